Context: an optimization exercise on an open-source flow, tuned for small area, a short achievable clock period and few clock cycles per item. The choices shown serve that exercise and are no tape-out recipe.
Where RTL was checked, it was by simulation tests only, not by an equivalence proof against the original.
Runs are listed by start time; runs that overlapped did not see each other's results, and the first one shown may already differ from the original design.
The series may have gaps, and a smaller design here may also do less where the tests do not look.
For runs 2 to 5, 17 and 18, only the layout was checked, not whether the RTL still works.
No driver is modelled on the clock port, so clocking that relies on it looks cheaper here than on a real chip.
Power figures rest on the tool's default switching activity, not on a simulated workload.

$ cat design.v
module sync_fifo (
    input  wire        clk,
    input  wire        reset,
    input  wire        FIFO_WR_EN,
    input  wire        FIFO_RD_EN,
    input  wire [31:0] write_data,
    output reg  [31:0] read_data,
    output wire        FIFO_FULL,
    output wire        FIFO_EMPTY
);
    localparam DEPTH      = 16;
    localparam ADDR_WIDTH = 4;            
    localparam PTR_WIDTH  = ADDR_WIDTH + 1;  
    reg [31:0] mem [0:DEPTH-1];
    reg [PTR_WIDTH-1:0] wr_ptr;    
    reg [PTR_WIDTH-1:0] rd_ptr;
    wire [ADDR_WIDTH-1:0] wr_addr = wr_ptr[ADDR_WIDTH-1:0];
    wire [ADDR_WIDTH-1:0] rd_addr = rd_ptr[ADDR_WIDTH-1:0];
    assign FIFO_EMPTY = (wr_ptr == rd_ptr);
    assign FIFO_FULL =
        (wr_addr == rd_addr) && (wr_ptr[PTR_WIDTH-1] != rd_ptr[PTR_WIDTH-1]);
    always @(posedge clk or posedge reset) begin
        if (reset) begin
            wr_ptr <= 0;
        end else begin
            if (FIFO_WR_EN && !FIFO_FULL) begin
                mem[wr_addr] <= write_data;
                wr_ptr <= wr_ptr + 1;        
            end
        end
    end
    always @(posedge clk or posedge reset) begin
        if (reset) begin
            rd_ptr <= 0;
            read_data <= 0;
        end else begin
            if (FIFO_RD_EN && !FIFO_EMPTY) begin
                read_data <= mem[rd_addr];
                rd_ptr <= rd_ptr + 1;        
            end
        end
    end
endmodule
`timescale 1ns / 1ps
module dma_controller(
    input wire clk,
    input wire reset,
    input wire trigger,
    input wire [4:0] length,
    input wire [31:0] source_address,
    input wire [31:0] destination_add,
    input wire ARREADY,
    input wire [31:0] RDATA,
    input wire RVALID,
    input wire AWREADY,
    input wire WREADY,
    input wire BVALID,
    output reg done,
    output reg [31:0] ARADDR,
    output reg ARVALID,
    output reg RREADY,
    output reg [31:0] AWADDR,
    output reg AWVALID,
    output reg [31:0] WDATA,
    output reg WVALID,
    output reg BREADY
);
    localparam READ_IDLE = 2'b00;
    localparam READ_INIT = 2'b01;
    localparam READ_WAIT = 2'b10;
    localparam READ_DATA = 2'b11;
    localparam WRITE_IDLE = 3'b000;
    localparam WRITE_WAIT = 3'b001;
    localparam WRITE_DATA = 3'b010;
    localparam WRITE_AW_HANDSHAKE = 3'b011;
    localparam WRITE_W_HANDSHAKE = 3'b100;
    localparam WRITE_RESP = 3'b101;
    localparam WRITE_STALL = 3'b110;
    reg [1:0] read_state;
    reg [2:0] write_state;
    reg [4:0] read_count, write_count;
    reg [31:0] current_read_addr, current_write_addr;
    reg [2:0] xfer_words;    
    reg fifo_write_en, fifo_read_en;
    wire fifo_full, fifo_empty;
    wire [31:0] fifo_read_data;
    reg [31:0] fifo_write_data;
    wire read_done, write_done;
    sync_fifo fifo (
        .clk(clk),
        .reset(reset),
        .FIFO_RD_EN(fifo_read_en),
        .FIFO_WR_EN(fifo_write_en),
        .write_data(fifo_write_data),
        .read_data(fifo_read_data),
        .FIFO_FULL(fifo_full),
        .FIFO_EMPTY(fifo_empty)
    );
    assign read_done = (read_count == xfer_words) && !(xfer_words == 0);
    assign write_done = (write_count == xfer_words) && !(xfer_words == 0);
    always @(posedge clk or posedge reset) begin
        if (reset) begin
            done <= 0;
        end
        else if (read_state == READ_IDLE && trigger) begin
            done <= 0;
        end
        else begin
            done <= read_done && write_done;
        end
    end    
    always @(posedge clk or posedge reset) begin
        if (reset) begin
            read_state <= READ_IDLE;
            read_count <= 0;
            xfer_words <= 0;
            ARADDR <= 0;
            ARVALID <= 0;
            RREADY <= 1;
            fifo_write_en <= 0;
        end else begin
            case (read_state)
                READ_IDLE: begin
                    ARADDR <= 0;
                    ARVALID <= 0;
                    if (trigger) begin
                        read_count <= 0;
                        xfer_words <= length[4:2];
                        current_read_addr <= source_address;
                        read_state <= READ_INIT;
                    end    
                end
                READ_INIT: begin
                    fifo_write_en <= 0;
                    if (read_count == xfer_words) begin    
                        read_state <= READ_IDLE;
                    end
                    else if (!fifo_full) begin
                        ARADDR <= current_read_addr;
                        ARVALID <= 1;
                        read_state <= READ_WAIT;
                    end
                end
                READ_WAIT: begin
                    if (ARREADY && ARVALID) begin
                        ARVALID <= 0;
                        read_state <= READ_DATA;
                    end
                end
                READ_DATA: begin
                    if (RVALID && RREADY) begin
                        fifo_write_en <= 1;
                        fifo_write_data <= RDATA;
                        read_count <= read_count + 1;
                        current_read_addr <= current_read_addr + 4;                 
                        read_state <= READ_INIT;
                    end    
                end                      
                default: read_state <= READ_IDLE;
            endcase
        end
    end
    always @(posedge clk or posedge reset) begin
        if (reset) begin
            write_state <= WRITE_IDLE;
            write_count <= 0;
            AWADDR <= 32'b0;            
            WDATA <= 32'b0;            
            AWVALID <= 0;
            WVALID <= 0;
            BREADY <= 1;
            fifo_read_en <= 0;
        end 
        else begin
            case (write_state)
                WRITE_IDLE: begin
                    AWADDR <= 32'b0;
                    WDATA <= 32'b0;
                    AWVALID <= 0;
                    WVALID <= 0;
                    if(!fifo_empty) begin
                        write_count <= 0;
                        current_write_addr <= destination_add;
                        fifo_read_en <= 1;
                        write_state <= WRITE_WAIT;
                    end
                    else if (trigger && read_state == READ_IDLE) begin
                        write_count <= 0;
                    end
                end
                WRITE_WAIT: begin
                    fifo_read_en <= 0;
                    if (write_count == xfer_words) begin   
                        write_state <= WRITE_IDLE;
                    end    
                    else begin
                        write_state <= WRITE_DATA;
                    end
                end
                WRITE_DATA: begin
                        AWADDR <= current_write_addr;
                        AWVALID <= 1;
                        WDATA <= fifo_read_data;
                        WVALID <= 1;
                        write_state <= WRITE_AW_HANDSHAKE;
                end
                WRITE_AW_HANDSHAKE: begin
                    if(AWVALID && AWREADY) begin
                        AWVALID <= 0;
                        write_state <= WRITE_W_HANDSHAKE;
                    end
                end
                WRITE_W_HANDSHAKE: begin
                    if(WVALID && WREADY) begin
                        WVALID <= 0;
                        write_state <= WRITE_RESP;
                    end
                end
                WRITE_RESP: begin
                    if(BVALID && BREADY) begin
                        write_count <= write_count + 1;
                        current_write_addr <= current_write_addr + 4;
                        if (!fifo_empty) begin
                            fifo_read_en <= 1;
                            write_state <= WRITE_WAIT;
                        end
                        else begin
                            write_state <= WRITE_STALL;
                        end
                    end
                end
                WRITE_STALL: begin
                    if (write_count == xfer_words) begin
                        write_state <= WRITE_IDLE;
                    end
                    else if (!fifo_empty) begin
                        fifo_read_en <= 1;
                        write_state <= WRITE_WAIT;
                    end
                end
                default: write_state <= WRITE_WAIT;
            endcase 
        end
    end
endmodule  
$ cat run.sh
#!/bin/bash
# synth_recipe.tcl (not shown) runs the flow's synth.tcl, then flattens the netlist and writes it again
# the make line also repeats each setting of config.mk as NAME=value (left out here)
make -C /OpenROAD-flow-scripts/flow DESIGN_CONFIG=/design/flow/config.mk WORK_HOME=/design/flow/orfs CLKGATE_MAP_FILE= SYNTH_SCRIPT=/design/flow/synth_recipe.tcl finish
$ cat config.mk
export PLATFORM = sky130hd
export DESIGN_NAME = dma_controller
export DESIGN_NICKNAME = dma_controller
export VERILOG_FILES = /design/flow/design.v
export SDC_FILE = /design/flow/constraint.sdc
export NUM_CORES = 4
export LEC_CHECK = 0
export CAP_MARGIN = 20
export CORE_MARGIN = 2
export CORE_UTILIZATION = 40
export SLEW_MARGIN = 20
$ cat constraint.sdc
create_clock -name core_clock -period 4.0 [get_ports {clk}]
set_input_delay 0.8000 -clock core_clock [delete_from_list [all_inputs] [get_ports {clk}]]
set_output_delay 0.8000 -clock core_clock [all_outputs]
set_load 0.01 [all_outputs]
==> results.py, run 1 <==
metrics = {
    "route": {
        "wl_mm": 85.0,
        "vias_per_cell": 5.65,
        "dr_total_vias": 20400,
        "drc": 0,
        "drt_iter0_markers": 1921,
        "firstDrtPassIters": 7,
        "ant_nets": 0,
        "post_drt_wl_per_cell_um": 23.6,
    },
    "sta": {
        "fmaxAchievable_ghz": 0.332,
        "period_minus_slack_ns": 3.01,
        "skew_ns": 0.0404,
        "timing_hold_violations_final": 0,
        "hold_ws_ns": 0.459,
        "worst_pin_slew_ns": 0.889,
        "relSlewSlack_pct": 40.6,
        "post-route-period-util_pct": 75.3,
        "rsz0062_at_grt": "false",
        "final_max_slew_viol_count": 0,
        "setup_viol": 0,
    },
    "setup_path": {
        "arrival_ns": 3.52,
        "cp-start-kind": "flip-flop",
        "worst-path-max-fanout": 49,
        "crit_required_ns": 4.50,
        "crit_chain": "inv_1 > ha_4 > nor3_2 > buf_4 > a211oi_1 > a311oi_1 > a2111oi_0 > o31ai_1",
        "path_class": "reg2reg",
        "cpPeakStageDelay_ns": 0.78,
        "critPathSlowestCell": "a2111oi_0",
        "endpoint_kind": "flip-flop",
    },
    "synthesis": {
        "synthSimpleGateAreaFrac_pct": 10.8,
        "synth_cell_type_count": 80,
        "synth_compound_area_share_pct": 10.8,
        "synth-xor-area-share_pct": 2.17,
        "synthCells": 2311,
        "synth_edf_count": 608,
        "synth_ff_type": "edfxtp_1",
        "synth_top_area_share_pct": 58.0,
        "synth_top_family_by_area": "compound AO/OA/AOI/OAI gates",
        "synth_area_mm2": 0.0315,
        "ys_seq_elements": 770,
        "ys_top_cells_by_count": "edfxtp_1 (608), nand2_1 (349), dfrtp_1 (162), nor2_1 (122), o21ai_0 (121)",
        "synthTopCellsByArea": "edfxtp_1 (58%), dfrtp_1 (13%), nand2_1 (4.2%)",
        "synth_mux_area_share_pct": 1.68,
        "syn_avg_cell_area_um2": 13.6,
        "seq_area_frac_synth_pct": 70.9,
        "async_flop_share_pct": 21.0,
        "synth.largest_area_cell": "edfxtp_1",
        "synth_most_common_cell": "edfxtp_1",
        "synth_warnings": 3,
        "synthAdderAreaFrac_pct": 0.716,
    },
    "clocking": {
        "clock_sinks": 770,
        "cts-resized-gates": 0,
        "cts_hold_buf": 0,
        "post_cts_buffers": 0,
        "cts_tree": "done",
        "clk_path_buf_depth": 3,
        "worstSkewPairLatency_ns": 0.65,
        "path_clk_slew_ns": 0.06,
        "clock-root-buffer": "clkbuf_16",
        "numCtsBuffers": 80,
        "cts_max_level": 3,
    },
    "place": {
        "place_congestion": 0.809,
        "dp_hpwl_mm": 48.9,
        "dp.cells": 3457,
        "numPortBuffers": 206,
    },
    "floorplan": {
        "ios": 211,
        "core_mm2": 0.0777,
        "dieHeight_um": 284,
        "rows": 102,
        "start_util_pct": 40.5,
        "die_w_um": 284,
        "die_area_mm2": 0.0809,
    },
    "grt": {
        "grt_first_pass_wirelength_mm": 128,
        "grtUsageMet2_pct": 33.5,
        "grt-ovfl-total": 0,
        "busiest_layer": "met2",
        "antenna_found_initial": 0,
        "grt_usage_pct": 20.7,
        "gr-usage-met3_pct": 3.00,
        "grt_max_degree": 140,
        "grt_pass1_vias": 20100,
        "grt.met1_usage_pct": 29.2,
    },
    "final_layout": {
        "fin_cells": 3608,
        "area_delta_synth_final_pct": 19.5,
        "num_antenna_cells": 0,
        "drive_gt1_share_pct": 10.4,
        "nNetsFinal": 2627,
    },
    "power_and_ir_drop": {
        "p_per_area_mw_per_mm2": 509,
        "ir_worst_vdd_uv": 349,
        "p_leak_nw": 12.8,
    },
    "status": {
        "status": "no timing/DRC/antenna violations",
    },
    "hold_path": {
        "min_path_type": "reg2reg",
    },
    "job": {
        "maxCapViolCount": 0,
    },
}
[per-layer routing]
layer | vias to the layer above | part of all wire, %
met4 | 0 | 2.2
li1 | 9112 | -
met5 | - | 0
met1 | 10300 | 43
met3 | 127 | 7.1
met2 | 808 | 48
[flip-flops by register name (all words and copies together) (netlist names), 3 cells and up]
| signal | count |
|---|---|
| current_write_addr | 32 |
| AWADDR | 32 |
| WDATA | 32 |
| write_count | 5 |
| read_count | 5 |
| current_read_addr | 32 |
| fifo.mem | 512 |
| fifo_write_data | 32 |
| xfer_words | 3 |
| fifo.wr_ptr | 5 |
| fifo.read_data | 32 |
| ARADDR | 32 |
| write_state | 3 |
| fifo.rd_ptr | 5 |
[layout by cell type (no fill, tap or decap), types with 33 or more instances in the layout]
master and instances:
a21oi_1 78, a221oi_1 33, a22o_1 34, a22oi_1 58, buf_4 41, clkbuf_16 82, clkdlybuf4s50_1 206, dfrtp_1 159
edfxtp_1 608, nand2_1 348, nand3_1 116, nor2_1 104, o21ai_0 121, xnor2_1 56
[critical path, delay by kind of cell, from the launching register on]
family	cells	cell delay (ns)
compound gates	4	1.24
flops	1	0.49
simple gates	1	0.10
buf+inv	2	0.38
fa+ha+maj	1	0.62
[power by group]
group          switching [W]  total, W  internal (W)
clock                0.00319   0.00762       0.00442
combinational        0.00117   0.00199      0.000814
sequential          0.000381   0.00952       0.00914
total                0.00475    0.0191        0.0144
[cell type report]
class                      count  area [µm²]
clock buffer                 106        2190
clock inverter                44         513
fill                        6645       40100
inverter                      23        90.1
multi-input combinational   1360        8450
sequential                   770       22300
tap                         1040        1300
timing repair buffer         265        2730
[cells by family (layout without fill, tap and decap cells)]
kind of cell | after synthesis | after routing
compound gates | 494 | 494
other cells | 1 | 2
fa+ha+maj | 18 | 18
flops | 770 | 770
simple gates | 725 | 725
xor+xnor | 78 | 78
buf+inv | 182 | 438
mux | 43 | 43
[path summary, 6_finish.rpt]
path                                      start           endpoint  slack (ns)  cells past startpoint
hold / removal             current_read_addr[0]          ARADDR[0]        0.46                      2
setup reg to reg                 fifo.rd_ptr[1]  fifo.read_data[3]        0.99                      8
hold reg to reg            current_read_addr[0]          ARADDR[0]        0.46                      2
max in group asynchronous                 reset     fifo.rd_ptr[3]        2.20                      3
setup / recovery                 fifo.rd_ptr[1]  fifo.read_data[3]        0.99                      8
min in group asynchronous                 reset      read_state[0]        1.01                      3
[metrics by stage]
step | worst slack (ns) | power, W | setup TNS [ns] | utilization [%] | instance area (µm²)
floorplan | -0.856 | 0.0108 | -131.57 | - | 31500
global placement | 0.809 | 0.0116 | 0 | 44.9 | 34900
detailed placement | 0.822 | 0.0117 | 0 | 44.9 | 34900
CTS | 1.04 | 0.0193 | 0 | 48.3 | 37600
global route | 0.778 | 0.0198 | 0 | 48.4 | 37600
finish | 0.988 | 0.0191 | 0 | 48.4 | 37600
Testbench counts, summed over its fixed seeds: cycles 17,536, words 1,889.
==> run 2, diff against run 1 <==
==> design.v (replaced) <==
`timescale 1ns / 1ps
module dma_controller(
    input wire clk,
    input wire reset,
    input wire trigger,
    input wire [4:0] length,
    input wire [31:0] source_address,
    input wire [31:0] destination_add,
    input wire ARREADY,
    input wire [31:0] RDATA,
    input wire RVALID,
    input wire AWREADY,
    input wire WREADY,
    input wire BVALID,
    output reg done,
    output wire [31:0] ARADDR,
    output wire ARVALID,
    output wire RREADY,
    output wire [31:0] AWADDR,
    output wire AWVALID,
    output wire [31:0] WDATA,
    output wire WVALID,
    output wire BREADY
);
    wire [2:0] words = length[4:2];
    addr_stream ar (.clk(clk), .reset(reset), .trigger(trigger), .words(words),
                    .base(source_address), .ready(ARREADY),
                    .valid(ARVALID), .addr(ARADDR));
    addr_stream aw (.clk(clk), .reset(reset), .trigger(trigger), .words(words),
                    .base(destination_add), .ready(AWREADY),
                    .valid(AWVALID), .addr(AWADDR));
    reg [2:0] b_left;
    wire busy = |b_left;
    assign WDATA = RDATA;
    assign WVALID = RVALID & busy;
    assign RREADY = WREADY & busy;
    assign BREADY = BVALID;
    always @(posedge clk or posedge reset) begin
        if (reset) begin
            b_left <= 3'd0;
            done <= 1'b0;
        end else if (trigger) begin
            b_left <= words;
            done <= 1'b0;
        end else if (busy && BVALID) begin
            b_left <= b_left - 3'd1;
            done <= b_left == 3'd1;
        end
    end
endmodule
module addr_stream(
    input wire clk,
    input wire reset,
    input wire trigger,
    input wire [2:0] words,
    input wire [31:0] base,
    input wire ready,
    output wire valid,
    output wire [31:0] addr
);
    localparam G = 4;                       
    localparam NG = (27 + G - 1) / G;       
    reg busy;
    reg [2:0] idx;
    reg [2:0] flip_lo;
    reg [NG-1:0] carry;
    assign valid = trigger | busy;
    wire hs = valid & ready;
    wire [2:0] idx_inc = idx + 3'd1;
    wire last = idx_inc == words;
    wire step = hs & !last;                 
    always @(posedge clk or posedge reset) begin
        if (reset) begin
            idx <= 3'd0;
            busy <= 1'b0;
        end else begin
            if (hs)
                idx <= last ? 3'd0 : idx_inc;
            if (hs)
                busy <= !last;
            else if (trigger)
                busy <= 1'b1;
        end
    end
    wire [2:0] flip_inc = flip_lo ^ {addr[3] & addr[2], addr[2], 1'b1};
    wire carry_inc = carry[0] | (&addr[4:2]);
    wire [26:0] up = base[31:5];
    always @(posedge clk) begin
        if (step)
            flip_lo <= flip_inc;
        else if (!busy)
            flip_lo <= 3'd0;
    end
    reg carry0;
    always @(posedge clk) begin
        if (step)
            carry0 <= carry_inc;
        else if (!busy)
            carry0 <= 1'b0;
    end
    genvar g, k;
    generate
        for (g = 0; g < NG; g = g + 1) begin : grp
            if (g == 0) begin : first
                always @(*) carry[g] = carry0;
            end else begin : rest
                reg below;
                always @(posedge clk)
                    below <= &up[g*G-1:0];
                always @(*) carry[g] = carry0 & below;
            end
        end
    endgenerate
    assign addr[1:0] = base[1:0];           
    assign addr[4:2] = base[4:2] ^ flip_lo;
    generate
        for (k = 0; k < 27; k = k + 1) begin : bit_up
            localparam integer GB = (k / G) * G;    
            wire inner;
            if (k == GB) begin : first
                assign inner = 1'b1;
            end else begin : rest
                assign inner = &up[k-1:GB];
            end
            assign addr[5 + k] = up[k] ^ (carry[k / G] & inner);
        end
    endgenerate
endmodule
==> flow/run.sh (new file) <==
#!/bin/bash
# Standard layout, but with the smallest buffer on the ports (the flow upsizes
# them where timing needs it).
set -euo pipefail
export BUFFER_PORTS_ARGS="-buffer_cell sky130_fd_sc_hd__buf_1"
bash standard.sh > standard.log 2>&1
==> standard.sh (new file) <==
#!/bin/bash
# synth_recipe.tcl (not shown) runs the flow's synth.tcl, then flattens the netlist and writes it again
# the make line also repeats each setting of config.mk as NAME=value (left out here)
make -C /OpenROAD-flow-scripts/flow DESIGN_CONFIG=/design/flow/config.mk WORK_HOME=/design/flow/orfs CLKGATE_MAP_FILE= SYNTH_SCRIPT=/design/flow/synth_recipe.tcl "${@:-finish}"
--- a/config.mk
+++ b/config.mk
@@ -8,4 +8,6 @@
 export CAP_MARGIN = 20
 export CORE_MARGIN = 2
 export CORE_UTILIZATION = 40
+export CTS_BUF_LIST = sky130_fd_sc_hd__clkbuf_4
+export SETUP_SLACK_MARGIN = 1.5
 export SLEW_MARGIN = 20
removed: run.sh
==> results.py, run 2 <==
metrics = {
    "route": {
        "ant_nets": 0,
        "firstDrtPassIters": 6,
        "vias_per_cell": 4.85,
        "post_drt_wl_per_cell_um": 12.6,
        "wl_mm": 6.06,
        "drc": 0,
        "drt_iter0_markers": 45,
        "dr_total_vias": 2331,
    },
    "synthesis": {
        "synth_top_area_share_pct": 11.3,
        "async_flop_share_pct": 37.5,
        "synth_most_common_cell": "buf_4",
        "synthCells": 295,
        "synth_area_mm2": 0.00266,
        "ys_seq_elements": 32,
        "synthTopCellsByArea": "dfrtp_1 (11%), buf_4 (10%), dfxtp_1 (9.0%)",
        "synth_ff_type": "dfxtp_1",
        "syn_avg_cell_area_um2": 9.00,
        "ys_top_cells_by_count": "buf_4 (37), xor2_1 (26), xnor2_1 (25), inv_1 (23), ha_1 (19)",
        "synth_warnings": 2,
        "synth.largest_area_cell": "dfrtp_1",
        "seq_area_frac_synth_pct": 29.4,
        "synth_edf_count": 8,
        "synth_cell_type_count": 33,
    },
    "clocking": {
        "path_clk_slew_ns": 0.10,
        "cts-resized-gates": 0,
        "clock_sinks": 32,
        "numCtsBuffers": 5,
        "clk_path_buf_depth": 2,
        "worstSkewPairLatency_ns": 0.32,
        "clock-root-buffer": "clkbuf_4",
        "cts_hold_buf": 0,
        "cts_tree": "done",
        "cts_max_level": 2,
    },
    "final_layout": {
        "stdcell_area_mm2": 0.00307,
        "area_delta_synth_final_pct": 15.5,
        "drive_gt1_share_pct": 5.20,
        "nNetsFinal": 531,
        "reg_top3": "ar.grp.rest.below: 6 flops, aw.grp.rest.below: 6 flops",
        "final_util_pct": 48.0,
        "final_cell_mix": "buf_1 (136), xor2_1 (26), xnor2_1 (25)",
        "layout_commonest_cell": "buf_1",
        "num_antenna_cells": 0,
    },
    "sta": {
        "period_minus_slack_ns": 2.39,
        "final_max_slew_viol_count": 0,
        "fin_setup_tns_ns": 0,
        "fmaxAchievable_ghz": 0.418,
        "rsz0062_at_grt": "false",
        "post-route-period-util_pct": 59.8,
        "timing_hold_violations_final": 0,
        "worst_pin_slew_ns": 0.657,
        "skew_ns": 0.00391,
        "setup_viol": 0,
        "relSlewSlack_pct": 55.7,
        "setup_ws_ns": 1.61,
    },
    "floorplan": {
        "ios": 211,
        "start_util_pct": 41.6,
        "core_mm2": 0.00639,
        "die_area_mm2": 0.00731,
        "rows": 29,
        "dieHeight_um": 85.5,
        "die_w_um": 85.5,
    },
    "power_and_ir_drop": {
        "switching_share_pct": 41.0,
        "ir_worst_vdd_uv": 296,
        "pwr-share-comb_pct": 49.3,
        "seq_power_share_pct": 37.2,
        "switchingPower_w": 0.000566,
        "p_per_area_mw_per_mm2": 450,
        "internal_power_w": 0.000815,
        "p_leak_nw": 1.29,
        "p_clk_share_pct": 13.5,
    },
    "setup_path": {
        "worst-path-max-fanout": 3,
        "cp-start-kind": "primary input",
        "r2r_slack_ns": 1.79,
        "r2r_cells": 4,
        "crit_top_cell": "buf_1",
        "arrival_ns": 1.59,
        "crit_required_ns": 3.20,
        "crit_chain": "buf_1 > nand4_1 > nor2_1 > xor2_1 > buf_1",
        "r2r-end": "aw.flip_lo[0]",
        "worstReg2RegStart": "aw.idx[0]",
        "critPathSlowestCell": "buf_1",
        "path_class": "in2out",
        "endpoint_kind": "output pin",
        "cpPeakStageDelay_ns": 0.17,
    },
    "place": {
        "place_congestion": 0.753,
        "place_ws_ns": 1.58,
        "numPortBuffers": 136,
        "post_dp_cell_area_mm2": 0.00297,
        "dp_hpwl_mm": 5.23,
    },
    "grt": {
        "grt_first_pass_wirelength_mm": 9.67,
        "antenna_found_initial": 0,
        "grt_max_degree": 14,
        "grt-ovfl-total": 0,
        "grt_usage_pct": 16.4,
        "grt_pass1_vias": 2214,
    },
    "status": {
        "status": "no timing/DRC/antenna violations",
    },
    "job": {
        "maxCapViolCount": 0,
    },
    "hold_path": {
        "min_path_type": "in2async",
    },
}
run 2: cell families after synthesis:
group	Yosys count	share of synthesized area, %
AND/OR/NAND/NOR	98	20.1
buffers and inverters	63	14.1
XOR/XNOR	53	18.7
flip-flops	32	29.4
AO/OA/AOI/OAI	27	7.54
adder cells (fa/ha/maj)	19	8.95
multiplexers	3	1.23
run 2: per-stage QoR:
step,hold WS (ns),instances,power [W]
final,0.447,481,0.00138
after global routing,0.481,481,0.00151
after CTS,0.457,479,0.00139
after detailed placement,0.474,468,0.00118
after global placement,0.469,468,0.00116
after floorplan,0.453,295,0.00102
run 2: repair_timing:
action / 4_1_cts / 5_1_grt
pin swaps: 0 / 0
endpoints found under the setup margin: 2 / 9
buffers inserted: 3 / 2
run 2: critical path: cells and delay by family:
kind	cells	cell delay, ns
xor gates and xnor gates	1	0.16
and+or+nand+nor	2	0.31
buffers and inverters	2	0.32
run 2: cell type report:
type	instances	area (µm²)
fillers	671	3320
inverters	23	86.3
repair buffers	141	548
clock buffers	7	52.6
multi-input cells	200	1500
well taps	77	96.3
clock inverters	1	3.75
flip-flops and latches	32	781
run 2: worst max-delay path by stage:
stage                             startpoint            end  slack [ns]  depth (start not counted)
final                     source_address[10]     ARADDR[12]        1.61                          5
after global routing               ar.carry0     ARADDR[10]        1.51                          5
after CTS                          aw.carry0     AWADDR[22]        1.53                          4
after detailed placement           length[3]  aw.flip_lo[2]        1.58                          4
after global placement             length[3]      aw.carry0        1.59                          4
after floorplan            source_address[9]     ARADDR[12]        1.91                          3
run 2: per-layer routing:
layer | share of wire, % | vias up | routed length, µm | GRT usage, %
li1 | - | 1185 | - | -
met1 | 39 | 1063 | 2390 | 18.7
met2 | 54 | 70 | 3270 | 30.1
met3 | 5.2 | 13 | 318 | 3.70
met4 | 1.3 | 0 | 81 | 5.34
met5 | 0 | - | 0 | 0
run 2: power groups by stage:
stage | logic (W) | registers (W) | clock network [W]
final | 0.000680 | 0.000514 | 0.000186
after global routing | 0.000767 | 0.000529 | 0.000210
after CTS | 0.000661 | 0.000530 | 0.000197
after detailed placement | 0.000627 | 0.000549 | 0
after global placement | 0.000616 | 0.000549 | 0
after floorplan | 0.000515 | 0.000506 | 0
==> run 3, diff against run 2 <==
--- a/design.v
+++ b/design.v
@@ -58,7 +58,7 @@
     output wire valid,
     output wire [31:0] addr
 );
-    localparam G = 4;                       
+    localparam G = 3;                       
     localparam NG = (27 + G - 1) / G;       
     reg busy;
     reg [2:0] idx;
==> results.py, run 3 <==
metrics = {
    "setup_path": {
        "arrival_ns": 1.58,
        "cpPeakStageDelay_ns": 0.52,
        "worst-path-max-fanout": 9,
        "endpoint_kind": "output pin",
        "crit_chain": "and2_1 > ha_1 > xor2_1 > buf_1",
        "cp-start-kind": "flip-flop",
        "crit_required_ns": 3.20,
        "critPathSlowestCell": "edfxtp_1",
        "path_class": "reg2out",
    },
    "synthesis": {
        "synth_ff_type": "dfxtp_1",
        "synth_top_area_share_pct": 11.6,
        "synth_edf_count": 8,
        "synth_warnings": 2,
        "synthCells": 299,
        "synth_mux_area_share_pct": 0.409,
        "synth_most_common_cell": "buf_4",
        "ys_top_cells_by_count": "buf_4 (37), nand3_1 (30), xnor2_1 (25), ha_1 (23), xor2_1 (22)",
        "synthAdderAreaFrac_pct": 10.4,
        "synth-xor-area-share_pct": 16.7,
        "synth_cell_type_count": 38,
        "synth_top_family_by_area": "simple AND/OR/NAND/NOR gates",
        "synthTopCellsByArea": "dfxtp_1 (12%), dfrtp_1 (11%), ha_1 (10%)",
        "synth_area_mm2": 0.00276,
        "synthSimpleGateAreaFrac_pct": 21.1,
        "ys_seq_elements": 36,
        "synth.largest_area_cell": "dfxtp_1",
        "seq_area_frac_synth_pct": 31.2,
        "syn_avg_cell_area_um2": 9.22,
        "async_flop_share_pct": 33.3,
        "synth_compound_area_share_pct": 7.08,
    },
    "sta": {
        "timing_hold_violations_final": 0,
        "worst_pin_slew_ns": 0.513,
        "setup_viol": 0,
        "post-route-period-util_pct": 59.6,
        "skew_ns": 0.0177,
        "fmaxAchievable_ghz": 0.419,
        "rsz0062_at_grt": "false",
        "fin_setup_tns_ns": 0,
        "final_max_slew_viol_count": 0,
        "period_minus_slack_ns": 2.38,
        "relSlewSlack_pct": 65.8,
    },
    "floorplan": {
        "core_mm2": 0.00672,
        "start_util_pct": 41.0,
        "die_w_um": 87.0,
        "rows": 30,
        "ios": 211,
        "dieHeight_um": 87.0,
        "die_area_mm2": 0.00757,
    },
    "job": {
        "maxCapViolCount": 0,
    },
    "clocking": {
        "cts_tree": "done",
        "numCtsBuffers": 5,
        "clock_sinks": 36,
        "path_clk_slew_ns": 0.12,
        "worstSkewPairLatency_ns": 0.34,
        "clk_path_buf_depth": 2,
        "cts_max_level": 2,
        "clock-root-buffer": "clkbuf_4",
    },
    "final_layout": {
        "drive_gt1_share_pct": 5.90,
        "nNetsFinal": 538,
        "reg_top3": "ar.grp.rest.below: 8 flops, aw.grp.rest.below: 8 flops",
        "stdcell_area_mm2": 0.00315,
        "final_cell_mix": "buf_1 (136), nand3_1 (30), xnor2_1 (25)",
        "area_delta_synth_final_pct": 14.4,
        "layout_commonest_cell": "buf_1",
        "num_antenna_cells": 0,
    },
    "route": {
        "wl_mm": 5.69,
        "firstDrtPassIters": 5,
        "dr_total_vias": 2341,
        "drt_iter0_markers": 42,
        "vias_per_cell": 4.81,
        "post_drt_wl_per_cell_um": 11.7,
        "drc": 0,
        "ant_nets": 0,
    },
    "grt": {
        "grt-ovfl-total": 0,
        "grt_usage_pct": 14.0,
        "antenna_found_initial": 0,
        "grt_pass1_vias": 2017,
        "grt_first_pass_wirelength_mm": 8.54,
        "grt_max_degree": 14,
    },
    "power_and_ir_drop": {
        "p_per_area_mw_per_mm2": 431,
        "p_leak_nw": 1.29,
        "ir_worst_vdd_uv": 209,
    },
    "place": {
        "place_congestion": 0.828,
        "numPortBuffers": 136,
        "dp_hpwl_mm": 4.87,
        "post_dp_cell_area_mm2": 0.00309,
    },
    "hold_path": {
        "min_path_type": "in2async",
    },
    "status": {
        "status": "no timing/DRC/antenna violations",
    },
}
## run 3: cell types whose count changed in the layout (fill, tap and decap cells not counted), sizes merged, moves of 3 or more
cell and change:
and2 +4, and3 -6, buf -3, dfxtp +4, ha +4, nand3 +22, nand4 -16, nor2 -7
nor2b -4, or2 +4, xor2 -4
## run 3: cell families after synthesis
family,count (synthesis)
adders and majority gates,23
muxes,1
buffers and inverters,59
xor gates and xnor gates,49
AOI/OAI and AO/OA,29
DFF,36
and+or+nand+nor,102
## run 3: worst max-delay path, delay by kind of cell (launching register included)
family | cells | cell delay, ns
flip-flops | 1 | 0.52
AND/OR/NAND/NOR | 1 | 0.21
adder cells (fa/ha/maj) | 1 | 0.19
buffers and inverters | 1 | 0.18
XOR/XNOR | 1 | 0.14
## run 3: through the flow
stage / cells / hold slack (ns) / power [W] / util, % / setup WS [ns]
after floorplan: 299 / 0.453 / 0.00103 / - / 1.93
after global placement: 477 / 0.466 / 0.00117 / 45.9 / 1.68
after detailed placement: 477 / 0.474 / 0.00118 / 45.9 / 1.68
after CTS: 485 / 0.439 / 0.00137 / 46.7 / 1.55
after global routing: 487 / 0.462 / 0.00148 / 46.9 / 1.51
final: 487 / 0.439 / 0.00136 / 46.9 / 1.62
## run 3: routing by layer
| layer | up-vias | global-route usage (%) | share of wire, % |
|---|---|---|---|
| li1 | 1194 | - | - |
| met1 | 1066 | 16.1 | 42 |
| met2 | 71 | 25.1 | 51 |
| met3 | 10 | 3.32 | 5.6 |
| met4 | 0 | 5.11 | 1.4 |
| met5 | - | 0 | 0 |
## run 3: cell type report
type,count,area [µm²]
Fill cell,696,3570
Clock buffer,6,45.0
Multi-Input combinational cell,204,1540
Sequential cell,36,861
Timing Repair Buffer,138,526
Tap cell,80,100
Inverter,21,78.8
Clock inverter,2,7.51
## run 3: final timing paths
path                       startpoint       endpoint  slack (ns)  cells after the start
setup / recovery            ar.carry0     ARADDR[12]        1.62                      4
hold / removal                  reset      b_left[1]        0.44                      2
setup reg to reg            aw.idx[0]  aw.flip_lo[0]        2.07                      4
hold reg to reg             aw.idx[1]      aw.idx[1]        0.49                      2
max in group asynchronous       reset      aw.idx[1]        3.20                      2
min in group core_clock     aw.idx[1]      aw.idx[1]        0.49                      2
## run 3: power by group
| part | internal (W) | leakage [nW] | total (W) | switching, W |
|---|---|---|---|---|
| clock | 0.0000719 | 0.0307 | 0.000188 | 0.000116 |
| combinational | 0.000263 | 0.909 | 0.000606 | 0.000343 |
| sequential | 0.000485 | 0.349 | 0.000566 | 0.0000812 |
## run 3: what timing repair did
item / in CTS / in global routing
buffers inserted: 0 / 2
endpoints found under the hold margin: 0 / 0
hold buffers: 0 / 0
gates resized for setup: 0 / 0
endpoints found under the setup margin: 0 / 11
==> run 4, diff against run 3 <==
--- a/design.v
+++ b/design.v
@@ -58,7 +58,7 @@
     output wire valid,
     output wire [31:0] addr
 );
-    localparam G = 3;                       
+    localparam G = 4;                       
     localparam NG = (27 + G - 1) / G;       
     reg busy;
     reg [2:0] idx;
==> flow/run.sh (replaced) <==
#!/bin/bash
# Standard layout in steps: the smallest buffer on the ports, no timing repair
# before clock tree synthesis, then repair by resizing gates only.
set -euo pipefail
export BUFFER_PORTS_ARGS="-buffer_cell sky130_fd_sc_hd__buf_1"
export SETUP_SLACK_MARGIN=0
bash standard.sh synth floorplan place > standard_place.log 2>&1
export SETUP_SLACK_MARGIN=1.8
export SETUP_MOVE_SEQUENCE=sizeup,swap
bash standard.sh cts > standard_cts.log 2>&1
bash standard.sh > standard_finish.log 2>&1
--- a/config.mk
+++ b/config.mk
@@ -9,5 +9,4 @@
 export CORE_MARGIN = 2
 export CORE_UTILIZATION = 40
 export CTS_BUF_LIST = sky130_fd_sc_hd__clkbuf_4
-export SETUP_SLACK_MARGIN = 1.5
 export SLEW_MARGIN = 20
==> results.py, run 4 <==
metrics = {
    "status": {
        "status": "no timing/DRC/antenna violations",
    },
    "setup_path": {
        "path_class": "reg2out",
        "timing.critical_path.to": "AWADDR[23]",
        "worstReg2RegStart": "aw.idx[0]",
        "crit_path_start": "aw.carry0",
        "endpoint_kind": "output pin",
        "cp-start-kind": "flip-flop",
        "r2r_slack_ns": 1.97,
        "r2r-end": "aw.flip_lo[0]",
        "arrival_ns": 1.66,
        "crit_required_ns": 3.20,
        "r2r_cells": 4,
        "worst-path-max-fanout": 13,
    },
    "synthesis": {
        "ys_top_cells_by_count": "buf_4 (37), xor2_1 (26), xnor2_1 (25), inv_1 (23), ha_1 (19)",
        "ys_seq_elements": 32,
        "synth_ff_type": "dfxtp_1",
        "synth.largest_area_cell": "dfrtp_1",
        "synth_top_area_share_pct": 11.3,
        "synth_edf_count": 8,
        "synth_warnings": 2,
        "synth_cell_type_count": 33,
        "synthAdderAreaFrac_pct": 8.95,
        "synth_compound_area_share_pct": 7.54,
        "synth_mux_area_share_pct": 1.23,
        "synth-xor-area-share_pct": 18.7,
        "async_flop_share_pct": 37.5,
        "synth_area_mm2": 0.00266,
        "synth_most_common_cell": "buf_4",
        "syn_avg_cell_area_um2": 9.00,
        "synthSimpleGateAreaFrac_pct": 20.1,
        "seq_area_frac_synth_pct": 29.4,
        "synthTopCellsByArea": "dfrtp_1 (11%), buf_4 (10%), dfxtp_1 (9.0%)",
        "synth_top_family_by_area": "simple AND/OR/NAND/NOR gates",
        "synthCells": 295,
    },
    "floorplan": {
        "core_mm2": 0.00639,
        "rows": 29,
        "ios": 211,
        "dieHeight_um": 85.5,
        "die_w_um": 85.5,
        "start_util_pct": 41.6,
        "die_area_mm2": 0.00731,
    },
    "route": {
        "dr_total_vias": 2344,
        "drc": 0,
        "wl_mm": 6.45,
        "vias_per_cell": 4.92,
        "drt_iter0_markers": 26,
        "ant_nets": 0,
        "firstDrtPassIters": 4,
        "post_drt_wl_per_cell_um": 13.5,
    },
    "grt": {
        "grt.met1_usage_pct": 19.2,
        "busiest_layer": "met2",
        "grt_usage_pct": 17.4,
        "grt_first_pass_wirelength_mm": 10.2,
        "grt_pass1_vias": 2361,
        "gr-usage-met3_pct": 3.70,
        "antenna_found_initial": 0,
        "grt_max_degree": 14,
        "grt-ovfl-total": 0,
        "grtUsageMet2_pct": 32.8,
    },
    "final_layout": {
        "drive_gt1_share_pct": 23.8,
        "final_cell_mix": "buf_1 (88), buf_2 (37), xor2_1 (24)",
        "num_antenna_cells": 0,
        "stdcell_area_mm2": 0.00338,
        "layout_commonest_cell": "buf_1",
        "area_delta_synth_final_pct": 27.3,
        "reg_top3": "ar.grp.rest.below: 6 flops, aw.grp.rest.below: 6 flops",
        "nNetsFinal": 526,
    },
    "clocking": {
        "post_cts_buffers": 0,
        "cts_max_level": 2,
        "path_clk_slew_ns": 0.09,
        "cts_hold_buf": 0,
        "worstSkewPairLatency_ns": 0.32,
        "clk_path_buf_depth": 2,
        "cts_tree": "done",
        "clock_sinks": 32,
        "clock-root-buffer": "clkbuf_4",
        "numCtsBuffers": 5,
    },
    "sta": {
        "worst_pin_slew_ns": 0.461,
        "relSlewSlack_pct": 69.0,
        "final_max_slew_viol_count": 0,
        "period_minus_slack_ns": 2.46,
        "fmaxAchievable_ghz": 0.406,
        "skew_ns": 0.00347,
        "fin_setup_tns_ns": 0,
        "rsz0062_at_grt": "true",
        "post-route-period-util_pct": 61.6,
        "setup_viol": 0,
        "timing_hold_violations_final": 0,
    },
    "place": {
        "post_dp_cell_area_mm2": 0.00297,
        "dp_hpwl_mm": 5.23,
        "numPortBuffers": 136,
        "place_congestion": 0.753,
    },
    "power_and_ir_drop": {
        "p_per_area_mw_per_mm2": 414,
        "ir_worst_vdd_uv": 305,
        "p_leak_nw": 1.43,
    },
    "hold_path": {
        "min_path_type": "in2async",
    },
    "job": {
        "maxCapViolCount": 0,
    },
}
[run 4: what timing repair did]
item,CTS,global route
gates resized for setup,87,19
cloned,0,0
pin swaps,18,21
setup endpoints to repair,62,61
[run 4: through the flow]
| stage | utilization (%) | setup WS (ns) | power (W) | cells | hold slack, ns |
|---|---|---|---|---|---|
| floorplan | - | 1.91 | 0.00102 | 295 | 0.453 |
| global placement | 46.6 | 1.59 | 0.00116 | 468 | 0.469 |
| detailed placement | 46.6 | 1.58 | 0.00118 | 468 | 0.474 |
| CTS | 51.4 | 1.52 | 0.00140 | 476 | 0.457 |
| global route | 52.9 | 1.40 | 0.00152 | 476 | 0.481 |
| finish | 52.9 | 1.54 | 0.00140 | 476 | 0.447 |
[run 4: routing by layer]
layer  part of all wire [%]  wire, µm  vias up
met5                      0         0        -
met4                    1.3        81        0
met3                    4.8       307       13
met2                     56      3600       74
met1                     38      2450     1087
li1                       -         -     1170
[run 4: cell families (layout without fill, tap and decap cells)]
logic type / count (synthesis) / count (layout)
xor+xnor: 53 / 53
fa+ha+maj: 19 / 19
simple gates: 98 / 98
compound gates: 27 / 27
flops: 32 / 32
mux: 3 / 3
buf+inv: 63 / 167
[run 4: how the worst min path moves through the flow]
stage          startpoint   endpoint  cells past startpoint  slack (ns)
3_3_place_gp    ar.idx[1]  ar.idx[1]                      2        0.47
5_1_grt             reset  ar.idx[2]                      2        0.48
2_1_floorplan   ar.idx[1]  ar.idx[1]                      2        0.45
6_report            reset    aw.busy                      2        0.45
4_1_cts             reset  ar.idx[2]                      2        0.46
3_5_place_dp    aw.idx[1]  aw.idx[1]                      2        0.47
[run 4: final cells by class]
type	count	area, µm²
clock inverter	1	3.75
clock buffer	7	52.6
tap	77	96.3
sequential	32	781
fill	624	3010
timing repair buffer	136	636
inverter	23	86.3
multi-input combinational	200	1720
[run 4: power breakdown]
| part | internal [W] | leakage (nW) | switching [W] |
|---|---|---|---|
| clock | 0.0000811 | 0.0338 | 0.000104 |
| sequential | 0.000446 | 0.318 | 0.000102 |
| combinational | 0.000295 | 1.08 | 0.000371 |
[run 4: critical path: stages (launching register included)]
cell and delay (ns):
edfxtp_1 0.63, and2_4 0.27, nand3_2 0.10, xnor2_2 0.19, buf_2 0.15
==> run 5, diff against run 4 <==
--- a/flow/run.sh
+++ b/flow/run.sh
@@ -5,7 +5,7 @@
 export BUFFER_PORTS_ARGS="-buffer_cell sky130_fd_sc_hd__buf_1"
 export SETUP_SLACK_MARGIN=0
 bash standard.sh synth floorplan place > standard_place.log 2>&1
-export SETUP_SLACK_MARGIN=1.8
+export SETUP_SLACK_MARGIN=2.0
 export SETUP_MOVE_SEQUENCE=sizeup,swap
 bash standard.sh cts > standard_cts.log 2>&1
 bash standard.sh > standard_finish.log 2>&1
==> results.py, run 5 <==
metrics = {
    "route": {
        "met3WireLength_um": 316,
        "drt_iter0_markers": 38,
        "ant_nets": 0,
        "dr_total_vias": 2360,
        "wl_met2_mm": 3.84,
        "drc": 0,
        "wl_met1_mm": 2.46,
        "post_drt_wl_per_cell_um": 14.1,
        "top_layer_used": "met4",
        "wl_mm": 6.69,
        "firstDrtPassIters": 4,
        "vias_per_cell": 4.96,
    },
    "job": {
        "maxCapViolCount": 0,
    },
    "final_layout": {
        "num_antenna_cells": 0,
        "drive_gt1_share_pct": 29.3,
        "layout_commonest_cell": "buf_1",
        "area_delta_synth_final_pct": 34.3,
        "stdcell_area_mm2": 0.00356,
        "final_cell_mix": "buf_1 (77), buf_2 (39), xor2_1 (24)",
        "reg_top3": "ar.grp.rest.below: 6 flops, aw.grp.rest.below: 6 flops",
        "nNetsFinal": 526,
    },
    "power_and_ir_drop": {
        "p_leak_nw": 1.51,
        "p_per_area_mw_per_mm2": 432,
        "ir_worst_vdd_uv": 313,
    },
    "synthesis": {
        "synthCells": 295,
        "synthAdderAreaFrac_pct": 8.95,
        "synth_area_mm2": 0.00266,
        "synth_edf_count": 8,
        "synth_mux_area_share_pct": 1.23,
        "synth_top_family_by_area": "simple AND/OR/NAND/NOR gates",
        "async_flop_share_pct": 37.5,
        "synthSimpleGateAreaFrac_pct": 20.1,
        "synth-xor-area-share_pct": 18.7,
        "synth.largest_area_cell": "dfrtp_1",
        "ys_seq_elements": 32,
        "synth_compound_area_share_pct": 7.54,
        "syn_avg_cell_area_um2": 9.00,
        "synth_cell_type_count": 33,
        "synth_most_common_cell": "buf_4",
        "synth_warnings": 2,
        "synth_ff_type": "dfxtp_1",
        "synth_top_area_share_pct": 11.3,
        "ys_top_cells_by_count": "buf_4 (37), xor2_1 (26), xnor2_1 (25), inv_1 (23), ha_1 (19)",
        "seq_area_frac_synth_pct": 29.4,
        "synthTopCellsByArea": "dfrtp_1 (11%), buf_4 (10%), dfxtp_1 (9.0%)",
    },
    "clocking": {
        "clock_sinks": 32,
        "clk_path_buf_depth": 2,
        "cts_hold_buf": 0,
        "path_clk_slew_ns": 0.10,
        "cts_tree": "done",
        "worstSkewPairLatency_ns": 0.32,
        "post_cts_buffers": 0,
        "clock-root-buffer": "clkbuf_4",
        "numCtsBuffers": 5,
        "cts_max_level": 2,
    },
    "floorplan": {
        "core_mm2": 0.00639,
        "start_util_pct": 41.6,
        "die_w_um": 85.5,
        "die_area_mm2": 0.00731,
        "dieHeight_um": 85.5,
        "rows": 29,
        "ios": 211,
    },
    "setup_path": {
        "cpPeakStageDelay_ns": 0.63,
        "worst-path-max-fanout": 13,
        "endpoint_kind": "output pin",
        "crit_required_ns": 3.20,
        "timing.critical_path.buf_inv": 1,
        "arrival_ns": 1.67,
        "path_delay_family": "flip-flops",
        "cp-start-kind": "flip-flop",
        "critPathSlowestCell": "edfxtp_1",
        "path_class": "reg2out",
        "crit_chain": "and2_4 > nand3_2 > xnor2_2 > buf_2",
    },
    "sta": {
        "rsz0062_at_grt": "true",
        "post-route-period-util_pct": 61.7,
        "fmaxAchievable_ghz": 0.405,
        "final_max_slew_viol_count": 0,
        "relSlewSlack_pct": 66.9,
        "setup_viol": 0,
        "skew_ns": 0.00234,
        "hold_ws_ns": 0.445,
        "fin_setup_tns_ns": 0,
        "timing_hold_violations_final": 0,
        "worst_pin_slew_ns": 0.493,
        "period_minus_slack_ns": 2.47,
        "setup_ws_ns": 1.53,
    },
    "grt": {
        "grt_first_pass_wirelength_mm": 10.4,
        "grt_pass1_vias": 2406,
        "grt_usage_pct": 17.7,
        "grt_max_degree": 14,
        "grt-ovfl-total": 0,
        "antenna_found_initial": 0,
    },
    "place": {
        "dp_hpwl_mm": 5.23,
        "numPortBuffers": 136,
        "post_dp_cell_area_mm2": 0.00297,
        "place_ws_ns": 1.58,
        "place_congestion": 0.753,
    },
    "hold_path": {
        "min_path_type": "in2async",
    },
    "status": {
        "status": "no timing/DRC/antenna violations",
    },
}
## run 5: cell count changes in the layout (fill, tap and decap cells not counted), moves of 2 or more
cell,before,now
buf_1,88,77
buf_2,37,39
buf_6,10,15
buf_8,0,4
inv_1,23,19
inv_2,0,4
nor3_1,6,4
nor3_2,0,2
o21ai_1,4,2
o21ai_2,0,2
xnor2_1,22,19
xnor2_4,0,4
## run 5: path summary, 6_finish.rpt
path                            cells past startpoint  slack (ns)       from       endpoint
worst max-delay path                                4        1.53  aw.carry0     AWADDR[23]
worst min-delay path                                2        0.44      reset      aw.idx[0]
worst max register to register                      4        2.10  aw.idx[0]  aw.flip_lo[0]
worst min register to register                      2        0.49  aw.idx[1]      aw.idx[1]
max in group asynchronous                           2        3.24      reset      ar.idx[2]
min in group core_clock                             2        0.49  aw.idx[1]      aw.idx[1]
## run 5: final cells by class
| cell class | instances | area, µm² |
|---|---|---|
| Clock buffer | 7 | 52.6 |
| Clock inverter | 1 | 3.75 |
| Fill cell | 600 | 2820 |
| Inverter | 23 | 86.3 |
| Multi-Input combinational cell | 200 | 1810 |
| Sequential cell | 32 | 781 |
| Tap cell | 77 | 96.3 |
| Timing Repair Buffer | 136 | 733 |
## run 5: what timing repair did
item	4_1_cts	5_1_grt
resized for setup	104	51
pin swaps	20	25
setup endpoints to repair	72	72
## run 5: worst reg2reg max path, stage by stage (launching register included)
cell	delay, ns
dfrtp_1	0.44
ha_1	0.35
xor2_1	0.42
nor3_2	0.13
o21ai_2	0.26
## run 5: logic make-up after synthesis
logic type | count (synthesis)
flops | 32
mux | 3
fa+ha+maj | 19
xor+xnor | 53
compound gates | 27
buf+inv | 63
simple gates | 98
## run 5: layer usage
layer  global-route usage (%)  vias to the layer above
met5                        0                        -
met4                     5.48                        0
met3                     3.70                       13
met2                     33.7                       76
met1                     19.4                     1098
li1                         -                     1173
## run 5: through the flow
step / power [W] / cells / utilization (%)
final: 0.00154 / 476 / 55.8
after global routing: 0.00167 / 476 / 55.8
after CTS: 0.00144 / 476 / 52.5
after detailed placement: 0.00118 / 468 / 46.6
after global placement: 0.00116 / 468 / 46.6
after floorplan: 0.00102 / 295 / -
## run 5: where the power goes
group,internal (W),switching [W]
clock,0.0000812,0.000106
combinational,0.000380,0.000403
sequential,0.000446,0.000122
==> run 6, diff against run 5 <==
--- a/design.v
+++ b/design.v
@@ -92,22 +92,27 @@
             flip_lo <= 3'd0;
     end
     reg carry0;
-    always @(posedge clk) begin
+    reg carry0_next;
+    always @(*) begin
         if (step)
-            carry0 <= carry_inc;
+            carry0_next = carry_inc;
         else if (!busy)
-            carry0 <= 1'b0;
+            carry0_next = 1'b0;
+        else
+            carry0_next = carry0;
     end
+    always @(posedge clk)
+        carry0 <= carry0_next;
     genvar g, k;
     generate
         for (g = 0; g < NG; g = g + 1) begin : grp
             if (g == 0) begin : first
                 always @(*) carry[g] = carry0;
             end else begin : rest
-                reg below;
+                reg into;
                 always @(posedge clk)
-                    below <= &up[g*G-1:0];
-                always @(*) carry[g] = carry0 & below;
+                    into <= carry0_next & (&up[g*G-1:0]);
+                always @(*) carry[g] = into;
             end
         end
     endgenerate
==> flow/run.sh (replaced) <==
#!/bin/bash
# Standard layout, but with the smallest buffer on the ports (the flow upsizes
# them where timing needs it).
set -euo pipefail
export BUFFER_PORTS_ARGS="-buffer_cell sky130_fd_sc_hd__buf_1"
bash standard.sh > standard.log 2>&1
--- a/config.mk
+++ b/config.mk
@@ -9,4 +9,5 @@
 export CORE_MARGIN = 2
 export CORE_UTILIZATION = 40
 export CTS_BUF_LIST = sky130_fd_sc_hd__clkbuf_4
+export SETUP_SLACK_MARGIN = 1.5
 export SLEW_MARGIN = 20
==> results.py, run 6 <==
metrics = {
    "power_and_ir_drop": {
        "switching_share_pct": 41.9,
        "p_clk_share_pct": 14.3,
        "pwr-share-comb_pct": 46.9,
        "power_w": 0.00136,
        "ir_worst_vdd_uv": 313,
        "p_per_area_mw_per_mm2": 469,
        "switchingPower_w": 0.000569,
        "seq_power_share_pct": 38.7,
        "p_leak_nw": 1.10,
        "internal_power_w": 0.000787,
    },
    "grt": {
        "grt_max_degree": 13,
        "grt_usage_pct": 16.8,
        "antenna_found_initial": 0,
        "grt_pass1_vias": 2160,
        "grt_first_pass_wirelength_mm": 9.74,
        "grt-ovfl-total": 0,
    },
    "synthesis": {
        "synth.largest_area_cell": "dfrtp_1",
        "synth_area_mm2": 0.00251,
        "synthCells": 271,
        "synth_cell_type_count": 38,
        "ys_top_cells_by_count": "buf_4 (37), xnor2_1 (31), xor2_1 (23), ha_1 (19), nand4_1 (19)",
        "ys_seq_elements": 32,
        "synth_top_area_share_pct": 11.9,
        "async_flop_share_pct": 37.5,
        "synth_edf_count": 6,
        "seq_area_frac_synth_pct": 30.2,
        "synth_warnings": 2,
        "synthTopCellsByArea": "dfrtp_1 (12%), dfxtp_1 (11%), buf_4 (11%)",
        "syn_avg_cell_area_um2": 9.28,
        "synth_most_common_cell": "buf_4",
        "synth_ff_type": "dfxtp_1",
    },
    "hold_path": {
        "min_path_type": "in2async",
    },
    "route": {
        "firstDrtPassIters": 4,
        "post_drt_wl_per_cell_um": 13.1,
        "drt_iter0_markers": 41,
        "top_layer_used": "met4",
        "wl_met1_mm": 2.28,
        "ant_nets": 0,
        "dr_total_vias": 2249,
        "wl_met2_mm": 3.14,
        "drc": 0,
        "vias_per_cell": 4.99,
        "wl_mm": 5.93,
        "met3WireLength_um": 415,
    },
    "setup_path": {
        "timing.critical_path.to": "AWVALID",
        "cpPeakStageDelay_ns": 0.34,
        "crit_path_start": "trigger",
        "r2r-end": "ar.grp[5].rest.into",
        "arrival_ns": 1.53,
        "crit_top_cell": "buf_1",
        "cp-start-kind": "primary input",
        "r2r_cells": 5,
        "r2r_slack_ns": 1.97,
        "worst-path-max-fanout": 11,
        "crit_chain": "buf_1 > nor2_1 > inv_1 > buf_1",
        "crit_required_ns": 3.20,
        "endpoint_kind": "output pin",
        "path_class": "in2out",
        "critPathSlowestCell": "buf_1",
        "worstReg2RegStart": "ar.idx[0]",
    },
    "sta": {
        "setup_viol": 0,
        "final_max_slew_viol_count": 0,
        "worst_pin_slew_ns": 0.659,
        "rsz0062_at_grt": "false",
        "post-route-period-util_pct": 58.3,
        "fmaxAchievable_ghz": 0.429,
        "fin_setup_tns_ns": 0,
        "period_minus_slack_ns": 2.33,
        "relSlewSlack_pct": 55.6,
        "hold_ws_ns": 0.439,
        "timing_hold_violations_final": 0,
        "skew_ns": 0.00870,
    },
    "floorplan": {
        "rows": 28,
        "start_util_pct": 42.0,
        "dieHeight_um": 83.3,
        "die_w_um": 83.3,
        "ios": 211,
        "die_area_mm2": 0.00694,
        "core_mm2": 0.00599,
    },
    "clocking": {
        "clk_path_buf_depth": 2,
        "cts-resized-gates": 0,
        "cts_hold_buf": 0,
        "path_clk_slew_ns": 0.11,
        "cts_max_level": 2,
        "clock_sinks": 32,
        "cts_tree": "done",
        "post_cts_buffers": 0,
        "numCtsBuffers": 5,
        "clock-root-buffer": "clkbuf_4",
        "worstSkewPairLatency_ns": 0.33,
    },
    "place": {
        "dp_hpwl_mm": 5.05,
        "numPortBuffers": 136,
        "post_dp_cell_area_mm2": 0.00284,
        "place_congestion": 0.820,
    },
    "final_layout": {
        "final_cell_mix": "buf_1 (136), xnor2_1 (31), xor2_1 (23)",
        "stdcell_area_mm2": 0.00289,
        "num_antenna_cells": 0,
        "nNetsFinal": 503,
        "n_fill_cell": 608,
        "layout_commonest_cell": "buf_1",
        "drive_gt1_share_pct": 3.46,
        "reg_top3": "ar.grp.rest.into: 6 flops, aw.grp.rest.into: 6 flops",
        "area_delta_synth_final_pct": 15.0,
    },
    "job": {
        "maxCapViolCount": 0,
    },
    "status": {
        "status": "no timing/DRC/antenna violations",
    },
}
[run 6: cell types whose count changed after synthesis, moves of 4 or more]
cell,before,now
and3_1,6,2
xnor2_1,25,31
nor2b_1,8,4
and2_1,14,4
inv_1,23,8
a41oi_1,0,4
nand3_1,12,16
o311ai_0,4,0
[run 6: cell type report]
| class | count | area, µm² | share of cell area [%] |
|---|---|---|---|
| timing repair buffer | 137 | 518 | 17.9 |
| sequential | 32 | 761 | 26.3 |
| tap | 75 | 93.8 | 3.24 |
| multi-input combinational | 191 | 1430 | 49.6 |
| clock inverter | 1 | 3.75 | 0.130 |
| inverter | 8 | 30.0 | 1.04 |
| clock buffer | 7 | 52.6 | 1.82 |
[run 6: per-layer routing]
metal,vias up,GRT usage [%]
li1,1133,-
met1,1017,17.9
met4,0,4.32
met2,82,31.4
met3,17,5.67
met5,-,0
[run 6: critical path, delay by kind of cell]
family / cells / cell delay, ns
buffers and inverters: 3 / 0.61
and+or+nand+nor: 1 / 0.12
[run 6: power by group through the flow]
| stage | Clock, W | Combinational [W] | Sequential, W |
|---|---|---|---|
| 2_1_floorplan | 0 | 0.000505 | 0.000507 |
| 3_3_place_gp | 0 | 0.000626 | 0.000528 |
| 3_5_place_dp | 0 | 0.000642 | 0.000530 |
| 4_1_cts | 0.000204 | 0.000644 | 0.000524 |
| 5_1_grt | 0.000220 | 0.000716 | 0.000536 |
| 6_report | 0.000194 | 0.000636 | 0.000525 |
[run 6: how the worst min path moves through the flow]
stage	slack (ns)	start	end
after floorplan	0.46	ar.idx[2]	ar.idx[2]
after CTS	0.44	reset	aw.idx[1]
after global routing	0.46	reset	aw.idx[2]
final	0.44	reset	aw.idx[0]
after detailed placement	0.49	ar.idx[2]	ar.idx[2]
after global placement	0.49	ar.idx[2]	ar.idx[2]
[run 6: cell families after synthesis]
family / after synthesis / share of synthesized area (%)
compound gates: 29 / 8.56
fa+ha+maj: 19 / 9.45
simple gates: 87 / 18.4
flops: 32 / 30.2
xor+xnor: 56 / 20.6
buf+inv: 48 / 12.7
[run 6: stage by stage]
step / setup slack [ns] / cells / utilization [%]
floorplan: 1.92 / 271 / -
global placement: 1.56 / 443 / 47.3
detailed placement: 1.54 / 443 / 47.3
CTS: 1.67 / 451 / 48.3
global route: 1.57 / 451 / 48.3
finish: 1.67 / 451 / 48.3
Testbench counts for the RTL of run 6, summed over its fixed seeds: cycles 5,957, words 1,889.
==> run 7, diff against run 6 <==
--- a/config.mk
+++ b/config.mk
@@ -9,5 +9,5 @@
 export CORE_MARGIN = 2
 export CORE_UTILIZATION = 40
 export CTS_BUF_LIST = sky130_fd_sc_hd__clkbuf_4
-export SETUP_SLACK_MARGIN = 1.5
+export SETUP_SLACK_MARGIN = 1.9
 export SLEW_MARGIN = 20
==> results.py, run 7 <==
metrics = {
    "status": {
        "status": "no timing/DRC/antenna violations",
    },
    "grt": {
        "grt-ovfl-total": 0,
        "grt_first_pass_wirelength_mm": 10.9,
        "grt_max_degree": 13,
        "antenna_found_initial": 0,
        "gr-usage-met3_pct": 6.06,
        "grtUsageMet2_pct": 37.0,
        "grt_usage_pct": 18.8,
        "grt_pass1_vias": 2348,
        "grt.met1_usage_pct": 18.9,
        "busiest_layer": "met2",
    },
    "place": {
        "numPortBuffers": 136,
        "place_congestion": 0.820,
        "dp_hpwl_mm": 5.05,
    },
    "sta": {
        "fin_setup_tns_ns": 0,
        "timing_hold_violations_final": 0,
        "final_max_slew_viol_count": 0,
        "setup_viol": 0,
        "post-route-period-util_pct": 55.3,
        "rsz0062_at_grt": "true",
        "worst_pin_slew_ns": 0.666,
        "fmaxAchievable_ghz": 0.452,
        "skew_ns": 0.00769,
        "period_minus_slack_ns": 2.21,
        "relSlewSlack_pct": 55.1,
    },
    "floorplan": {
        "ios": 211,
        "rows": 28,
        "die_area_mm2": 0.00694,
        "die_w_um": 83.3,
        "dieHeight_um": 83.3,
        "core_mm2": 0.00599,
        "start_util_pct": 42.0,
    },
    "synthesis": {
        "ys_seq_elements": 32,
        "ys_top_cells_by_count": "buf_4 (37), xnor2_1 (31), xor2_1 (23), ha_1 (19), nand4_1 (19)",
        "synth_area_mm2": 0.00251,
        "async_flop_share_pct": 37.5,
        "synth_top_area_share_pct": 11.9,
        "synthTopCellsByArea": "dfrtp_1 (12%), dfxtp_1 (11%), buf_4 (11%)",
        "seq_area_frac_synth_pct": 30.2,
        "synth_edf_count": 6,
        "synthCells": 271,
        "synth_warnings": 2,
        "synth.largest_area_cell": "dfrtp_1",
        "syn_avg_cell_area_um2": 9.28,
        "synth_ff_type": "dfxtp_1",
        "synth_most_common_cell": "buf_4",
        "synth_cell_type_count": 38,
    },
    "final_layout": {
        "reg_top3": "ar.grp.rest.into: 6 flops, aw.grp.rest.into: 6 flops",
        "final_cell_mix": "buf_2 (43), buf_1 (36), xnor2_1 (25)",
        "final_util_pct": 63.9,
        "layout_commonest_cell": "buf_2",
        "drive_gt1_share_pct": 44.3,
        "area_delta_synth_final_pct": 52.2,
        "num_antenna_cells": 0,
        "nNetsFinal": 513,
    },
    "power_and_ir_drop": {
        "p_per_area_mw_per_mm2": 413,
        "ir_worst_vdd_uv": 363,
        "p_leak_nw": 1.59,
    },
    "clocking": {
        "clock-root-buffer": "clkbuf_4",
        "clk_path_buf_depth": 2,
        "path_clk_slew_ns": 0.11,
        "cts_tree": "done",
        "clock_sinks": 32,
        "worstSkewPairLatency_ns": 0.32,
        "cts_hold_buf": 0,
        "numCtsBuffers": 5,
        "cts_max_level": 2,
    },
    "route": {
        "vias_per_cell": 5.08,
        "wl_mm": 7.15,
        "drc": 0,
        "ant_nets": 0,
        "drt_iter0_markers": 37,
        "dr_total_vias": 2344,
        "post_drt_wl_per_cell_um": 15.5,
        "firstDrtPassIters": 4,
    },
    "setup_path": {
        "endpoint_kind": "output pin",
        "path_class": "in2out",
        "arrival_ns": 1.41,
        "worst-path-max-fanout": 3,
        "r2r_cells": 5,
        "crit_required_ns": 3.20,
        "cp-start-kind": "primary input",
    },
    "hold_path": {
        "min_path_type": "in2async",
    },
    "job": {
        "maxCapViolCount": 0,
    },
}
run 7: cell counts after synthesis:
Identical to the previous run, type by type.
run 7: layer usage:
| metal | part of all wire, % | vias to the layer above | wire (µm) |
|---|---|---|---|
| met1 | 34 | 1092 | 2460 |
| met4 | 1.4 | 0 | 102 |
| met2 | 58 | 88 | 4170 |
| li1 | - | 1148 | - |
| met3 | 5.8 | 16 | 416 |
| met5 | 0 | - | 0 |
run 7: worst max-delay path, cell delays in order:
cell	delay, ns
buf_8	0.08
and2_4	0.16
nand2_4	0.05
xnor2_2	0.16
buf_2	0.16
run 7: worst paths after layout:
path | from | endpoint | slack, ns
setup / recovery | source_address[21] | ARADDR[23] | 1.79
hold / removal | reset | aw.idx[2] | 0.45
setup reg to reg | ar.idx[0] | ar.grp[5].rest.into | 1.96
hold reg to reg | ar.idx[2] | ar.idx[2] | 0.50
max in group asynchronous | reset | aw.busy | 3.22
min in group core_clock | ar.idx[2] | ar.idx[2] | 0.50
run 7: cell families (layout without fill, tap and decap cells):
family,count (synthesis),in the layout,share of synthesized area (%)
AOI/OAI and AO/OA,29,29,8.56
xor gates and xnor gates,56,56,20.6
adders and majority gates,19,19,9.45
buffers and inverters,48,163,12.7
DFF,32,32,30.2
and+or+nand+nor,87,87,18.4
run 7: layout make-up:
class / count / area [µm²]
Clock inverter: 1 / 3.75
Tap cell: 75 / 93.8
Multi-Input combinational cell: 191 / 1820
Inverter: 8 / 30.0
Clock buffer: 7 / 52.6
Fill cell: 500 / 2160
Sequential cell: 32 / 763
Timing Repair Buffer: 147 / 1060
run 7: per-stage QoR:
| stage | worst slack (ns) | instances | hold slack, ns | cell area (µm²) | power, W |
|---|---|---|---|---|---|
| 6_report | 1.79 | 461 | 0.448 | 3830 | 0.00158 |
| 4_1_cts | 1.77 | 454 | 0.441 | 3550 | 0.00146 |
| 2_1_floorplan | 1.92 | 271 | 0.461 | 2510 | 0.00101 |
| 3_3_place_gp | 1.56 | 443 | 0.488 | 2840 | 0.00115 |
| 5_1_grt | 1.76 | 461 | 0.470 | 3830 | 0.00170 |
| 3_5_place_dp | 1.54 | 443 | 0.494 | 2840 | 0.00117 |
run 7: power breakdown:
part / internal (W) / switching, W / leakage (nW) / total [W]
clock: 0.0000812 / 0.000111 / 0.0338 / 0.000192
combinational: 0.000420 / 0.000417 / 1.24 / 0.000837
sequential: 0.000443 / 0.000108 / 0.318 / 0.000551
run 7: timing repair:
item | CTS | global route
setup buffers | 3 | 7
setup endpoints to repair | 61 | 63
endpoints found under the hold margin | 0 | 0
pin swaps | 34 | 34
resized for setup | 194 | 69
==> run 8, diff against run 7 <==
--- a/config.mk
+++ b/config.mk
@@ -9,5 +9,5 @@
 export CORE_MARGIN = 2
 export CORE_UTILIZATION = 40
 export CTS_BUF_LIST = sky130_fd_sc_hd__clkbuf_4
-export SETUP_SLACK_MARGIN = 1.9
+export SETUP_SLACK_MARGIN = 1.7
 export SLEW_MARGIN = 20
==> results.py, run 8 <==
metrics = {
    "power_and_ir_drop": {
        "seq_power_share_pct": 38.5,
        "internal_power_w": 0.000795,
        "ir_worst_vdd_uv": 315,
        "power_w": 0.00136,
        "p_per_area_mw_per_mm2": 463,
        "switchingPower_w": 0.000570,
        "pwr-share-comb_pct": 47.2,
        "p_leak_nw": 1.21,
        "p_clk_share_pct": 14.3,
        "switching_share_pct": 41.8,
    },
    "synthesis": {
        "synthSimpleGateAreaFrac_pct": 18.4,
        "ys_seq_elements": 32,
        "synth-xor-area-share_pct": 20.6,
        "synth_cell_type_count": 38,
        "synth_compound_area_share_pct": 8.56,
        "synth_ff_type": "dfxtp_1",
        "synth_most_common_cell": "buf_4",
        "synth_warnings": 2,
        "ys_top_cells_by_count": "buf_4 (37), xnor2_1 (31), xor2_1 (23), ha_1 (19), nand4_1 (19)",
        "synth_mux_area_share_pct": 0,
        "synthTopCellsByArea": "dfrtp_1 (12%), dfxtp_1 (11%), buf_4 (11%)",
        "synthAdderAreaFrac_pct": 9.45,
        "synth_area_mm2": 0.00251,
        "synth_top_area_share_pct": 11.9,
        "synth_top_family_by_area": "XOR/XNOR gates",
        "synth_edf_count": 6,
        "async_flop_share_pct": 37.5,
        "synth.largest_area_cell": "dfrtp_1",
        "seq_area_frac_synth_pct": 30.2,
        "synthCells": 271,
        "syn_avg_cell_area_um2": 9.28,
    },
    "route": {
        "vias_per_cell": 4.98,
        "post_drt_wl_per_cell_um": 13.2,
        "dr_total_vias": 2251,
        "wl_mm": 5.95,
        "firstDrtPassIters": 4,
        "drt_iter0_markers": 40,
        "drc": 0,
        "ant_nets": 0,
    },
    "grt": {
        "grt.met1_usage_pct": 17.9,
        "grt_usage_pct": 16.8,
        "grtUsageMet2_pct": 31.5,
        "gr-usage-met3_pct": 5.67,
        "grt_first_pass_wirelength_mm": 9.74,
        "antenna_found_initial": 0,
        "grt-ovfl-total": 0,
        "grt_pass1_vias": 2162,
        "grt_max_degree": 13,
        "busiest_layer": "met2",
    },
    "floorplan": {
        "core_mm2": 0.00599,
        "start_util_pct": 42.0,
        "rows": 28,
        "ios": 211,
        "die_area_mm2": 0.00694,
        "die_w_um": 83.3,
        "dieHeight_um": 83.3,
    },
    "clocking": {
        "cts_hold_buf": 0,
        "path_clk_slew_ns": 0.11,
        "clock-root-buffer": "clkbuf_4",
        "clock_sinks": 32,
        "numCtsBuffers": 5,
        "cts_tree": "done",
        "clk_path_buf_depth": 2,
        "worstSkewPairLatency_ns": 0.33,
        "cts_max_level": 2,
    },
    "place": {
        "post_dp_cell_area_mm2": 0.00284,
        "place_ws_ns": 1.54,
        "dp_hpwl_mm": 5.05,
        "place_congestion": 0.820,
        "numPortBuffers": 136,
    },
    "sta": {
        "final_max_slew_viol_count": 0,
        "fin_setup_tns_ns": 0,
        "rsz0062_at_grt": "true",
        "timing_hold_violations_final": 0,
        "relSlewSlack_pct": 55.9,
        "skew_ns": 0.00951,
        "setup_viol": 0,
        "post-route-period-util_pct": 56.5,
        "fmaxAchievable_ghz": 0.442,
        "worst_pin_slew_ns": 0.654,
        "setup_ws_ns": 1.74,
        "period_minus_slack_ns": 2.26,
    },
    "setup_path": {
        "worst-path-max-fanout": 3,
        "arrival_ns": 1.46,
        "crit_chain": "buf_1 > and3_1 > nand2_1 > xnor2_1 > clkbuf_2",
        "cp-start-kind": "primary input",
        "critPathSlowestCell": "and3_1",
        "endpoint_kind": "output pin",
        "crit_required_ns": 3.20,
        "path_class": "in2out",
        "cpPeakStageDelay_ns": 0.18,
    },
    "final_layout": {
        "layout_commonest_cell": "buf_1",
        "reg_top3": "ar.grp.rest.into: 6 flops, aw.grp.rest.into: 6 flops",
        "final_cell_mix": "buf_1 (100), xnor2_1 (31), clkbuf_2 (30)",
        "drive_gt1_share_pct": 13.8,
        "stdcell_area_mm2": 0.00295,
        "area_delta_synth_final_pct": 17.3,
        "num_antenna_cells": 0,
        "multi_input_area_mm2": 0.00144,
        "n_fill_cell": 600,
        "seqCellArea_um2": 761,
        "nNetsFinal": 504,
    },
    "job": {
        "maxCapViolCount": 0,
    },
    "hold_path": {
        "min_path_type": "in2async",
    },
    "status": {
        "status": "no timing/DRC/antenna violations",
    },
}
run 8: cell counts after synthesis:
No cell type changed its count.
run 8: power by group through the flow:
stage	Combinational (W)	Sequential (W)	Clock [W]
after global placement	0.000626	0.000528	0
final	0.000644	0.000525	0.000195
after floorplan	0.000505	0.000507	0
after CTS	0.000645	0.000524	0.000204
after detailed placement	0.000642	0.000530	0
after global routing	0.000724	0.000536	0.000220
run 8: repair_timing:
item,in CTS,in global routing
setup endpoints to repair,2,25
setup buffers,0,1
pin swaps,0,4
gates resized for setup,3,39
cloned,0,0
hold endpoints to repair,0,0
run 8: routing by layer:
metal  part of all wire (%)  vias up
met1                     38     1014
met5                      0        -
met2                     54       88
met4                    1.2        0
met3                    6.9       16
li1                       -     1133
run 8: metrics by stage:
stage	instances	hold WS, ns	utilization, %
global route	452	0.458	49.2
detailed placement	443	0.494	47.3
floorplan	271	0.461	-
finish	452	0.439	49.2
CTS	451	0.441	48.4
global placement	443	0.488	47.3
run 8: kinds of logic after synthesis:
kind of cell / count (synthesis)
buffers and inverters: 48
and+or+nand+nor: 87
xor gates and xnor gates: 56
adders and majority gates: 19
AOI/OAI and AO/OA: 29
DFF: 32
run 8: final timing paths:
path                                         start  slack [ns]                  end  cells after the start
min in group core_clock                  ar.idx[2]        0.51            ar.idx[2]                      1
worst min register to register           ar.idx[2]        0.51            ar.idx[2]                      1
worst min-delay path                         reset        0.44            aw.idx[0]                      2
worst max-delay path            source_address[10]        1.74           ARADDR[12]                      5
worst max register to register           ar.idx[0]        1.97  ar.grp[5].rest.into                      5
max in group asynchronous                    reset        3.22              aw.busy                      2
run 8: cell type report:
cell class	instances	share of cell area, %
Timing Repair Buffer	138	19.3
Inverter	8	1.02
Sequential cell	32	25.8
Multi-Input combinational cell	191	48.8
Tap cell	75	3.18
Clock inverter	1	0.127
Clock buffer	7	1.78
run 8: worst max-delay path: cells and delay by family:
kind	cells	cell delay, ns
AND/OR/NAND/NOR	2	0.25
XOR/XNOR	1	0.13
buffers and inverters	2	0.28
==> run 9, diff against run 8 <==
--- a/design.v
+++ b/design.v
@@ -61,28 +61,25 @@
     localparam G = 4;                       
     localparam NG = (27 + G - 1) / G;       
     reg busy;
-    reg [2:0] idx;
     reg [2:0] flip_lo;
     reg [NG-1:0] carry;
     assign valid = trigger | busy;
     wire hs = valid & ready;
-    wire [2:0] idx_inc = idx + 3'd1;
-    wire last = idx_inc == words;
+    wire [2:0] flip_inc = flip_lo ^ {addr[3] & addr[2], addr[2], 1'b1};
+    wire [2:0] lo = base[4:2];
+    wire c1 = lo[0] & words[0];
+    wire c2 = (lo[1] & words[1]) | ((lo[1] | words[1]) & c1);
+    wire [2:0] flip_end = words ^ {c2, c1, 1'b0};
+    wire last = flip_inc == flip_end;
     wire step = hs & !last;                 
     always @(posedge clk or posedge reset) begin
-        if (reset) begin
-            idx <= 3'd0;
+        if (reset)
             busy <= 1'b0;
-        end else begin
-            if (hs)
-                idx <= last ? 3'd0 : idx_inc;
-            if (hs)
-                busy <= !last;
-            else if (trigger)
-                busy <= 1'b1;
-        end
+        else if (hs)
+            busy <= !last;
+        else if (trigger)
+            busy <= 1'b1;
     end
-    wire [2:0] flip_inc = flip_lo ^ {addr[3] & addr[2], addr[2], 1'b1};
     wire carry_inc = carry[0] | (&addr[4:2]);
     wire [26:0] up = base[31:5];
     always @(posedge clk) begin
--- a/config.mk
+++ b/config.mk
@@ -8,6 +8,6 @@
 export CAP_MARGIN = 20
 export CORE_MARGIN = 2
 export CORE_UTILIZATION = 40
-export CTS_BUF_LIST = sky130_fd_sc_hd__clkbuf_4
+export CTS_BUF_LIST = sky130_fd_sc_hd__clkbuf_4 sky130_fd_sc_hd__clkbuf_8
 export SETUP_SLACK_MARGIN = 1.7
 export SLEW_MARGIN = 20
==> results.py, run 9 <==
metrics = {
    "final_layout": {
        "n_fill_cell": 589,
        "fin_cells": 459,
        "final_cell_mix": "buf_1 (102), xnor2_1 (31), clkbuf_2 (24)",
        "layout_commonest_cell": "buf_1",
        "num_antenna_cells": 0,
        "nNetsFinal": 511,
        "area_delta_synth_final_pct": 21.1,
        "drive_gt1_share_pct": 15.1,
        "reg_top3": "ar.grp.rest.into: 6 flops, aw.grp.rest.into: 6 flops",
    },
    "clocking": {
        "clock-root-buffer": "clkbuf_8",
        "path_clk_slew_ns": 0.10,
        "cts_tree": "done",
        "worstSkewPairLatency_ns": 0.27,
        "cts_max_level": 1,
        "clock_sinks": 26,
        "cts_hold_buf": 0,
        "numCtsBuffers": 3,
        "clk_path_buf_depth": 2,
    },
    "place": {
        "place_ws_ns": 1.33,
        "place_congestion": 0.840,
        "numPortBuffers": 136,
        "dp.cells": 453,
        "dp_hpwl_mm": 4.81,
    },
    "status": {
        "status": "no timing/DRC/antenna violations",
    },
    "route": {
        "post_drt_wl_per_cell_um": 12.5,
        "drc": 0,
        "vias_per_cell": 5.06,
        "firstDrtPassIters": 6,
        "wl_mm": 5.72,
        "dr_total_vias": 2323,
        "drt_iter0_markers": 45,
        "ant_nets": 0,
    },
    "setup_path": {
        "r2r_slack_ns": 1.94,
        "endpoint_kind": "output pin",
        "worst-path-max-fanout": 3,
        "crit_required_ns": 3.20,
        "critPathSlowestCell": "and3_4",
        "cp-start-kind": "primary input",
        "r2r_cells": 5,
        "worstReg2RegStart": "ar.flip_lo[0]",
        "arrival_ns": 1.44,
        "path_class": "in2out",
        "cpPeakStageDelay_ns": 0.18,
        "r2r-end": "ar.grp[2].rest.into",
        "crit_chain": "clkbuf_2 > and3_4 > nand2_1 > xnor2_1 > buf_2",
        "crit_path_start": "source_address[22]",
    },
    "power_and_ir_drop": {
        "ir_worst_vdd_uv": 292,
        "p_leak_nw": 1.19,
        "p_per_area_mw_per_mm2": 431,
    },
    "grt": {
        "grt_max_degree": 16,
        "grt_pass1_vias": 1975,
        "grt-ovfl-total": 0,
        "grt_first_pass_wirelength_mm": 8.20,
        "antenna_found_initial": 0,
        "grt_usage_pct": 15.3,
    },
    "synthesis": {
        "synth_mux_area_share_pct": 0.409,
        "synth_top_family_by_area": "simple AND/OR/NAND/NOR gates",
        "synth_cell_type_count": 46,
        "synth_compound_area_share_pct": 11.0,
        "synthAdderAreaFrac_pct": 8.69,
        "synth_top_area_share_pct": 11.4,
        "synth_ff_type": "dfxtp_1",
        "synth-xor-area-share_pct": 20.8,
        "async_flop_share_pct": 23.1,
        "synth_warnings": 2,
        "synthTopCellsByArea": "dfxtp_1 (11%), xnor2_1 (11%), buf_4 (11%)",
        "synth_edf_count": 6,
        "synth_most_common_cell": "buf_4",
        "ys_top_cells_by_count": "buf_4 (37), xnor2_1 (32), xor2_1 (21), nand3_1 (19)",
        "seq_area_frac_synth_pct": 24.9,
        "synthSimpleGateAreaFrac_pct": 20.8,
        "ys_seq_elements": 26,
        "synth.largest_area_cell": "dfxtp_1",
        "syn_avg_cell_area_um2": 8.68,
        "synthCells": 282,
        "synth_area_mm2": 0.00245,
    },
    "floorplan": {
        "dieHeight_um": 82.2,
        "ios": 211,
        "rows": 28,
        "die_w_um": 82.2,
        "start_util_pct": 41.4,
        "core_mm2": 0.00592,
        "die_area_mm2": 0.00676,
    },
    "job": {
        "maxCapViolCount": 0,
    },
    "sta": {
        "period_minus_slack_ns": 2.24,
        "rsz0062_at_grt": "false",
        "post-route-period-util_pct": 55.9,
        "final_max_slew_viol_count": 0,
        "skew_ns": 0.00435,
        "fin_setup_tns_ns": 0,
        "relSlewSlack_pct": 59.4,
        "setup_ws_ns": 1.76,
        "worst_pin_slew_ns": 0.606,
        "fmaxAchievable_ghz": 0.447,
        "setup_viol": 0,
        "timing_hold_violations_final": 0,
    },
    "hold_path": {
        "min_path_type": "in2async",
    },
}
run 9: per-stage QoR:
stage	hold WS (ns)	util, %	total power [W]	cell area [µm²]
5_1_grt	0.412	50.1	0.00137	2970
2_1_floorplan	0.525	-	0.000878	2460
3_5_place_dp	0.532	46.9	0.00102	2780
6_report	0.412	50.1	0.00128	2970
4_1_cts	0.412	48.5	0.00126	2870
3_3_place_gp	0.504	46.9	0.00102	2780
run 9: logic make-up (layout without fill, tap and decap cells):
logic type,after synthesis,count (layout)
AND/OR/NAND/NOR,93,93
XOR/XNOR,55,55
buffers and inverters,50,152
AO/OA/AOI/OAI,40,40
flip-flops,26,26
adder cells (fa/ha/maj),17,17
multiplexers,1,1
run 9: area by class of cell:
| cell class | instances | area (µm²) | area share, % |
|---|---|---|---|
| flip-flops and latches | 26 | 611 | 20.6 |
| repair buffers | 138 | 574 | 19.4 |
| well taps | 75 | 93.8 | 3.16 |
| clock inverters | 1 | 30.0 | 1.01 |
| inverters | 10 | 37.5 | 1.27 |
| clock buffers | 3 | 41.3 | 1.39 |
| multi-input cells | 206 | 1580 | 53.2 |
run 9: repair_timing:
item | CTS | global route
endpoints found under the hold margin | 0 | 0
pin swaps | 0 | 6
setup buffers | 0 | 2
gates resized for setup | 7 | 45
endpoints found under the setup margin | 18 | 26
run 9: worst max-delay path by stage:
stage / to / depth (start not counted) / slack (ns)
floorplan: aw.flip_lo[0] / 6 / 1.72
global placement: ar.flip_lo[0] / 5 / 1.37
detailed placement: ar.flip_lo[0] / 5 / 1.33
CTS: AWADDR[24] / 5 / 1.70
global route: ARADDR[24] / 5 / 1.70
finish: ARADDR[24] / 5 / 1.76
run 9: power by group:
| group | internal, W | total [W] | switching [W] |
|---|---|---|---|
| combinational | 0.000273 | 0.000632 | 0.000358 |
| clock | 0.000134 | 0.000223 | 0.0000892 |
| sequential | 0.000342 | 0.000423 | 0.0000804 |
run 9: worst max-delay path, delay by kind of cell:
kind          cells  cell delay (ns)
buf+inv           2             0.26
simple gates      2             0.24
xor+xnor          1             0.14
run 9: layer usage:
metal | track usage (%) | up-vias | wire (µm)
met5 | 0 | - | 0
met4 | 4.50 | 0 | 85
met3 | 2.17 | 8 | 451
met2 | 29.6 | 93 | 2950
met1 | 17.0 | 1050 | 2240
li1 | - | 1172 | -
Testbench counts for the RTL of run 9, summed over its fixed seeds: cycles 5,957, words 1,889.
==> run 10, diff against run 9 <==
--- a/config.mk
+++ b/config.mk
@@ -8,6 +8,5 @@
 export CAP_MARGIN = 20
 export CORE_MARGIN = 2
 export CORE_UTILIZATION = 40
-export CTS_BUF_LIST = sky130_fd_sc_hd__clkbuf_4 sky130_fd_sc_hd__clkbuf_8
-export SETUP_SLACK_MARGIN = 1.7
+export SETUP_SLACK_MARGIN = 1.8
 export SLEW_MARGIN = 20
==> results.py, run 10 <==
metrics = {
    "route": {
        "post_drt_wl_per_cell_um": 13.2,
        "drc": 0,
        "drt_iter0_markers": 41,
        "vias_per_cell": 5.12,
        "firstDrtPassIters": 4,
        "dr_total_vias": 2375,
        "wl_mm": 6.10,
        "ant_nets": 0,
    },
    "synthesis": {
        "synth_area_mm2": 0.00245,
        "synth_cell_type_count": 46,
        "synth_warnings": 2,
        "syn_avg_cell_area_um2": 8.68,
        "synthTopCellsByArea": "dfxtp_1 (11%), xnor2_1 (11%), buf_4 (11%)",
        "async_flop_share_pct": 23.1,
        "ys_seq_elements": 26,
        "synth_ff_type": "dfxtp_1",
        "ys_top_cells_by_count": "buf_4 (37), xnor2_1 (32), xor2_1 (21), nand3_1 (19)",
        "synth_most_common_cell": "buf_4",
        "synth.largest_area_cell": "dfxtp_1",
        "synth_edf_count": 6,
        "synth_top_area_share_pct": 11.4,
        "synthCells": 282,
        "seq_area_frac_synth_pct": 24.9,
    },
    "place": {
        "place_ws_ns": 1.48,
        "dp_hpwl_mm": 4.74,
        "numPortBuffers": 136,
        "place_congestion": 0.796,
    },
    "grt": {
        "antenna_found_initial": 0,
        "grt_first_pass_wirelength_mm": 8.77,
        "grt_usage_pct": 16.0,
        "grt_pass1_vias": 2183,
        "grt-ovfl-total": 0,
        "grt_max_degree": 15,
    },
    "clocking": {
        "clock_sinks": 26,
        "cts_tree": "done",
        "clk_path_buf_depth": 2,
        "cts_max_level": 1,
        "path_clk_slew_ns": 0.10,
        "worstSkewPairLatency_ns": 0.27,
        "clock-root-buffer": "clkbuf_8",
        "cts_hold_buf": 0,
        "numCtsBuffers": 3,
    },
    "floorplan": {
        "dieHeight_um": 82.2,
        "rows": 28,
        "ios": 211,
        "start_util_pct": 41.4,
        "die_w_um": 82.2,
        "die_area_mm2": 0.00676,
        "core_mm2": 0.00592,
    },
    "sta": {
        "worst_pin_slew_ns": 0.398,
        "relSlewSlack_pct": 73.2,
        "final_max_slew_viol_count": 0,
        "fmaxAchievable_ghz": 0.450,
        "rsz0062_at_grt": "true",
        "period_minus_slack_ns": 2.22,
        "post-route-period-util_pct": 55.6,
        "fin_setup_tns_ns": 0,
        "setup_viol": 0,
        "timing_hold_violations_final": 0,
        "setup_ws_ns": 1.78,
        "skew_ns": 0.00773,
    },
    "power_and_ir_drop": {
        "ir_worst_vdd_uv": 298,
        "power_w": 0.00134,
        "p_per_area_mw_per_mm2": 388,
        "p_leak_nw": 1.41,
    },
    "setup_path": {
        "crit_chain": "buf_6 > and3_4 > nand2_2 > xnor2_1 > buf_2",
        "worst-path-max-fanout": 3,
        "endpoint_kind": "output pin",
        "crit_required_ns": 3.20,
        "path_class": "in2out",
        "r2r_cells": 5,
        "critPathSlowestCell": "and3_4",
        "cp-start-kind": "primary input",
        "cpPeakStageDelay_ns": 0.19,
        "arrival_ns": 1.42,
    },
    "hold_path": {
        "min_path_type": "in2async",
    },
    "final_layout": {
        "area_delta_synth_final_pct": 41.2,
        "num_antenna_cells": 0,
        "layout_commonest_cell": "buf_1",
        "nNetsFinal": 516,
        "drive_gt1_share_pct": 36.5,
        "final_cell_mix": "buf_1 (59), buf_2 (36), xnor2_1 (27)",
        "reg_top3": "ar.grp.rest.into: 6 flops, aw.grp.rest.into: 6 flops",
    },
    "status": {
        "status": "no timing/DRC/antenna violations",
    },
    "job": {
        "maxCapViolCount": 0,
    },
}
## run 10: per-layer routing
| metal | track usage (%) | vias to the layer above | part of all wire [%] |
|---|---|---|---|
| met3 | 3.26 | 10 | 7.9 |
| met4 | 3.50 | 0 | 1.1 |
| met1 | 18.0 | 1094 | 40 |
| met2 | 30.6 | 92 | 51 |
| met5 | 0 | - | 0 |
| li1 | - | 1179 | - |
## run 10: report_power, final
group	leakage [nW]	internal [W]	switching [W]
clock	0.0228	0.0000712	0.0000831
sequential	0.244	0.000343	0.0000900
combinational	1.14	0.000364	0.000391
total	1.41	0.000778	0.000564
## run 10: repair_timing
item                       CTS  global route
gates cloned                 0             0
pin swaps                    7            41
gates resized for setup     55           147
buffers inserted             3             4
setup endpoints to repair   38            66
## run 10: kinds of logic after synthesis
kind of cell / synth area share [%]
and+or+nand+nor: 20.8
xor gates and xnor gates: 20.8
buffers and inverters: 13.4
AOI/OAI and AO/OA: 11.0
DFF: 24.9
adders and majority gates: 8.69
muxes: 0.409
## run 10: critical path, delay by kind of cell
family	cells	cell delay, ns
xor gates and xnor gates	1	0.15
buffers and inverters	2	0.23
and+or+nand+nor	2	0.24
## run 10: path summary, 6_finish.rpt
path	start	to	slack [ns]
worst max-delay path	destination_add[26]	AWADDR[28]	1.78
worst min-delay path	reset	b_left[2]	0.41
worst max register to register	ar.flip_lo[1]	ar.flip_lo[2]	1.98
min in group core_clock	done	done	0.53
max in group asynchronous	reset	aw.busy	3.39
worst min register to register	done	done	0.53
## run 10: stage by stage
stage,hold WS [ns],util [%],instance area (µm²),std cells
5_1_grt,0.439,58.4,3460,464
3_5_place_dp,0.514,47.3,2800,453
6_report,0.408,58.4,3460,464
3_3_place_gp,0.504,47.3,2800,453
4_1_cts,0.414,50.9,3010,460
2_1_floorplan,0.525,-,2490,282
## run 10: area by class of cell
class	instances	area (µm²)
Multi-Input combinational cell	206	1860
Inverter	10	37.5
Sequential cell	26	611
Tap cell	75	93.8
Fill cell	533	2460
Timing Repair Buffer	143	807
Clock buffer	4	45.0
==> run 11, diff against run 10 <==
--- a/config.mk
+++ b/config.mk
@@ -8,5 +8,5 @@
 export CAP_MARGIN = 20
 export CORE_MARGIN = 2
 export CORE_UTILIZATION = 40
-export SETUP_SLACK_MARGIN = 1.8
+export SETUP_SLACK_MARGIN = 1.6
 export SLEW_MARGIN = 20
==> results.py, run 11 <==
metrics = {
    "setup_path": {
        "endpoint_kind": "output pin",
        "cpPeakStageDelay_ns": 0.22,
        "crit_chain": "buf_1 > and3_4 > nand2_1 > xnor2_1 > clkbuf_2",
        "path_class": "in2out",
        "r2r_slack_ns": 1.95,
        "cp-start-kind": "primary input",
        "timing.critical_path.to": "AWADDR[28]",
        "crit_path_start": "destination_add[26]",
        "r2r_cells": 5,
        "worst-path-max-fanout": 3,
        "arrival_ns": 1.54,
        "r2r-end": "ar.flip_lo[2]",
        "crit_required_ns": 3.20,
        "worstReg2RegStart": "ar.flip_lo[0]",
        "critPathSlowestCell": "and3_4",
    },
    "synthesis": {
        "synthTopCellsByArea": "dfxtp_1 (11%), xnor2_1 (11%), buf_4 (11%)",
        "ys_top_cells_by_count": "buf_4 (37), xnor2_1 (32), xor2_1 (21), nand3_1 (19)",
        "syn_avg_cell_area_um2": 8.68,
        "synthSimpleGateAreaFrac_pct": 20.8,
        "synth.largest_area_cell": "dfxtp_1",
        "synth-xor-area-share_pct": 20.8,
        "synth_top_family_by_area": "simple AND/OR/NAND/NOR gates",
        "synth_compound_area_share_pct": 11.0,
        "synth_cell_type_count": 46,
        "synthAdderAreaFrac_pct": 8.69,
        "synth_ff_type": "dfxtp_1",
        "synth_top_area_share_pct": 11.4,
        "synth_mux_area_share_pct": 0.409,
        "synth_warnings": 2,
        "seq_area_frac_synth_pct": 24.9,
        "ys_seq_elements": 26,
        "async_flop_share_pct": 23.1,
        "synthCells": 282,
        "synth_area_mm2": 0.00245,
        "synth_edf_count": 6,
        "synth_most_common_cell": "buf_4",
    },
    "hold_path": {
        "min_path_type": "in2async",
    },
    "sta": {
        "setup_viol": 0,
        "worst_pin_slew_ns": 0.624,
        "rsz0062_at_grt": "false",
        "relSlewSlack_pct": 58.2,
        "skew_ns": 0.00253,
        "final_max_slew_viol_count": 0,
        "fin_setup_tns_ns": 0,
        "fmaxAchievable_ghz": 0.428,
        "post-route-period-util_pct": 58.4,
        "period_minus_slack_ns": 2.34,
        "timing_hold_violations_final": 0,
    },
    "clocking": {
        "post_cts_buffers": 0,
        "cts_max_level": 1,
        "clock_sinks": 26,
        "clk_path_buf_depth": 2,
        "cts_tree": "done",
        "worstSkewPairLatency_ns": 0.27,
        "cts_hold_buf": 0,
        "path_clk_slew_ns": 0.09,
        "numCtsBuffers": 3,
        "clock-root-buffer": "clkbuf_8",
    },
    "route": {
        "vias_per_cell": 5.15,
        "drc": 0,
        "ant_nets": 0,
        "drt_iter0_markers": 45,
        "wl_mm": 5.77,
        "post_drt_wl_per_cell_um": 12.6,
        "firstDrtPassIters": 4,
        "dr_total_vias": 2353,
    },
    "floorplan": {
        "start_util_pct": 41.4,
        "ios": 211,
        "rows": 28,
        "dieHeight_um": 82.2,
        "die_area_mm2": 0.00676,
        "core_mm2": 0.00592,
        "die_w_um": 82.2,
    },
    "job": {
        "maxCapViolCount": 0,
    },
    "grt": {
        "antenna_found_initial": 0,
        "grt-ovfl-total": 0,
        "grt_first_pass_wirelength_mm": 8.47,
        "grt_max_degree": 15,
        "grt_usage_pct": 15.7,
        "grt_pass1_vias": 2018,
    },
    "power_and_ir_drop": {
        "internal_power_w": 0.000688,
        "p_leak_nw": 1.07,
        "p_clk_share_pct": 14.3,
        "seq_power_share_pct": 34.7,
        "ir_worst_vdd_uv": 304,
        "pwr-share-comb_pct": 51.0,
        "p_per_area_mw_per_mm2": 422,
        "switchingPower_w": 0.000517,
        "switching_share_pct": 42.9,
    },
    "place": {
        "post_dp_cell_area_mm2": 0.00277,
        "numPortBuffers": 136,
        "place_congestion": 0.806,
        "dp_hpwl_mm": 4.89,
    },
    "status": {
        "status": "no timing/DRC/antenna violations",
    },
    "final_layout": {
        "area_delta_synth_final_pct": 16.5,
        "layout_commonest_cell": "buf_1",
        "stdcell_area_mm2": 0.00285,
        "reg_top3": "ar.grp.rest.into: 6 flops, aw.grp.rest.into: 6 flops",
        "drive_gt1_share_pct": 4.97,
        "nNetsFinal": 509,
        "final_cell_mix": "buf_1 (132), xnor2_1 (32), xor2_1 (21)",
        "num_antenna_cells": 0,
    },
}
[run 11: worst min-delay path by stage]
stage | to | slack [ns]
global route | b_left[2] | 0.41
global placement | done | 0.51
floorplan | b_left[1] | 0.52
finish | b_left[2] | 0.40
CTS | b_left[2] | 0.41
detailed placement | done | 0.51
[run 11: layout make-up]
type,count,area (µm²)
inverters,10,37.5
well taps,75,93.8
multi-input cells,206,1540
repair buffers,136,515
flip-flops and latches,26,611
clock buffers,4,55.1
fillers,636,3070
[run 11: critical path: cells and delay by family]
kind	cells	cell delay [ns]
xor+xnor	1	0.16
buf+inv	2	0.30
simple gates	2	0.28
[run 11: power by group through the flow]
stage	Combinational [W]	Clock, W	Sequential (W)
floorplan	0.000467	0	0.000403
global placement	0.000587	0	0.000421
detailed placement	0.000591	0	0.000422
CTS	0.000598	0.000178	0.000417
global route	0.000679	0.000189	0.000427
finish	0.000615	0.000172	0.000419
[run 11: routing by layer]
| metal | routed length, µm | up-vias | global-route usage (%) |
|---|---|---|---|
| li1 | - | 1168 | - |
| met4 | 114 | 0 | 5.17 |
| met5 | 0 | - | 0 |
| met1 | 2230 | 1072 | 16.9 |
| met3 | 482 | 10 | 3.48 |
| met2 | 2940 | 103 | 30.0 |
[run 11: kinds of logic (layout without fill, tap and decap cells)]
family,Yosys count,count (layout)
AOI/OAI and AO/OA,40,40
xor gates and xnor gates,55,55
adders and majority gates,17,17
buffers and inverters,50,150
DFF,26,26
muxes,1,1
and+or+nand+nor,93,93
[run 11: through the flow]
step                      power (W)  std cells  hold WS [ns]  setup WS [ns]  utilization (%)
after global routing        0.00129        457         0.410           1.60             48.2
after CTS                   0.00119        457         0.408           1.60             47.7
after global placement      0.00101        453         0.508           1.20             46.7
after floorplan            0.000870        282         0.525           1.65                -
after detailed placement    0.00101        453         0.511           1.16             46.7
final                       0.00121        457         0.404           1.66             48.2
[run 11: repair_timing]
action / 4_1_cts / 5_1_grt
setup endpoints to repair: 7 / 22
pin swaps: 0 / 0
resized for setup: 1 / 9
==> run 12, diff against run 11 <==
--- a/config.mk
+++ b/config.mk
@@ -5,8 +5,8 @@
 export SDC_FILE = /design/flow/constraint.sdc
 export NUM_CORES = 4
 export LEC_CHECK = 0
-export CAP_MARGIN = 20
+export CAP_MARGIN = 0
 export CORE_MARGIN = 2
 export CORE_UTILIZATION = 40
-export SETUP_SLACK_MARGIN = 1.6
-export SLEW_MARGIN = 20
+export SETUP_SLACK_MARGIN = 1.7
+export SLEW_MARGIN = 0
==> results.py, run 12 <==
metrics = {
    "sta": {
        "skew_ns": 0.00407,
        "rsz0062_at_grt": "false",
        "relSlewSlack_pct": 59.4,
        "fin_setup_tns_ns": 0,
        "fmaxAchievable_ghz": 0.447,
        "post-route-period-util_pct": 55.9,
        "period_minus_slack_ns": 2.24,
        "setup_ws_ns": 1.76,
        "final_max_slew_viol_count": 0,
        "worst_pin_slew_ns": 0.606,
        "setup_viol": 0,
        "hold_ws_ns": 0.407,
        "timing_hold_violations_final": 0,
    },
    "synthesis": {
        "synthTopCellsByArea": "dfxtp_1 (11%), xnor2_1 (11%), buf_4 (11%)",
        "synth_ff_type": "dfxtp_1",
        "ys_seq_elements": 26,
        "synth_top_area_share_pct": 11.4,
        "synth_warnings": 2,
        "ys_top_cells_by_count": "buf_4 (37), xnor2_1 (32), xor2_1 (21), nand3_1 (19)",
        "synth.largest_area_cell": "dfxtp_1",
        "synthCells": 282,
        "syn_avg_cell_area_um2": 8.68,
        "synth_edf_count": 6,
        "synth_area_mm2": 0.00245,
        "seq_area_frac_synth_pct": 24.9,
        "async_flop_share_pct": 23.1,
        "synth_most_common_cell": "buf_4",
        "synth_cell_type_count": 46,
    },
    "clocking": {
        "cts_hold_buf": 0,
        "cts_tree": "done",
        "path_clk_slew_ns": 0.10,
        "clock-root-buffer": "clkbuf_8",
        "worstSkewPairLatency_ns": 0.27,
        "numCtsBuffers": 3,
        "clock_sinks": 26,
        "cts_max_level": 1,
        "clk_path_buf_depth": 2,
    },
    "floorplan": {
        "die_area_mm2": 0.00676,
        "rows": 28,
        "dieHeight_um": 82.2,
        "start_util_pct": 41.4,
        "ios": 211,
        "die_w_um": 82.2,
        "core_mm2": 0.00592,
    },
    "route": {
        "drt_iter0_markers": 41,
        "ant_nets": 0,
        "post_drt_wl_per_cell_um": 12.5,
        "dr_total_vias": 2340,
        "wl_mm": 5.74,
        "firstDrtPassIters": 4,
        "vias_per_cell": 5.10,
        "drc": 0,
    },
    "final_layout": {
        "num_antenna_cells": 0,
        "drive_gt1_share_pct": 15.1,
        "area_delta_synth_final_pct": 20.9,
        "final_util_pct": 50.0,
        "n_fill_cell": 593,
        "nNetsFinal": 511,
        "reg_top3": "ar.grp.rest.into: 6 flops, aw.grp.rest.into: 6 flops",
        "final_cell_mix": "buf_1 (102), xnor2_1 (31), clkbuf_2 (24)",
        "fin_cells": 459,
        "layout_commonest_cell": "buf_1",
    },
    "power_and_ir_drop": {
        "p_per_area_mw_per_mm2": 424,
        "internal_power_w": 0.000725,
        "pwr-share-comb_pct": 50.3,
        "seq_power_share_pct": 33.7,
        "p_clk_share_pct": 16.0,
        "switching_share_pct": 42.3,
        "ir_worst_vdd_uv": 293,
        "p_leak_nw": 1.18,
        "switchingPower_w": 0.000530,
    },
    "place": {
        "place_congestion": 0.840,
        "dp.cells": 453,
        "dp_hpwl_mm": 4.81,
        "numPortBuffers": 136,
        "place_ws_ns": 1.33,
    },
    "grt": {
        "grt_pass1_vias": 1974,
        "grt_usage_pct": 15.4,
        "grt_max_degree": 16,
        "grt_first_pass_wirelength_mm": 8.21,
        "antenna_found_initial": 0,
        "grt-ovfl-total": 0,
    },
    "setup_path": {
        "endpoint_kind": "output pin",
        "path_class": "in2out",
        "crit_required_ns": 3.20,
        "worst-path-max-fanout": 3,
        "cp-start-kind": "primary input",
        "arrival_ns": 1.44,
    },
    "status": {
        "status": "no timing/DRC/antenna violations",
    },
    "job": {
        "maxCapViolCount": 0,
    },
    "hold_path": {
        "min_path_type": "in2async",
    },
}
## run 12: final cells by class
type | instances | area (µm²) | share of cell area (%)
multi-input cells | 206 | 1580 | 53.3
inverters | 10 | 37.5 | 1.27
repair buffers | 138 | 574 | 19.4
clock buffers | 4 | 66.3 | 2.24
flip-flops and latches | 26 | 611 | 20.6
well taps | 75 | 93.8 | 3.17
## run 12: timing repair
action,CTS,global route
pin swaps,0,6
setup buffers,0,2
setup endpoints to repair,18,26
resized for setup,7,45
hold endpoints to repair,0,0
## run 12: power groups by stage
stage	clock network [W]	registers, W	logic, W
after floorplan	0	0.000406	0.000472
after global placement	0	0.000425	0.000590
after detailed placement	0	0.000427	0.000591
after CTS	0.000206	0.000421	0.000606
after global routing	0.000217	0.000433	0.000698
final	0.000201	0.000423	0.000631
## run 12: final timing paths
path                                    startpoint  slack [ns]  cells past startpoint             endpoint
worst max-delay path            source_address[22]        1.76                      5           ARADDR[24]
worst min-delay path                         reset        0.41                      2            b_left[1]
worst max register to register       ar.flip_lo[0]        1.94                      5  ar.grp[2].rest.into
worst min register to register                done        0.55                      2                 done
max in group asynchronous                    reset        3.38                      2            b_left[0]
min in group core_clock                       done        0.55                      2                 done
## run 12: critical path, cell delays in order
cell	delay, ns
clkbuf_2	0.11
and3_4	0.18
nand2_1	0.06
xnor2_1	0.14
buf_2	0.15
## run 12: per-stage QoR
step,instance area (µm²),total power [W]
2_1_floorplan,2460,0.000878
3_3_place_gp,2780,0.00102
3_5_place_dp,2780,0.00102
4_1_cts,2870,0.00123
5_1_grt,2960,0.00135
6_report,2960,0.00126
## run 12: cells by family (layout without fill, tap and decap cells)
kind of cell,Yosys count,after routing,synth area share (%)
adder cells (fa/ha/maj),17,17,8.69
AND/OR/NAND/NOR,93,93,20.8
AO/OA/AOI/OAI,40,40,11.0
multiplexers,1,1,0.409
XOR/XNOR,55,55,20.8
flip-flops,26,26,24.9
buffers and inverters,50,152,13.4
## run 12: routing by layer
| metal | wire [µm] | GRT usage [%] | vias to the layer above |
|---|---|---|---|
| met2 | 2970 | 29.4 | 103 |
| met5 | 0 | 0 | - |
| li1 | - | - | 1171 |
| met4 | 85 | 5.50 | 0 |
| met1 | 2210 | 17.2 | 1058 |
| met3 | 478 | 2.17 | 8 |
==> run 13, diff against run 12 <==
--- a/config.mk
+++ b/config.mk
@@ -5,8 +5,9 @@
 export SDC_FILE = /design/flow/constraint.sdc
 export NUM_CORES = 4
 export LEC_CHECK = 0
-export CAP_MARGIN = 0
+export CAP_MARGIN = 20
 export CORE_MARGIN = 2
-export CORE_UTILIZATION = 40
+export CORE_UTILIZATION = 60
+export PLACE_DENSITY = 0.8
 export SETUP_SLACK_MARGIN = 1.7
-export SLEW_MARGIN = 0
+export SLEW_MARGIN = 20
==> results.py, run 13 <==
metrics = {
    "status": {
        "status": "no timing/DRC/antenna violations",
    },
    "synthesis": {
        "synth_edf_count": 6,
        "async_flop_share_pct": 23.1,
        "synthCells": 282,
        "synth_area_mm2": 0.00245,
        "syn_avg_cell_area_um2": 8.68,
        "synth_top_area_share_pct": 11.4,
        "synth_most_common_cell": "buf_4",
        "synth_warnings": 2,
        "seq_area_frac_synth_pct": 24.9,
        "synthTopCellsByArea": "dfxtp_1 (11%), xnor2_1 (11%), buf_4 (11%)",
        "synth_cell_type_count": 46,
        "synth_ff_type": "dfxtp_1",
        "synth.largest_area_cell": "dfxtp_1",
        "ys_top_cells_by_count": "buf_4 (37), xnor2_1 (32), xor2_1 (21), nand3_1 (19)",
        "ys_seq_elements": 26,
    },
    "sta": {
        "relSlewSlack_pct": 55.7,
        "timing_hold_violations_final": 0,
        "rsz0062_at_grt": "false",
        "final_max_slew_viol_count": 0,
        "fmaxAchievable_ghz": 0.441,
        "post-route-period-util_pct": 56.7,
        "period_minus_slack_ns": 2.27,
        "setup_viol": 0,
        "skew_ns": 0.00150,
        "hold_ws_ns": 0.402,
        "worst_pin_slew_ns": 0.661,
        "fin_setup_tns_ns": 0,
    },
    "power_and_ir_drop": {
        "p_leak_nw": 1.20,
        "ir_worst_vdd_uv": 326,
        "p_per_area_mw_per_mm2": 435,
        "power_w": 0.00128,
    },
    "clocking": {
        "numCtsBuffers": 3,
        "cts_hold_buf": 0,
        "clock_sinks": 26,
        "worstSkewPairLatency_ns": 0.27,
        "path_clk_slew_ns": 0.10,
        "clock-root-buffer": "clkbuf_8",
        "cts_max_level": 1,
        "cts_tree": "done",
        "clk_path_buf_depth": 2,
    },
    "route": {
        "wl_mm": 6.73,
        "vias_per_cell": 5.65,
        "drt_iter0_markers": 113,
        "post_drt_wl_per_cell_um": 15.5,
        "dr_total_vias": 2445,
        "drc": 0,
        "ant_nets": 0,
        "firstDrtPassIters": 5,
    },
    "floorplan": {
        "ios": 211,
        "start_util_pct": 61.7,
        "die_w_um": 67.9,
        "die_area_mm2": 0.00461,
        "dieHeight_um": 67.9,
        "rows": 23,
        "core_mm2": 0.00397,
    },
    "place": {
        "post_dp_cell_area_mm2": 0.00275,
        "dp.cells": 428,
        "place_congestion": 0.844,
        "numPortBuffers": 136,
        "dp_hpwl_mm": 5.70,
    },
    "grt": {
        "antenna_found_initial": 0,
        "grt_first_pass_wirelength_mm": 9.98,
        "grt_pass1_vias": 2226,
        "grt_max_degree": 16,
        "grt_usage_pct": 28.6,
        "grt-ovfl-total": 0,
    },
    "final_layout": {
        "fin_cells": 433,
        "final_cell_mix": "buf_1 (99), xnor2_1 (30), clkbuf_2 (27)",
        "area_delta_synth_final_pct": 20.1,
        "layout_commonest_cell": "buf_1",
        "num_antenna_cells": 0,
        "nNetsFinal": 510,
        "reg_top3": "ar.grp.rest.into: 6 flops, aw.grp.rest.into: 6 flops",
        "stdcell_area_mm2": 0.00294,
        "drive_gt1_share_pct": 16.2,
    },
    "setup_path": {
        "r2r_cells": 5,
        "arrival_ns": 1.47,
        "cpPeakStageDelay_ns": 0.18,
        "crit_chain": "buf_1 > and3_1 > nand2_1 > xnor2_1 > buf_2",
        "r2r-end": "ar.flip_lo[2]",
        "worstReg2RegStart": "ar.flip_lo[0]",
        "endpoint_kind": "output pin",
        "path_delay_family": "buffers and inverters",
        "cp-start-kind": "primary input",
        "worst-path-max-fanout": 3,
        "timing.critical_path.buf_inv": 2,
        "critPathSlowestCell": "and3_1",
        "path_class": "in2out",
        "r2r_slack_ns": 1.96,
        "crit_required_ns": 3.20,
    },
    "job": {
        "maxCapViolCount": 0,
    },
    "hold_path": {
        "min_path_type": "in2async",
    },
}
[run 13: cell counts after synthesis]
No cell type changed its count.
[run 13: final cells by class]
cell class	count	area (µm²)
clock buffer	4	66.3
sequential	26	611
inverter	10	37.5
tap	50	62.6
multi-input combinational	206	1590
fill	327	1030
timing repair buffer	137	579
[run 13: timing repair]
item	in CTS	in global routing
pin swaps	0	6
setup endpoints to repair	18	44
resized for setup	10	47
setup buffers	0	1
endpoints found under the hold margin	0	0
[run 13: metrics by stage]
stage	utilization (%)	setup slack, ns
6_report	74.1	1.73
5_1_grt	74.1	1.69
4_1_cts	71.6	1.70
3_5_place_dp	69.2	1.36
3_3_place_gp	69.2	1.41
2_1_floorplan	-	1.72
[run 13: where the power goes]
group	switching [W]	total (W)	internal, W
Sequential	0.0000789	0.000421	0.000342
Combinational	0.000375	0.000659	0.000284
Clock	0.0000908	0.000200	0.000109
[run 13: worst reg2reg max path: stages (launching register included)]
cell and delay (ns):
edfxtp_1 0.48, xnor2_2 0.21, or3_4 0.39, a211o_1 0.32
and2_2 0.21, a221oi_1 0.25
[run 13: worst max path at each step]
stage / from / to / slack [ns] / cells after the start
finish: destination_add[22] / AWADDR[24] / 1.73 / 5
global placement: length[3] / ar.flip_lo[1] / 1.41 / 5
CTS: destination_add[26] / AWADDR[28] / 1.70 / 5
detailed placement: length[3] / ar.flip_lo[0] / 1.36 / 5
floorplan: length[3] / aw.flip_lo[0] / 1.72 / 6
global route: source_address[13] / ARADDR[14] / 1.69 / 4
[run 13: kinds of logic (layout without fill, tap and decap cells)]
kind of cell | count (synthesis) | count (layout) | synth area share (%)
mux | 1 | 1 | 0.409
buf+inv | 50 | 151 | 13.4
flops | 26 | 26 | 24.9
xor+xnor | 55 | 55 | 20.8
fa+ha+maj | 17 | 17 | 8.69
compound gates | 40 | 40 | 11.0
simple gates | 93 | 93 | 20.8
[run 13: layer usage]
metal	global-route usage [%]	part of all wire (%)
met3	5.76	8.3
met2	51.6	53
met1	33.8	37
met4	9.50	2.0
met5	0	0
==> run 14, diff against run 13 <==
--- a/config.mk
+++ b/config.mk
@@ -7,7 +7,6 @@
 export LEC_CHECK = 0
 export CAP_MARGIN = 20
 export CORE_MARGIN = 2
-export CORE_UTILIZATION = 60
-export PLACE_DENSITY = 0.8
+export CORE_UTILIZATION = 40
 export SETUP_SLACK_MARGIN = 1.7
 export SLEW_MARGIN = 20
==> results.py, run 14 <==
metrics = {
    "setup_path": {
        "worst-path-max-fanout": 3,
        "cp-start-kind": "primary input",
        "crit_required_ns": 3.20,
        "path_class": "in2out",
        "arrival_ns": 1.44,
        "endpoint_kind": "output pin",
    },
    "sta": {
        "period_minus_slack_ns": 2.24,
        "setup_viol": 0,
        "setup_ws_ns": 1.76,
        "fin_setup_tns_ns": 0,
        "fmaxAchievable_ghz": 0.447,
        "worst_pin_slew_ns": 0.606,
        "post-route-period-util_pct": 55.9,
        "timing_hold_violations_final": 0,
        "final_max_slew_viol_count": 0,
        "relSlewSlack_pct": 59.4,
        "skew_ns": 0.00407,
        "rsz0062_at_grt": "false",
    },
    "clocking": {
        "cts_tree": "done",
        "numCtsBuffers": 3,
        "cts_hold_buf": 0,
        "clock-root-buffer": "clkbuf_8",
        "cts_max_level": 1,
        "clock_sinks": 26,
        "clk_path_buf_depth": 2,
        "path_clk_slew_ns": 0.10,
        "worstSkewPairLatency_ns": 0.27,
    },
    "grt": {
        "grt_usage_pct": 15.4,
        "grt_max_degree": 16,
        "antenna_found_initial": 0,
        "grt_pass1_vias": 1974,
        "grt-ovfl-total": 0,
        "grt_first_pass_wirelength_mm": 8.21,
    },
    "place": {
        "dp_hpwl_mm": 4.81,
        "numPortBuffers": 136,
        "place_ws_ns": 1.33,
        "place_congestion": 0.840,
        "dp.cells": 453,
    },
    "final_layout": {
        "drive_gt1_share_pct": 15.1,
        "layout_commonest_cell": "buf_1",
        "num_antenna_cells": 0,
        "n_fill_cell": 593,
        "reg_top3": "ar.grp.rest.into: 6 flops, aw.grp.rest.into: 6 flops",
        "fin_cells": 459,
        "final_util_pct": 50.0,
        "nNetsFinal": 511,
        "final_cell_mix": "buf_1 (102), xnor2_1 (31), clkbuf_2 (24)",
        "area_delta_synth_final_pct": 20.9,
    },
    "route": {
        "dr_total_vias": 2340,
        "wl_met1_mm": 2.21,
        "post_drt_wl_per_cell_um": 12.5,
        "drt_iter0_markers": 41,
        "vias_per_cell": 5.10,
        "top_layer_used": "met4",
        "wl_met2_mm": 2.97,
        "met3WireLength_um": 478,
        "ant_nets": 0,
        "firstDrtPassIters": 4,
        "drc": 0,
        "wl_mm": 5.74,
    },
    "power_and_ir_drop": {
        "p_clk_share_pct": 16.0,
        "pwr-share-comb_pct": 50.3,
        "ir_worst_vdd_uv": 293,
        "switching_share_pct": 42.3,
        "seq_power_share_pct": 33.7,
        "p_leak_nw": 1.18,
        "p_per_area_mw_per_mm2": 424,
        "switchingPower_w": 0.000530,
        "internal_power_w": 0.000725,
    },
    "job": {
        "maxCapViolCount": 0,
    },
    "synthesis": {
        "synth.largest_area_cell": "dfxtp_1",
        "synthTopCellsByArea": "dfxtp_1 (11%), xnor2_1 (11%), buf_4 (11%)",
        "syn_avg_cell_area_um2": 8.68,
        "synth_ff_type": "dfxtp_1",
        "synth_cell_type_count": 46,
        "async_flop_share_pct": 23.1,
        "ys_seq_elements": 26,
        "synth_area_mm2": 0.00245,
        "synth_edf_count": 6,
        "synth_top_area_share_pct": 11.4,
        "seq_area_frac_synth_pct": 24.9,
        "ys_top_cells_by_count": "buf_4 (37), xnor2_1 (32), xor2_1 (21), nand3_1 (19)",
        "synth_most_common_cell": "buf_4",
        "synth_warnings": 2,
        "synthCells": 282,
    },
    "hold_path": {
        "min_path_type": "in2async",
    },
    "floorplan": {
        "die_w_um": 82.2,
        "start_util_pct": 41.4,
        "rows": 28,
        "core_mm2": 0.00592,
        "ios": 211,
        "dieHeight_um": 82.2,
        "die_area_mm2": 0.00676,
    },
    "status": {
        "status": "no timing/DRC/antenna violations",
    },
}
## run 14: area by class of cell
type	count	area [µm²]	area share, %
Multi-Input combinational cell	206	1580	53.3
Sequential cell	26	611	20.6
Timing Repair Buffer	138	574	19.4
Tap cell	75	93.8	3.17
Clock buffer	4	66.3	2.24
Inverter	10	37.5	1.27
## run 14: power by group through the flow
stage / logic [W] / registers [W] / clock network [W]
final: 0.000631 / 0.000423 / 0.000201
after global routing: 0.000698 / 0.000433 / 0.000217
after CTS: 0.000606 / 0.000421 / 0.000206
after detailed placement: 0.000591 / 0.000427 / 0
after global placement: 0.000590 / 0.000425 / 0
after floorplan: 0.000472 / 0.000406 / 0
## run 14: metrics by stage
step           area, µm²  hold WS (ns)  total power (W)
6_report            2960         0.407          0.00126
4_1_cts             2870         0.406          0.00123
2_1_floorplan       2460         0.525         0.000878
3_5_place_dp        2780         0.532          0.00102
5_1_grt             2960         0.408          0.00135
3_3_place_gp        2780         0.504          0.00102
## run 14: kinds of logic after synthesis
family,count (synthesis),share of synthesized area (%)
buffers and inverters,50,13.4
DFF,26,24.9
xor gates and xnor gates,55,20.8
muxes,1,0.409
AOI/OAI and AO/OA,40,11.0
adders and majority gates,17,8.69
and+or+nand+nor,93,20.8
## run 14: routing by layer
metal / GRT usage (%) / up-vias
li1: - / 1171
met1: 17.2 / 1058
met2: 29.4 / 103
met3: 2.17 / 8
met4: 5.50 / 0
met5: 0 / -
## run 14: what timing repair did
item	in CTS	in global routing
pin swaps	0	6
endpoints found under the setup margin	18	26
setup buffers	0	2
gates resized for setup	7	45
## run 14: worst max-delay path, stage by stage
cell and delay (ns):
clkbuf_2 0.11, and3_4 0.18, nand2_1 0.06, xnor2_1 0.14, buf_2 0.15
## run 14: path summary, 6_finish.rpt
check,slack (ns),cells after the start,to,start
worst max-delay path,1.76,5,ARADDR[24],source_address[22]
worst min-delay path,0.41,2,b_left[1],reset
worst max register to register,1.94,5,ar.grp[2].rest.into,ar.flip_lo[0]
worst min register to register,0.55,2,done,done
max in group asynchronous,3.38,2,b_left[0],reset
min in group core_clock,0.55,2,done,done
==> run 15, diff against run 14 <==
--- a/config.mk
+++ b/config.mk
@@ -5,6 +5,7 @@
 export SDC_FILE = /design/flow/constraint.sdc
 export NUM_CORES = 4
 export LEC_CHECK = 0
+export ABC_AREA = 1
 export CAP_MARGIN = 20
 export CORE_MARGIN = 2
 export CORE_UTILIZATION = 40
==> results.py, run 15 <==
metrics = {
    "floorplan": {
        "core_mm2": 0.00603,
        "start_util_pct": 42.0,
        "dieHeight_um": 83.6,
        "ios": 211,
        "rows": 28,
        "die_w_um": 83.6,
        "die_area_mm2": 0.00699,
    },
    "synthesis": {
        "ys_seq_elements": 26,
        "synth_area_mm2": 0.00253,
        "ys_top_cells_by_count": "nand2_1 (93), inv_1 (40), buf_4 (38), xor2_1 (36), nand3_1 (33)",
        "synth_most_common_cell": "nand2_1",
        "synthCells": 361,
        "synth_mux_area_share_pct": 0,
        "syn_avg_cell_area_um2": 7.02,
        "synthSimpleGateAreaFrac_pct": 29.9,
        "synthAdderAreaFrac_pct": 8.40,
        "seq_area_frac_synth_pct": 24.1,
        "synthTopCellsByArea": "nand2_1 (14%), xor2_1 (12%), buf_4 (11%)",
        "synth_top_family_by_area": "simple AND/OR/NAND/NOR gates",
        "synth_edf_count": 6,
        "synth.largest_area_cell": "nand2_1",
        "synth_warnings": 2,
        "synth_ff_type": "dfxtp_1",
        "synth_top_area_share_pct": 13.8,
        "synth_compound_area_share_pct": 5.23,
        "synth-xor-area-share_pct": 15.2,
        "async_flop_share_pct": 23.1,
        "synth_cell_type_count": 22,
    },
    "power_and_ir_drop": {
        "p_leak_nw": 1.50,
        "p_per_area_mw_per_mm2": 372,
        "ir_worst_vdd_uv": 208,
    },
    "setup_path": {
        "path_class": "in2out",
        "worst-path-max-fanout": 3,
        "cpPeakStageDelay_ns": 0.16,
        "critPathSlowestCell": "xnor2_2",
        "crit_required_ns": 3.20,
        "crit_chain": "buf_2 > nand2_2 > nor2_4 > nand2_2 > xnor2_2 > buf_2",
        "cp-start-kind": "primary input",
        "path_delay_family": "buffers and inverters",
        "endpoint_kind": "output pin",
        "worstReg2RegStart": "aw.flip_lo[0]",
        "arrival_ns": 1.47,
        "timing.critical_path.buf_inv": 2,
        "crit_path_start": "source_address[6]",
    },
    "grt": {
        "grt-ovfl-total": 0,
        "antenna_found_initial": 0,
        "grt_usage_pct": 16.0,
        "grt_max_degree": 16,
        "grt_pass1_vias": 2311,
        "grt_first_pass_wirelength_mm": 9.72,
    },
    "final_layout": {
        "drive_gt1_share_pct": 15.3,
        "reg_top3": "ar.grp.rest.into: 6 flops, aw.grp.rest.into: 6 flops",
        "area_delta_synth_final_pct": 20.8,
        "final_cell_mix": "buf_1 (102), nand2_1 (89), inv_1 (38)",
        "num_antenna_cells": 0,
        "nNetsFinal": 590,
        "layout_commonest_cell": "buf_1",
    },
    "route": {
        "firstDrtPassIters": 4,
        "vias_per_cell": 4.70,
        "ant_nets": 0,
        "drc": 0,
        "wl_mm": 5.89,
        "dr_total_vias": 2527,
        "drt_iter0_markers": 42,
        "post_drt_wl_per_cell_um": 11.0,
    },
    "hold_path": {
        "min_path_type": "in2async",
    },
    "sta": {
        "skew_ns": 0.00340,
        "fin_setup_tns_ns": 0,
        "final_max_slew_viol_count": 0,
        "post-route-period-util_pct": 56.9,
        "setup_ws_ns": 1.73,
        "period_minus_slack_ns": 2.27,
        "rsz0062_at_grt": "true",
        "relSlewSlack_pct": 66.6,
        "worst_pin_slew_ns": 0.498,
        "fmaxAchievable_ghz": 0.440,
        "setup_viol": 0,
        "timing_hold_violations_final": 0,
    },
    "job": {
        "maxCapViolCount": 0,
    },
    "place": {
        "numPortBuffers": 136,
        "dp_hpwl_mm": 4.94,
        "place_congestion": 0.816,
        "place_ws_ns": 1.62,
    },
    "clocking": {
        "cts_tree": "done",
        "numCtsBuffers": 3,
        "worstSkewPairLatency_ns": 0.27,
        "cts_max_level": 1,
        "clk_path_buf_depth": 2,
        "cts_hold_buf": 0,
        "path_clk_slew_ns": 0.10,
        "clock_sinks": 26,
        "clock-root-buffer": "clkbuf_8",
    },
    "status": {
        "status": "no timing/DRC/antenna violations",
    },
}
-- run 15: layout make-up --
type	count	area, µm²
clock buffer	4	66.3
fill	630	2960
inverter	40	150
multi-input combinational	257	1580
sequential	26	611
tap	75	93.8
timing repair buffer	136	558
-- run 15: logic make-up (layout without fill, tap and decap cells) --
logic type,after synthesis,after routing
buffers and inverters,78,180
DFF,26,26
xor gates and xnor gates,44,44
AOI/OAI and AO/OA,25,25
adders and majority gates,17,17
and+or+nand+nor,171,171
-- run 15: final timing paths --
check / slack (ns) / cells after the start / end
min in group core_clock: 0.56 / 3 / done
worst max register to register: 2.24 / 11 / aw.flip_lo[0]
max in group asynchronous: 3.42 / 2 / b_left[1]
worst max-delay path: 1.73 / 6 / ARADDR[8]
worst min-delay path: 0.39 / 2 / done
worst min register to register: 0.56 / 3 / done
-- run 15: metrics by stage --
stage,hold slack [ns],std cells,area [µm²],util [%],power [W]
6_report,0.392,538,3060,50.8,0.00114
5_1_grt,0.397,538,3060,50.8,0.00125
4_1_cts,0.388,538,2960,49.0,0.00114
3_5_place_dp,0.556,534,2850,47.3,0.000933
3_3_place_gp,0.518,534,2850,47.3,0.000921
2_1_floorplan,0.503,361,2530,-,0.000798
-- run 15: power by group --
group	internal [W]	total, W	switching (W)
Combinational	0.000188	0.000557	0.000369
Sequential	0.000337	0.000385	0.0000476
Clock	0.000109	0.000197	0.0000882
Total	0.000634	0.00114	0.000505
-- run 15: timing repair --
item | 4_1_cts | 5_1_grt
pin swaps | 1 | 11
endpoints found under the setup margin | 9 | 22
resized for setup | 19 | 47
buffers inserted | 0 | 0
endpoints found under the hold margin | 0 | 0
-- run 15: worst reg2reg max path, stage by stage (launching register included) --
cell and delay, ns:
edfxtp_1 0.48, inv_1 0.11, nand2_1 0.08, nand2_2 0.12, nand2_1 0.06, nand2_1 0.08
nand2_1 0.07, nand2_1 0.06, nand2_1 0.06, nand2_2 0.10, nand2_1 0.12, nand2_1 0.16
-- run 15: layer usage --
metal | GRT usage, % | routed length (µm)
met1 | 19.3 | 2490
met2 | 28.7 | 2830
met3 | 4.25 | 530
met4 | 3.37 | 38
met5 | 0 | 0
==> run 16, diff against run 15 <==
--- a/config.mk
+++ b/config.mk
@@ -5,9 +5,9 @@
 export SDC_FILE = /design/flow/constraint.sdc
 export NUM_CORES = 4
 export LEC_CHECK = 0
-export ABC_AREA = 1
 export CAP_MARGIN = 20
 export CORE_MARGIN = 2
 export CORE_UTILIZATION = 40
+export CTS_BUF_LIST = sky130_fd_sc_hd__clkbuf_8
 export SETUP_SLACK_MARGIN = 1.7
 export SLEW_MARGIN = 20
==> results.py, run 16 <==
metrics = {
    "floorplan": {
        "die_w_um": 82.2,
        "die_area_mm2": 0.00676,
        "start_util_pct": 41.4,
        "ios": 211,
        "rows": 28,
        "dieHeight_um": 82.2,
        "core_mm2": 0.00592,
    },
    "hold_path": {
        "min_path_type": "in2async",
    },
    "power_and_ir_drop": {
        "ir_worst_vdd_uv": 292,
        "p_leak_nw": 1.19,
        "p_per_area_mw_per_mm2": 431,
    },
    "sta": {
        "worst_pin_slew_ns": 0.606,
        "post-route-period-util_pct": 55.9,
        "timing_hold_violations_final": 0,
        "period_minus_slack_ns": 2.24,
        "skew_ns": 0.00435,
        "rsz0062_at_grt": "false",
        "relSlewSlack_pct": 59.4,
        "fmaxAchievable_ghz": 0.447,
        "fin_setup_tns_ns": 0,
        "hold_ws_ns": 0.412,
        "final_max_slew_viol_count": 0,
        "setup_viol": 0,
    },
    "setup_path": {
        "cp-start-kind": "primary input",
        "path_class": "in2out",
        "r2r-end": "ar.grp[2].rest.into",
        "timing.critical_path.buf_inv": 2,
        "worst-path-max-fanout": 3,
        "r2r_cells": 5,
        "arrival_ns": 1.44,
        "crit_required_ns": 3.20,
        "endpoint_kind": "output pin",
        "critPathSlowestCell": "and3_4",
        "worstReg2RegStart": "ar.flip_lo[0]",
        "cpPeakStageDelay_ns": 0.18,
        "r2r_slack_ns": 1.94,
        "path_delay_family": "buffers and inverters",
        "crit_chain": "clkbuf_2 > and3_4 > nand2_1 > xnor2_1 > buf_2",
    },
    "grt": {
        "grt_usage_pct": 15.3,
        "grt_pass1_vias": 1975,
        "grt-ovfl-total": 0,
        "grt_max_degree": 16,
        "antenna_found_initial": 0,
        "grt_first_pass_wirelength_mm": 8.20,
    },
    "synthesis": {
        "ys_top_cells_by_count": "buf_4 (37), xnor2_1 (32), xor2_1 (21), nand3_1 (19)",
        "synth_cell_type_count": 46,
        "synth_warnings": 2,
        "synth.largest_area_cell": "dfxtp_1",
        "synthTopCellsByArea": "dfxtp_1 (11%), xnor2_1 (11%), buf_4 (11%)",
        "seq_area_frac_synth_pct": 24.9,
        "synth_area_mm2": 0.00245,
        "syn_avg_cell_area_um2": 8.68,
        "synthCells": 282,
        "ys_seq_elements": 26,
        "synth_ff_type": "dfxtp_1",
        "async_flop_share_pct": 23.1,
        "synth_top_area_share_pct": 11.4,
        "synth_most_common_cell": "buf_4",
        "synth_edf_count": 6,
    },
    "route": {
        "wl_mm": 5.72,
        "drt_iter0_markers": 45,
        "post_drt_wl_per_cell_um": 12.5,
        "firstDrtPassIters": 6,
        "drc": 0,
        "ant_nets": 0,
        "vias_per_cell": 5.06,
        "dr_total_vias": 2323,
    },
    "clocking": {
        "clk_path_buf_depth": 2,
        "path_clk_slew_ns": 0.10,
        "cts_tree": "done",
        "clock-root-buffer": "clkbuf_8",
        "cts_max_level": 1,
        "cts_hold_buf": 0,
        "numCtsBuffers": 3,
        "clock_sinks": 26,
        "worstSkewPairLatency_ns": 0.27,
    },
    "place": {
        "numPortBuffers": 136,
        "place_congestion": 0.840,
        "dp.cells": 453,
        "dp_hpwl_mm": 4.81,
    },
    "final_layout": {
        "area_delta_synth_final_pct": 21.1,
        "nNetsFinal": 511,
        "n_fill_cell": 589,
        "num_antenna_cells": 0,
        "final_cell_mix": "buf_1 (102), xnor2_1 (31), clkbuf_2 (24)",
        "layout_commonest_cell": "buf_1",
        "drive_gt1_share_pct": 15.1,
        "reg_top3": "ar.grp.rest.into: 6 flops, aw.grp.rest.into: 6 flops",
        "fin_cells": 459,
    },
    "job": {
        "maxCapViolCount": 0,
    },
    "status": {
        "status": "no timing/DRC/antenna violations",
    },
}
## run 16: through the flow
| stage | utilization, % | setup WS (ns) | instance area [µm²] | power (W) |
|---|---|---|---|---|
| detailed placement | 46.9 | 1.33 | 2780 | 0.00102 |
| global route | 50.1 | 1.70 | 2970 | 0.00137 |
| floorplan | - | 1.72 | 2460 | 0.000878 |
| global placement | 46.9 | 1.37 | 2780 | 0.00102 |
| CTS | 48.5 | 1.70 | 2870 | 0.00126 |
| finish | 50.1 | 1.76 | 2970 | 0.00128 |
## run 16: area by class of cell
type,instances,area (µm²),share of cell area [%]
Multi-Input combinational cell,206,1580,53.2
Clock buffer,3,41.3,1.39
Clock inverter,1,30.0,1.01
Tap cell,75,93.8,3.16
Inverter,10,37.5,1.27
Timing Repair Buffer,138,574,19.4
Sequential cell,26,611,20.6
## run 16: report_power, final
group          internal [W]  total (W)  switching, W
Combinational      0.000273   0.000632      0.000358
Sequential         0.000342   0.000423     0.0000804
Clock              0.000134   0.000223     0.0000892
Total              0.000750    0.00128      0.000528
## run 16: cells by family after synthesis
logic type               count (synthesis)  synth area share, %
multiplexers                             1                0.409
AND/OR/NAND/NOR                         93                 20.8
AO/OA/AOI/OAI                           40                 11.0
XOR/XNOR                                55                 20.8
buffers and inverters                   50                 13.4
flip-flops                              26                 24.9
adder cells (fa/ha/maj)                 17                 8.69
## run 16: how the worst max path moves through the flow
| stage | end | start | cells after the start | slack [ns] |
|---|---|---|---|---|
| after floorplan | aw.flip_lo[0] | length[3] | 6 | 1.72 |
| after global placement | ar.flip_lo[0] | length[3] | 5 | 1.37 |
| after detailed placement | ar.flip_lo[0] | length[3] | 5 | 1.33 |
| after CTS | AWADDR[24] | destination_add[22] | 5 | 1.70 |
| after global routing | ARADDR[24] | source_address[22] | 5 | 1.70 |
| final | ARADDR[24] | source_address[22] | 5 | 1.76 |
## run 16: layer usage
| layer | GRT usage [%] | up-vias | routed length, µm |
|---|---|---|---|
| met5 | 0 | - | 0 |
| met4 | 4.50 | 0 | 85 |
| met3 | 2.17 | 8 | 451 |
| met2 | 29.6 | 93 | 2950 |
| met1 | 17.0 | 1050 | 2240 |
| li1 | - | 1172 | - |
## run 16: what timing repair did
action	CTS	global route
pin swaps	0	6
resized for setup	7	45
setup buffers	0	2
setup endpoints to repair	18	26
gates cloned	0	0
==> run 17, diff against run 16 <==
--- a/design.v
+++ b/design.v
@@ -58,7 +58,7 @@
     output wire valid,
     output wire [31:0] addr
 );
-    localparam G = 4;                       
+    localparam G = 3;                       
     localparam NG = (27 + G - 1) / G;       
     reg busy;
     reg [2:0] flip_lo;
--- a/config.mk
+++ b/config.mk
@@ -8,6 +8,5 @@
 export CAP_MARGIN = 20
 export CORE_MARGIN = 2
 export CORE_UTILIZATION = 40
-export CTS_BUF_LIST = sky130_fd_sc_hd__clkbuf_8
-export SETUP_SLACK_MARGIN = 1.7
+export SETUP_SLACK_MARGIN = 1.8
 export SLEW_MARGIN = 20
==> results.py, run 17 <==
metrics = {
    "status": {
        "status": "no timing/DRC/antenna violations",
    },
    "clocking": {
        "cts_max_level": 2,
        "cts_hold_buf": 0,
        "numCtsBuffers": 5,
        "clock_sinks": 30,
        "worstSkewPairLatency_ns": 0.27,
        "cts_tree": "done",
        "clock-root-buffer": "clkbuf_8",
        "path_clk_slew_ns": 0.06,
        "clk_path_buf_depth": 2,
    },
    "power_and_ir_drop": {
        "ir_worst_vdd_uv": 292,
        "p_per_area_mw_per_mm2": 443,
        "p_leak_nw": 1.40,
    },
    "final_layout": {
        "reg_top3": "ar.grp.rest.into: 8 flops, aw.grp.rest.into: 8 flops",
        "final_cell_mix": "buf_1 (62), buf_2 (33), nand3_1 (31)",
        "nNetsFinal": 517,
        "fin_cells": 463,
        "drive_gt1_share_pct": 34.3,
        "area_delta_synth_final_pct": 36.9,
        "num_antenna_cells": 0,
        "layout_commonest_cell": "buf_1",
    },
    "floorplan": {
        "dieHeight_um": 82.8,
        "core_mm2": 0.00596,
        "die_area_mm2": 0.00685,
        "ios": 211,
        "start_util_pct": 41.7,
        "die_w_um": 82.8,
        "rows": 28,
    },
    "setup_path": {
        "critPathSlowestCell": "o211a_1",
        "r2r_slack_ns": 1.88,
        "endpoint_kind": "flip-flop",
        "timing.critical_path.buf_inv": 3,
        "crit_top_cell": "buf_4",
        "crit_chain": "buf_12 > buf_4 > a31oi_1 > nor3_2 > o211a_1 > nor3_4 > buf_4 > nor3_1",
        "worstReg2RegStart": "ar.flip_lo[0]",
        "crit_path_start": "source_address[2]",
        "arrival_ns": 2.22,
        "cpPeakStageDelay_ns": 0.33,
        "crit_required_ns": 4.02,
        "path_delay_family": "compound AO/OA/AOI/OAI gates",
        "path_class": "in2reg",
        "cp-start-kind": "primary input",
        "worst-path-max-fanout": 4,
    },
    "hold_path": {
        "min_path_type": "in2async",
    },
    "route": {
        "drc": 0,
        "drt_iter0_markers": 62,
        "wl_met1_mm": 2.44,
        "firstDrtPassIters": 4,
        "top_layer_used": "met4",
        "ant_nets": 0,
        "met3WireLength_um": 472,
        "vias_per_cell": 5.14,
        "dr_total_vias": 2380,
        "wl_met2_mm": 3.60,
        "post_drt_wl_per_cell_um": 14.2,
        "wl_mm": 6.57,
    },
    "sta": {
        "relSlewSlack_pct": 63.2,
        "post-route-period-util_pct": 55.1,
        "final_max_slew_viol_count": 0,
        "timing_hold_violations_final": 0,
        "setup_ws_ns": 1.79,
        "fmaxAchievable_ghz": 0.453,
        "setup_viol": 0,
        "period_minus_slack_ns": 2.21,
        "skew_ns": 0.00407,
        "rsz0062_at_grt": "true",
        "worst_pin_slew_ns": 0.549,
        "fin_setup_tns_ns": 0,
    },
    "place": {
        "dp.cells": 448,
        "place_congestion": 0.786,
        "dp_hpwl_mm": 5.26,
        "place_ws_ns": 1.34,
        "numPortBuffers": 136,
    },
    "synthesis": {
        "async_flop_share_pct": 20.0,
        "synth.largest_area_cell": "dfxtp_1",
        "synth_top_area_share_pct": 14.5,
        "seq_area_frac_synth_pct": 27.8,
        "synth_most_common_cell": "buf_4",
        "synth_warnings": 2,
        "synthCells": 277,
        "synthTopCellsByArea": "dfxtp_1 (15%), buf_4 (11%), ha_1 (11%)",
        "synth_edf_count": 6,
        "synth_area_mm2": 0.00248,
        "synth_cell_type_count": 36,
        "syn_avg_cell_area_um2": 8.96,
        "synth_ff_type": "dfxtp_1",
        "ys_top_cells_by_count": "buf_4 (37), nand3_1 (33), xnor2_1 (24), ha_1 (21), xor2_1 (21)",
        "ys_seq_elements": 30,
    },
    "grt": {
        "grt_first_pass_wirelength_mm": 8.94,
        "grt_usage_pct": 17.2,
        "antenna_found_initial": 0,
        "grt-ovfl-total": 0,
        "grt_max_degree": 12,
        "grt_pass1_vias": 2043,
    },
    "job": {
        "maxCapViolCount": 0,
    },
}
[run 17: cell types whose count changed after synthesis, sizes merged, moves of 3 or more]
| cell | previous run | this run |
|---|---|---|
| a2111oi | 0 | 4 |
| a211oi | 0 | 5 |
| a21boi | 1 | 4 |
| a21oi | 11 | 15 |
| and3 | 5 | 2 |
| dfxtp | 14 | 18 |
| ha | 17 | 21 |
| nand3 | 19 | 33 |
| nand4 | 17 | 0 |
| nor3 | 3 | 6 |
| nor3b | 5 | 2 |
| xnor2 | 32 | 24 |
[run 17: worst paths after layout]
check,end,depth (start not counted)
setup / recovery,ar.flip_lo[0],8
hold / removal,aw.busy,2
setup reg to reg,ar.flip_lo[0],5
hold reg to reg,done,2
max in group asynchronous,b_left[0],2
min in group core_clock,done,2
[run 17: repair_timing]
item / CTS / global route
gates cloned: 0 / 1
endpoints found under the setup margin: 48 / 65
resized for setup: 33 / 129
pin swaps: 1 / 30
buffers inserted: 0 / 6
[run 17: worst register-to-register path, delay by kind of cell, from the launching register on]
family	cells	cell delay [ns]
XOR/XNOR	1	0.18
AND/OR/NAND/NOR	2	0.52
flip-flops	1	0.52
AO/OA/AOI/OAI	2	0.60
[run 17: power by group]
group	switching, W	internal, W	leakage (nW)
Clock	0.000109	0.000138	0.0482
Sequential	0.0000758	0.000388	0.276
Combinational	0.000457	0.000337	1.07
Total	0.000641	0.000864	1.40
[run 17: final cells by class]
type	instances	area, µm²
inverter	8	30.0
clock buffer	7	86.3
multi-input combinational	200	1770
timing repair buffer	142	719
sequential	30	691
tap	75	93.8
fill	562	2560
clock inverter	1	5.00
[run 17: per-stage QoR]
stage | hold WS (ns) | utilization (%) | instance area (µm²) | power, W
floorplan | 0.525 | - | 2510 | 0.000939
global route | 0.406 | 57.1 | 3400 | 0.00162
detailed placement | 0.508 | 47.4 | 2830 | 0.00110
global placement | 0.500 | 47.4 | 2830 | 0.00108
CTS | 0.394 | 50.1 | 2980 | 0.00137
finish | 0.399 | 57.1 | 3400 | 0.00150
[run 17: cells by family (layout without fill, tap and decap cells)]
group / after synthesis / count (layout) / synth area share (%)
buffers and inverters: 48 / 158 / 12.9
XOR/XNOR: 45 / 45 / 15.9
AND/OR/NAND/NOR: 86 / 86 / 17.8
adder cells (fa/ha/maj): 21 / 21 / 10.6
flip-flops: 30 / 30 / 27.8
AO/OA/AOI/OAI: 47 / 48 / 15.0
[run 17: layer usage]
layer	global-route usage (%)	up-vias
met4	5.25	0
li1	-	1168
met3	4.98	12
met1	19.0	1106
met5	0	-
met2	31.7	94
==> run 18, diff against run 17 <==
--- a/config.mk
+++ b/config.mk
@@ -8,5 +8,5 @@
 export CAP_MARGIN = 20
 export CORE_MARGIN = 2
 export CORE_UTILIZATION = 40
-export SETUP_SLACK_MARGIN = 1.8
+export SETUP_SLACK_MARGIN = 1.7
 export SLEW_MARGIN = 20
==> results.py, run 18 <==
metrics = {
    "final_layout": {
        "fin_cells": 456,
        "nNetsFinal": 510,
        "n_fill_cell": 609,
        "layout_commonest_cell": "buf_1",
        "reg_top3": "ar.grp.rest.into: 8 flops, aw.grp.rest.into: 8 flops",
        "final_util_pct": 49.6,
        "final_cell_mix": "buf_1 (125), nand3_1 (33), xnor2_1 (23)",
        "drive_gt1_share_pct": 9.45,
        "area_delta_synth_final_pct": 19.0,
        "num_antenna_cells": 0,
    },
    "place": {
        "place_ws_ns": 1.25,
        "place_congestion": 0.755,
        "dp.cells": 448,
        "numPortBuffers": 136,
        "dp_hpwl_mm": 5.42,
    },
    "route": {
        "wl_met1_mm": 2.39,
        "post_drt_wl_per_cell_um": 13.9,
        "top_layer_used": "met4",
        "wl_mm": 6.32,
        "drt_iter0_markers": 56,
        "vias_per_cell": 4.94,
        "firstDrtPassIters": 4,
        "ant_nets": 0,
        "met3WireLength_um": 554,
        "dr_total_vias": 2251,
        "wl_met2_mm": 3.22,
        "drc": 0,
    },
    "setup_path": {
        "crit_top_cell": "buf_1",
        "critPathSlowestCell": "buf_1",
        "cpPeakStageDelay_ns": 0.22,
        "crit_required_ns": 3.20,
        "endpoint_kind": "output pin",
        "arrival_ns": 1.45,
        "worst-path-max-fanout": 5,
        "r2r_cells": 5,
        "crit_chain": "buf_1 > xnor2_2 > inv_1 > buf_1",
        "cp-start-kind": "primary input",
        "path_class": "in2out",
    },
    "floorplan": {
        "rows": 28,
        "start_util_pct": 41.7,
        "die_w_um": 82.8,
        "dieHeight_um": 82.8,
        "die_area_mm2": 0.00685,
        "ios": 211,
        "core_mm2": 0.00596,
    },
    "grt": {
        "grt_max_degree": 12,
        "grt_usage_pct": 17.3,
        "grt-ovfl-total": 0,
        "grt_pass1_vias": 1965,
        "grt_first_pass_wirelength_mm": 8.85,
        "antenna_found_initial": 0,
    },
    "synthesis": {
        "synthCells": 277,
        "synth_top_family_by_area": "simple AND/OR/NAND/NOR gates",
        "synth_most_common_cell": "buf_4",
        "synthTopCellsByArea": "dfxtp_1 (15%), buf_4 (11%), ha_1 (11%)",
        "ys_seq_elements": 30,
        "synthSimpleGateAreaFrac_pct": 17.8,
        "synth_compound_area_share_pct": 15.0,
        "synth_mux_area_share_pct": 0,
        "seq_area_frac_synth_pct": 27.8,
        "synth_area_mm2": 0.00248,
        "synth-xor-area-share_pct": 15.9,
        "async_flop_share_pct": 20.0,
        "synth_warnings": 2,
        "synthAdderAreaFrac_pct": 10.6,
        "synth.largest_area_cell": "dfxtp_1",
        "syn_avg_cell_area_um2": 8.96,
        "synth_ff_type": "dfxtp_1",
        "synth_top_area_share_pct": 14.5,
        "ys_top_cells_by_count": "buf_4 (37), nand3_1 (33), xnor2_1 (24), ha_1 (21), xor2_1 (21)",
        "synth_edf_count": 6,
        "synth_cell_type_count": 36,
    },
    "clocking": {
        "clk_path_buf_depth": 2,
        "worstSkewPairLatency_ns": 0.28,
        "cts_hold_buf": 0,
        "clock_sinks": 30,
        "cts_max_level": 2,
        "cts_tree": "done",
        "path_clk_slew_ns": 0.06,
        "post_cts_buffers": 0,
        "clock-root-buffer": "clkbuf_8",
        "numCtsBuffers": 5,
    },
    "sta": {
        "timing_hold_violations_final": 0,
        "fin_setup_tns_ns": 0,
        "setup_viol": 0,
        "period_minus_slack_ns": 2.25,
        "fmaxAchievable_ghz": 0.445,
        "rsz0062_at_grt": "true",
        "relSlewSlack_pct": 66.1,
        "worst_pin_slew_ns": 0.506,
        "hold_ws_ns": 0.395,
        "setup_ws_ns": 1.75,
        "final_max_slew_viol_count": 0,
        "post-route-period-util_pct": 56.2,
        "skew_ns": 0.00914,
    },
    "power_and_ir_drop": {
        "switching_share_pct": 42.5,
        "p_leak_nw": 1.15,
        "pwr-share-comb_pct": 47.1,
        "internal_power_w": 0.000783,
        "p_per_area_mw_per_mm2": 461,
        "switchingPower_w": 0.000578,
        "seq_power_share_pct": 33.3,
        "p_clk_share_pct": 19.6,
        "ir_worst_vdd_uv": 338,
    },
    "hold_path": {
        "min_path_type": "in2async",
    },
    "status": {
        "status": "no timing/DRC/antenna violations",
    },
    "job": {
        "maxCapViolCount": 0,
    },
}
[run 18: cell counts after synthesis]
No cell type changed its count.
[run 18: power groups by stage]
stage	Clock [W]	Sequential [W]	Combinational, W
after floorplan	0	0.000437	0.000492
after global placement	0	0.000455	0.000614
after detailed placement	0	0.000457	0.000622
after CTS	0.000272	0.000452	0.000636
after global routing	0.000289	0.000464	0.000710
final	0.000267	0.000453	0.000641
[run 18: final cells by class]
type,count,area (µm²),share of cell area (%)
well taps,75,93.8,3.18
inverters,8,30.0,1.02
clock inverters,1,3.75,0.127
multi-input cells,199,1520,51.3
clock buffers,7,96.3,3.26
repair buffers,136,524,17.7
flip-flops and latches,30,691,23.4
[run 18: routing by layer]
metal  vias to the layer above  track usage, %
met2                        72            30.2
li1                       1145               -
met1                      1016            18.5
met3                        18            6.82
met5                         -               0
met4                         0            7.54
[run 18: worst paths after layout]
check	startpoint	to	slack, ns
worst max-delay path	destination_add[2]	AWADDR[2]	1.75
worst min-delay path	reset	b_left[1]	0.39
worst max register to register	aw.flip_lo[0]	aw.grp[3].rest.into	1.94
worst min register to register	done	done	0.52
max in group asynchronous	reset	b_left[0]	3.41
min in group core_clock	done	done	0.52
[run 18: stage by stage]
stage	area, µm²	total power [W]
floorplan	2500	0.000929
detailed placement	2820	0.00108
CTS	2930	0.00136
global placement	2820	0.00107
global route	2950	0.00146
finish	2950	0.00136
[run 18: critical path: cells and delay by family]
| kind | cells | cell delay, ns |
|---|---|---|
| xor gates and xnor gates | 1 | 0.17 |
| buffers and inverters | 3 | 0.48 |
[run 18: cell families (layout without fill, tap and decap cells)]
group | count (synthesis) | count (layout)
flops | 30 | 30
buf+inv | 48 | 152
simple gates | 86 | 86
fa+ha+maj | 21 | 21
xor+xnor | 45 | 45
compound gates | 47 | 47
[run 18: repair_timing]
action	in CTS	in global routing
pin swaps	0	1
endpoints found under the setup margin	15	20
resized for setup	5	14
==> run 19, diff against run 18 <==
--- a/design.v
+++ b/design.v
@@ -58,7 +58,7 @@
     output wire valid,
     output wire [31:0] addr
 );
-    localparam G = 3;                       
+    localparam G = 4;                       
     localparam NG = (27 + G - 1) / G;       
     reg busy;
     reg [2:0] flip_lo;
==> flow/run.sh (replaced) <==
#!/bin/bash
# Standard layout, with the smallest buffer on the ports (the flow upsizes
# them where timing needs it) and a small clock tree for the few registers.
set -euo pipefail
export BUFFER_PORTS_ARGS="-buffer_cell sky130_fd_sc_hd__buf_1"
export CTS_ARGS="-repair_clock_nets -dont_use_dummy_load -sink_clustering_enable"
bash standard.sh > standard.log 2>&1
==> results.py, run 19 <==
metrics = {
    "status": {
        "status": "no timing/DRC/antenna violations",
    },
    "clocking": {
        "clock-root-buffer": "clkbuf_8",
        "numCtsBuffers": 3,
        "clock_sinks": 26,
        "clk_path_buf_depth": 2,
        "cts_tree": "done",
        "cts_max_level": 1,
        "worstSkewPairLatency_ns": 0.27,
        "path_clk_slew_ns": 0.10,
    },
    "setup_path": {
        "arrival_ns": 1.44,
        "path_delay_family": "buffers and inverters",
        "crit_required_ns": 3.20,
        "worst-path-max-fanout": 3,
        "cp-start-kind": "primary input",
        "r2r_slack_ns": 1.95,
        "critPathSlowestCell": "and3_4",
        "endpoint_kind": "output pin",
        "r2r-end": "ar.grp[2].rest.into",
        "timing.critical_path.buf_inv": 2,
        "crit_chain": "clkbuf_2 > and3_4 > nand2_1 > xnor2_1 > buf_2",
        "r2r_cells": 5,
        "cpPeakStageDelay_ns": 0.18,
        "path_class": "in2out",
        "worstReg2RegStart": "ar.flip_lo[0]",
    },
    "grt": {
        "grt_max_degree": 16,
        "grt_pass1_vias": 1970,
        "antenna_found_initial": 0,
        "grt_usage_pct": 15.4,
        "grt-ovfl-total": 0,
        "grt_first_pass_wirelength_mm": 8.20,
    },
    "synthesis": {
        "synthCells": 282,
        "ys_seq_elements": 26,
        "ys_top_cells_by_count": "buf_4 (37), xnor2_1 (32), xor2_1 (21), nand3_1 (19)",
        "synth_warnings": 2,
        "synth_ff_type": "dfxtp_1",
        "synth.largest_area_cell": "dfxtp_1",
        "synth_area_mm2": 0.00245,
        "synth_top_area_share_pct": 11.4,
        "synth_edf_count": 6,
        "synthTopCellsByArea": "dfxtp_1 (11%), xnor2_1 (11%), buf_4 (11%)",
        "async_flop_share_pct": 23.1,
        "synth_most_common_cell": "buf_4",
        "synth_cell_type_count": 46,
        "seq_area_frac_synth_pct": 24.9,
        "syn_avg_cell_area_um2": 8.68,
    },
    "floorplan": {
        "core_mm2": 0.00592,
        "ios": 211,
        "die_area_mm2": 0.00676,
        "die_w_um": 82.2,
        "rows": 28,
        "start_util_pct": 41.4,
        "dieHeight_um": 82.2,
    },
    "final_layout": {
        "reg_top3": "ar.grp.rest.into: 6 flops, aw.grp.rest.into: 6 flops",
        "final_cell_mix": "buf_1 (102), xnor2_1 (31), clkbuf_2 (24)",
        "drive_gt1_share_pct": 14.9,
        "fin_cells": 458,
        "area_delta_synth_final_pct": 19.9,
        "seqCellArea_um2": 611,
        "layout_commonest_cell": "buf_1",
        "num_antenna_cells": 0,
        "nNetsFinal": 511,
        "n_fill_cell": 594,
        "multi_input_area_mm2": 0.00158,
    },
    "route": {
        "dr_total_vias": 2338,
        "drc": 0,
        "firstDrtPassIters": 4,
        "ant_nets": 0,
        "wl_mm": 5.72,
        "drt_iter0_markers": 31,
        "vias_per_cell": 5.10,
        "post_drt_wl_per_cell_um": 12.5,
    },
    "sta": {
        "skew_ns": 0.0147,
        "fmaxAchievable_ghz": 0.447,
        "relSlewSlack_pct": 59.4,
        "setup_viol": 0,
        "post-route-period-util_pct": 55.9,
        "worst_pin_slew_ns": 0.606,
        "timing_hold_violations_final": 0,
        "rsz0062_at_grt": "false",
        "final_max_slew_viol_count": 0,
        "period_minus_slack_ns": 2.24,
        "fin_setup_tns_ns": 0,
    },
    "job": {
        "maxCapViolCount": 0,
    },
    "place": {
        "place_congestion": 0.840,
        "dp_hpwl_mm": 4.81,
        "dp.cells": 453,
        "numPortBuffers": 136,
    },
    "power_and_ir_drop": {
        "p_leak_nw": 1.17,
        "p_per_area_mw_per_mm2": 411,
        "ir_worst_vdd_uv": 288,
    },
    "hold_path": {
        "min_path_type": "in2async",
    },
}
run 19: cell types whose count changed in the layout (fill, tap and decap cells not counted), moves of 7 or more:
cell      before  now
nand4_1        0   17
clkbuf_2       9   24
buf_1        125  102
nand3_1       33   19
xnor2_1       23   31
buf_2          2    9
run 19: through the flow:
step                total power (W)  hold WS [ns]  worst slack (ns)  cell area (µm²)  util (%)
CTS                         0.00119         0.406              1.70             2840      48.0
global route                0.00130         0.408              1.70             2940      49.6
finish                      0.00121         0.407              1.76             2940      49.6
floorplan                  0.000878         0.525              1.72             2460         -
detailed placement          0.00102         0.532              1.33             2780      46.9
global placement            0.00102         0.504              1.37             2780      46.9
run 19: how the worst max path moves through the flow:
| stage | start | endpoint | slack, ns | cells past startpoint |
|---|---|---|---|---|
| finish | source_address[22] | ARADDR[24] | 1.76 | 5 |
| global route | source_address[22] | ARADDR[24] | 1.70 | 5 |
| CTS | length[2] | aw.flip_lo[2] | 1.70 | 6 |
| detailed placement | length[3] | ar.flip_lo[0] | 1.33 | 5 |
| global placement | length[3] | ar.flip_lo[0] | 1.37 | 5 |
| floorplan | length[3] | aw.flip_lo[0] | 1.72 | 6 |
run 19: final cells by class:
| cell class | count | area share, % |
|---|---|---|
| multi-input combinational | 206 | 53.8 |
| sequential | 26 | 20.8 |
| inverter | 10 | 1.28 |
| timing repair buffer | 138 | 19.6 |
| clock buffer | 3 | 1.41 |
| tap | 75 | 3.20 |
run 19: report_power, final:
| group | internal [W] | total (W) | switching (W) |
|---|---|---|---|
| Combinational | 0.000273 | 0.000631 | 0.000358 |
| Clock | 0.0000675 | 0.000152 | 0.0000847 |
| Sequential | 0.000342 | 0.000423 | 0.0000805 |
| Total | 0.000683 | 0.00121 | 0.000523 |
run 19: kinds of logic after synthesis:
group	after synthesis	share of synthesized area (%)
and+or+nand+nor	93	20.8
xor gates and xnor gates	55	20.8
buffers and inverters	50	13.4
AOI/OAI and AO/OA	40	11.0
DFF	26	24.9
adders and majority gates	17	8.69
muxes	1	0.409
run 19: layer usage:
layer	global-route usage (%)	vias up	wire length, µm
met5	0	-	0
met4	5.50	0	85
met3	2.17	8	478
met2	29.4	103	2960
met1	17.2	1057	2200
li1	-	1170	-
run 19: timing repair:
item                                    CTS  global route
resized for setup                         7            45
endpoints found under the setup margin   18            26
hold buffers                              0             0
pin swaps                                 0             6
buffers inserted                          0             2
Testbench counts for the RTL of run 19, summed over its fixed seeds: cycles 5,957, words 1,889.
==> run 20, diff against run 19 <==
==> flow/run.sh (replaced) <==
#!/bin/bash
# Standard layout, with the smallest buffer on the ports (the flow upsizes
# them where timing needs it) and a small clock tree for the few registers.
set -euo pipefail
export BUFFER_PORTS_ARGS="-buffer_cell sky130_fd_sc_hd__buf_1"
export CTS_ARGS="-repair_clock_nets -dont_use_dummy_load -buf_list sky130_fd_sc_hd__clkbuf_8 -root_buf sky130_fd_sc_hd__clkbuf_8 -sink_clustering_enable -sink_clustering_size 30 -sink_clustering_max_diameter 100"
bash standard.sh > standard.log 2>&1
==> results.py, run 20 <==
metrics = {
    "status": {
        "status": "no timing/DRC/antenna violations",
    },
    "final_layout": {
        "final_cell_mix": "buf_1 (102), xnor2_1 (31), clkbuf_2 (24)",
        "nNetsFinal": 511,
        "reg_top3": "ar.grp.rest.into: 6 flops, aw.grp.rest.into: 6 flops",
        "drive_gt1_share_pct": 14.9,
        "n_fill_cell": 594,
        "area_delta_synth_final_pct": 19.9,
        "layout_commonest_cell": "buf_1",
        "num_antenna_cells": 0,
    },
    "power_and_ir_drop": {
        "p_per_area_mw_per_mm2": 411,
        "switching_share_pct": 43.4,
        "switchingPower_w": 0.000523,
        "internal_power_w": 0.000683,
        "seq_power_share_pct": 35.1,
        "ir_worst_vdd_uv": 288,
        "p_leak_nw": 1.17,
        "pwr-share-comb_pct": 52.3,
        "p_clk_share_pct": 12.6,
    },
    "job": {
        "maxCapViolCount": 0,
    },
    "route": {
        "firstDrtPassIters": 4,
        "drt_iter0_markers": 31,
        "drc": 0,
        "dr_total_vias": 2338,
        "vias_per_cell": 5.10,
        "ant_nets": 0,
        "wl_mm": 5.72,
        "post_drt_wl_per_cell_um": 12.5,
    },
    "clocking": {
        "path_clk_slew_ns": 0.10,
        "cts_tree": "done",
        "clk_path_buf_depth": 2,
        "cts_max_level": 1,
        "clock_sinks": 26,
        "cts_hold_buf": 0,
        "numCtsBuffers": 3,
        "worstSkewPairLatency_ns": 0.27,
        "clock-root-buffer": "clkbuf_8",
    },
    "synthesis": {
        "synthCells": 282,
        "synth_cell_type_count": 46,
        "async_flop_share_pct": 23.1,
        "synth_ff_type": "dfxtp_1",
        "synth.largest_area_cell": "dfxtp_1",
        "synth_most_common_cell": "buf_4",
        "synth_edf_count": 6,
        "synth_warnings": 2,
        "ys_seq_elements": 26,
        "seq_area_frac_synth_pct": 24.9,
        "synthTopCellsByArea": "dfxtp_1 (11%), xnor2_1 (11%), buf_4 (11%)",
        "synth_area_mm2": 0.00245,
        "synth_top_area_share_pct": 11.4,
        "syn_avg_cell_area_um2": 8.68,
        "ys_top_cells_by_count": "buf_4 (37), xnor2_1 (32), xor2_1 (21), nand3_1 (19)",
    },
    "grt": {
        "grt_max_degree": 16,
        "grt_usage_pct": 15.4,
        "antenna_found_initial": 0,
        "grt_first_pass_wirelength_mm": 8.20,
        "grt-ovfl-total": 0,
        "grt_pass1_vias": 1970,
    },
    "setup_path": {
        "worstReg2RegStart": "ar.flip_lo[0]",
        "r2r-end": "ar.grp[2].rest.into",
        "worst-path-max-fanout": 3,
        "crit_required_ns": 3.20,
        "cp-start-kind": "primary input",
        "r2r_cells": 5,
        "path_class": "in2out",
        "r2r_slack_ns": 1.95,
        "endpoint_kind": "output pin",
        "arrival_ns": 1.44,
    },
    "floorplan": {
        "die_area_mm2": 0.00676,
        "ios": 211,
        "dieHeight_um": 82.2,
        "core_mm2": 0.00592,
        "rows": 28,
        "die_w_um": 82.2,
        "start_util_pct": 41.4,
    },
    "sta": {
        "rsz0062_at_grt": "false",
        "period_minus_slack_ns": 2.24,
        "post-route-period-util_pct": 55.9,
        "final_max_slew_viol_count": 0,
        "fmaxAchievable_ghz": 0.447,
        "hold_ws_ns": 0.407,
        "relSlewSlack_pct": 59.4,
        "skew_ns": 0.0147,
        "setup_viol": 0,
        "fin_setup_tns_ns": 0,
        "worst_pin_slew_ns": 0.606,
        "timing_hold_violations_final": 0,
    },
    "place": {
        "numPortBuffers": 136,
        "place_congestion": 0.840,
        "dp_hpwl_mm": 4.81,
    },
    "hold_path": {
        "min_path_type": "in2async",
    },
}
==> run 20: cell counts in the layout (fill, tap and decap cells not counted) <==
No cell type changed its count.
==> run 20: critical path: stages <==
cell and delay (ns):
clkbuf_2 0.11, and3_4 0.18, nand2_1 0.06, xnor2_1 0.14, buf_2 0.15
==> run 20: through the flow <==
stage	util [%]	setup WS [ns]	power, W	cell area [µm²]	instances
after global routing	49.6	1.70	0.00130	2940	458
after floorplan	-	1.72	0.000878	2460	282
final	49.6	1.76	0.00121	2940	458
after global placement	46.9	1.37	0.00102	2780	453
after detailed placement	46.9	1.33	0.00102	2780	453
after CTS	48.0	1.70	0.00119	2840	456
==> run 20: power by group through the flow <==
stage | registers (W) | logic, W | clock network, W
after global routing | 0.000433 | 0.000698 | 0.000168
after floorplan | 0.000406 | 0.000472 | 0
final | 0.000423 | 0.000631 | 0.000152
after global placement | 0.000425 | 0.000590 | 0
after CTS | 0.000421 | 0.000606 | 0.000158
after detailed placement | 0.000427 | 0.000591 | 0
==> run 20: worst max-delay path by stage <==
stage	start	endpoint	slack, ns	depth (start not counted)
2_1_floorplan	length[3]	aw.flip_lo[0]	1.72	6
4_1_cts	length[2]	aw.flip_lo[2]	1.70	6
6_report	source_address[22]	ARADDR[24]	1.76	5
3_5_place_dp	length[3]	ar.flip_lo[0]	1.33	5
5_1_grt	source_address[22]	ARADDR[24]	1.70	5
3_3_place_gp	length[3]	ar.flip_lo[0]	1.37	5
==> run 20: metal layers <==
layer	share of wire, %	track usage, %
met5	0	0
met1	38	17.2
met2	52	29.4
met3	8.4	2.17
met4	1.5	5.50
==> run 20: layout make-up <==
class	instances	area, µm²	share of cell area [%]
multi-input combinational	206	1580	53.8
clock buffer	3	41.3	1.41
tap	75	93.8	3.20
timing repair buffer	138	574	19.6
inverter	10	37.5	1.28
sequential	26	611	20.8
==> run 20: kinds of logic (layout without fill, tap and decap cells) <==
logic type      Yosys count  count (layout)  share of synthesized area, %
compound gates           40              40                          11.0
xor+xnor                 55              55                          20.8
fa+ha+maj                17              17                          8.69
buf+inv                  50             151                          13.4
flops                    26              26                          24.9
mux                       1               1                         0.409
simple gates             93              93                          20.8
==> run 20: what timing repair did <==
| item | in CTS | in global routing |
|---|---|---|
| buffers inserted | 0 | 2 |
| pin swaps | 0 | 6 |
| endpoints found under the setup margin | 18 | 26 |
| endpoints found under the hold margin | 0 | 0 |
| resized for setup | 7 | 45 |
==> run 21, diff against run 20 <==
==> flow/run.sh (replaced) <==
#!/bin/bash
# Standard layout, with the smallest buffer on the ports (the flow upsizes
# them where timing needs it) and a small clock tree for the few registers.
set -euo pipefail
export BUFFER_PORTS_ARGS="-buffer_cell sky130_fd_sc_hd__buf_1"
export CTS_ARGS="-sink_clustering_enable -repair_clock_nets -dont_use_dummy_load"
bash standard.sh > standard.log 2>&1
==> results.py, run 21 <==
metrics = {
    "status": {
        "status": "no timing/DRC/antenna violations",
    },
    "clocking": {
        "clock-root-buffer": "clkbuf_8",
        "cts_max_level": 1,
        "cts_tree": "done",
        "worstSkewPairLatency_ns": 0.27,
        "cts_hold_buf": 0,
        "numCtsBuffers": 3,
        "path_clk_slew_ns": 0.10,
        "clk_path_buf_depth": 2,
        "clock_sinks": 26,
    },
    "power_and_ir_drop": {
        "pwr-share-comb_pct": 52.3,
        "p_clk_share_pct": 12.6,
        "seq_power_share_pct": 35.1,
        "p_per_area_mw_per_mm2": 411,
        "ir_worst_vdd_uv": 288,
        "p_leak_nw": 1.17,
        "internal_power_w": 0.000683,
        "switching_share_pct": 43.4,
        "switchingPower_w": 0.000523,
    },
    "synthesis": {
        "synthCells": 282,
        "synth_area_mm2": 0.00245,
        "seq_area_frac_synth_pct": 24.9,
        "synth_warnings": 2,
        "synth_cell_type_count": 46,
        "synth_most_common_cell": "buf_4",
        "synth.largest_area_cell": "dfxtp_1",
        "synth_ff_type": "dfxtp_1",
        "synth_top_area_share_pct": 11.4,
        "async_flop_share_pct": 23.1,
        "ys_seq_elements": 26,
        "ys_top_cells_by_count": "buf_4 (37), xnor2_1 (32), xor2_1 (21), nand3_1 (19)",
        "synth_edf_count": 6,
        "synthTopCellsByArea": "dfxtp_1 (11%), xnor2_1 (11%), buf_4 (11%)",
        "syn_avg_cell_area_um2": 8.68,
    },
    "floorplan": {
        "ios": 211,
        "core_mm2": 0.00592,
        "start_util_pct": 41.4,
        "die_area_mm2": 0.00676,
        "dieHeight_um": 82.2,
        "rows": 28,
        "die_w_um": 82.2,
    },
    "place": {
        "numPortBuffers": 136,
        "place_congestion": 0.840,
        "post_dp_cell_area_mm2": 0.00278,
        "dp_hpwl_mm": 4.81,
    },
    "sta": {
        "period_minus_slack_ns": 2.24,
        "skew_ns": 0.0147,
        "fin_setup_tns_ns": 0,
        "relSlewSlack_pct": 59.4,
        "rsz0062_at_grt": "false",
        "timing_hold_violations_final": 0,
        "worst_pin_slew_ns": 0.606,
        "fmaxAchievable_ghz": 0.447,
        "setup_viol": 0,
        "final_max_slew_viol_count": 0,
        "hold_ws_ns": 0.407,
        "post-route-period-util_pct": 55.9,
    },
    "grt": {
        "grt_pass1_vias": 1970,
        "grt-ovfl-total": 0,
        "busiest_layer": "met2",
        "grt.met1_usage_pct": 17.2,
        "grt_max_degree": 16,
        "gr-usage-met3_pct": 2.17,
        "antenna_found_initial": 0,
        "grtUsageMet2_pct": 29.4,
        "grt_first_pass_wirelength_mm": 8.20,
        "grt_usage_pct": 15.4,
    },
    "route": {
        "vias_per_cell": 5.10,
        "post_drt_wl_per_cell_um": 12.5,
        "wl_mm": 5.72,
        "drt_iter0_markers": 31,
        "drc": 0,
        "ant_nets": 0,
        "firstDrtPassIters": 4,
        "dr_total_vias": 2338,
    },
    "setup_path": {
        "path_class": "in2out",
        "cp-start-kind": "primary input",
        "worst-path-max-fanout": 3,
        "endpoint_kind": "output pin",
        "crit_required_ns": 3.20,
        "arrival_ns": 1.44,
    },
    "final_layout": {
        "final_cell_mix": "buf_1 (102), xnor2_1 (31), clkbuf_2 (24)",
        "layout_commonest_cell": "buf_1",
        "num_antenna_cells": 0,
        "reg_top3": "ar.grp.rest.into: 6 flops, aw.grp.rest.into: 6 flops",
        "n_fill_cell": 594,
        "stdcell_area_mm2": 0.00294,
        "area_delta_synth_final_pct": 19.9,
        "drive_gt1_share_pct": 14.9,
        "nNetsFinal": 511,
    },
    "job": {
        "maxCapViolCount": 0,
    },
    "hold_path": {
        "min_path_type": "in2async",
    },
}
[run 21: power by group through the flow]
stage / logic [W] / registers, W / clock network (W)
CTS: 0.000606 / 0.000421 / 0.000158
finish: 0.000631 / 0.000423 / 0.000152
detailed placement: 0.000591 / 0.000427 / 0
global placement: 0.000590 / 0.000425 / 0
global route: 0.000698 / 0.000433 / 0.000168
floorplan: 0.000472 / 0.000406 / 0
[run 21: repair_timing]
item                       4_1_cts  5_1_grt
gates resized for setup          7       45
setup endpoints to repair       18       26
buffers inserted                 0        2
pin swaps                        0        6
[run 21: logic make-up (layout without fill, tap and decap cells)]
group / after synthesis / count (layout) / synth area share (%)
AOI/OAI and AO/OA: 40 / 40 / 11.0
xor gates and xnor gates: 55 / 55 / 20.8
adders and majority gates: 17 / 17 / 8.69
buffers and inverters: 50 / 151 / 13.4
DFF: 26 / 26 / 24.9
muxes: 1 / 1 / 0.409
and+or+nand+nor: 93 / 93 / 20.8
[run 21: per-stage QoR]
stage               power, W  cells  worst slack, ns  utilization, %
floorplan           0.000878    282             1.72               -
global placement     0.00102    453             1.37            46.9
detailed placement   0.00102    453             1.33            46.9
CTS                  0.00119    456             1.70            48.0
global route         0.00130    458             1.70            49.6
finish               0.00121    458             1.76            49.6
[run 21: final cells by class]
cell class	instances	area, µm²	share of cell area [%]
timing repair buffer	138	574	19.6
multi-input combinational	206	1580	53.8
inverter	10	37.5	1.28
sequential	26	611	20.8
tap	75	93.8	3.20
clock buffer	3	41.3	1.41
[run 21: worst paths after layout]
check                              startpoint                  end  slack [ns]  cells after the start
max in group asynchronous               reset            b_left[0]        3.36                      2
max reg2reg                     ar.flip_lo[0]  ar.grp[2].rest.into        1.95                      5
min in group core_clock                  done                 done        0.55                      2
min reg2reg                              done                 done        0.55                      2
min                                     reset            b_left[1]        0.41                      2
max                        source_address[22]           ARADDR[24]        1.76                      5
[run 21: routing by layer]
| metal | wire, µm | up-vias |
|---|---|---|
| met5 | 0 | - |
| li1 | - | 1170 |
| met3 | 478 | 8 |
| met1 | 2200 | 1057 |
| met4 | 85 | 0 |
| met2 | 2960 | 103 |
[run 21: critical path: stages]
cell	delay [ns]
clkbuf_2	0.11
and3_4	0.18
nand2_1	0.06
xnor2_1	0.14
buf_2	0.15
==> run 22, diff against run 21 <==
==> flow/run.sh (replaced) <==
#!/bin/bash
# Standard layout, with the smallest buffer on the ports (the flow upsizes
# them where timing needs it) and a small clock tree for the few registers.
set -euo pipefail
export BUFFER_PORTS_ARGS="-buffer_cell sky130_fd_sc_hd__buf_1"
export CTS_ARGS="-repair_clock_nets -dont_use_dummy_load -sink_clustering_enable -sink_clustering_size 40 -sink_clustering_max_diameter 300 -sink_clustering_levels 1 -buf_list sky130_fd_sc_hd__clkbuf_8"
bash standard.sh > standard.log 2>&1
==> results.py, run 22 <==
metrics = {
    "status": {
        "status": "no timing/DRC/antenna violations",
    },
    "grt": {
        "grt-ovfl-total": 0,
        "grt_pass1_vias": 1970,
        "grt_usage_pct": 15.4,
        "antenna_found_initial": 0,
        "grt_max_degree": 16,
        "grt_first_pass_wirelength_mm": 8.20,
    },
    "sta": {
        "worst_pin_slew_ns": 0.606,
        "post-route-period-util_pct": 55.9,
        "skew_ns": 0.0147,
        "period_minus_slack_ns": 2.24,
        "fmaxAchievable_ghz": 0.447,
        "final_max_slew_viol_count": 0,
        "relSlewSlack_pct": 59.4,
        "fin_setup_tns_ns": 0,
        "setup_viol": 0,
        "rsz0062_at_grt": "false",
        "timing_hold_violations_final": 0,
    },
    "synthesis": {
        "ys_top_cells_by_count": "buf_4 (37), xnor2_1 (32), xor2_1 (21), nand3_1 (19)",
        "synthTopCellsByArea": "dfxtp_1 (11%), xnor2_1 (11%), buf_4 (11%)",
        "async_flop_share_pct": 23.1,
        "synth.largest_area_cell": "dfxtp_1",
        "ys_seq_elements": 26,
        "synthCells": 282,
        "syn_avg_cell_area_um2": 8.68,
        "synth_warnings": 2,
        "seq_area_frac_synth_pct": 24.9,
        "synth_edf_count": 6,
        "synth_top_area_share_pct": 11.4,
        "synth_most_common_cell": "buf_4",
        "synth_cell_type_count": 46,
        "synth_ff_type": "dfxtp_1",
        "synth_area_mm2": 0.00245,
    },
    "power_and_ir_drop": {
        "seq_power_share_pct": 35.1,
        "p_leak_nw": 1.17,
        "switching_share_pct": 43.4,
        "ir_worst_vdd_uv": 288,
        "internal_power_w": 0.000683,
        "p_clk_share_pct": 12.6,
        "switchingPower_w": 0.000523,
        "p_per_area_mw_per_mm2": 411,
        "pwr-share-comb_pct": 52.3,
    },
    "setup_path": {
        "r2r-end": "ar.grp[2].rest.into",
        "critPathSlowestCell": "and3_4",
        "cpPeakStageDelay_ns": 0.18,
        "crit_path_start": "source_address[22]",
        "path_class": "in2out",
        "arrival_ns": 1.44,
        "cp-start-kind": "primary input",
        "worstReg2RegStart": "ar.flip_lo[0]",
        "path_delay_family": "buffers and inverters",
        "timing.critical_path.to": "ARADDR[24]",
        "timing.critical_path.buf_inv": 2,
        "crit_required_ns": 3.20,
        "endpoint_kind": "output pin",
        "r2r_slack_ns": 1.95,
        "worst-path-max-fanout": 3,
        "crit_chain": "clkbuf_2 > and3_4 > nand2_1 > xnor2_1 > buf_2",
        "r2r_cells": 5,
        "path_depth": 5,
    },
    "floorplan": {
        "dieHeight_um": 82.2,
        "ios": 211,
        "core_mm2": 0.00592,
        "die_area_mm2": 0.00676,
        "start_util_pct": 41.4,
        "rows": 28,
        "die_w_um": 82.2,
    },
    "hold_path": {
        "min_path_type": "in2async",
    },
    "clocking": {
        "numCtsBuffers": 3,
        "cts_hold_buf": 0,
        "cts_max_level": 1,
        "cts_tree": "done",
        "clock-root-buffer": "clkbuf_8",
        "clk_path_buf_depth": 2,
        "worstSkewPairLatency_ns": 0.27,
        "path_clk_slew_ns": 0.10,
        "clock_sinks": 26,
    },
    "route": {
        "drc": 0,
        "drt_iter0_markers": 31,
        "vias_per_cell": 5.10,
        "dr_total_vias": 2338,
        "ant_nets": 0,
        "wl_mm": 5.72,
        "firstDrtPassIters": 4,
        "post_drt_wl_per_cell_um": 12.5,
    },
    "final_layout": {
        "n_fill_cell": 594,
        "nNetsFinal": 511,
        "num_antenna_cells": 0,
        "layout_commonest_cell": "buf_1",
        "final_cell_mix": "buf_1 (102), xnor2_1 (31), clkbuf_2 (24)",
        "fin_cells": 458,
        "area_delta_synth_final_pct": 19.9,
        "reg_top3": "ar.grp.rest.into: 6 flops, aw.grp.rest.into: 6 flops",
        "drive_gt1_share_pct": 14.9,
    },
    "place": {
        "dp_hpwl_mm": 4.81,
        "dp.cells": 453,
        "numPortBuffers": 136,
        "place_congestion": 0.840,
    },
    "job": {
        "maxCapViolCount": 0,
    },
}
[run 22: cell counts after synthesis]
No cell type changed its count.
[run 22: what timing repair did]
action                     CTS  global route
buffers inserted             0             2
setup endpoints to repair   18            26
resized for setup            7            45
pin swaps                    0             6
[run 22: metrics by stage]
stage                     area, µm²  util (%)  worst slack [ns]  hold WS (ns)  total power (W)
after global routing           2940      49.6              1.70         0.408          0.00130
after CTS                      2840      48.0              1.70         0.406          0.00119
final                          2940      49.6              1.76         0.407          0.00121
after global placement         2780      46.9              1.37         0.504          0.00102
after floorplan                2460         -              1.72         0.525         0.000878
after detailed placement       2780      46.9              1.33         0.532          0.00102
[run 22: cell families after synthesis]
group,synth area share (%)
AOI/OAI and AO/OA,11.0
xor gates and xnor gates,20.8
adders and majority gates,8.69
buffers and inverters,13.4
DFF,24.9
muxes,0.409
and+or+nand+nor,20.8
[run 22: cell type report]
cell class | count | area, µm² | share of cell area (%)
Clock buffer | 3 | 41.3 | 1.41
Sequential cell | 26 | 611 | 20.8
Tap cell | 75 | 93.8 | 3.20
Multi-Input combinational cell | 206 | 1580 | 53.8
Timing Repair Buffer | 138 | 574 | 19.6
Inverter | 10 | 37.5 | 1.28
[run 22: how the worst min path moves through the flow]
stage,startpoint,to,cells after the start
final,reset,b_left[1],2
after floorplan,b_left[1],b_left[1],2
after detailed placement,done,done,2
after global placement,done,done,2
after global routing,reset,b_left[1],2
after CTS,reset,b_left[1],2
[run 22: power by group through the flow]
stage	Clock (W)	Combinational, W	Sequential (W)
after CTS	0.000158	0.000606	0.000421
after global placement	0	0.000590	0.000425
final	0.000152	0.000631	0.000423
after detailed placement	0	0.000591	0.000427
after floorplan	0	0.000472	0.000406
after global routing	0.000168	0.000698	0.000433
[run 22: metal layers]
metal | wire [µm] | GRT usage (%)
met1 | 2200 | 17.2
met2 | 2960 | 29.4
met3 | 478 | 2.17
met4 | 85 | 5.50
met5 | 0 | 0
==> run 23, diff against run 22 <==
==> flow/run.sh (replaced) <==
#!/bin/bash
# Standard layout, with the smallest buffer on the ports (the flow upsizes
# them where timing needs it) and a small clock tree for the few registers.
set -euo pipefail
export BUFFER_PORTS_ARGS="-buffer_cell sky130_fd_sc_hd__buf_1"
export CTS_ARGS="-repair_clock_nets -dont_use_dummy_load -buf_list sky130_fd_sc_hd__clkbuf_8 -root_buf sky130_fd_sc_hd__clkbuf_8"
bash standard.sh > standard.log 2>&1
==> results.py, run 23 <==
metrics = {
    "status": {
        "status": "no timing/DRC/antenna violations",
    },
    "clocking": {
        "clock_sinks": 26,
        "worstSkewPairLatency_ns": 0.27,
        "clock-root-buffer": "clkbuf_8",
        "cts_max_level": 1,
        "cts_tree": "done",
        "numCtsBuffers": 3,
        "cts_hold_buf": 0,
        "clk_path_buf_depth": 2,
        "path_clk_slew_ns": 0.10,
    },
    "power_and_ir_drop": {
        "p_clk_share_pct": 12.6,
        "pwr-share-comb_pct": 52.3,
        "switchingPower_w": 0.000523,
        "switching_share_pct": 43.4,
        "seq_power_share_pct": 35.1,
        "p_leak_nw": 1.17,
        "ir_worst_vdd_uv": 288,
        "p_per_area_mw_per_mm2": 411,
        "internal_power_w": 0.000683,
    },
    "route": {
        "vias_per_cell": 5.10,
        "dr_total_vias": 2338,
        "post_drt_wl_per_cell_um": 12.5,
        "drt_iter0_markers": 31,
        "wl_mm": 5.72,
        "firstDrtPassIters": 4,
        "ant_nets": 0,
        "drc": 0,
    },
    "synthesis": {
        "seq_area_frac_synth_pct": 24.9,
        "synth_top_family_by_area": "simple AND/OR/NAND/NOR gates",
        "synthCells": 282,
        "synth_area_mm2": 0.00245,
        "synth_cell_type_count": 46,
        "synth_edf_count": 6,
        "async_flop_share_pct": 23.1,
        "syn_avg_cell_area_um2": 8.68,
        "synth_ff_type": "dfxtp_1",
        "synth_most_common_cell": "buf_4",
        "synth.largest_area_cell": "dfxtp_1",
        "synthTopCellsByArea": "dfxtp_1 (11%), xnor2_1 (11%), buf_4 (11%)",
        "synth_warnings": 2,
        "synth_top_area_share_pct": 11.4,
        "synthSimpleGateAreaFrac_pct": 20.8,
        "ys_top_cells_by_count": "buf_4 (37), xnor2_1 (32), xor2_1 (21), nand3_1 (19)",
        "synth_compound_area_share_pct": 11.0,
        "synth-xor-area-share_pct": 20.8,
        "synth_mux_area_share_pct": 0.409,
        "synthAdderAreaFrac_pct": 8.69,
        "ys_seq_elements": 26,
    },
    "setup_path": {
        "endpoint_kind": "output pin",
        "arrival_ns": 1.44,
        "cp-start-kind": "primary input",
        "r2r_slack_ns": 1.95,
        "crit_required_ns": 3.20,
        "worst-path-max-fanout": 3,
        "path_class": "in2out",
    },
    "floorplan": {
        "ios": 211,
        "die_w_um": 82.2,
        "die_area_mm2": 0.00676,
        "core_mm2": 0.00592,
        "start_util_pct": 41.4,
        "dieHeight_um": 82.2,
        "rows": 28,
    },
    "sta": {
        "relSlewSlack_pct": 59.4,
        "rsz0062_at_grt": "false",
        "fin_setup_tns_ns": 0,
        "setup_viol": 0,
        "skew_ns": 0.0147,
        "period_minus_slack_ns": 2.24,
        "worst_pin_slew_ns": 0.606,
        "final_max_slew_viol_count": 0,
        "fmaxAchievable_ghz": 0.447,
        "post-route-period-util_pct": 55.9,
        "timing_hold_violations_final": 0,
    },
    "final_layout": {
        "nNetsFinal": 511,
        "fin_cells": 458,
        "num_antenna_cells": 0,
        "reg_top3": "ar.grp.rest.into: 6 flops, aw.grp.rest.into: 6 flops",
        "drive_gt1_share_pct": 14.9,
        "n_fill_cell": 594,
        "layout_commonest_cell": "buf_1",
        "final_cell_mix": "buf_1 (102), xnor2_1 (31), clkbuf_2 (24)",
        "area_delta_synth_final_pct": 19.9,
    },
    "place": {
        "dp.cells": 453,
        "numPortBuffers": 136,
        "place_congestion": 0.840,
        "dp_hpwl_mm": 4.81,
    },
    "grt": {
        "grt-ovfl-total": 0,
        "grt_max_degree": 16,
        "grt_first_pass_wirelength_mm": 8.20,
        "grt_pass1_vias": 1970,
        "grt_usage_pct": 15.4,
        "antenna_found_initial": 0,
    },
    "job": {
        "maxCapViolCount": 0,
    },
    "hold_path": {
        "min_path_type": "in2async",
    },
}
run 23: cell counts in the layout (fill, tap and decap cells not counted):
Identical to the previous run, type by type.
run 23: routing by layer:
| layer | track usage, % | wire, µm | vias up |
|---|---|---|---|
| met5 | 0 | 0 | - |
| met4 | 5.50 | 85 | 0 |
| met3 | 2.17 | 478 | 8 |
| met2 | 29.4 | 2960 | 103 |
| met1 | 17.2 | 2200 | 1057 |
| li1 | - | - | 1170 |
run 23: cells by family after synthesis:
logic type / count (synthesis)
DFF: 26
muxes: 1
adders and majority gates: 17
and+or+nand+nor: 93
xor gates and xnor gates: 55
AOI/OAI and AO/OA: 40
buffers and inverters: 50
run 23: through the flow:
| step | utilization [%] | cell area (µm²) | power, W | setup WS, ns | hold slack [ns] |
|---|---|---|---|---|---|
| 5_1_grt | 49.6 | 2940 | 0.00130 | 1.70 | 0.408 |
| 2_1_floorplan | - | 2460 | 0.000878 | 1.72 | 0.525 |
| 6_report | 49.6 | 2940 | 0.00121 | 1.76 | 0.407 |
| 4_1_cts | 48.0 | 2840 | 0.00119 | 1.70 | 0.406 |
| 3_3_place_gp | 46.9 | 2780 | 0.00102 | 1.37 | 0.504 |
| 3_5_place_dp | 46.9 | 2780 | 0.00102 | 1.33 | 0.532 |
run 23: power by group through the flow:
stage | sequential, W | combinational (W) | clock (W)
3_3_place_gp | 0.000425 | 0.000590 | 0
5_1_grt | 0.000433 | 0.000698 | 0.000168
4_1_cts | 0.000421 | 0.000606 | 0.000158
3_5_place_dp | 0.000427 | 0.000591 | 0
2_1_floorplan | 0.000406 | 0.000472 | 0
6_report | 0.000423 | 0.000631 | 0.000152
run 23: final timing paths:
path,cells after the start,to,startpoint
min in group core_clock,2,done,done
max in group asynchronous,2,b_left[0],reset
worst min-delay path,2,b_left[1],reset
worst max register to register,5,ar.grp[2].rest.into,ar.flip_lo[0]
worst max-delay path,5,ARADDR[24],source_address[22]
worst min register to register,2,done,done
run 23: repair_timing:
| item | in CTS | in global routing |
|---|---|---|
| cloned | 0 | 0 |
| endpoints found under the setup margin | 18 | 26 |
| gates resized for setup | 7 | 45 |
| buffers inserted | 0 | 2 |
| pin swaps | 0 | 6 |
run 23: final cells by class:
cell class | instances | area [µm²] | area share (%)
Multi-Input combinational cell | 206 | 1580 | 53.8
Sequential cell | 26 | 611 | 20.8
Timing Repair Buffer | 138 | 574 | 19.6
Tap cell | 75 | 93.8 | 3.20
Clock buffer | 3 | 41.3 | 1.41
Inverter | 10 | 37.5 | 1.28
run 23: critical path: stages:
cell	delay (ns)
clkbuf_2	0.11
and3_4	0.18
nand2_1	0.06
xnor2_1	0.14
buf_2	0.15
==> run 24, diff against run 23 <==
==> flow/run.sh (replaced) <==
#!/bin/bash
# Standard layout, with the smallest buffer on the ports (the flow upsizes
# them where timing needs it) and a clock tree of one buffer for the few
# registers (flow/one_clock_buffer.tcl).
set -euo pipefail
here=$(cd "$(dirname "$0")" && pwd)
export BUFFER_PORTS_ARGS="-buffer_cell sky130_fd_sc_hd__buf_1"
export PRE_CTS_TCL="$here/one_clock_buffer.tcl"
bash standard.sh > standard.log 2>&1
==> flow/one_clock_buffer.tcl (new file) <==
# Sourced before clock tree synthesis. The design has only a few registers, so
# the clock tree is a single buffer between the clock port and all of them.
rename clock_tree_synthesis __unused_clock_tree_synthesis
proc clock_tree_synthesis {args} {
  set block [ord::get_db_block]
  set xs 0
  set ys 0
  set n 0
  foreach iterm [[$block findNet clk] getITerms] {
    set box [[$iterm getInst] getBBox]
    incr xs [expr {([$box xMin] + [$box xMax]) / 2}]
    incr ys [expr {([$box yMin] + [$box yMax]) / 2}]
    incr n
  }
  set dbu [$block getDbUnitsPerMicron]
  set x [expr {double($xs) / $n / $dbu}]
  set y [expr {double($ys) / $n / $dbu}]
  insert_buffer -buffer_cell sky130_fd_sc_hd__clkbuf_8 -net clk \
    -location [list $x $y] -buffer_name clkbuf_0_clk -net_name clknet_0_clk
  foreach name {clk clknet_0_clk} {
    [$block findNet $name] setSigType CLOCK
  }
  puts "clock tree: one sky130_fd_sc_hd__clkbuf_8 at ($x, $y) driving $n clock pins"
}
==> results.py, run 24 <==
metrics = {
    "synthesis": {
        "syn_avg_cell_area_um2": 8.68,
        "synth_warnings": 2,
        "synth_ff_type": "dfxtp_1",
        "ys_seq_elements": 26,
        "synth_edf_count": 6,
        "synth.largest_area_cell": "dfxtp_1",
        "synth_top_area_share_pct": 11.4,
        "async_flop_share_pct": 23.1,
        "seq_area_frac_synth_pct": 24.9,
        "synth_cell_type_count": 46,
        "ys_top_cells_by_count": "buf_4 (37), xnor2_1 (32), xor2_1 (21), nand3_1 (19)",
        "synthCells": 282,
        "synth_most_common_cell": "buf_4",
        "synthTopCellsByArea": "dfxtp_1 (11%), xnor2_1 (11%), buf_4 (11%)",
        "synth_area_mm2": 0.00245,
    },
    "place": {
        "place_congestion": 0.840,
        "numPortBuffers": 136,
        "place_ws_ns": 1.33,
        "dp_hpwl_mm": 4.81,
        "dp.cells": 453,
    },
    "floorplan": {
        "ios": 211,
        "die_w_um": 82.2,
        "dieHeight_um": 82.2,
        "rows": 28,
        "start_util_pct": 41.4,
    },
    "status": {
        "error": "Error: cts.tcl, 36 invalid command name \"NULL\"",
        "status": "stopped before the end",
        "lastStage": "clock tree synthesis",
    },
}
==> run 24: logic make-up after synthesis <==
kind of cell	Yosys count	share of synthesized area [%]
multiplexers	1	0.409
flip-flops	26	24.9
AND/OR/NAND/NOR	93	20.8
AO/OA/AOI/OAI	40	11.0
buffers and inverters	50	13.4
adder cells (fa/ha/maj)	17	8.69
XOR/XNOR	55	20.8
==> run 24: worst max path at each step <==
| stage | end | slack (ns) |
|---|---|---|
| 3_3_place_gp | ar.flip_lo[0] | 1.37 |
| 2_1_floorplan | aw.flip_lo[0] | 1.72 |
| 3_5_place_dp | ar.flip_lo[0] | 1.33 |
==> run 24: stage by stage <==
| step | cell area, µm² | hold slack (ns) |
|---|---|---|
| detailed placement | 2780 | 0.532 |
| global placement | 2780 | 0.504 |
| floorplan | 2460 | 0.525 |
==> run 24: power by group through the flow <==
stage	Combinational (W)	Sequential [W]	Clock [W]
after floorplan	0.000472	0.000406	0
after global placement	0.000590	0.000425	0
after detailed placement	0.000591	0.000427	0
==> run 25, diff against run 24 <==
==> flow/run.sh (replaced) <==
#!/bin/bash
# Standard layout, with the smallest buffer on the ports (the flow upsizes
# them where timing needs it) and a small clock tree for the few registers.
set -euo pipefail
export BUFFER_PORTS_ARGS="-buffer_cell sky130_fd_sc_hd__buf_1"
export CTS_ARGS="-sink_clustering_enable -repair_clock_nets -dont_use_dummy_load"
bash standard.sh > standard.log 2>&1
--- a/config.mk
+++ b/config.mk
@@ -5,6 +5,7 @@
 export SDC_FILE = /design/flow/constraint.sdc
 export NUM_CORES = 4
 export LEC_CHECK = 0
+export ABC_CLOCK_PERIOD_IN_PS = 1800
 export CAP_MARGIN = 20
 export CORE_MARGIN = 2
 export CORE_UTILIZATION = 40
removed: flow/one_clock_buffer.tcl
==> results.py, run 25 <==
metrics = {
    "grt": {
        "grt_usage_pct": 15.4,
        "antenna_found_initial": 0,
        "grt_first_pass_wirelength_mm": 8.20,
        "grt_max_degree": 16,
        "grt-ovfl-total": 0,
        "grt_pass1_vias": 1970,
    },
    "final_layout": {
        "area_delta_synth_final_pct": 19.9,
        "final_cell_mix": "buf_1 (102), xnor2_1 (31), clkbuf_2 (24)",
        "stdcell_area_mm2": 0.00294,
        "final_util_pct": 49.6,
        "reg_top3": "ar.grp.rest.into: 6 flops, aw.grp.rest.into: 6 flops",
        "num_antenna_cells": 0,
        "layout_commonest_cell": "buf_1",
        "nNetsFinal": 511,
        "drive_gt1_share_pct": 14.9,
    },
    "synthesis": {
        "synth_top_area_share_pct": 11.4,
        "synth_edf_count": 6,
        "synth_most_common_cell": "buf_4",
        "synth.largest_area_cell": "dfxtp_1",
        "syn_avg_cell_area_um2": 8.68,
        "ys_seq_elements": 26,
        "synthSimpleGateAreaFrac_pct": 20.8,
        "synth_top_family_by_area": "simple AND/OR/NAND/NOR gates",
        "synth_ff_type": "dfxtp_1",
        "async_flop_share_pct": 23.1,
        "synth_cell_type_count": 46,
        "synth_area_mm2": 0.00245,
        "seq_area_frac_synth_pct": 24.9,
        "synthTopCellsByArea": "dfxtp_1 (11%), xnor2_1 (11%), buf_4 (11%)",
        "synth_mux_area_share_pct": 0.409,
        "ys_top_cells_by_count": "buf_4 (37), xnor2_1 (32), xor2_1 (21), nand3_1 (19)",
        "synthCells": 282,
        "synth-xor-area-share_pct": 20.8,
        "synth_warnings": 2,
        "synthAdderAreaFrac_pct": 8.69,
        "synth_compound_area_share_pct": 11.0,
    },
    "setup_path": {
        "cpPeakStageDelay_ns": 0.18,
        "critPathSlowestCell": "and3_4",
        "arrival_ns": 1.44,
        "endpoint_kind": "output pin",
        "worst-path-max-fanout": 3,
        "crit_chain": "clkbuf_2 > and3_4 > nand2_1 > xnor2_1 > buf_2",
        "cp-start-kind": "primary input",
        "crit_required_ns": 3.20,
        "path_class": "in2out",
    },
    "route": {
        "post_drt_wl_per_cell_um": 12.5,
        "ant_nets": 0,
        "dr_total_vias": 2338,
        "drc": 0,
        "wl_mm": 5.72,
        "firstDrtPassIters": 4,
        "drt_iter0_markers": 31,
        "vias_per_cell": 5.10,
    },
    "sta": {
        "post-route-period-util_pct": 55.9,
        "setup_ws_ns": 1.76,
        "rsz0062_at_grt": "false",
        "period_minus_slack_ns": 2.24,
        "skew_ns": 0.0147,
        "worst_pin_slew_ns": 0.606,
        "fmaxAchievable_ghz": 0.447,
        "fin_setup_tns_ns": 0,
        "setup_viol": 0,
        "relSlewSlack_pct": 59.4,
        "final_max_slew_viol_count": 0,
        "timing_hold_violations_final": 0,
    },
    "clocking": {
        "worstSkewPairLatency_ns": 0.27,
        "clock_sinks": 26,
        "clk_path_buf_depth": 2,
        "cts_max_level": 1,
        "cts_tree": "done",
        "path_clk_slew_ns": 0.10,
        "numCtsBuffers": 3,
        "cts_hold_buf": 0,
        "clock-root-buffer": "clkbuf_8",
    },
    "place": {
        "numPortBuffers": 136,
        "dp_hpwl_mm": 4.81,
        "place_ws_ns": 1.33,
        "place_congestion": 0.840,
        "post_dp_cell_area_mm2": 0.00278,
    },
    "floorplan": {
        "core_mm2": 0.00592,
        "dieHeight_um": 82.2,
        "die_area_mm2": 0.00676,
        "ios": 211,
        "rows": 28,
        "start_util_pct": 41.4,
        "die_w_um": 82.2,
    },
    "power_and_ir_drop": {
        "p_leak_nw": 1.17,
        "p_per_area_mw_per_mm2": 411,
        "power_w": 0.00121,
        "ir_worst_vdd_uv": 288,
    },
    "job": {
        "maxCapViolCount": 0,
    },
    "hold_path": {
        "min_path_type": "in2async",
    },
    "status": {
        "status": "no timing/DRC/antenna violations",
    },
}
-- run 25: cell type report --
cell class	instances	area, µm²
clock buffer	3	41.3
fill	594	2990
inverter	10	37.5
multi-input combinational	206	1580
sequential	26	611
tap	75	93.8
timing repair buffer	138	574
-- run 25: repair_timing --
item                       CTS  global route
gates cloned                 0             0
gates resized for setup      7            45
pin swaps                    0             6
setup endpoints to repair   18            26
buffers inserted             0             2
-- run 25: kinds of logic after synthesis --
kind of cell / after synthesis
AOI/OAI and AO/OA: 40
xor gates and xnor gates: 55
adders and majority gates: 17
buffers and inverters: 50
DFF: 26
muxes: 1
and+or+nand+nor: 93
-- run 25: worst paths after layout --
check | from | slack, ns | depth (start not counted) | to
max | source_address[22] | 1.76 | 5 | ARADDR[24]
min | reset | 0.41 | 2 | b_left[1]
max reg2reg | ar.flip_lo[0] | 1.95 | 5 | ar.grp[2].rest.into
min reg2reg | done | 0.55 | 2 | done
max in group asynchronous | reset | 3.36 | 2 | b_left[0]
min in group core_clock | done | 0.55 | 2 | done
-- run 25: through the flow --
step | instances | hold slack, ns
2_1_floorplan | 282 | 0.525
3_3_place_gp | 453 | 0.504
3_5_place_dp | 453 | 0.532
4_1_cts | 456 | 0.406
5_1_grt | 458 | 0.408
6_report | 458 | 0.407
-- run 25: per-layer routing --
metal	wire, µm	up-vias	track usage, %	share of wire, %
li1	-	1170	-	-
met1	2200	1057	17.2	38
met2	2960	103	29.4	52
met3	478	8	2.17	8.4
met4	85	0	5.50	1.5
met5	0	-	0	0
-- run 25: where the power goes --
part | internal [W] | leakage, nW | switching (W)
Clock | 0.0000675 | 0.0216 | 0.0000847
Combinational | 0.000273 | 0.906 | 0.000358
Sequential | 0.000342 | 0.244 | 0.0000805
Total | 0.000683 | 1.17 | 0.000523
-- run 25: worst max-delay path, delay by kind of cell --
family | cells | cell delay (ns)
XOR/XNOR | 1 | 0.14
buffers and inverters | 2 | 0.26
AND/OR/NAND/NOR | 2 | 0.24
==> run 26, diff against run 25 <==
--- a/config.mk
+++ b/config.mk
@@ -5,7 +5,7 @@
 export SDC_FILE = /design/flow/constraint.sdc
 export NUM_CORES = 4
 export LEC_CHECK = 0
-export ABC_CLOCK_PERIOD_IN_PS = 1800
+export ABC_CLOCK_PERIOD_IN_PS = 1000
 export CAP_MARGIN = 20
 export CORE_MARGIN = 2
 export CORE_UTILIZATION = 40
==> results.py, run 26 <==
metrics = {
    "status": {
        "status": "no timing/DRC/antenna violations",
    },
    "clocking": {
        "cts_tree": "done",
        "worstSkewPairLatency_ns": 0.27,
        "cts_max_level": 1,
        "numCtsBuffers": 3,
        "clock-root-buffer": "clkbuf_8",
        "path_clk_slew_ns": 0.10,
        "clock_sinks": 26,
        "cts_hold_buf": 0,
        "clk_path_buf_depth": 2,
    },
    "synthesis": {
        "synth_top_area_share_pct": 11.4,
        "synth_ff_type": "dfxtp_1",
        "syn_avg_cell_area_um2": 8.68,
        "synth_warnings": 2,
        "synth_edf_count": 6,
        "async_flop_share_pct": 23.1,
        "ys_top_cells_by_count": "buf_4 (37), xnor2_1 (32), xor2_1 (21), nand3_1 (19)",
        "synthCells": 282,
        "synth.largest_area_cell": "dfxtp_1",
        "synth_cell_type_count": 46,
        "seq_area_frac_synth_pct": 24.9,
        "synth_area_mm2": 0.00245,
        "ys_seq_elements": 26,
        "synthTopCellsByArea": "dfxtp_1 (11%), xnor2_1 (11%), buf_4 (11%)",
        "synth_most_common_cell": "buf_4",
    },
    "final_layout": {
        "layout_commonest_cell": "buf_1",
        "nNetsFinal": 511,
        "num_antenna_cells": 0,
        "final_cell_mix": "buf_1 (102), xnor2_1 (31), clkbuf_2 (24)",
        "area_delta_synth_final_pct": 19.9,
        "reg_top3": "ar.grp.rest.into: 6 flops, aw.grp.rest.into: 6 flops",
        "drive_gt1_share_pct": 14.9,
    },
    "grt": {
        "grt_usage_pct": 15.4,
        "antenna_found_initial": 0,
        "grt_first_pass_wirelength_mm": 8.20,
        "grt_pass1_vias": 1970,
        "grt-ovfl-total": 0,
        "grt_max_degree": 16,
    },
    "route": {
        "post_drt_wl_per_cell_um": 12.5,
        "drt_iter0_markers": 31,
        "firstDrtPassIters": 4,
        "drc": 0,
        "vias_per_cell": 5.10,
        "dr_total_vias": 2338,
        "ant_nets": 0,
        "wl_mm": 5.72,
    },
    "sta": {
        "fin_setup_tns_ns": 0,
        "rsz0062_at_grt": "false",
        "timing_hold_violations_final": 0,
        "setup_viol": 0,
        "final_max_slew_viol_count": 0,
        "period_minus_slack_ns": 2.24,
        "setup_ws_ns": 1.76,
        "worst_pin_slew_ns": 0.606,
        "relSlewSlack_pct": 59.4,
        "post-route-period-util_pct": 55.9,
        "skew_ns": 0.0147,
        "fmaxAchievable_ghz": 0.447,
    },
    "place": {
        "place_ws_ns": 1.33,
        "numPortBuffers": 136,
        "place_congestion": 0.840,
        "dp_hpwl_mm": 4.81,
    },
    "power_and_ir_drop": {
        "seq_power_share_pct": 35.1,
        "p_clk_share_pct": 12.6,
        "pwr-share-comb_pct": 52.3,
        "switching_share_pct": 43.4,
        "p_per_area_mw_per_mm2": 411,
        "internal_power_w": 0.000683,
        "ir_worst_vdd_uv": 288,
        "switchingPower_w": 0.000523,
        "p_leak_nw": 1.17,
    },
    "floorplan": {
        "die_w_um": 82.2,
        "core_mm2": 0.00592,
        "dieHeight_um": 82.2,
        "rows": 28,
        "die_area_mm2": 0.00676,
        "start_util_pct": 41.4,
        "ios": 211,
    },
    "hold_path": {
        "min_path_type": "in2async",
    },
    "setup_path": {
        "worst-path-max-fanout": 3,
        "cp-start-kind": "primary input",
        "crit_required_ns": 3.20,
        "path_class": "in2out",
        "arrival_ns": 1.44,
        "crit_path_start": "source_address[22]",
        "critPathSlowestCell": "and3_4",
        "crit_chain": "clkbuf_2 > and3_4 > nand2_1 > xnor2_1 > buf_2",
        "path_delay_family": "buffers and inverters",
        "cpPeakStageDelay_ns": 0.18,
        "timing.critical_path.buf_inv": 2,
        "endpoint_kind": "output pin",
        "worstReg2RegStart": "ar.flip_lo[0]",
    },
    "job": {
        "maxCapViolCount": 0,
    },
}
-- run 26: cell counts after synthesis --
No cell type changed its count.
-- run 26: kinds of logic after synthesis --
family | after synthesis | share of synthesized area [%]
buffers and inverters | 50 | 13.4
adder cells (fa/ha/maj) | 17 | 8.69
XOR/XNOR | 55 | 20.8
AND/OR/NAND/NOR | 93 | 20.8
multiplexers | 1 | 0.409
flip-flops | 26 | 24.9
AO/OA/AOI/OAI | 40 | 11.0
-- run 26: worst register-to-register path: cells and delay by family, from the launching register on --
kind             cells  cell delay, ns
XOR/XNOR             1            0.21
flip-flops           1            0.47
AND/OR/NAND/NOR      1            0.40
AO/OA/AOI/OAI        3            0.90
-- run 26: cell type report --
| cell class | count | area [µm²] |
|---|---|---|
| timing repair buffer | 138 | 574 |
| tap | 75 | 93.8 |
| sequential | 26 | 611 |
| fill | 594 | 2990 |
| clock buffer | 3 | 41.3 |
| multi-input combinational | 206 | 1580 |
| inverter | 10 | 37.5 |
-- run 26: final timing paths --
kind	slack, ns	to	cells past startpoint
worst max-delay path	1.76	ARADDR[24]	5
worst min-delay path	0.41	b_left[1]	2
worst max register to register	1.95	ar.grp[2].rest.into	5
worst min register to register	0.55	done	2
max in group asynchronous	3.36	b_left[0]	2
min in group core_clock	0.55	done	2
-- run 26: per-stage QoR --
| stage | total power [W] | instances | hold WS [ns] | utilization, % | area (µm²) |
|---|---|---|---|---|---|
| after floorplan | 0.000878 | 282 | 0.525 | - | 2460 |
| after global placement | 0.00102 | 453 | 0.504 | 46.9 | 2780 |
| after detailed placement | 0.00102 | 453 | 0.532 | 46.9 | 2780 |
| after CTS | 0.00119 | 456 | 0.406 | 48.0 | 2840 |
| after global routing | 0.00130 | 458 | 0.408 | 49.6 | 2940 |
| final | 0.00121 | 458 | 0.407 | 49.6 | 2940 |
-- run 26: repair_timing --
action,4_1_cts,5_1_grt
gates resized for setup,7,45
buffers inserted,0,2
pin swaps,0,6
setup endpoints to repair,18,26
-- run 26: power by group through the flow --
stage                     logic, W  clock network, W  registers, W
final                     0.000631          0.000152      0.000423
after global routing      0.000698          0.000168      0.000433
after CTS                 0.000606          0.000158      0.000421
after detailed placement  0.000591                 0      0.000427
after global placement    0.000590                 0      0.000425
after floorplan           0.000472                 0      0.000406
-- run 26: metal layers --
| metal | global-route usage [%] | wire [µm] | vias up |
|---|---|---|---|
| met4 | 5.50 | 85 | 0 |
| met3 | 2.17 | 478 | 8 |
| li1 | - | - | 1170 |
| met2 | 29.4 | 2960 | 103 |
| met1 | 17.2 | 2200 | 1057 |
| met5 | 0 | 0 | - |
==> run 27, diff against run 26 <==
==> flow/run.sh (replaced) <==
#!/bin/bash
# Standard layout, with the smallest buffer on the ports (the flow upsizes
# them where timing needs it), gates sized down after floorplanning
# (flow/downsize.tcl) and no dummy load in the clock tree.
set -euo pipefail
here=$(cd "$(dirname "$0")" && pwd)
export BUFFER_PORTS_ARGS="-buffer_cell sky130_fd_sc_hd__buf_1"
export CTS_ARGS="-sink_clustering_enable -repair_clock_nets -dont_use_dummy_load"
export POST_FLOORPLAN_TCL="$here/downsize.tcl"
bash standard.sh > standard.log 2>&1
==> flow/downsize.tcl (new file) <==
# Sourced after floorplanning: put every combinational gate that synthesis
# sized up back to its smallest drive strength; the timing repair after
# placement and clock tree synthesis sizes up again only where timing needs it.
set n 0
foreach inst [get_cells *] {
  set cell [get_property $inst ref_name]
  if {![regexp {^(sky130_fd_sc_hd__[a-z0-9]+)_([0-9]+)$} $cell -> base size]} { continue }
  if {$size <= 1} { continue }
  if {[regexp {df|dl|sdf|edf|conb|tap|fill|decap|clkbuf|clkinv|buf|inv} $base]} { continue }
  foreach s {1 0} {
    set small [get_lib_cells -quiet */${base}_$s]
    if {$small ne ""} {
      replace_cell $inst [lindex $small 0]
      incr n
      break
    }
  }
}
puts "downsized $n gates"
--- a/config.mk
+++ b/config.mk
@@ -5,7 +5,6 @@
 export SDC_FILE = /design/flow/constraint.sdc
 export NUM_CORES = 4
 export LEC_CHECK = 0
-export ABC_CLOCK_PERIOD_IN_PS = 1000
 export CAP_MARGIN = 20
 export CORE_MARGIN = 2
 export CORE_UTILIZATION = 40
==> results.py, run 27 <==
metrics = {
    "clocking": {
        "clk_path_buf_depth": 2,
        "path_clk_slew_ns": 0.09,
        "worstSkewPairLatency_ns": 0.27,
        "post_cts_buffers": 0,
        "clock-root-buffer": "clkbuf_8",
        "clock_sinks": 26,
        "cts_max_level": 1,
        "numCtsBuffers": 3,
        "cts_tree": "done",
    },
    "synthesis": {
        "synth_top_area_share_pct": 11.4,
        "synth_edf_count": 6,
        "async_flop_share_pct": 23.1,
        "synth_cell_type_count": 46,
        "synth.largest_area_cell": "dfxtp_1",
        "synth_most_common_cell": "buf_4",
        "synthCells": 282,
        "synth_warnings": 2,
        "synthTopCellsByArea": "dfxtp_1 (11%), xnor2_1 (11%), buf_4 (11%)",
        "ys_seq_elements": 26,
        "syn_avg_cell_area_um2": 8.68,
        "ys_top_cells_by_count": "buf_4 (37), xnor2_1 (32), xor2_1 (21), nand3_1 (19)",
        "synth_area_mm2": 0.00245,
        "seq_area_frac_synth_pct": 24.9,
        "synth_ff_type": "dfxtp_1",
    },
    "setup_path": {
        "crit_path_start": "destination_add[22]",
        "crit_required_ns": 3.20,
        "worst-path-max-fanout": 3,
        "crit_chain": "buf_2 > and3_4 > nand2_1 > xnor2_1 > buf_2",
        "critPathSlowestCell": "and3_4",
        "endpoint_kind": "output pin",
        "cpPeakStageDelay_ns": 0.19,
        "r2r_slack_ns": 1.97,
        "crit_top_cell": "buf_2",
        "path_class": "in2out",
        "worstReg2RegStart": "ar.flip_lo[0]",
        "arrival_ns": 1.46,
        "cp-start-kind": "primary input",
    },
    "sta": {
        "setup_viol": 0,
        "skew_ns": 0.0101,
        "period_minus_slack_ns": 2.26,
        "fin_setup_tns_ns": 0,
        "final_max_slew_viol_count": 0,
        "timing_hold_violations_final": 0,
        "post-route-period-util_pct": 56.5,
        "rsz0062_at_grt": "true",
        "worst_pin_slew_ns": 0.639,
        "fmaxAchievable_ghz": 0.443,
        "relSlewSlack_pct": 57.2,
    },
    "floorplan": {
        "die_area_mm2": 0.00676,
        "core_mm2": 0.00592,
        "rows": 28,
        "die_w_um": 82.2,
        "start_util_pct": 41.4,
        "dieHeight_um": 82.2,
        "ios": 211,
    },
    "place": {
        "dp_hpwl_mm": 5.09,
        "place_congestion": 0.802,
        "numPortBuffers": 136,
    },
    "final_layout": {
        "nNetsFinal": 509,
        "final_cell_mix": "buf_1 (103), xnor2_1 (31), clkbuf_2 (25)",
        "drive_gt1_share_pct": 13.6,
        "area_delta_synth_final_pct": 19.1,
        "reg_top3": "ar.grp.rest.into: 6 flops, aw.grp.rest.into: 6 flops",
        "num_antenna_cells": 0,
        "layout_commonest_cell": "buf_1",
        "final_util_pct": 49.3,
    },
    "route": {
        "post_drt_wl_per_cell_um": 13.0,
        "wl_mm": 5.95,
        "drt_iter0_markers": 51,
        "dr_total_vias": 2272,
        "ant_nets": 0,
        "firstDrtPassIters": 4,
        "vias_per_cell": 4.98,
        "drc": 0,
    },
    "power_and_ir_drop": {
        "p_per_area_mw_per_mm2": 416,
        "p_leak_nw": 1.16,
        "ir_worst_vdd_uv": 253,
    },
    "hold_path": {
        "min_path_type": "in2async",
    },
    "grt": {
        "antenna_found_initial": 0,
        "grt-ovfl-total": 0,
        "grt_max_degree": 15,
        "grt_pass1_vias": 2025,
        "grt_first_pass_wirelength_mm": 8.96,
        "grt_usage_pct": 16.7,
    },
    "job": {
        "maxCapViolCount": 0,
    },
    "status": {
        "status": "no timing/DRC/antenna violations",
    },
}
## run 27: worst max-delay path: cells and delay by family
family | cells | cell delay, ns
buf+inv | 2 | 0.26
simple gates | 2 | 0.25
xor+xnor | 1 | 0.14
## run 27: area by class of cell
class | instances | area, µm²
clock buffer | 3 | 41.3
fill | 595 | 3000
inverter | 10 | 37.5
multi-input combinational | 206 | 1580
sequential | 26 | 611
tap | 75 | 93.8
timing repair buffer | 136 | 552
## run 27: final timing paths
kind,to,cells past startpoint
min in group core_clock,done,2
setup / recovery,AWADDR[24],5
setup reg to reg,ar.flip_lo[0],5
max in group asynchronous,b_left[0],2
hold / removal,ar.busy,2
hold reg to reg,done,2
## run 27: cells by family after synthesis
group / count (synthesis) / synth area share (%)
and+or+nand+nor: 93 / 20.8
xor gates and xnor gates: 55 / 20.8
buffers and inverters: 50 / 13.4
AOI/OAI and AO/OA: 40 / 11.0
DFF: 26 / 24.9
adders and majority gates: 17 / 8.69
muxes: 1 / 0.409
## run 27: repair_timing
| action | 4_1_cts | 5_1_grt |
|---|---|---|
| endpoints found under the setup margin | 28 | 38 |
| resized for setup | 20 | 31 |
| hold buffers | 0 | 0 |
| pin swaps | 1 | 6 |
## run 27: power by group
group	internal, W	switching [W]
logic	0.000279	0.000366
clock network	0.0000674	0.0000785
registers	0.000342	0.0000786
## run 27: per-layer routing
layer	GRT usage [%]	share of wire [%]	up-vias
met5	0	0	-
met4	5.33	1.2	0
met3	1.85	6.5	14
met2	29.5	50	71
met1	21.1	42	1019
li1	-	-	1168
## run 27: through the flow
step | cell area (µm²) | cells | power, W | setup WS, ns | hold WS (ns)
after floorplan | 2460 | 282 | 0.000878 | 1.72 | 0.525
after global placement | 2740 | 453 | 0.000971 | 1.25 | 0.510
after detailed placement | 2740 | 453 | 0.000983 | 1.17 | 0.525
after CTS | 2850 | 456 | 0.00119 | 1.72 | 0.421
after global routing | 2920 | 456 | 0.00131 | 1.69 | 0.434
final | 2920 | 456 | 0.00121 | 1.74 | 0.418
==> run 28, diff against run 27 <==
--- a/flow/run.sh
+++ b/flow/run.sh
@@ -6,5 +6,5 @@
 here=$(cd "$(dirname "$0")" && pwd)
 export BUFFER_PORTS_ARGS="-buffer_cell sky130_fd_sc_hd__buf_1"
 export CTS_ARGS="-sink_clustering_enable -repair_clock_nets -dont_use_dummy_load"
-export POST_FLOORPLAN_TCL="$here/downsize.tcl"
+export REMOVE_ABC_BUFFERS=1
 bash standard.sh > standard.log 2>&1
removed: flow/downsize.tcl
==> results.py, run 28 <==
metrics = {
    "status": {
        "status": "no timing/DRC/antenna violations",
    },
    "route": {
        "firstDrtPassIters": 6,
        "drt_iter0_markers": 54,
        "ant_nets": 0,
        "drc": 0,
        "post_drt_wl_per_cell_um": 15.2,
        "dr_total_vias": 2404,
        "wl_mm": 6.94,
        "vias_per_cell": 5.27,
    },
    "synthesis": {
        "synth_cell_type_count": 46,
        "synth_ff_type": "dfxtp_1",
        "seq_area_frac_synth_pct": 24.9,
        "synth.largest_area_cell": "dfxtp_1",
        "synthCells": 282,
        "synth_top_area_share_pct": 11.4,
        "synth_area_mm2": 0.00245,
        "synth_mux_area_share_pct": 0.409,
        "synth_edf_count": 6,
        "synthSimpleGateAreaFrac_pct": 20.8,
        "synthAdderAreaFrac_pct": 8.69,
        "async_flop_share_pct": 23.1,
        "ys_top_cells_by_count": "buf_4 (37), xnor2_1 (32), xor2_1 (21), nand3_1 (19)",
        "synth_warnings": 2,
        "syn_avg_cell_area_um2": 8.68,
        "synth_compound_area_share_pct": 11.0,
        "synth_top_family_by_area": "simple AND/OR/NAND/NOR gates",
        "synthTopCellsByArea": "dfxtp_1 (11%), xnor2_1 (11%), buf_4 (11%)",
        "synth_most_common_cell": "buf_4",
        "ys_seq_elements": 26,
        "synth-xor-area-share_pct": 20.8,
    },
    "grt": {
        "grt_pass1_vias": 2059,
        "grt-ovfl-total": 0,
        "grt_usage_pct": 18.9,
        "grt_first_pass_wirelength_mm": 9.60,
        "antenna_found_initial": 0,
        "grt_max_degree": 15,
    },
    "floorplan": {
        "core_mm2": 0.00592,
        "die_w_um": 82.2,
        "rows": 28,
        "ios": 211,
        "start_util_pct": 41.4,
        "dieHeight_um": 82.2,
        "die_area_mm2": 0.00676,
    },
    "clocking": {
        "clk_path_buf_depth": 2,
        "post_cts_buffers": 0,
        "numCtsBuffers": 3,
        "cts_max_level": 1,
        "cts_hold_buf": 0,
        "clock-root-buffer": "clkbuf_8",
        "path_clk_slew_ns": 0.09,
        "worstSkewPairLatency_ns": 0.27,
        "clock_sinks": 26,
        "cts_tree": "done",
    },
    "setup_path": {
        "cpPeakStageDelay_ns": 0.20,
        "crit_chain": "buf_1 > and3_4 > nand2_1 > xnor2_1 > buf_2",
        "arrival_ns": 1.45,
        "worst-path-max-fanout": 3,
        "critPathSlowestCell": "and3_4",
        "path_class": "in2out",
        "endpoint_kind": "output pin",
        "cp-start-kind": "primary input",
        "r2r_slack_ns": 1.91,
        "crit_required_ns": 3.20,
        "path_delay_family": "buffers and inverters",
        "timing.critical_path.buf_inv": 2,
    },
    "place": {
        "post_dp_cell_area_mm2": 0.00276,
        "dp_hpwl_mm": 5.88,
        "numPortBuffers": 136,
        "place_congestion": 0.830,
    },
    "final_layout": {
        "seqCellArea_um2": 611,
        "reg_top3": "ar.grp.rest.into: 6 flops, aw.grp.rest.into: 6 flops",
        "final_cell_mix": "buf_1 (110), xnor2_1 (31), xor2_1 (20), clkbuf_2 (20), nand3_1 (19)",
        "num_antenna_cells": 0,
        "area_delta_synth_final_pct": 18.1,
        "drive_gt1_share_pct": 11.8,
        "stdcell_area_mm2": 0.00289,
        "multi_input_area_mm2": 0.00157,
        "nNetsFinal": 509,
        "layout_commonest_cell": "buf_1",
        "n_fill_cell": 607,
    },
    "sta": {
        "fin_setup_tns_ns": 0,
        "rsz0062_at_grt": "false",
        "post-route-period-util_pct": 56.3,
        "timing_hold_violations_final": 0,
        "skew_ns": 0.00814,
        "final_max_slew_viol_count": 0,
        "setup_viol": 0,
        "relSlewSlack_pct": 57.7,
        "period_minus_slack_ns": 2.25,
        "fmaxAchievable_ghz": 0.444,
        "worst_pin_slew_ns": 0.632,
    },
    "hold_path": {
        "min_path_type": "in2async",
    },
    "power_and_ir_drop": {
        "ir_worst_vdd_uv": 247,
        "p_per_area_mw_per_mm2": 414,
        "p_leak_nw": 1.14,
    },
    "job": {
        "maxCapViolCount": 0,
    },
}
## run 28: per-stage QoR
stage	util, %	power [W]	setup slack (ns)	instances	hold WS, ns
after floorplan	-	0.000824	1.53	242	0.525
after global placement	46.7	0.00100	1.16	453	0.495
after detailed placement	46.7	0.00101	1.15	453	0.517
after CTS	47.8	0.00118	1.67	456	0.429
after global routing	48.8	0.00129	1.69	456	0.444
final	48.8	0.00120	1.75	456	0.421
## run 28: timing repair
action,CTS,global route
endpoints found under the setup margin,21,28
gates resized for setup,9,32
pin swaps,0,2
## run 28: metal layers
layer / track usage (%) / share of wire [%]
met1: 21.8 / 41
met2: 28.1 / 42
met5: 5.83 / 0.49
met4: 4.50 / 0.76
met3: 13.0 / 16
## run 28: cell type report
class	count	area share (%)
Tap cell	75	3.25
Timing Repair Buffer	136	18.8
Sequential cell	26	21.1
Inverter	10	1.30
Clock buffer	3	1.43
Multi-Input combinational cell	206	54.1
## run 28: kinds of logic after synthesis
kind of cell    count (synthesis)
fa+ha+maj                      17
xor+xnor                       55
flops                          26
compound gates                 40
mux                             1
buf+inv                        50
simple gates                   93
## run 28: final timing paths
check                                         from                   to  cells after the start
worst max-delay path            source_address[21]           ARADDR[24]                      5
worst min-delay path                         reset            b_left[0]                      2
worst max register to register       ar.flip_lo[0]  ar.grp[6].rest.into                      5
worst min register to register                done                 done                      2
max in group asynchronous                    reset            b_left[2]                      2
min in group core_clock                       done                 done                      2
## run 28: report_power, final
| part | internal (W) | switching [W] |
|---|---|---|
| registers | 0.000343 | 0.0000822 |
| logic | 0.000270 | 0.000355 |
| clock network | 0.0000674 | 0.0000792 |
| total | 0.000680 | 0.000517 |
==> run 29, diff against run 28 <==
==> flow/run.sh (replaced) <==
#!/bin/bash
# Standard layout, with the smallest buffer on the ports (the flow upsizes
# them where timing needs it), the buffers that synthesis inserted removed
# before placement, and no dummy load in the clock tree.
set -euo pipefail
export BUFFER_PORTS_ARGS="-buffer_cell sky130_fd_sc_hd__buf_1"
export REMOVE_ABC_BUFFERS=1
export CTS_ARGS="-sink_clustering_enable -repair_clock_nets -dont_use_dummy_load"
bash standard.sh > standard.log 2>&1
==> results.py, run 29 <==
metrics = {
    "status": {
        "status": "no timing/DRC/antenna violations",
    },
    "route": {
        "dr_total_vias": 2404,
        "ant_nets": 0,
        "vias_per_cell": 5.27,
        "drt_iter0_markers": 54,
        "firstDrtPassIters": 6,
        "post_drt_wl_per_cell_um": 15.2,
        "drc": 0,
        "wl_mm": 6.94,
    },
    "clocking": {
        "worstSkewPairLatency_ns": 0.27,
        "path_clk_slew_ns": 0.09,
        "cts_tree": "done",
        "cts_max_level": 1,
        "clock_sinks": 26,
        "clock-root-buffer": "clkbuf_8",
        "clk_path_buf_depth": 2,
        "numCtsBuffers": 3,
    },
    "floorplan": {
        "ios": 211,
        "core_mm2": 0.00592,
        "die_area_mm2": 0.00676,
        "start_util_pct": 41.4,
        "die_w_um": 82.2,
        "dieHeight_um": 82.2,
        "rows": 28,
    },
    "setup_path": {
        "arrival_ns": 1.45,
        "r2r_slack_ns": 1.91,
        "cp-start-kind": "primary input",
        "path_class": "in2out",
        "endpoint_kind": "output pin",
        "worst-path-max-fanout": 3,
        "crit_required_ns": 3.20,
    },
    "grt": {
        "antenna_found_initial": 0,
        "grt_first_pass_wirelength_mm": 9.60,
        "grt_max_degree": 15,
        "grt-ovfl-total": 0,
        "grt_pass1_vias": 2059,
        "grt_usage_pct": 18.9,
    },
    "final_layout": {
        "seqCellArea_um2": 611,
        "drive_gt1_share_pct": 11.8,
        "nNetsFinal": 509,
        "final_cell_mix": "buf_1 (110), xnor2_1 (31), xor2_1 (20), clkbuf_2 (20), nand3_1 (19)",
        "layout_commonest_cell": "buf_1",
        "num_antenna_cells": 0,
        "n_fill_cell": 607,
        "area_delta_synth_final_pct": 18.1,
        "reg_top3": "ar.grp.rest.into: 6 flops, aw.grp.rest.into: 6 flops",
        "multi_input_area_mm2": 0.00157,
    },
    "synthesis": {
        "ys_top_cells_by_count": "buf_4 (37), xnor2_1 (32), xor2_1 (21), nand3_1 (19)",
        "async_flop_share_pct": 23.1,
        "synth_area_mm2": 0.00245,
        "synth_edf_count": 6,
        "synth_top_area_share_pct": 11.4,
        "seq_area_frac_synth_pct": 24.9,
        "synth.largest_area_cell": "dfxtp_1",
        "synthTopCellsByArea": "dfxtp_1 (11%), xnor2_1 (11%), buf_4 (11%)",
        "ys_seq_elements": 26,
        "synth_cell_type_count": 46,
        "synth_most_common_cell": "buf_4",
        "synthCells": 282,
        "synth_warnings": 2,
        "synth_ff_type": "dfxtp_1",
        "syn_avg_cell_area_um2": 8.68,
    },
    "power_and_ir_drop": {
        "p_per_area_mw_per_mm2": 414,
        "p_leak_nw": 1.14,
        "ir_worst_vdd_uv": 247,
    },
    "sta": {
        "rsz0062_at_grt": "false",
        "setup_viol": 0,
        "post-route-period-util_pct": 56.3,
        "setup_ws_ns": 1.75,
        "final_max_slew_viol_count": 0,
        "worst_pin_slew_ns": 0.632,
        "skew_ns": 0.00814,
        "fmaxAchievable_ghz": 0.444,
        "relSlewSlack_pct": 57.7,
        "period_minus_slack_ns": 2.25,
        "timing_hold_violations_final": 0,
        "fin_setup_tns_ns": 0,
    },
    "place": {
        "numPortBuffers": 136,
        "dp_hpwl_mm": 5.88,
        "place_congestion": 0.830,
        "place_ws_ns": 1.15,
    },
    "hold_path": {
        "min_path_type": "in2async",
    },
    "job": {
        "maxCapViolCount": 0,
    },
}
run 29: cell counts after synthesis:
No cell type changed its count.
run 29: path summary, 6_finish.rpt:
kind,start,to,cells past startpoint
worst max-delay path,source_address[21],ARADDR[24],5
worst min-delay path,reset,b_left[0],2
worst max register to register,ar.flip_lo[0],ar.grp[6].rest.into,5
worst min register to register,done,done,2
max in group asynchronous,reset,b_left[2],2
min in group core_clock,done,done,2
run 29: cell families (layout without fill, tap and decap cells):
family	after synthesis	in the layout	synth area share, %
flip-flops	26	26	24.9
AO/OA/AOI/OAI	40	40	11.0
AND/OR/NAND/NOR	93	93	20.8
multiplexers	1	1	0.409
XOR/XNOR	55	55	20.8
buffers and inverters	50	149	13.4
adder cells (fa/ha/maj)	17	17	8.69
run 29: through the flow:
step | total power [W] | instances | hold slack (ns) | util, % | area [µm²]
after floorplan | 0.000824 | 242 | 0.525 | - | 2160
after global placement | 0.00100 | 453 | 0.495 | 46.7 | 2760
after detailed placement | 0.00101 | 453 | 0.517 | 46.7 | 2760
after CTS | 0.00118 | 456 | 0.429 | 47.8 | 2830
after global routing | 0.00129 | 456 | 0.444 | 48.8 | 2890
final | 0.00120 | 456 | 0.421 | 48.8 | 2890
run 29: worst max-delay path: stages:
cell     delay (ns)
buf_1          0.12
and3_4         0.20
nand2_1        0.06
xnor2_1        0.12
buf_2          0.14
run 29: final cells by class:
cell class                 count  share of cell area (%)
clock buffer                   3                    1.43
inverter                      10                    1.30
multi-input combinational    206                    54.1
sequential                    26                    21.1
tap                           75                    3.25
timing repair buffer         136                    18.8
run 29: repair_timing:
action,in CTS,in global routing
hold buffers,0,0
setup endpoints to repair,21,28
buffers inserted,0,0
pin swaps,0,2
resized for setup,9,32
run 29: routing by layer:
metal  up-vias  routed length, µm  part of all wire, %  track usage [%]
li1       1167                  -                    -                -
met1      1080               2850                   41             21.8
met2       148               2910                   42             28.1
met3         7               1100                   16             13.0
met4         2                 53                 0.76             4.50
met5         -                 34                 0.49             5.83
run 29: report_power, final:
group          leakage [nW]  total [W]  switching [W]  internal, W
Combinational         0.871   0.000625       0.000355     0.000270
Sequential            0.244   0.000425      0.0000822     0.000343
Clock                0.0216   0.000147      0.0000792    0.0000674
==> run 30, diff against run 29 <==
==> flow/run.sh (replaced) <==
#!/bin/bash
# Standard layout, with its own ABC mapping script for synthesis
# (flow/abc.script), the smallest buffer on the ports (the flow upsizes them
# where timing needs it), the buffers that synthesis inserted removed before
# placement, and no dummy load in the clock tree.
set -euo pipefail
here=$(cd "$(dirname "$0")" && pwd)
cp -r "$FLOW_HOME/scripts" scripts_abc
cp "$here/abc.script" scripts_abc/abc_speed.script
SCRIPTS_DIR="$PWD/scripts_abc" bash standard.sh synth > standard_synth.log 2>&1
export BUFFER_PORTS_ARGS="-buffer_cell sky130_fd_sc_hd__buf_1"
export REMOVE_ABC_BUFFERS=1
export CTS_ARGS="-sink_clustering_enable -repair_clock_nets -dont_use_dummy_load"
bash standard.sh > standard.log 2>&1
==> flow/abc.script (new file) <==
&get -n
&st
&dch
&nf
&st
&syn2
&if -g -K 6
&synch2
&nf
&st
&syn2
&if -g -K 6
&synch2
&nf
&st
&syn2
&if -g -K 6
&synch2
&nf
&st
&syn2
&if -g -K 6
&synch2
&nf
&st
&syn2
&if -g -K 6
&synch2
&nf
&put
==> results.py, run 30 <==
metrics = {
    "sta": {
        "final_max_slew_viol_count": 0,
        "rsz0062_at_grt": "true",
        "fmaxAchievable_ghz": 0.440,
        "post-route-period-util_pct": 56.8,
        "timing_hold_violations_final": 0,
        "worst_pin_slew_ns": 0.663,
        "skew_ns": 0.0105,
        "relSlewSlack_pct": 55.6,
        "period_minus_slack_ns": 2.27,
        "setup_viol": 0,
        "fin_setup_tns_ns": 0,
        "setup_ws_ns": 1.73,
    },
    "synthesis": {
        "ys_top_cells_by_count": "buf_4 (37), xnor2_1 (32), xor2_1 (21), nand3_1 (19)",
        "synth_warnings": 2,
        "synthAdderAreaFrac_pct": 8.80,
        "ys_seq_elements": 26,
        "synth_edf_count": 6,
        "seq_area_frac_synth_pct": 25.3,
        "synth_top_area_share_pct": 11.6,
        "synth_cell_type_count": 41,
        "synth_top_family_by_area": "XOR/XNOR gates",
        "synth_area_mm2": 0.00242,
        "synth_compound_area_share_pct": 10.6,
        "async_flop_share_pct": 23.1,
        "synthCells": 279,
        "synth_mux_area_share_pct": 0.414,
        "synthSimpleGateAreaFrac_pct": 20.8,
        "syn_avg_cell_area_um2": 8.66,
        "synth_ff_type": "dfxtp_1",
        "synth-xor-area-share_pct": 21.1,
        "synth.largest_area_cell": "dfxtp_1",
        "synth_most_common_cell": "buf_4",
        "synthTopCellsByArea": "dfxtp_1 (12%), xnor2_1 (12%), buf_4 (11%)",
    },
    "setup_path": {
        "worstReg2RegStart": "ar.flip_lo[0]",
        "cp-start-kind": "primary input",
        "crit_required_ns": 4.18,
        "crit_path_start": "source_address[2]",
        "path_delay_family": "compound AO/OA/AOI/OAI gates",
        "path_class": "in2reg",
        "r2r_cells": 5,
        "endpoint_kind": "flip-flop",
        "cpPeakStageDelay_ns": 0.41,
        "critPathSlowestCell": "or3_1",
        "path_depth": 6,
        "timing.critical_path.buf_inv": 1,
        "arrival_ns": 2.45,
        "crit_chain": "clkbuf_2 > xnor2_4 > or3_1 > a211o_1 > a21o_1 > a311oi_1",
        "worst-path-max-fanout": 7,
    },
    "place": {
        "place_congestion": 0.820,
        "dp_hpwl_mm": 5.94,
        "place_ws_ns": 1.13,
        "numPortBuffers": 136,
    },
    "grt": {
        "grt_first_pass_wirelength_mm": 10.3,
        "antenna_found_initial": 0,
        "grt_pass1_vias": 2124,
        "grt_usage_pct": 20.2,
        "grt-ovfl-total": 0,
        "grt_max_degree": 16,
    },
    "route": {
        "firstDrtPassIters": 4,
        "ant_nets": 0,
        "drc": 0,
        "drt_iter0_markers": 79,
        "wl_mm": 7.20,
        "dr_total_vias": 2422,
        "vias_per_cell": 5.28,
        "post_drt_wl_per_cell_um": 15.7,
    },
    "clocking": {
        "numCtsBuffers": 3,
        "cts_max_level": 1,
        "clock-root-buffer": "clkbuf_8",
        "cts_tree": "done",
        "clk_path_buf_depth": 2,
        "worstSkewPairLatency_ns": 0.27,
        "path_clk_slew_ns": 0.10,
        "clock_sinks": 26,
        "cts_hold_buf": 0,
    },
    "final_layout": {
        "reg_top3": "ar.grp.rest.into: 6 flops, aw.grp.rest.into: 6 flops",
        "final_cell_mix": "buf_1 (104), xnor2_1 (30), clkbuf_2 (23)",
        "num_antenna_cells": 0,
        "layout_commonest_cell": "buf_1",
        "drive_gt1_share_pct": 15.1,
        "nNetsFinal": 512,
        "area_delta_synth_final_pct": 22.6,
    },
    "floorplan": {
        "dieHeight_um": 81.7,
        "ios": 211,
        "rows": 28,
        "die_w_um": 81.7,
        "core_mm2": 0.00589,
        "start_util_pct": 41.1,
        "die_area_mm2": 0.00668,
    },
    "status": {
        "status": "no timing/DRC/antenna violations",
    },
    "power_and_ir_drop": {
        "p_leak_nw": 1.15,
        "p_per_area_mw_per_mm2": 415,
        "ir_worst_vdd_uv": 290,
    },
    "job": {
        "maxCapViolCount": 0,
    },
    "hold_path": {
        "min_path_type": "in2async",
    },
}
==> run 30: logic make-up after synthesis <==
family	Yosys count
and+or+nand+nor	93
xor gates and xnor gates	55
buffers and inverters	47
AOI/OAI and AO/OA	40
DFF	26
adders and majority gates	17
muxes	1
==> run 30: metrics by stage <==
step	instance area [µm²]	hold WS (ns)	instances	total power [W]	util, %
floorplan	2140	0.494	242	0.000795	-
global placement	2740	0.500	453	0.000972	46.6
detailed placement	2740	0.506	453	0.000978	46.6
CTS	2820	0.360	456	0.00116	47.9
global route	2960	0.373	459	0.00132	50.3
finish	2960	0.360	459	0.00123	50.3
==> run 30: layout make-up <==
cell class	instances	area, µm²
Clock buffer	3	41.3
Fill cell	598	2920
Sequential cell	26	611
Multi-Input combinational cell	206	1610
Tap cell	75	93.8
Timing Repair Buffer	139	573
Inverter	10	37.5
==> run 30: final timing paths <==
path                                       end  slack [ns]
min in group core_clock                   done        0.52
setup / recovery           ar.grp[2].rest.into        1.73
hold / removal                         aw.busy        0.36
max in group asynchronous              ar.busy        3.48
setup reg to reg           ar.grp[2].rest.into        1.91
hold reg to reg                           done        0.52
==> run 30: report_power, final <==
group,leakage (nW),total (W),switching (W),internal (W)
registers,0.244,0.000427,0.0000845,0.000343
clock network,0.0216,0.000151,0.0000835,0.0000676
logic,0.881,0.000651,0.000370,0.000282
==> run 30: what timing repair did <==
action | 4_1_cts | 5_1_grt
setup endpoints to repair | 28 | 43
pin swaps | 0 | 3
gates resized for setup | 13 | 50
buffers inserted | 0 | 3
==> run 30: worst reg2reg max path, delay by kind of cell (launching register included) <==
kind	cells	cell delay (ns)
AOI/OAI and AO/OA	3	0.89
and+or+nand+nor	1	0.41
DFF	1	0.51
xor gates and xnor gates	1	0.19
==> run 30: metal layers <==
metal,GRT usage [%],part of all wire [%],up-vias,wire [µm]
met4,1.00,0.17,0,12
met5,3.33,0,-,0
met3,12.4,15,4,1050
met1,25.2,42,1102,3000
li1,-,-,1172,-
met2,31.1,44,144,3130
==> run 31, diff against run 30 <==
==> flow/abc.script (replaced) <==
strash
dch
map -B 0.9
topo
stime -c
==> results.py, run 31 <==
metrics = {
    "sta": {
        "timing_hold_violations_final": 0,
        "rsz0062_at_grt": "true",
        "hold_ws_ns": 0.366,
        "final_max_slew_viol_count": 0,
        "worst_pin_slew_ns": 0.712,
        "fin_setup_tns_ns": 0,
        "fmaxAchievable_ghz": 0.437,
        "setup_viol": 0,
        "post-route-period-util_pct": 57.2,
        "period_minus_slack_ns": 2.29,
        "relSlewSlack_pct": 52.0,
        "skew_ns": 0.0144,
    },
    "floorplan": {
        "dieHeight_um": 82.6,
        "die_w_um": 82.6,
        "die_area_mm2": 0.00683,
        "start_util_pct": 41.5,
        "ios": 211,
        "core_mm2": 0.00596,
        "rows": 28,
    },
    "synthesis": {
        "synth_mux_area_share_pct": 0,
        "synth_warnings": 2,
        "ys_top_cells_by_count": "nand2_1 (97), clkinv_1 (40), buf_4 (37), nand3_1 (36), xor2_1 (36)",
        "synth_compound_area_share_pct": 5.06,
        "synthCells": 360,
        "synth_most_common_cell": "nand2_1",
        "synth_ff_type": "dfxtp_1",
        "synthSimpleGateAreaFrac_pct": 28.8,
        "synth_top_family_by_area": "simple AND/OR/NAND/NOR gates",
        "synth_top_area_share_pct": 14.7,
        "synthTopCellsByArea": "nand2_1 (15%), xor2_1 (13%), dfxtp_1 (11%)",
        "syn_avg_cell_area_um2": 6.87,
        "synth-xor-area-share_pct": 15.6,
        "synth_cell_type_count": 15,
        "synthAdderAreaFrac_pct": 8.60,
        "synth_edf_count": 6,
        "synth.largest_area_cell": "nand2_1",
        "seq_area_frac_synth_pct": 24.7,
        "synth_area_mm2": 0.00247,
        "ys_seq_elements": 26,
        "async_flop_share_pct": 23.1,
    },
    "setup_path": {
        "r2r_cells": 5,
        "crit_required_ns": 3.20,
        "arrival_ns": 1.49,
        "cp-start-kind": "primary input",
        "path_class": "in2out",
        "endpoint_kind": "output pin",
        "worst-path-max-fanout": 3,
    },
    "place": {
        "place_congestion": 0.796,
        "numPortBuffers": 136,
        "dp_hpwl_mm": 5.68,
    },
    "power_and_ir_drop": {
        "seq_power_share_pct": 36.7,
        "ir_worst_vdd_uv": 214,
        "p_leak_nw": 1.36,
        "internal_power_w": 0.000586,
        "switchingPower_w": 0.000477,
        "p_per_area_mw_per_mm2": 355,
        "switching_share_pct": 44.9,
        "pwr-share-comb_pct": 49.5,
        "p_clk_share_pct": 13.8,
    },
    "clocking": {
        "cts_tree": "done",
        "clock_sinks": 26,
        "post_cts_buffers": 0,
        "clock-root-buffer": "clkbuf_8",
        "clk_path_buf_depth": 2,
        "worstSkewPairLatency_ns": 0.27,
        "numCtsBuffers": 3,
        "cts_max_level": 1,
        "path_clk_slew_ns": 0.10,
    },
    "grt": {
        "antenna_found_initial": 0,
        "grt-ovfl-total": 0,
        "grt_first_pass_wirelength_mm": 9.65,
        "grt_usage_pct": 18.5,
        "grt_max_degree": 16,
        "grt_pass1_vias": 2192,
    },
    "final_layout": {
        "final_cell_mix": "buf_1 (97), nand2_1 (93), clkinv_1 (36), xor2_1 (36), nand3_1 (27)",
        "reg_top3": "ar.grp.rest.into: 6 flops, aw.grp.rest.into: 6 flops",
        "nNetsFinal": 590,
        "drive_gt1_share_pct": 15.6,
        "n_fill_cell": 630,
        "num_antenna_cells": 0,
        "layout_commonest_cell": "buf_1",
        "area_delta_synth_final_pct": 21.0,
    },
    "status": {
        "status": "no timing/DRC/antenna violations",
    },
    "job": {
        "maxCapViolCount": 0,
    },
    "route": {
        "dr_total_vias": 2558,
        "vias_per_cell": 4.76,
        "wl_mm": 6.80,
        "drt_iter0_markers": 88,
        "drc": 0,
        "firstDrtPassIters": 4,
        "ant_nets": 0,
        "post_drt_wl_per_cell_um": 12.7,
    },
    "hold_path": {
        "min_path_type": "in2async",
    },
}
## run 31: routing by layer
metal,global-route usage (%),share of wire (%),wire length [µm],up-vias
li1,-,-,-,1323
met1,23.6,42,2840,1090
met2,27.3,43,2900,141
met3,10.0,15,1020,4
met4,3.44,0.46,31,0
met5,6.67,0,0,-
## run 31: kinds of logic after synthesis
logic type | count (synthesis)
and+or+nand+nor | 171
buffers and inverters | 77
xor gates and xnor gates | 44
DFF | 26
AOI/OAI and AO/OA | 25
adders and majority gates | 17
## run 31: power by group through the flow
stage	combinational (W)	clock, W	sequential (W)
6_report	0.000526	0.000147	0.000390
2_1_floorplan	0.000349	0	0.000382
3_3_place_gp	0.000498	0	0.000395
5_1_grt	0.000614	0.000166	0.000400
3_5_place_dp	0.000504	0	0.000398
4_1_cts	0.000514	0.000156	0.000392
## run 31: worst max-delay path, cell delays in order
cell and delay, ns:
buf_1 0.17, nand3_2 0.13, nor2_2 0.11, xor2_1 0.14, buf_2 0.14
## run 31: path summary, 6_finish.rpt
kind                               to  slack [ns]                 from
max                        AWADDR[24]        1.71  destination_add[22]
min                         b_left[2]        0.37                reset
max reg2reg                 b_left[0]        2.19            b_left[0]
min reg2reg                 b_left[1]        0.56            b_left[1]
max in group asynchronous     aw.busy        3.47                reset
min in group core_clock     b_left[1]        0.56            b_left[1]
## run 31: cell type report
type                            count  area [µm²]  area share, %
Multi-Input combinational cell    257        1530           51.0
Sequential cell                    26         611           20.4
Timing Repair Buffer              136         569           19.0
Inverter                           40         151           5.06
Tap cell                           75        93.8           3.13
Clock buffer                        3        41.3           1.38
## run 31: through the flow
stage               cells  total power (W)  instance area [µm²]  setup WS [ns]  utilization [%]
floorplan             323         0.000732                 2200           1.92                -
global placement      534         0.000893                 2800           1.65             47.0
detailed placement    534         0.000902                 2800           1.63             47.0
CTS                   537          0.00106                 2870           1.66             48.2
global route          537          0.00118                 2990           1.60             50.3
finish                537          0.00106                 2990           1.71             50.3
## run 31: repair_timing
item,4_1_cts,5_1_grt
setup endpoints to repair,11,23
hold endpoints to repair,0,0
pin swaps,1,8
gates cloned,0,0
hold buffers,0,0
resized for setup,17,58
==> run 32, diff against run 31 <==
==> flow/run.sh (replaced) <==
#!/bin/bash
# Standard layout, with the smallest buffer on the ports (the flow upsizes
# them where timing needs it), the buffers that synthesis inserted removed
# before placement, and no dummy load in the clock tree.
set -euo pipefail
export BUFFER_PORTS_ARGS="-buffer_cell sky130_fd_sc_hd__buf_1"
export REMOVE_ABC_BUFFERS=1
export CTS_ARGS="-sink_clustering_enable -repair_clock_nets -dont_use_dummy_load"
bash standard.sh > standard.log 2>&1
--- a/config.mk
+++ b/config.mk
@@ -8,5 +8,5 @@
 export CAP_MARGIN = 20
 export CORE_MARGIN = 2
 export CORE_UTILIZATION = 40
-export SETUP_SLACK_MARGIN = 1.7
+export SETUP_SLACK_MARGIN = 1.8
 export SLEW_MARGIN = 20
removed: flow/abc.script
==> results.py, run 32 <==
metrics = {
    "final_layout": {
        "n_fill_cell": 546,
        "num_antenna_cells": 0,
        "final_cell_mix": "buf_1 (60), buf_2 (35), xnor2_1 (28)",
        "reg_top3": "ar.grp.rest.into: 6 flops, aw.grp.rest.into: 6 flops",
        "fin_cells": 461,
        "final_util_pct": 56.4,
        "drive_gt1_share_pct": 33.4,
        "nNetsFinal": 514,
        "area_delta_synth_final_pct": 36.4,
        "layout_commonest_cell": "buf_1",
    },
    "sta": {
        "fin_setup_tns_ns": 0,
        "worst_pin_slew_ns": 0.630,
        "timing_hold_violations_final": 0,
        "post-route-period-util_pct": 55.1,
        "skew_ns": 0.00787,
        "period_minus_slack_ns": 2.20,
        "relSlewSlack_pct": 57.8,
        "setup_viol": 0,
        "fmaxAchievable_ghz": 0.454,
        "final_max_slew_viol_count": 0,
        "rsz0062_at_grt": "true",
    },
    "clocking": {
        "path_clk_slew_ns": 0.09,
        "clk_path_buf_depth": 2,
        "worstSkewPairLatency_ns": 0.27,
        "cts_hold_buf": 0,
        "clock_sinks": 26,
        "cts_tree": "done",
        "cts_max_level": 1,
        "clock-root-buffer": "clkbuf_8",
        "numCtsBuffers": 3,
    },
    "floorplan": {
        "rows": 28,
        "ios": 211,
        "core_mm2": 0.00592,
        "start_util_pct": 41.4,
        "die_w_um": 82.2,
        "die_area_mm2": 0.00676,
        "dieHeight_um": 82.2,
    },
    "power_and_ir_drop": {
        "ir_worst_vdd_uv": 267,
        "p_clk_share_pct": 11.3,
        "pwr-share-comb_pct": 55.1,
        "internal_power_w": 0.000743,
        "switching_share_pct": 42.8,
        "p_leak_nw": 1.36,
        "seq_power_share_pct": 33.6,
        "p_per_area_mw_per_mm2": 389,
        "switchingPower_w": 0.000555,
    },
    "synthesis": {
        "synthSimpleGateAreaFrac_pct": 20.8,
        "async_flop_share_pct": 23.1,
        "synthAdderAreaFrac_pct": 8.69,
        "synthTopCellsByArea": "dfxtp_1 (11%), xnor2_1 (11%), buf_4 (11%)",
        "synth_area_mm2": 0.00245,
        "syn_avg_cell_area_um2": 8.68,
        "ys_top_cells_by_count": "buf_4 (37), xnor2_1 (32), xor2_1 (21), nand3_1 (19)",
        "synth_cell_type_count": 46,
        "ys_seq_elements": 26,
        "synth_compound_area_share_pct": 11.0,
        "synth_ff_type": "dfxtp_1",
        "synth-xor-area-share_pct": 20.8,
        "synth_mux_area_share_pct": 0.409,
        "synth_top_family_by_area": "simple AND/OR/NAND/NOR gates",
        "seq_area_frac_synth_pct": 24.9,
        "synth_most_common_cell": "buf_4",
        "synth.largest_area_cell": "dfxtp_1",
        "synth_warnings": 2,
        "synth_top_area_share_pct": 11.4,
        "synthCells": 282,
        "synth_edf_count": 6,
    },
    "place": {
        "dp_hpwl_mm": 5.88,
        "place_congestion": 0.830,
        "dp.cells": 453,
        "numPortBuffers": 136,
    },
    "route": {
        "drc": 0,
        "wl_mm": 7.43,
        "dr_total_vias": 2467,
        "vias_per_cell": 5.35,
        "ant_nets": 0,
        "drt_iter0_markers": 59,
        "firstDrtPassIters": 4,
        "post_drt_wl_per_cell_um": 16.1,
    },
    "grt": {
        "antenna_found_initial": 0,
        "grt_pass1_vias": 2131,
        "grt_usage_pct": 19.5,
        "grt_max_degree": 15,
        "grt_first_pass_wirelength_mm": 9.87,
        "grt-ovfl-total": 0,
    },
    "status": {
        "status": "no timing/DRC/antenna violations",
    },
    "setup_path": {
        "crit_required_ns": 3.20,
        "cp-start-kind": "primary input",
        "path_class": "in2out",
        "endpoint_kind": "output pin",
        "worst-path-max-fanout": 3,
        "arrival_ns": 1.40,
    },
    "hold_path": {
        "min_path_type": "in2async",
    },
    "job": {
        "maxCapViolCount": 0,
    },
}
## run 32: cell count changes after synthesis, sizes merged, moves of 6 or more
cell,previous run,this run
a31oi,0,6
clkinv,40,0
inv,0,10
nand2,97,14
nand3,36,19
nand4,6,17
nor2,28,13
xnor2,8,32
xor2,36,21
## run 32: what timing repair did
| action | 4_1_cts | 5_1_grt |
|---|---|---|
| gates resized for setup | 76 | 90 |
| gates cloned | 0 | 0 |
| endpoints found under the setup margin | 55 | 61 |
| buffers inserted | 3 | 2 |
| pin swaps | 8 | 23 |
## run 32: logic make-up after synthesis
| logic type | after synthesis |
|---|---|
| AOI/OAI and AO/OA | 40 |
| DFF | 26 |
| muxes | 1 |
| xor gates and xnor gates | 55 |
| and+or+nand+nor | 93 |
| adders and majority gates | 17 |
| buffers and inverters | 50 |
## run 32: metrics by stage
step	instance area [µm²]	hold WS [ns]	setup slack [ns]	power [W]
after global routing	3340	0.447	1.76	0.00139
after CTS	3030	0.429	1.77	0.00122
after detailed placement	2760	0.517	1.15	0.00101
final	3340	0.424	1.80	0.00130
after global placement	2760	0.495	1.16	0.00100
after floorplan	2160	0.525	1.53	0.000824
## run 32: routing by layer
layer	GRT usage, %	part of all wire [%]	wire (µm)	up-vias
met3	13.2	15	1140	7
met1	21.7	39	2920	1136
met2	29.8	44	3310	149
met4	5.00	0.96	71	0
met5	6.67	0	0	-
li1	-	-	-	1175
## run 32: cell type report
cell class                      count  area [µm²]  share of cell area (%)
Inverter                           10        37.5                    1.12
Multi-Input combinational cell    206        1810                    54.3
Timing Repair Buffer              141         742                    22.2
Sequential cell                    26         611                    18.3
Tap cell                           75        93.8                    2.81
Clock buffer                        3        41.3                    1.24
## run 32: power groups by stage
stage / Clock, W / Combinational (W) / Sequential [W]
floorplan: 0 / 0.000421 / 0.000403
detailed placement: 0 / 0.000585 / 0.000423
global placement: 0 / 0.000579 / 0.000424
finish: 0.000147 / 0.000716 / 0.000436
global route: 0.000164 / 0.000785 / 0.000444
CTS: 0.000150 / 0.000643 / 0.000424
## run 32: path summary, 6_finish.rpt
path	from	to	slack, ns	cells past startpoint
setup / recovery	destination_add[25]	AWADDR[28]	1.80	5
hold / removal	reset	ar.busy	0.42	2
setup reg to reg	ar.flip_lo[0]	ar.grp[6].rest.into	1.95	5
hold reg to reg	done	done	0.53	2
max in group asynchronous	reset	aw.busy	3.36	2
min in group core_clock	done	done	0.53	2
## run 32: critical path, stage by stage
cell and delay, ns:
buf_6 0.08, and3_4 0.19, nand2_2 0.06, xnor2_2 0.13, buf_2 0.14
==> run 33, diff against run 32 <==
--- a/config.mk
+++ b/config.mk
@@ -8,5 +8,5 @@
 export CAP_MARGIN = 20
 export CORE_MARGIN = 2
 export CORE_UTILIZATION = 40
-export SETUP_SLACK_MARGIN = 1.8
+export SETUP_SLACK_MARGIN = 1.6
 export SLEW_MARGIN = 20
==> results.py, run 33 <==
metrics = {
    "status": {
        "status": "no timing/DRC/antenna violations",
    },
    "sta": {
        "final_max_slew_viol_count": 0,
        "relSlewSlack_pct": 58.0,
        "fin_setup_tns_ns": 0,
        "post-route-period-util_pct": 57.6,
        "setup_viol": 0,
        "skew_ns": 0.00762,
        "setup_ws_ns": 1.69,
        "rsz0062_at_grt": "false",
        "worst_pin_slew_ns": 0.627,
        "timing_hold_violations_final": 0,
        "fmaxAchievable_ghz": 0.434,
        "period_minus_slack_ns": 2.31,
    },
    "setup_path": {
        "crit_top_cell": "buf_1",
        "cpPeakStageDelay_ns": 0.21,
        "arrival_ns": 1.51,
        "r2r_cells": 5,
        "crit_chain": "buf_1 > and3_1 > nand2_1 > xnor2_1 > buf_1",
        "worst-path-max-fanout": 3,
        "endpoint_kind": "output pin",
        "path_class": "in2out",
        "path_depth": 5,
        "critPathSlowestCell": "and3_1",
        "timing.critical_path.buf_inv": 2,
        "cp-start-kind": "primary input",
        "path_delay_family": "buffers and inverters",
        "crit_required_ns": 3.20,
    },
    "route": {
        "drt_iter0_markers": 68,
        "post_drt_wl_per_cell_um": 15.2,
        "drc": 0,
        "wl_met1_mm": 2.79,
        "dr_total_vias": 2408,
        "met3WireLength_mm": 1.19,
        "top_layer_used": "met4",
        "wl_mm": 6.93,
        "wl_met2_mm": 2.89,
        "firstDrtPassIters": 6,
        "vias_per_cell": 5.28,
        "ant_nets": 0,
    },
    "synthesis": {
        "synth.largest_area_cell": "dfxtp_1",
        "syn_avg_cell_area_um2": 8.68,
        "synth_most_common_cell": "buf_4",
        "ys_top_cells_by_count": "buf_4 (37), xnor2_1 (32), xor2_1 (21), nand3_1 (19)",
        "synth_top_area_share_pct": 11.4,
        "async_flop_share_pct": 23.1,
        "synth_area_mm2": 0.00245,
        "synthCells": 282,
        "synth_edf_count": 6,
        "synth_cell_type_count": 46,
        "synth_ff_type": "dfxtp_1",
        "synth_warnings": 2,
        "ys_seq_elements": 26,
        "synthTopCellsByArea": "dfxtp_1 (11%), xnor2_1 (11%), buf_4 (11%)",
        "seq_area_frac_synth_pct": 24.9,
    },
    "clocking": {
        "clock_sinks": 26,
        "clk_path_buf_depth": 2,
        "post_cts_buffers": 0,
        "cts_hold_buf": 0,
        "numCtsBuffers": 3,
        "worstSkewPairLatency_ns": 0.27,
        "cts_tree": "done",
        "path_clk_slew_ns": 0.09,
        "clock-root-buffer": "clkbuf_8",
        "cts_max_level": 1,
    },
    "grt": {
        "grt_max_degree": 15,
        "antenna_found_initial": 0,
        "grt-ovfl-total": 0,
        "grt_usage_pct": 18.9,
        "grt_first_pass_wirelength_mm": 9.62,
        "grt_pass1_vias": 2061,
    },
    "power_and_ir_drop": {
        "ir_worst_vdd_uv": 247,
        "p_per_area_mw_per_mm2": 416,
        "p_leak_nw": 1.07,
    },
    "floorplan": {
        "start_util_pct": 41.4,
        "rows": 28,
        "core_mm2": 0.00592,
        "die_area_mm2": 0.00676,
        "ios": 211,
        "die_w_um": 82.2,
        "dieHeight_um": 82.2,
    },
    "place": {
        "place_ws_ns": 1.15,
        "numPortBuffers": 136,
        "place_congestion": 0.830,
        "dp.cells": 453,
        "dp_hpwl_mm": 5.88,
    },
    "final_layout": {
        "final_cell_mix": "buf_1 (134), xnor2_1 (31), xor2_1 (21)",
        "seqCellArea_um2": 611,
        "nNetsFinal": 509,
        "num_antenna_cells": 0,
        "area_delta_synth_final_pct": 15.9,
        "drive_gt1_share_pct": 4.20,
        "reg_top3": "ar.grp.rest.into: 6 flops, aw.grp.rest.into: 6 flops",
        "fin_cells": 456,
        "multi_input_area_mm2": 0.00154,
        "n_fill_cell": 607,
        "layout_commonest_cell": "buf_1",
    },
    "job": {
        "maxCapViolCount": 0,
    },
    "hold_path": {
        "min_path_type": "in2async",
    },
}
## run 33: where the power goes
group	internal (W)	switching [W]
registers	0.000343	0.0000793
clock network	0.0000674	0.0000791
logic	0.000260	0.000352
total	0.000670	0.000511
## run 33: final timing paths
check	startpoint	to	slack [ns]
min	reset	b_left[0]	0.42
min reg2reg	done	done	0.53
max reg2reg	ar.flip_lo[0]	ar.grp[6].rest.into	1.91
max	source_address[22]	ARADDR[24]	1.69
min in group core_clock	done	done	0.53
max in group asynchronous	reset	b_left[2]	3.36
## run 33: cells by family after synthesis
logic type               Yosys count  synth area share, %
AO/OA/AOI/OAI                     40                 11.0
XOR/XNOR                          55                 20.8
adder cells (fa/ha/maj)           17                 8.69
buffers and inverters             50                 13.4
flip-flops                        26                 24.9
multiplexers                       1                0.409
AND/OR/NAND/NOR                   93                 20.8
## run 33: through the flow
step,total power (W),hold WS (ns),instance area (µm²),utilization [%]
2_1_floorplan,0.000824,0.525,2160,-
3_3_place_gp,0.00100,0.495,2760,46.7
3_5_place_dp,0.00101,0.517,2760,46.7
4_1_cts,0.00117,0.429,2820,47.6
5_1_grt,0.00128,0.444,2840,48.0
6_report,0.00118,0.421,2840,48.0
## run 33: timing repair
action,4_1_cts,5_1_grt
setup endpoints to repair,13,17
gates cloned,0,0
gates resized for setup,4,6
## run 33: cell type report
type | count | share of cell area, %
Clock buffer | 3 | 1.45
Inverter | 10 | 1.32
Multi-Input combinational cell | 206 | 54.3
Sequential cell | 26 | 21.5
Tap cell | 75 | 3.31
Timing Repair Buffer | 136 | 18.1
## run 33: layer usage
metal  up-vias  global-route usage, %
met5         -                   5.83
met4         0                   4.50
met3         5                   13.0
met2       159                   28.1
met1      1073                   21.8
li1       1171                      -
## run 33: worst register-to-register path: cells and delay by family, from the launching register on
| kind | cells | cell delay (ns) |
|---|---|---|
| AO/OA/AOI/OAI | 3 | 0.91 |
| flip-flops | 1 | 0.47 |
| AND/OR/NAND/NOR | 1 | 0.39 |
| XOR/XNOR | 1 | 0.21 |

==> re-timing with driven ports <==
The results above use ideal ports. As a check the final layouts listed here were re-extracted and re-timed, cells and wires unchanged. Step 1, drivers: a clkbuf_16 drives clk and a buf_2 each remaining input, both assumed. Step 2 times the ports against the registers' clock, not the clock port: input delays grow and output delays shrink by t, the midpoint of the rising clock arrivals with the driver on. Slacks: ideal / step 1 / step 2; pairs: ideal / step 1.
run | t (ns) | setup slack, ns | hold slack, ns | worst data-port slew with drivers (ns)
run 1 | 0.695 | 0.988 / 0.988 / 0.780 | 0.459 / 0.459 / 0.459 | 0.09
run 2 | 0.344 | 1.607 / 1.581 / 1.581 | 0.447 / 0.441 / 0.491 | 0.08
run 3 | 0.350 | 1.615 / 1.593 / 1.654 | 0.439 / 0.437 / 0.493 | 0.07
run 4 | 0.342 | 1.537 / 1.510 / 1.524 | 0.447 / 0.441 / 0.492 | 0.08
run 5 | 0.344 | 1.533 / 1.507 / 1.522 | 0.445 / 0.439 / 0.492 | 0.08
run 6 | 0.349 | 1.670 / 1.648 / 1.525 | 0.439 / 0.436 / 0.506 | 0.07
run 7 | 0.342 | 1.787 / 1.729 / 1.652 | 0.448 / 0.445 / 0.504 | 0.08
run 8 | 0.348 | 1.739 / 1.703 / 1.584 | 0.439 / 0.437 / 0.507 | 0.07
run 9 | 0.295 | 1.762 / 1.724 / 1.498 | 0.412 / 0.403 / 0.549 | 0.08
run 10 | 0.288 | 1.776 / 1.735 / 1.568 | 0.408 / 0.402 / 0.532 | 0.07
run 11 | 0.292 | 1.664 / 1.640 / 1.440 | 0.404 / 0.396 / 0.527 | 0.07
run 12 | 0.300 | 1.762 / 1.724 / 1.492 | 0.407 / 0.398 / 0.550 | 0.08
run 13 | 0.298 | 1.732 / 1.690 / 1.515 | 0.402 / 0.397 / 0.552 | 0.08
run 14 | 0.300 | 1.762 / 1.724 / 1.492 | 0.407 / 0.398 / 0.550 | 0.08
run 15 | 0.298 | 1.725 / 1.701 / 1.674 | 0.392 / 0.397 / 0.564 | 0.08
run 16 | 0.295 | 1.762 / 1.724 / 1.498 | 0.412 / 0.403 / 0.549 | 0.08
run 17 | 0.299 | 1.794 / 1.775 / 1.476 | 0.399 / 0.392 / 0.525 | 0.08
run 18 | 0.306 | 1.751 / 1.719 / 1.446 | 0.395 / 0.389 / 0.524 | 0.11
run 19 | 0.293 | 1.762 / 1.724 / 1.500 | 0.407 / 0.399 / 0.546 | 0.08
run 20 | 0.293 | 1.762 / 1.724 / 1.500 | 0.407 / 0.399 / 0.546 | 0.08
run 21 | 0.293 | 1.762 / 1.724 / 1.500 | 0.407 / 0.399 / 0.546 | 0.08
run 22 | 0.293 | 1.762 / 1.724 / 1.500 | 0.407 / 0.399 / 0.546 | 0.08
run 23 | 0.293 | 1.762 / 1.724 / 1.500 | 0.407 / 0.399 / 0.546 | 0.08
run 25 | 0.293 | 1.762 / 1.724 / 1.500 | 0.407 / 0.399 / 0.546 | 0.08
run 26 | 0.293 | 1.762 / 1.724 / 1.500 | 0.407 / 0.399 / 0.546 | 0.08
run 27 | 0.290 | 1.740 / 1.705 / 1.510 | 0.418 / 0.412 / 0.537 | 0.08
run 28 | 0.292 | 1.747 / 1.716 / 1.477 | 0.421 / 0.414 / 0.530 | 0.13
run 29 | 0.292 | 1.747 / 1.716 / 1.477 | 0.421 / 0.414 / 0.530 | 0.13
run 30 | 0.291 | 1.727 / 1.714 / 1.438 | 0.360 / 0.370 / 0.522 | 0.14
run 31 | 0.291 | 1.711 / 1.677 / 1.677 | 0.366 / 0.365 / 0.561 | 0.13
run 32 | 0.293 | 1.796 / 1.736 / 1.570 | 0.424 / 0.416 / 0.530 | 0.13
run 33 | 0.292 | 1.694 / 1.657 / 1.450 | 0.421 / 0.414 / 0.534 | 0.13
After both steps setup and hold are still met in every run listed. For run 17, which loses most, drivers alone change the setup slack by -0.019 ns; drivers and shift together by -0.318 ns.
